This design comes from an exercise in tuning for small area on the open sky130 flow, not from production work. RTL that was checked went through simulation tests only; none was proved equivalent to the original. The runs stand in the order in which they began. Some may have run side by side, so a run need not build on the results above it, and the first need not be the original design. Not every run is shown, and edits may drop behaviour that the tests do not exercise. No functional check of the RTL was part of runs 6 to 9, 15, 18 and 19. Power is estimated from default activity; no workload was simulated.

File: flow/design.v
module fadd(input logic clk,
            input logic [31:0] x1,
            input logic [31:0] x2,
            output logic [31:0] y
    );
    logic big;
    assign big=(x1[30:23]==x2[30:23])? ((x1[22:0]>=x2[22:0])? 1'b1 : 1'b0) : ((x1[30:23]>x2[30:23])? 1'b1 : 1'b0);
    logic calc;
    logic s1;
    logic s2;
    logic [7:0] e1;
    logic [7:0] e2;
    logic [24:0] x1_m;
    logic [24:0] x2_m;
    assign x1_m={2'b01,x1[22:0]};
    assign x2_m={2'b01,x2[22:0]};
    logic [24:0] big_x;
    logic [24:0] small_x;
    logic [24:0] m2;
    always_comb begin
        if(m2[24]==1'b1) begin
                y={s2,e2+8'd1,m2[23:1]};
        end else if(m2[23]==1'b1) begin
                y={s2,e2,m2[22:0]};
        end else if(m2[22]==1'b1) begin
                y=(e2>8'd1)? {s2,e2-8'd1,m2[21:0],1'd0} : 32'd0;
        end else if(m2[21]==1'b1) begin
                y=(e2>8'd2)? {s2,e2-8'd2,m2[20:0],2'd0} : 32'd0;
        end else if(m2[20]==1'b1) begin
                y=(e2>8'd3)? {s2,e2-8'd3,m2[19:0],3'd0} : 32'd0;
        end else if(m2[19]==1'b1) begin
                y=(e2>8'd4)? {s2,e2-8'd4,m2[18:0],4'd0} : 32'd0;
        end else if(m2[18]==1'b1) begin
                y=(e2>8'd5)? {s2,e2-8'd5,m2[17:0],5'd0} : 32'd0;
        end else if(m2[17]==1'b1) begin
                y=(e2>8'd6)? {s2,e2-8'd6,m2[16:0],6'd0} : 32'd0;
        end else if(m2[16]==1'b1) begin
                y=(e2>8'd7)? {s2,e2-8'd7,m2[15:0],7'd0} : 32'd0;
        end else if(m2[15]==1'b1) begin
                y=(e2>8'd8)? {s2,e2-8'd8,m2[14:0],8'd0} : 32'd0;
        end else if(m2[14]==1'b1) begin
                y=(e2>8'd9)? {s2,e2-8'd9,m2[13:0],9'd0} : 32'd0;
        end else if(m2[13]==1'b1) begin
                y=(e2>8'd10)? {s2,e2-8'd10,m2[12:0],10'd0} : 32'd0;
        end else if(m2[12]==1'b1) begin
                y=(e2>8'd11)? {s2,e2-8'd11,m2[11:0],11'd0} : 32'd0;
        end else if(m2[11]==1'b1) begin
                y=(e2>8'd12)? {s2,e2-8'd12,m2[10:0],12'd0} : 32'd0;
        end else if(m2[10]==1'b1) begin
                y=(e2>8'd13)? {s2,e2-8'd13,m2[9:0],13'd0} : 32'd0;
        end else if(m2[9]==1'b1) begin
                y=(e2>8'd14)? {s2,e2-8'd14,m2[8:0],14'd0} : 32'd0;
        end else if(m2[8]==1'b1) begin
                y=(e2>8'd15)? {s2,e2-8'd15,m2[7:0],15'd0} : 32'd0;
        end else if(m2[7]==1'b1) begin
                y=(e2>8'd16)? {s2,e2-8'd16,m2[6:0],16'd0} : 32'd0;
        end else if(m2[6]==1'b1) begin
                y=(e2>8'd17)? {s2,e2-8'd17,m2[5:0],17'd0} : 32'd0;
        end else if(m2[5]==1'b1) begin
                y=(e2>8'd18)? {s2,e2-8'd18,m2[4:0],18'd0} : 32'd0;
        end else if(m2[4]==1'b1) begin
                y=(e2>8'd19)? {s2,e2-8'd19,m2[3:0],19'd0} : 32'd0;
        end else if(m2[3]==1'b1) begin
                y=(e2>8'd20)? {s2,e2-8'd20,m2[2:0],20'd0} : 32'd0;
        end else if(m2[2]==1'b1) begin
                y=(e2>8'd21)? {s2,e2-8'd21,m2[1:0],21'd0} : 32'd0;
        end else if(m2[1]==1'b1) begin
                y=(e2>8'd22)? {s2,e2-8'd22,m2[0],22'd0} : 32'd0;
        end else if(m2[0]==1'b1) begin
                y=(e2>8'd23)? {s2,e2-8'd23,23'd0} : 32'd0;
        end else begin
                y=32'd0;
        end    
    end
    always@(posedge clk) begin
        s1<=(big)? x1[31] : x2[31];
        e1<=(big)? x1[30:23] : x2[30:23];
        calc<=x1[31]^x2[31];
        big_x<=(big)? ((x1[30:23]==8'd0)? 24'd0 : x1_m) : ((x2[30:23]==8'd0)? 24'd0 : x2_m);
        small_x<=(big)? ((x2[30:23]==8'd0)? 24'd0 : x2_m>>(x1[30:23]-x2[30:23])) : ((x1[30:23]==8'd0)? 24'd0 : x1_m>>(x2[30:23]-x1[30:23]));
        s2<=s1;
        e2<=e1;
        m2<=(calc)? (big_x-small_x) : (big_x+small_x);
    end
endmodule
module fsub(input logic clk,
            input logic [31:0] x1,
            input logic [31:0] x2,
            output logic [31:0] y);
    logic [31:0] x2_sub;
    assign x2_sub={~x2[31],x2[30:0]};
    fadd uut(.clk(clk),.x1(x1),.x2(x2_sub),.y(y));
endmodule
module fmul(input logic clk,
            input logic [31:0] x1,
           input logic [31:0] x2,
            output logic [31:0] y
    );
   logic s1;
   logic [7:0] e1;
   logic [22:0] m1;
   logic s2;
   logic [7:0] e2;
   logic [22:0] m2;
   assign {s1,e1,m1}=x1;
   assign {s2,e2,m2}=x2;
   logic [8:0] e1a;
   logic [8:0] e2a;
   logic zero1;
   logic zero2;
   assign e1a={1'b0,e1};
   assign e2a={1'b0,e2};
   logic s3;
   logic s3_2;
   logic [8:0] e3a;
   logic [8:0] e3a_2;
   logic [12:0] m1h;
   logic [10:0] m1l;
   logic [12:0] m2h;
   logic [10:0] m2l;
   assign m1h={1'b1,m1[22:11]};
   assign m1l=m1[10:0];
   assign m2h={1'b1,m2[22:11]};
   assign m2l=m2[10:0];
   logic [25:0] hh;
   logic [23:0] hl;
   logic [23:0] lh;
   logic [25:0] sum;
   logic [8:0] e3b;
   logic [7:0] e3;
   assign e3=(~e3a_2[8])? 8'd0 : ((sum[25])? e3b[7:0] : e3a_2[7:0]);
   logic [22:0] m3;
   assign m3=(sum[25])? sum[24:2] : sum[23:1];
   assign y=(zero2==1'b1)? 32'd0 : ((e3==8'd0)? {s3_2,8'd1,23'd0} : {s3_2,e3,m3});
   always@(posedge clk) begin
      hh<=m1h*m2h;
      hl<=m1h*m2l;
      lh<=m1l*m2h;
      e3a<=e1a+e2a+9'd129;
      s3<=s1^s2;
      zero1<=(e1==8'd0 | e2==8'd0)? 1'b1 : 1'b0;
      sum<=hh+(hl>>11)+(lh>>11)+26'd2;
      e3b<=e3a+9'b1;
      e3a_2<=e3a;
      s3_2<=s3;
      zero2<=zero1;
    end
endmodule
module ftoi(input logic clk,
            input logic [31:0] x,
            output logic [31:0] y);
    logic s1;
    logic s2;
    assign s1=x[31];
    logic [7:0] e1;
    assign e1=x[30:23];
    logic [31:0] m1;
    logic [31:0] y1;
    assign m1={9'd1,x[22:0]};
    always@(posedge clk) begin
        s2<=s1;
        if(e1>=8'd150 & e1<=8'd158) begin
            y1<=(m1<<(e1-8'd150));
        end else if(e1==8'd149) begin
            y1<=(m1[0])? ((m1>>1)+32'd1) : (m1>>1);
        end else if(e1==8'd148) begin
            y1<=(m1[1])? ((m1>>2)+32'd1) : (m1>>2);
        end else if(e1==8'd147) begin
            y1<=(m1[2])? ((m1>>3)+32'd1) : (m1>>3);
        end else if(e1==8'd146) begin
            y1<=(m1[3])? ((m1>>4)+32'd1) : (m1>>4);
        end else if(e1==8'd145) begin
            y1<=(m1[4])? ((m1>>5)+32'd1) : (m1>>5);
        end else if(e1==8'd144) begin
            y1<=(m1[5])? ((m1>>6)+32'd1) : (m1>>6);
        end else if(e1==8'd143) begin
            y1<=(m1[6])? ((m1>>7)+32'd1) : (m1>>7);
        end else if(e1==8'd142) begin
            y1<=(m1[7])? ((m1>>8)+32'd1) : (m1>>8);
        end else if(e1==8'd141) begin
            y1<=(m1[8])? ((m1>>9)+32'd1) : (m1>>9);
        end else if(e1==8'd140) begin
            y1<=(m1[9])? ((m1>>10)+32'd1) : (m1>>10);
        end else if(e1==8'd139) begin
            y1<=(m1[10])? ((m1>>11)+32'd1) : (m1>>11);
        end else if(e1==8'd138) begin
            y1<=(m1[11])? ((m1>>12)+32'd1) : (m1>>12);
        end else if(e1==8'd137) begin
            y1<=(m1[12])? ((m1>>13)+32'd1) : (m1>>13);
        end else if(e1==8'd136) begin
            y1<=(m1[13])? ((m1>>14)+32'd1) : (m1>>14);
        end else if(e1==8'd135) begin
            y1<=(m1[14])? ((m1>>15)+32'd1) : (m1>>15);
        end else if(e1==8'd134) begin
            y1<=(m1[15])? ((m1>>16)+32'd1) : (m1>>16);
        end else if(e1==8'd133) begin
            y1<=(m1[16])? ((m1>>17)+32'd1) : (m1>>17);
        end else if(e1==8'd132) begin
            y1<=(m1[17])? ((m1>>18)+32'd1) : (m1>>18);
        end else if(e1==8'd131) begin
            y1<=(m1[18])? ((m1>>19)+32'd1) : (m1>>19);
        end else if(e1==8'd130) begin
            y1<=(m1[19])? ((m1>>20)+32'd1) : (m1>>20);
        end else if(e1==8'd129) begin
            y1<=(m1[20])? ((m1>>21)+32'd1) : (m1>>21);
        end else if(e1==8'd128) begin
            y1<=(m1[21])? ((m1>>22)+32'd1) : (m1>>22);
        end else if(e1==8'd127) begin
            y1<=(m1[22])? ((m1>>23)+32'd1) : (m1>>23);
        end else if(e1==8'd126) begin
            y1<=32'd1;
        end else begin
            y1<=32'd0;
        end
        y<=(s2)? (~y1+32'd1) : y1;
    end
endmodule
module itof(input logic clk,
            input logic [31:0] x,
            output logic [31:0] y);
    logic s1;
    logic s2;
    logic [31:0] abs_x;
    logic [31:0] tmp;
    logic [7:0] e1;
    logic [7:0] e2;
    logic [22:0] m1;
    logic [22:0] m2;
    logic up;
    assign e2=(up==1'b0)? e1 : (&m1==1'b0)? e1 : e1+1;
    assign m2=(up==1'b0)? m1 : (&m1==1'b0)? m1+1 : 23'd0;
    assign tmp={s1,e2,m2};
    always_comb begin
        if(abs_x[31]==1'b1) begin
            e1=8'd0;
            m1=23'd0;
            up=1'd0;
        end else if(abs_x[30]==1'b1) begin
            e1=8'd157;
            m1=abs_x[29:7];
            up=abs_x[6];
        end else if(abs_x[29]==1'b1) begin
            e1=8'd156;
            m1=abs_x[28:6];
            up=abs_x[5];
        end else if(abs_x[28]==1'b1) begin
            e1=8'd155;
            m1=abs_x[27:5];
            up=abs_x[4];
        end else if(abs_x[27]==1'b1) begin
            e1=8'd154;
            m1=abs_x[26:4];
            up=abs_x[3];
        end else if(abs_x[26]==1'b1) begin
            e1=8'd153;
            m1=abs_x[25:3];
            up=abs_x[2];
        end else if(abs_x[25]==1'b1) begin
            e1=8'd152;
            m1=abs_x[24:2];
            up=abs_x[1];
        end else if(abs_x[24]==1'b1) begin
            e1=8'd151;
            m1=abs_x[23:1];
            up=abs_x[0];
        end else if(abs_x[23]==1'b1) begin
            e1=8'd150;
            m1=abs_x[22:0];
            up=1'b0;
        end else if(abs_x[22]==1'b1) begin
            e1=8'd149;
            m1=(abs_x[21:0]<<1);
            up=1'b0;
        end else if(abs_x[21]==1'b1) begin
            e1=8'd148;
            m1=(abs_x[20:0]<<2);
            up=1'b0;
        end else if(abs_x[20]==1'b1) begin
            e1=8'd147;
            m1=(abs_x[19:0]<<3);
            up=1'b0;
        end else if(abs_x[19]==1'b1) begin
            e1=8'd146;
            m1=(abs_x[18:0]<<4);
            up=1'b0;
        end else if(abs_x[18]==1'b1) begin
            e1=8'd145;
            m1=(abs_x[17:0]<<5);
            up=1'b0;
        end else if(abs_x[17]==1'b1) begin
            e1=8'd144;
            m1=(abs_x[16:0]<<6);
            up=1'b0;
        end else if(abs_x[16]==1'b1) begin
            e1=8'd143;
            m1=(abs_x[15:0]<<7);
            up=1'b0;
        end else if(abs_x[15]==1'b1) begin
            e1=8'd142;
            m1=(abs_x[14:0]<<8);
            up=1'b0;
        end else if(abs_x[14]==1'b1) begin
            e1=8'd141;
            m1=(abs_x[13:0]<<9);
            up=1'b0;
        end else if(abs_x[13]==1'b1) begin
            e1=8'd140;
            m1=(abs_x[12:0]<<10);
            up=1'b0;
        end else if(abs_x[12]==1'b1) begin
            e1=8'd139;
            m1=(abs_x[11:0]<<11);
            up=1'b0;
        end else if(abs_x[11]==1'b1) begin
            e1=8'd138;
            m1=(abs_x[10:0]<<12);
            up=1'b0;
        end else if(abs_x[10]==1'b1) begin
            e1=8'd137;
            m1=(abs_x[9:0]<<13);
            up=1'b0;
        end else if(abs_x[9]==1'b1) begin
            e1=8'd136;
            m1=(abs_x[8:0]<<14);
            up=1'b0;
        end else if(abs_x[8]==1'b1) begin
            e1=8'd135;
            m1=(abs_x[7:0]<<15);
            up=1'b0;
        end else if(abs_x[7]==1'b1) begin
            e1=8'd134;
            m1=(abs_x[6:0]<<16);
            up=1'b0;
        end else if(abs_x[6]==1'b1) begin
            e1=8'd133;
            m1=(abs_x[5:0]<<17);
            up=1'b0;
        end else if(abs_x[5]==1'b1) begin
            e1=8'd132;
            m1=(abs_x[4:0]<<18);
            up=1'b0;
        end else if(abs_x[4]==1'b1) begin
            e1=8'd131;
            m1=(abs_x[3:0]<<19);
            up=1'b0;
        end else if(abs_x[3]==1'b1) begin
            e1=8'd130;
            m1=(abs_x[2:0]<<20);
            up=1'b0;
        end else if(abs_x[2]==1'b1) begin
            e1=8'd129;
            m1=(abs_x[1:0]<<21);
            up=1'b0;
        end else if(abs_x[1]==1'b1) begin
            e1=8'd128;
            m1=(abs_x[0]<<22);
            up=1'b0;
        end else if(abs_x[0]==1'b1) begin
            e1=8'd127;
            m1=23'd0;
            up=1'b0;
        end else begin
            e1=8'd0;
            m1=23'd0;
            up=1'b0;
        end
    end
    always@(posedge clk) begin
        if(x[31]==1'b1) begin
            s1<=1'b1;
            abs_x<=~x+1;
        end else begin
            s1<=1'b0;
            abs_x<=x;
        end
        y<=tmp;
    end
endmodule
module floor(input logic clk,
            input logic [31:0] x,
            output logic [31:0] y);
    logic s2;
    logic s3;
    logic [7:0] e1;
    logic [7:0] e2;
    logic [22:0] m1;
    logic [23:0] m2;
    logic [24:0] m3;
    logic [23:0] over;
    logic all_zero;
    logic [31:0] tmp;
    assign e1=x[30:23];
    assign m1=x[22:0];
    assign m3=(all_zero)? m2 : m2+over;
    assign tmp=(e2<=8'd126)? ((s2==1'b0)? 32'd0 : 32'hbf800000) : ((m3[24]==1'b1)? {s2,e2+8'd1,m3[23:1]} : {s2,e2,m3[22:0]});
    always@(posedge clk) begin
        s2<=x[31];
        e2<=e1;
        if(e1==8'd127) begin
            m2<={1'b1,m1&23'b00000000000000000000000};
            over<=(x[31]<<23);
            all_zero<=~|m1[22:0];
        end else if(e1==8'd128) begin
            m2<={1'b1,m1&23'b10000000000000000000000};
            over<=(x[31]<<22);
            all_zero<=~|m1[21:0];
        end else if(e1==8'd129) begin
            m2<={1'b1,m1&23'b11000000000000000000000};
            over<=(x[31]<<21);
            all_zero<=~|m1[20:0];
        end else if(e1==8'd130) begin
            m2<={1'b1,m1&23'b11100000000000000000000};
            over<=(x[31]<<20);
            all_zero<=~|m1[19:0];
        end else if(e1==8'd131) begin
            m2<={1'b1,m1&23'b11110000000000000000000};
            over<=(x[31]<<19);
            all_zero<=~|m1[18:0];
        end else if(e1==8'd132) begin
            m2<={1'b1,m1&23'b11111000000000000000000};
            over<=(x[31]<<18);
            all_zero<=~|m1[17:0];
        end else if(e1==8'd133) begin
            m2<={1'b1,m1&23'b11111100000000000000000};
            over<=(x[31]<<17);
            all_zero<=~|m1[16:0];
        end else if(e1==8'd134) begin
            m2<={1'b1,m1&23'b11111110000000000000000};
            over<=(x[31]<<16);
            all_zero<=~|m1[15:0];
        end else if(e1==8'd135) begin
            m2<={1'b1,m1&23'b11111111000000000000000};
            over<=(x[31]<<15);
            all_zero<=~|m1[14:0];
        end else if(e1==8'd136) begin
            m2<={1'b1,m1&23'b11111111100000000000000};
            over<=(x[31]<<14);
            all_zero<=~|m1[13:0];
        end else if(e1==8'd137) begin
            m2<={1'b1,m1&23'b11111111110000000000000};
            over<=(x[31]<<13);
            all_zero<=~|m1[12:0];
        end else if(e1==8'd138) begin
            m2<={1'b1,m1&23'b11111111111000000000000};
            over<=(x[31]<<12);
            all_zero<=~|m1[11:0];
        end else if(e1==8'd139) begin
            m2<={1'b1,m1&23'b11111111111100000000000};
            over<=(x[31]<<11);
            all_zero<=~|m1[10:0];
        end else if(e1==8'd140) begin
            m2<={1'b1,m1&23'b11111111111110000000000};
            over<=(x[31]<<10);
            all_zero<=~|m1[9:0];
        end else if(e1==8'd141) begin
            m2<={1'b1,m1&23'b11111111111111000000000};
            over<=(x[31]<<9);
            all_zero<=~|m1[8:0];
        end else if(e1==8'd142) begin
            m2<={1'b1,m1&23'b11111111111111100000000};
            over<=(x[31]<<8);
            all_zero<=~|m1[7:0];
        end else if(e1==8'd143) begin
            m2<={1'b1,m1&23'b11111111111111110000000};
            over<=(x[31]<<7);
            all_zero<=~|m1[6:0];
        end else if(e1==8'd144) begin
            m2<={1'b1,m1&23'b11111111111111111000000};
            over<=(x[31]<<6);
            all_zero<=~|m1[5:0];
        end else if(e1==8'd145) begin
            m2<={1'b1,m1&23'b11111111111111111100000};
            over<=(x[31]<<5);
            all_zero<=~|m1[4:0];
        end else if(e1==8'd146) begin
            m2<={1'b1,m1&23'b11111111111111111110000};
            over<=(x[31]<<4);
            all_zero<=~|m1[3:0];
        end else if(e1==8'd147) begin
            m2<={1'b1,m1&23'b11111111111111111111000};
            over<=(x[31]<<3);
            all_zero<=~|m1[2:0];
        end else if(e1==8'd148) begin
            m2<={1'b1,m1&23'b11111111111111111111100};
            over<=(x[31]<<2);
            all_zero<=~|m1[1:0];
        end else if(e1==8'd149) begin
            m2<={1'b1,m1&23'b11111111111111111111110};
            over<=(x[31]<<1);
            all_zero<=~m1[0];
        end else if(e1>8'd149) begin
            m2<=m1;
            over<=24'd0;
            all_zero<=1'b0;
        end 
   else begin
            m2<=24'd0;
            over<=24'd0;
            all_zero<=1'b0;
        end
        y<=tmp;
    end
endmodule
module fpu(input logic clk,
           input logic [2:0] op,
           input logic [31:0] x1,
           input logic [31:0] x2,
           output logic [31:0] y);
    logic [31:0] y_add;
    logic [31:0] y_sub;
    logic [31:0] y_mul;
    logic [31:0] y_ftoi;
    logic [31:0] y_itof;
    logic [31:0] y_floor;
    logic [2:0] op1;
    logic [2:0] op2;
    fadd  u_fadd (.clk(clk),.x1(x1),.x2(x2),.y(y_add));
    fsub  u_fsub (.clk(clk),.x1(x1),.x2(x2),.y(y_sub));
    fmul  u_fmul (.clk(clk),.x1(x1),.x2(x2),.y(y_mul));
    ftoi  u_ftoi (.clk(clk),.x(x1),.y(y_ftoi));
    itof  u_itof (.clk(clk),.x(x1),.y(y_itof));
    floor u_floor(.clk(clk),.x(x1),.y(y_floor));
    always@(posedge clk) begin
        op1<=op;
        op2<=op1;
    end
    always_comb begin
        case(op2)
            3'd0: y=y_add;
            3'd1: y=y_sub;
            3'd2: y=y_mul;
            3'd3: y=y_ftoi;
            3'd4: y=y_itof;
            3'd5: y=y_floor;
            default: y=32'd0;
        endcase
    end
endmodule
File: flow/run.sh
#!/bin/bash
# synth_recipe.tcl (not shown) runs the flow's synth.tcl, then flattens the netlist and writes it again
# the make line also repeats each setting of config.mk as NAME=value (left out here)
make -C /OpenROAD-flow-scripts/flow DESIGN_CONFIG=/design/flow/config.mk WORK_HOME=/design/flow/orfs CLKGATE_MAP_FILE= SYNTH_SCRIPT=/design/flow/synth_recipe.tcl finish
File: flow/config.mk
export PLATFORM = sky130hd
export DESIGN_NAME = fpu
export DESIGN_NICKNAME = fpu
export VERILOG_FILES = /design/flow/design.v
export SDC_FILE = /design/flow/constraint.sdc
export NUM_CORES = 4
export LEC_CHECK = 0
export CAP_MARGIN = 20
export CORE_MARGIN = 2
export CORE_UTILIZATION = 40
export SLEW_MARGIN = 20
File: flow/constraint.sdc
create_clock -name core_clock -period 10.0 [get_ports {clk}]
set_input_delay 2.0000 -clock core_clock [delete_from_list [all_inputs] [get_ports {clk}]]
set_output_delay 2.0000 -clock core_clock [all_outputs]
set_load 0.01 [all_outputs]
==> impl_metrics.csv, run 1 <==
group,metric,value,unit
synthesis,synth_cell_types,114,
floorplan,die_w,399,um
synthesis,synthArstFlopShare,0,%
timing,maxSlewViolCount,0,
cts,post_cts_buffers,0,
power_and_ir_drop,p_leak,27.1,nW
grt,grt_pass1_vias,67000,
floorplan,rows,144,
detailed_routing,post_drt_wl_per_cell,34.9,um
synthesis,ys_seq_area_share,14.3,%
synthesis,ys_ff_latch,447,
cts,cts_tree,"built",
worst_setup_path,path_class,"reg2out",
detailed_routing,final_antenna_net_count,0,
grt,grt_usage,43.9,%
timing,skew,33.4,ps
layout,fill_cells,15900,
detailed_routing,drc,0,
synthesis,ys.flop_type,"dfxtp_1",
hold_path,hold_path.class,"reg2reg",
timing,slew-limit-headroom,14.0,%
timing,hold_violations,0,
worst_setup_path,worstPathRequired,8000,ps
layout,final_layout_size_suffix_gt1_share,7.68,%
grt,grt_max_degree,56,
synthesis,synth_edf_count,0,
worst_setup_path,reg2reg_depth,10,
synthesis,yosysWarnings,6,
synthesis,avgSynthCellArea,7.30,um^2
detailed_routing,dr.pass1.iters,12,
power_and_ir_drop,power_density,249,nW/um^2
worst_setup_path,critPathLaunchType,"flop",
grt,grt_pass1_wl,507000,um
floorplan,start_util,40.4,%
placement,port-buffer-count,99,
cts,cts_buffers,52,
layout,area_delta_synth_final,7.89,%
timing,setup_tns,0,ps
timing,rsz0062_at_grt,"no",
cts,cts.sinks,447,
flow_run,drv_cap,0,
placement,hpwl,268000,um
placement,gp_congestion,1.09,
synthesis,yosys-top-cells-area,"dfxtp_1 (14%), fa_1 (11%), ha_1 (8.4%), xnor2_1 (6.3%), nand2_1 (5.8%)",
outcome,outcome,"no timing/DRC/antenna violations",
cts,ctsHoldBuffers,0,
detailed_routing,drt_iter0_markers,11700,
detailed_routing,viasPerCell,6.91,
worst_setup_path,cp_data_arrival_time,7470,ps
synthesis,synthCells,8547,
cts,clk_latency,660,ps
floorplan,die-area,159000,um^2
cts,clk_pin_slew,70,ps
detailed_routing,vias,71700,
timing,fmax,106,MHz
synthesis,syn-cell-area,62400,um^2
grt,grt_overflow,0,
layout,finalInstanceArea,67300,um^2
timing,worst_slew_pin_slew,1290,ps
power_and_ir_drop,vdd_ir_drop_max,0.317,mV
timing,period_share,94.7,%
placement,placed_area,65500,um^2
hold_path,min_path_cells,0,
floorplan,io_pins,100,
worst_setup_path,cp_max_fo,20,
synthesis,yosysTopAreaCellShare,14.3,%
floorplan,fp.dieH,399,um
timing,min_period,9470,ps
cts,ctsRootBufferMaster,"clkbuf_16",
worst_setup_path,endpoint_kind,"output port",
cts,htreeDepth,2,
grt,antenna_found_initial,32,
cts,cts_resized,0,
cts,cts_buffer_depth,3,
synthesis,synth_top_area_cell,"dfxtp_1",
timing,setup_violations,0,
floorplan,coreArea,154000,um^2
detailed_routing,wirelength,362000,um
layout,nets,9099,
## cell usage after synthesis (all sizes together) (48+ instances only)
cell type	number
nor3	208
clkbuf	558
nand3	204
ha	418
and3	67
a211oi	127
o21ai	536
inv	520
nand2b	66
nand4	68
fa	334
or3	50
o211ai	87
o221ai	71
a221oi	97
dfxtp	447
a21o	59
a2111oi	48
nor2b	66
and2	50
a22oi	67
nor4	52
a31oi	144
xor2	53
nand2	969
o22ai	110
nor3b	49
o31ai	84
buf	201
xnor2	447
mux2i	141
a21oi	646
nor2	806
## registers in the layout (all words and copies together) (netlist names), 24 cells and up
name	count
u_ftoi.y	32
u_fsub.uut.big_x	24
u_ftoi.y1	32
u_fmul.hh	26
u_itof.abs_x	32
u_fmul.sum	25
u_floor.m2	24
u_fsub.uut.small_x	24
u_floor.y	32
u_itof.y	31
u_fadd.m2	24
u_fsub.uut.m2	25
## cells by family after synthesis
group,count (synthesis),synth area share [%]
AO/OA/AOI/OAI,2587,27.6
multiplexers,194,3.58
AND/OR/NAND/NOR,2763,20.3
flip-flops,447,14.3
adder cells (fa/ha/maj),752,19.1
XOR/XNOR,500,7.02
buffers and inverters,1304,8.07
## worst max-delay path, stage by stage, from the launching register on
cell and delay [ps]:
dfxtp_2 500, clkinv_1 100, buf_4 420, ha_1 650, buf_4 330, a21boi_0 710, o21ai_0 270, buf_4 260
and2_1 200, buf_4 200, a221o_1 300, a221oi_1 690, nor4_1 100, o31ai_1 640, o211ai_1 390, a211o_1 480
clkdlybuf4s50_1 520
## routing by layer
metal  share of wire [%]  global-route usage [%]  vias up
met5               0.084                   0.636        -
met2                  40                    62.2     5787
met3                  14                    15.0     1416
met4                 7.1                    24.3       26
met1                  39                    57.8    34500
li1                    -                       -    29900
## layout make-up
type	instances	area [um^2]	share of cell area (%)
clock inverter	26	277	0.411
timing repair buffer	437	3440	5.11
sequential	447	8970	13.3
inverter	545	2050	3.04
multi-input combinational	6796	48500	72.1
clock buffer	67	1460	2.17
antenna	12	30.0	0.0446
tap	2044	2560	3.80
## per-stage QoR
stage          hold WS, ps  cells  util (%)  setup slack [ps]  total power (W)
2_1_floorplan          310   8547         -              1430          0.00966
3_3_place_gp           311  10300      42.4              1110           0.0142
3_5_place_dp           313  10300      42.4              1090           0.0142
4_1_cts                328  10400      43.5              1010           0.0162
5_1_grt                329  10400      43.6               504           0.0174
6_report               326  10400      43.6               525           0.0168
## path summary, 6_finish.rpt
| kind | start | end | slack (ps) |
|---|---|---|---|
| worst max-delay path | u_fsub.uut.e2[5]$_DFF_P_ | y[20] | 530 |
| worst min-delay path | op1[1]$_DFF_P_ | op2[1]$_DFF_P_ | 330 |
| worst max register to register | u_itof.abs_x[22]$_DFF_P_ | u_itof.y[24]$_DFF_P_ | 5040 |
| worst min register to register | op1[1]$_DFF_P_ | op2[1]$_DFF_P_ | 330 |
## report_power, final
part / internal (W) / switching, W / leakage [nW]
combinational: 0.00392 / 0.00827 / 22.5
clock: 0.00109 / 0.000831 / 0.836
sequential: 0.00224 / 0.000417 / 3.73
## cell usage in the layout, fill, tap and decap left out, types with 66 or more instances in the layout
master / instances
a211oi_1: 124
a21oi_1: 644
a221oi_1: 97
a22oi_1: 67
a31oi_1: 143
and3_1: 67
buf_4: 336
clkdlybuf4s50_1: 80
dfxtp_1: 431
fa_1: 333
ha_1: 416
inv_1: 509
mux2i_1: 141
nand2_1: 968
nand2b_1: 66
nand3_1: 204
nand4_1: 68
nor2_1: 797
nor3_1: 204
o211ai_1: 87
o21ai_0: 515
o221ai_1: 71
o22ai_1: 110
o31ai_1: 82
xnor2_1: 447
==> inputs of run 2 (changes only) <==
==> flow/design.v (replaced) <==
module fmul_tree(input logic [22:0] a,
                 input logic [22:0] b,
                 output logic [25:0] X,
                 output logic [25:0] Y,
                 output logic c1,
                 output logic c2);
    logic p1;
    logic p2;
    logic p3;
    logic p4;
    logic p5;
    logic p6;
    logic p7;
    logic p8;
    logic p9;
    logic p10;
    logic p11;
    logic p12;
    logic p13;
    logic p14;
    logic p15;
    logic p16;
    logic p17;
    logic p18;
    logic p19;
    logic p20;
    logic p21;
    logic p22;
    logic p23;
    logic p24;
    logic p25;
    logic p26;
    logic p27;
    logic p28;
    logic p29;
    logic p30;
    logic p31;
    logic p32;
    logic p33;
    logic p34;
    logic p35;
    logic p36;
    logic p37;
    logic p38;
    logic p39;
    logic p40;
    logic p41;
    logic p42;
    logic p43;
    logic p44;
    logic p45;
    logic p46;
    logic p47;
    logic p48;
    logic p49;
    logic p50;
    logic p51;
    logic p52;
    logic p53;
    logic p54;
    logic p55;
    logic p56;
    logic p57;
    logic p58;
    logic p59;
    logic p60;
    logic p61;
    logic p62;
    logic p63;
    logic p64;
    logic p65;
    logic p66;
    logic p67;
    logic p68;
    logic p69;
    logic p70;
    logic p71;
    logic p72;
    logic p73;
    logic p74;
    logic p75;
    logic p76;
    logic p77;
    logic p78;
    logic p79;
    logic p80;
    logic p81;
    logic p82;
    logic p83;
    logic p84;
    logic p85;
    logic p86;
    logic p87;
    logic p88;
    logic p89;
    logic p90;
    logic p91;
    logic p92;
    logic p93;
    logic p94;
    logic p95;
    logic p96;
    logic p97;
    logic p98;
    logic p99;
    logic p100;
    logic p101;
    logic p102;
    logic p103;
    logic p104;
    logic p105;
    logic p106;
    logic p107;
    logic p108;
    logic p109;
    logic p110;
    logic p111;
    logic p112;
    logic p113;
    logic p114;
    logic p115;
    logic p116;
    logic p117;
    logic p118;
    logic p119;
    logic p120;
    logic p121;
    logic p122;
    logic p123;
    logic p124;
    logic p125;
    logic p126;
    logic p127;
    logic p128;
    logic p129;
    logic p130;
    logic p131;
    logic p132;
    logic p133;
    logic p134;
    logic p135;
    logic p136;
    logic p137;
    logic p138;
    logic p139;
    logic p140;
    logic p141;
    logic p142;
    logic p143;
    logic p144;
    logic p145;
    logic p146;
    logic p147;
    logic p148;
    logic p149;
    logic p150;
    logic p151;
    logic p152;
    logic p153;
    logic p154;
    logic p155;
    logic p156;
    logic p157;
    logic p158;
    logic p159;
    logic p160;
    logic p161;
    logic p162;
    logic p163;
    logic p164;
    logic p165;
    logic p166;
    logic p167;
    logic p168;
    logic p169;
    logic p170;
    logic p171;
    logic p172;
    logic p173;
    logic p174;
    logic p175;
    logic p176;
    logic p177;
    logic p178;
    logic p179;
    logic p180;
    logic p181;
    logic p182;
    logic p183;
    logic p184;
    logic p185;
    logic p186;
    logic p187;
    logic p188;
    logic p189;
    logic p190;
    logic p191;
    logic p192;
    logic p193;
    logic p194;
    logic p195;
    logic p196;
    logic p197;
    logic p198;
    logic p199;
    logic p200;
    logic p201;
    logic p202;
    logic p203;
    logic p204;
    logic p205;
    logic p206;
    logic p207;
    logic p208;
    logic p209;
    logic p210;
    logic p211;
    logic p212;
    logic p213;
    logic p214;
    logic p215;
    logic p216;
    logic p217;
    logic p218;
    logic p219;
    logic p220;
    logic p221;
    logic p222;
    logic p223;
    logic p224;
    logic p225;
    logic p226;
    logic p227;
    logic p228;
    logic p229;
    logic p230;
    logic p231;
    logic p232;
    logic p233;
    logic p234;
    logic p235;
    logic p236;
    logic p237;
    logic p238;
    logic p239;
    logic p240;
    logic p241;
    logic p242;
    logic p243;
    logic p244;
    logic p245;
    logic p246;
    logic p247;
    logic p248;
    logic p249;
    logic p250;
    logic p251;
    logic p252;
    logic p253;
    logic p254;
    logic p255;
    logic p256;
    logic p257;
    logic p258;
    logic p259;
    logic p260;
    logic p261;
    logic p262;
    logic p263;
    logic p264;
    logic p265;
    logic p266;
    logic p267;
    logic p268;
    logic p269;
    logic p270;
    logic p271;
    logic p272;
    logic p273;
    logic p274;
    logic p275;
    logic p276;
    logic p277;
    logic p278;
    logic p279;
    logic p280;
    logic p281;
    logic p282;
    logic p283;
    logic p284;
    logic p285;
    logic p286;
    logic p287;
    logic p288;
    logic p289;
    logic p290;
    logic p291;
    logic p292;
    logic p293;
    logic p294;
    logic p295;
    logic p296;
    logic p297;
    logic p298;
    logic p299;
    logic p300;
    logic p301;
    logic p302;
    logic p303;
    logic p304;
    logic p305;
    logic p306;
    logic p307;
    logic p308;
    logic p309;
    logic p310;
    logic p311;
    logic p312;
    logic p313;
    logic p314;
    logic p315;
    logic p316;
    logic p317;
    logic p318;
    logic p319;
    logic p320;
    logic p321;
    logic p322;
    logic p323;
    logic p324;
    logic p325;
    logic p326;
    logic p327;
    logic p328;
    logic p329;
    logic p330;
    logic p331;
    logic p332;
    logic p333;
    logic p334;
    logic p335;
    logic p336;
    logic p337;
    logic p338;
    logic p339;
    logic p340;
    logic p341;
    logic p342;
    logic p343;
    logic p344;
    logic p345;
    logic p346;
    logic p347;
    logic p348;
    logic p349;
    logic p350;
    logic p351;
    logic p352;
    logic p353;
    logic p354;
    logic p355;
    logic p356;
    logic p357;
    logic p358;
    logic p359;
    logic p360;
    logic p361;
    logic p362;
    logic p363;
    logic p364;
    logic p365;
    logic p366;
    logic p367;
    logic p368;
    logic p369;
    logic p370;
    logic p371;
    logic p372;
    logic p373;
    logic p374;
    logic p375;
    logic p376;
    logic p377;
    logic p378;
    logic p379;
    logic p380;
    logic p381;
    logic p382;
    logic p383;
    logic p384;
    logic p385;
    logic p386;
    logic p387;
    logic p388;
    logic p389;
    logic p390;
    logic p391;
    logic p392;
    logic p393;
    logic p394;
    logic p395;
    logic p396;
    logic p397;
    logic p398;
    logic p399;
    logic p400;
    logic p401;
    logic p402;
    logic p403;
    logic p404;
    logic p405;
    logic p406;
    logic p407;
    logic p408;
    logic p409;
    logic p410;
    logic p411;
    logic p412;
    logic p413;
    logic p414;
    logic p415;
    logic p416;
    logic p417;
    logic p418;
    logic p419;
    logic p420;
    logic p421;
    logic p422;
    logic p423;
    logic p424;
    logic p425;
    logic p426;
    logic p427;
    logic p428;
    logic p429;
    logic p430;
    logic p431;
    logic p432;
    logic p433;
    logic p434;
    logic p435;
    logic p436;
    logic p437;
    logic p438;
    logic p439;
    logic p440;
    logic p441;
    logic p442;
    logic p443;
    logic p444;
    logic p445;
    logic p446;
    logic p447;
    logic p448;
    logic p449;
    logic p450;
    logic p451;
    logic p452;
    logic p453;
    logic p454;
    logic s455;
    logic c456;
    logic s457;
    logic c458;
    logic s459;
    logic c460;
    logic s461;
    logic c462;
    logic s463;
    logic c464;
    logic s465;
    logic c466;
    logic s467;
    logic c468;
    logic s469;
    logic c470;
    logic s471;
    logic c472;
    logic s473;
    logic c474;
    logic s475;
    logic c476;
    logic s477;
    logic c478;
    logic s479;
    logic c480;
    logic s481;
    logic c482;
    logic s483;
    logic c484;
    logic s485;
    logic c486;
    logic s487;
    logic c488;
    logic s489;
    logic c490;
    logic s491;
    logic c492;
    logic s493;
    logic c494;
    logic s495;
    logic c496;
    logic s497;
    logic c498;
    logic s499;
    logic c500;
    logic s501;
    logic c502;
    logic s503;
    logic c504;
    logic s505;
    logic c506;
    logic s507;
    logic c508;
    logic s509;
    logic c510;
    logic s511;
    logic c512;
    logic s513;
    logic c514;
    logic s515;
    logic c516;
    logic s517;
    logic c518;
    logic s519;
    logic c520;
    logic s521;
    logic c522;
    logic s523;
    logic c524;
    logic s525;
    logic c526;
    logic s527;
    logic c528;
    logic s529;
    logic c530;
    logic s531;
    logic c532;
    logic s533;
    logic c534;
    logic s535;
    logic c536;
    logic s537;
    logic c538;
    logic s539;
    logic c540;
    logic s541;
    logic c542;
    logic s543;
    logic c544;
    logic k545;
    logic k546;
    logic k547;
    logic k548;
    logic k549;
    logic k550;
    logic k551;
    logic k552;
    logic k553;
    logic k554;
    logic s555;
    logic c556;
    logic s557;
    logic c558;
    logic s559;
    logic c560;
    logic s561;
    logic c562;
    logic s563;
    logic c564;
    logic s565;
    logic c566;
    logic s567;
    logic c568;
    logic s569;
    logic c570;
    logic s571;
    logic c572;
    logic s573;
    logic c574;
    logic s575;
    logic c576;
    logic s577;
    logic c578;
    logic s579;
    logic c580;
    logic s581;
    logic c582;
    logic s583;
    logic c584;
    logic s585;
    logic c586;
    logic s587;
    logic c588;
    logic s589;
    logic c590;
    logic s591;
    logic c592;
    logic s593;
    logic c594;
    logic s595;
    logic c596;
    logic s597;
    logic c598;
    logic s599;
    logic c600;
    logic s601;
    logic c602;
    logic s603;
    logic c604;
    logic s605;
    logic c606;
    logic s607;
    logic c608;
    logic s609;
    logic c610;
    logic s611;
    logic c612;
    logic s613;
    logic c614;
    logic s615;
    logic c616;
    logic s617;
    logic c618;
    logic s619;
    logic c620;
    logic s621;
    logic c622;
    logic s623;
    logic c624;
    logic s625;
    logic c626;
    logic s627;
    logic c628;
    logic s629;
    logic c630;
    logic s631;
    logic c632;
    logic s633;
    logic c634;
    logic s635;
    logic c636;
    logic s637;
    logic c638;
    logic s639;
    logic c640;
    logic s641;
    logic c642;
    logic s643;
    logic c644;
    logic k645;
    logic k646;
    logic k647;
    logic k648;
    logic k649;
    logic k650;
    logic k651;
    logic k652;
    logic k653;
    logic k654;
    logic s655;
    logic c656;
    logic s657;
    logic c658;
    logic s659;
    logic c660;
    logic s661;
    logic c662;
    logic s663;
    logic c664;
    logic s665;
    logic c666;
    logic s667;
    logic c668;
    logic s669;
    logic c670;
    logic s671;
    logic c672;
    logic s673;
    logic c674;
    logic s675;
    logic c676;
    logic s677;
    logic c678;
    logic s679;
    logic c680;
    logic s681;
    logic c682;
    logic s683;
    logic c684;
    logic s685;
    logic c686;
    logic s687;
    logic c688;
    logic s689;
    logic c690;
    logic s691;
    logic c692;
    logic s693;
    logic c694;
    logic s695;
    logic c696;
    logic s697;
    logic c698;
    logic s699;
    logic c700;
    logic s701;
    logic c702;
    logic s703;
    logic c704;
    logic s705;
    logic c706;
    logic s707;
    logic c708;
    logic s709;
    logic c710;
    logic s711;
    logic c712;
    logic s713;
    logic c714;
    logic s715;
    logic c716;
    logic s717;
    logic c718;
    logic s719;
    logic c720;
    logic s721;
    logic c722;
    logic s723;
    logic c724;
    logic s725;
    logic c726;
    logic s727;
    logic c728;
    logic s729;
    logic c730;
    logic s731;
    logic c732;
    logic s733;
    logic c734;
    logic s735;
    logic c736;
    logic s737;
    logic c738;
    logic s739;
    logic c740;
    logic s741;
    logic c742;
    logic s743;
    logic c744;
    logic s745;
    logic c746;
    logic s747;
    logic c748;
    logic s749;
    logic c750;
    logic s751;
    logic c752;
    logic s753;
    logic c754;
    logic s755;
    logic c756;
    logic s757;
    logic c758;
    logic s759;
    logic c760;
    logic s761;
    logic c762;
    logic s763;
    logic c764;
    logic s765;
    logic c766;
    logic s767;
    logic c768;
    logic s769;
    logic c770;
    logic s771;
    logic c772;
    logic s773;
    logic c774;
    logic s775;
    logic c776;
    logic s777;
    logic c778;
    logic s779;
    logic c780;
    logic s781;
    logic c782;
    logic s783;
    logic c784;
    logic s785;
    logic c786;
    logic s787;
    logic c788;
    logic s789;
    logic c790;
    logic s791;
    logic c792;
    logic s793;
    logic c794;
    logic s795;
    logic c796;
    logic s797;
    logic c798;
    logic s799;
    logic c800;
    logic s801;
    logic c802;
    logic s803;
    logic c804;
    logic s805;
    logic c806;
    logic s807;
    logic c808;
    logic s809;
    logic c810;
    logic s811;
    logic c812;
    logic s813;
    logic c814;
    logic s815;
    logic c816;
    logic s817;
    logic c818;
    logic s819;
    logic c820;
    logic s821;
    logic c822;
    logic s823;
    logic c824;
    logic s825;
    logic c826;
    logic s827;
    logic c828;
    logic s829;
    logic c830;
    logic s831;
    logic c832;
    logic s833;
    logic c834;
    logic s835;
    logic c836;
    logic s837;
    logic c838;
    logic s839;
    logic c840;
    logic s841;
    logic c842;
    logic s843;
    logic c844;
    logic s845;
    logic c846;
    logic s847;
    logic c848;
    logic s849;
    logic c850;
    logic s851;
    logic c852;
    logic s853;
    logic c854;
    logic s855;
    logic c856;
    logic s857;
    logic c858;
    logic s859;
    logic c860;
    logic s861;
    logic c862;
    logic s863;
    logic c864;
    logic s865;
    logic c866;
    logic s867;
    logic c868;
    logic s869;
    logic c870;
    logic s871;
    logic c872;
    logic s873;
    logic c874;
    logic s875;
    logic c876;
    logic s877;
    logic c878;
    logic s879;
    logic c880;
    logic s881;
    logic c882;
    logic s883;
    logic c884;
    logic s885;
    logic c886;
    logic s887;
    logic c888;
    logic s889;
    logic c890;
    logic s891;
    logic c892;
    logic s893;
    logic c894;
    logic s895;
    logic c896;
    logic s897;
    logic c898;
    logic s899;
    logic c900;
    logic s901;
    logic c902;
    logic s903;
    logic c904;
    logic s905;
    logic c906;
    logic s907;
    logic c908;
    logic s909;
    logic c910;
    logic s911;
    logic c912;
    logic s913;
    logic c914;
    logic s915;
    logic c916;
    logic s917;
    logic c918;
    logic s919;
    logic c920;
    logic s921;
    logic c922;
    logic s923;
    logic c924;
    logic s925;
    logic c926;
    logic s927;
    logic c928;
    logic s929;
    logic c930;
    logic s931;
    logic c932;
    logic s933;
    logic c934;
    logic s935;
    logic c936;
    logic s937;
    logic c938;
    logic s939;
    logic c940;
    logic s941;
    logic c942;
    logic s943;
    logic c944;
    logic s945;
    logic c946;
    logic s947;
    logic c948;
    logic s949;
    logic c950;
    logic s951;
    logic c952;
    logic s953;
    logic c954;
    logic s955;
    logic c956;
    logic s957;
    logic c958;
    logic s959;
    logic c960;
    logic s961;
    logic c962;
    logic s963;
    logic c964;
    logic s965;
    logic c966;
    logic s967;
    logic c968;
    logic s969;
    logic c970;
    logic s971;
    logic c972;
    logic s973;
    logic c974;
    logic s975;
    logic c976;
    logic s977;
    logic c978;
    logic s979;
    logic c980;
    logic s981;
    logic c982;
    logic s983;
    logic c984;
    logic s985;
    logic c986;
    logic s987;
    logic c988;
    logic s989;
    logic c990;
    logic s991;
    logic c992;
    logic s993;
    logic c994;
    logic s995;
    logic c996;
    logic s997;
    logic c998;
    logic s999;
    logic c1000;
    logic s1001;
    logic c1002;
    logic s1003;
    logic c1004;
    logic s1005;
    logic c1006;
    logic s1007;
    logic c1008;
    logic s1009;
    logic c1010;
    logic s1011;
    logic c1012;
    logic s1013;
    logic c1014;
    logic s1015;
    logic c1016;
    logic s1017;
    logic c1018;
    logic s1019;
    logic c1020;
    logic s1021;
    logic c1022;
    logic s1023;
    logic c1024;
    logic s1025;
    logic c1026;
    logic s1027;
    logic c1028;
    logic s1029;
    logic c1030;
    logic s1031;
    logic c1032;
    logic s1033;
    logic c1034;
    logic s1035;
    logic c1036;
    logic s1037;
    logic c1038;
    logic s1039;
    logic c1040;
    logic s1041;
    logic c1042;
    logic s1043;
    logic c1044;
    logic s1045;
    logic c1046;
    logic s1047;
    logic c1048;
    logic s1049;
    logic c1050;
    logic s1051;
    logic c1052;
    logic s1053;
    logic c1054;
    logic s1055;
    logic c1056;
    logic s1057;
    logic c1058;
    logic s1059;
    logic c1060;
    logic s1061;
    logic c1062;
    logic s1063;
    logic c1064;
    logic s1065;
    logic c1066;
    logic s1067;
    logic c1068;
    logic s1069;
    logic c1070;
    logic s1071;
    logic c1072;
    logic s1073;
    logic c1074;
    logic s1075;
    logic c1076;
    logic s1077;
    logic c1078;
    logic s1079;
    logic c1080;
    logic s1081;
    logic c1082;
    logic s1083;
    logic c1084;
    logic s1085;
    logic c1086;
    logic s1087;
    logic c1088;
    logic s1089;
    logic c1090;
    logic s1091;
    logic c1092;
    logic s1093;
    logic c1094;
    logic s1095;
    logic c1096;
    logic s1097;
    logic c1098;
    logic s1099;
    logic c1100;
    logic s1101;
    logic c1102;
    logic s1103;
    logic c1104;
    logic s1105;
    logic c1106;
    logic s1107;
    logic c1108;
    logic s1109;
    logic c1110;
    logic s1111;
    logic c1112;
    logic s1113;
    logic c1114;
    logic s1115;
    logic c1116;
    logic s1117;
    logic c1118;
    logic s1119;
    logic c1120;
    logic s1121;
    logic c1122;
    logic s1123;
    logic c1124;
    logic s1125;
    logic c1126;
    logic s1127;
    logic c1128;
    logic s1129;
    logic c1130;
    logic s1131;
    logic c1132;
    logic s1133;
    logic c1134;
    logic s1135;
    logic c1136;
    logic s1137;
    logic c1138;
    logic s1139;
    logic c1140;
    logic s1141;
    logic c1142;
    logic s1143;
    logic c1144;
    logic s1145;
    logic c1146;
    logic s1147;
    logic c1148;
    logic s1149;
    logic c1150;
    logic s1151;
    logic c1152;
    logic s1153;
    logic c1154;
    logic s1155;
    logic c1156;
    logic s1157;
    logic c1158;
    logic s1159;
    logic c1160;
    logic s1161;
    logic c1162;
    logic s1163;
    logic c1164;
    logic s1165;
    logic c1166;
    logic s1167;
    logic c1168;
    logic s1169;
    logic c1170;
    logic s1171;
    logic c1172;
    logic s1173;
    logic c1174;
    logic s1175;
    logic c1176;
    logic s1177;
    logic c1178;
    logic s1179;
    logic c1180;
    logic s1181;
    logic c1182;
    logic s1183;
    logic c1184;
    logic s1185;
    logic c1186;
    logic s1187;
    logic c1188;
    logic s1189;
    logic c1190;
    logic s1191;
    logic c1192;
    logic s1193;
    logic c1194;
    logic s1195;
    logic c1196;
    logic s1197;
    logic c1198;
    logic s1199;
    logic c1200;
    logic s1201;
    logic c1202;
    logic s1203;
    logic c1204;
    logic s1205;
    logic c1206;
    logic s1207;
    logic c1208;
    logic s1209;
    logic c1210;
    logic s1211;
    logic c1212;
    logic s1213;
    logic c1214;
    logic s1215;
    logic c1216;
    logic s1217;
    logic c1218;
    logic s1219;
    logic c1220;
    logic s1221;
    logic c1222;
    logic s1223;
    logic c1224;
    logic s1225;
    logic c1226;
    logic s1227;
    logic c1228;
    logic s1229;
    logic c1230;
    logic s1231;
    logic c1232;
    logic s1233;
    logic c1234;
    logic s1235;
    logic c1236;
    logic s1237;
    logic c1238;
    logic s1239;
    logic c1240;
    logic s1241;
    logic c1242;
    logic s1243;
    logic c1244;
    assign p1 = ~(a[11] & b[11]);
    assign p2 = ~(a[11] & b[12]);
    assign p3 = ~(a[11] & b[13]);
    assign p4 = ~(a[11] & b[14]);
    assign p5 = ~(a[11] & b[15]);
    assign p6 = ~(a[11] & b[16]);
    assign p7 = ~(a[11] & b[17]);
    assign p8 = ~(a[11] & b[18]);
    assign p9 = ~(a[11] & b[19]);
    assign p10 = ~(a[11] & b[20]);
    assign p11 = ~(a[11] & b[21]);
    assign p12 = ~(a[11] & b[22]);
    assign p13 = ~a[11];
    assign p14 = ~(a[12] & b[11]);
    assign p15 = ~(a[12] & b[12]);
    assign p16 = ~(a[12] & b[13]);
    assign p17 = ~(a[12] & b[14]);
    assign p18 = ~(a[12] & b[15]);
    assign p19 = ~(a[12] & b[16]);
    assign p20 = ~(a[12] & b[17]);
    assign p21 = ~(a[12] & b[18]);
    assign p22 = ~(a[12] & b[19]);
    assign p23 = ~(a[12] & b[20]);
    assign p24 = ~(a[12] & b[21]);
    assign p25 = ~(a[12] & b[22]);
    assign p26 = ~a[12];
    assign p27 = ~(a[13] & b[11]);
    assign p28 = ~(a[13] & b[12]);
    assign p29 = ~(a[13] & b[13]);
    assign p30 = ~(a[13] & b[14]);
    assign p31 = ~(a[13] & b[15]);
    assign p32 = ~(a[13] & b[16]);
    assign p33 = ~(a[13] & b[17]);
    assign p34 = ~(a[13] & b[18]);
    assign p35 = ~(a[13] & b[19]);
    assign p36 = ~(a[13] & b[20]);
    assign p37 = ~(a[13] & b[21]);
    assign p38 = ~(a[13] & b[22]);
    assign p39 = ~a[13];
    assign p40 = ~(a[14] & b[11]);
    assign p41 = ~(a[14] & b[12]);
    assign p42 = ~(a[14] & b[13]);
    assign p43 = ~(a[14] & b[14]);
    assign p44 = ~(a[14] & b[15]);
    assign p45 = ~(a[14] & b[16]);
    assign p46 = ~(a[14] & b[17]);
    assign p47 = ~(a[14] & b[18]);
    assign p48 = ~(a[14] & b[19]);
    assign p49 = ~(a[14] & b[20]);
    assign p50 = ~(a[14] & b[21]);
    assign p51 = ~(a[14] & b[22]);
    assign p52 = ~a[14];
    assign p53 = ~(a[15] & b[11]);
    assign p54 = ~(a[15] & b[12]);
    assign p55 = ~(a[15] & b[13]);
    assign p56 = ~(a[15] & b[14]);
    assign p57 = ~(a[15] & b[15]);
    assign p58 = ~(a[15] & b[16]);
    assign p59 = ~(a[15] & b[17]);
    assign p60 = ~(a[15] & b[18]);
    assign p61 = ~(a[15] & b[19]);
    assign p62 = ~(a[15] & b[20]);
    assign p63 = ~(a[15] & b[21]);
    assign p64 = ~(a[15] & b[22]);
    assign p65 = ~a[15];
    assign p66 = ~(a[16] & b[11]);
    assign p67 = ~(a[16] & b[12]);
    assign p68 = ~(a[16] & b[13]);
    assign p69 = ~(a[16] & b[14]);
    assign p70 = ~(a[16] & b[15]);
    assign p71 = ~(a[16] & b[16]);
    assign p72 = ~(a[16] & b[17]);
    assign p73 = ~(a[16] & b[18]);
    assign p74 = ~(a[16] & b[19]);
    assign p75 = ~(a[16] & b[20]);
    assign p76 = ~(a[16] & b[21]);
    assign p77 = ~(a[16] & b[22]);
    assign p78 = ~a[16];
    assign p79 = ~(a[17] & b[11]);
    assign p80 = ~(a[17] & b[12]);
    assign p81 = ~(a[17] & b[13]);
    assign p82 = ~(a[17] & b[14]);
    assign p83 = ~(a[17] & b[15]);
    assign p84 = ~(a[17] & b[16]);
    assign p85 = ~(a[17] & b[17]);
    assign p86 = ~(a[17] & b[18]);
    assign p87 = ~(a[17] & b[19]);
    assign p88 = ~(a[17] & b[20]);
    assign p89 = ~(a[17] & b[21]);
    assign p90 = ~(a[17] & b[22]);
    assign p91 = ~a[17];
    assign p92 = ~(a[18] & b[11]);
    assign p93 = ~(a[18] & b[12]);
    assign p94 = ~(a[18] & b[13]);
    assign p95 = ~(a[18] & b[14]);
    assign p96 = ~(a[18] & b[15]);
    assign p97 = ~(a[18] & b[16]);
    assign p98 = ~(a[18] & b[17]);
    assign p99 = ~(a[18] & b[18]);
    assign p100 = ~(a[18] & b[19]);
    assign p101 = ~(a[18] & b[20]);
    assign p102 = ~(a[18] & b[21]);
    assign p103 = ~(a[18] & b[22]);
    assign p104 = ~a[18];
    assign p105 = ~(a[19] & b[11]);
    assign p106 = ~(a[19] & b[12]);
    assign p107 = ~(a[19] & b[13]);
    assign p108 = ~(a[19] & b[14]);
    assign p109 = ~(a[19] & b[15]);
    assign p110 = ~(a[19] & b[16]);
    assign p111 = ~(a[19] & b[17]);
    assign p112 = ~(a[19] & b[18]);
    assign p113 = ~(a[19] & b[19]);
    assign p114 = ~(a[19] & b[20]);
    assign p115 = ~(a[19] & b[21]);
    assign p116 = ~(a[19] & b[22]);
    assign p117 = ~a[19];
    assign p118 = ~(a[20] & b[11]);
    assign p119 = ~(a[20] & b[12]);
    assign p120 = ~(a[20] & b[13]);
    assign p121 = ~(a[20] & b[14]);
    assign p122 = ~(a[20] & b[15]);
    assign p123 = ~(a[20] & b[16]);
    assign p124 = ~(a[20] & b[17]);
    assign p125 = ~(a[20] & b[18]);
    assign p126 = ~(a[20] & b[19]);
    assign p127 = ~(a[20] & b[20]);
    assign p128 = ~(a[20] & b[21]);
    assign p129 = ~(a[20] & b[22]);
    assign p130 = ~a[20];
    assign p131 = ~(a[21] & b[11]);
    assign p132 = ~(a[21] & b[12]);
    assign p133 = ~(a[21] & b[13]);
    assign p134 = ~(a[21] & b[14]);
    assign p135 = ~(a[21] & b[15]);
    assign p136 = ~(a[21] & b[16]);
    assign p137 = ~(a[21] & b[17]);
    assign p138 = ~(a[21] & b[18]);
    assign p139 = ~(a[21] & b[19]);
    assign p140 = ~(a[21] & b[20]);
    assign p141 = ~(a[21] & b[21]);
    assign p142 = ~(a[21] & b[22]);
    assign p143 = ~a[21];
    assign p144 = ~(a[22] & b[11]);
    assign p145 = ~(a[22] & b[12]);
    assign p146 = ~(a[22] & b[13]);
    assign p147 = ~(a[22] & b[14]);
    assign p148 = ~(a[22] & b[15]);
    assign p149 = ~(a[22] & b[16]);
    assign p150 = ~(a[22] & b[17]);
    assign p151 = ~(a[22] & b[18]);
    assign p152 = ~(a[22] & b[19]);
    assign p153 = ~(a[22] & b[20]);
    assign p154 = ~(a[22] & b[21]);
    assign p155 = ~(a[22] & b[22]);
    assign p156 = ~a[22];
    assign p157 = ~b[11];
    assign p158 = ~b[12];
    assign p159 = ~b[13];
    assign p160 = ~b[14];
    assign p161 = ~b[15];
    assign p162 = ~b[16];
    assign p163 = ~b[17];
    assign p164 = ~b[18];
    assign p165 = ~b[19];
    assign p166 = ~b[20];
    assign p167 = ~b[21];
    assign p168 = ~b[22];
    assign p169 = ~(a[11] & b[0]);
    assign p170 = ~(a[0] & b[11]);
    assign p171 = ~(a[11] & b[1]);
    assign p172 = ~(a[1] & b[11]);
    assign p173 = ~(a[11] & b[2]);
    assign p174 = ~(a[2] & b[11]);
    assign p175 = ~(a[11] & b[3]);
    assign p176 = ~(a[3] & b[11]);
    assign p177 = ~(a[11] & b[4]);
    assign p178 = ~(a[4] & b[11]);
    assign p179 = ~(a[11] & b[5]);
    assign p180 = ~(a[5] & b[11]);
    assign p181 = ~(a[11] & b[6]);
    assign p182 = ~(a[6] & b[11]);
    assign p183 = ~(a[11] & b[7]);
    assign p184 = ~(a[7] & b[11]);
    assign p185 = ~(a[11] & b[8]);
    assign p186 = ~(a[8] & b[11]);
    assign p187 = ~(a[11] & b[9]);
    assign p188 = ~(a[9] & b[11]);
    assign p189 = ~(a[11] & b[10]);
    assign p190 = ~(a[10] & b[11]);
    assign p191 = ~(a[12] & b[0]);
    assign p192 = ~(a[0] & b[12]);
    assign p193 = ~(a[12] & b[1]);
    assign p194 = ~(a[1] & b[12]);
    assign p195 = ~(a[12] & b[2]);
    assign p196 = ~(a[2] & b[12]);
    assign p197 = ~(a[12] & b[3]);
    assign p198 = ~(a[3] & b[12]);
    assign p199 = ~(a[12] & b[4]);
    assign p200 = ~(a[4] & b[12]);
    assign p201 = ~(a[12] & b[5]);
    assign p202 = ~(a[5] & b[12]);
    assign p203 = ~(a[12] & b[6]);
    assign p204 = ~(a[6] & b[12]);
    assign p205 = ~(a[12] & b[7]);
    assign p206 = ~(a[7] & b[12]);
    assign p207 = ~(a[12] & b[8]);
    assign p208 = ~(a[8] & b[12]);
    assign p209 = ~(a[12] & b[9]);
    assign p210 = ~(a[9] & b[12]);
    assign p211 = ~(a[12] & b[10]);
    assign p212 = ~(a[10] & b[12]);
    assign p213 = ~(a[13] & b[0]);
    assign p214 = ~(a[0] & b[13]);
    assign p215 = ~(a[13] & b[1]);
    assign p216 = ~(a[1] & b[13]);
    assign p217 = ~(a[13] & b[2]);
    assign p218 = ~(a[2] & b[13]);
    assign p219 = ~(a[13] & b[3]);
    assign p220 = ~(a[3] & b[13]);
    assign p221 = ~(a[13] & b[4]);
    assign p222 = ~(a[4] & b[13]);
    assign p223 = ~(a[13] & b[5]);
    assign p224 = ~(a[5] & b[13]);
    assign p225 = ~(a[13] & b[6]);
    assign p226 = ~(a[6] & b[13]);
    assign p227 = ~(a[13] & b[7]);
    assign p228 = ~(a[7] & b[13]);
    assign p229 = ~(a[13] & b[8]);
    assign p230 = ~(a[8] & b[13]);
    assign p231 = ~(a[13] & b[9]);
    assign p232 = ~(a[9] & b[13]);
    assign p233 = ~(a[13] & b[10]);
    assign p234 = ~(a[10] & b[13]);
    assign p235 = ~(a[14] & b[0]);
    assign p236 = ~(a[0] & b[14]);
    assign p237 = ~(a[14] & b[1]);
    assign p238 = ~(a[1] & b[14]);
    assign p239 = ~(a[14] & b[2]);
    assign p240 = ~(a[2] & b[14]);
    assign p241 = ~(a[14] & b[3]);
    assign p242 = ~(a[3] & b[14]);
    assign p243 = ~(a[14] & b[4]);
    assign p244 = ~(a[4] & b[14]);
    assign p245 = ~(a[14] & b[5]);
    assign p246 = ~(a[5] & b[14]);
    assign p247 = ~(a[14] & b[6]);
    assign p248 = ~(a[6] & b[14]);
    assign p249 = ~(a[14] & b[7]);
    assign p250 = ~(a[7] & b[14]);
    assign p251 = ~(a[14] & b[8]);
    assign p252 = ~(a[8] & b[14]);
    assign p253 = ~(a[14] & b[9]);
    assign p254 = ~(a[9] & b[14]);
    assign p255 = ~(a[14] & b[10]);
    assign p256 = ~(a[10] & b[14]);
    assign p257 = ~(a[15] & b[0]);
    assign p258 = ~(a[0] & b[15]);
    assign p259 = ~(a[15] & b[1]);
    assign p260 = ~(a[1] & b[15]);
    assign p261 = ~(a[15] & b[2]);
    assign p262 = ~(a[2] & b[15]);
    assign p263 = ~(a[15] & b[3]);
    assign p264 = ~(a[3] & b[15]);
    assign p265 = ~(a[15] & b[4]);
    assign p266 = ~(a[4] & b[15]);
    assign p267 = ~(a[15] & b[5]);
    assign p268 = ~(a[5] & b[15]);
    assign p269 = ~(a[15] & b[6]);
    assign p270 = ~(a[6] & b[15]);
    assign p271 = ~(a[15] & b[7]);
    assign p272 = ~(a[7] & b[15]);
    assign p273 = ~(a[15] & b[8]);
    assign p274 = ~(a[8] & b[15]);
    assign p275 = ~(a[15] & b[9]);
    assign p276 = ~(a[9] & b[15]);
    assign p277 = ~(a[15] & b[10]);
    assign p278 = ~(a[10] & b[15]);
    assign p279 = ~(a[16] & b[0]);
    assign p280 = ~(a[0] & b[16]);
    assign p281 = ~(a[16] & b[1]);
    assign p282 = ~(a[1] & b[16]);
    assign p283 = ~(a[16] & b[2]);
    assign p284 = ~(a[2] & b[16]);
    assign p285 = ~(a[16] & b[3]);
    assign p286 = ~(a[3] & b[16]);
    assign p287 = ~(a[16] & b[4]);
    assign p288 = ~(a[4] & b[16]);
    assign p289 = ~(a[16] & b[5]);
    assign p290 = ~(a[5] & b[16]);
    assign p291 = ~(a[16] & b[6]);
    assign p292 = ~(a[6] & b[16]);
    assign p293 = ~(a[16] & b[7]);
    assign p294 = ~(a[7] & b[16]);
    assign p295 = ~(a[16] & b[8]);
    assign p296 = ~(a[8] & b[16]);
    assign p297 = ~(a[16] & b[9]);
    assign p298 = ~(a[9] & b[16]);
    assign p299 = ~(a[16] & b[10]);
    assign p300 = ~(a[10] & b[16]);
    assign p301 = ~(a[17] & b[0]);
    assign p302 = ~(a[0] & b[17]);
    assign p303 = ~(a[17] & b[1]);
    assign p304 = ~(a[1] & b[17]);
    assign p305 = ~(a[17] & b[2]);
    assign p306 = ~(a[2] & b[17]);
    assign p307 = ~(a[17] & b[3]);
    assign p308 = ~(a[3] & b[17]);
    assign p309 = ~(a[17] & b[4]);
    assign p310 = ~(a[4] & b[17]);
    assign p311 = ~(a[17] & b[5]);
    assign p312 = ~(a[5] & b[17]);
    assign p313 = ~(a[17] & b[6]);
    assign p314 = ~(a[6] & b[17]);
    assign p315 = ~(a[17] & b[7]);
    assign p316 = ~(a[7] & b[17]);
    assign p317 = ~(a[17] & b[8]);
    assign p318 = ~(a[8] & b[17]);
    assign p319 = ~(a[17] & b[9]);
    assign p320 = ~(a[9] & b[17]);
    assign p321 = ~(a[17] & b[10]);
    assign p322 = ~(a[10] & b[17]);
    assign p323 = ~(a[18] & b[0]);
    assign p324 = ~(a[0] & b[18]);
    assign p325 = ~(a[18] & b[1]);
    assign p326 = ~(a[1] & b[18]);
    assign p327 = ~(a[18] & b[2]);
    assign p328 = ~(a[2] & b[18]);
    assign p329 = ~(a[18] & b[3]);
    assign p330 = ~(a[3] & b[18]);
    assign p331 = ~(a[18] & b[4]);
    assign p332 = ~(a[4] & b[18]);
    assign p333 = ~(a[18] & b[5]);
    assign p334 = ~(a[5] & b[18]);
    assign p335 = ~(a[18] & b[6]);
    assign p336 = ~(a[6] & b[18]);
    assign p337 = ~(a[18] & b[7]);
    assign p338 = ~(a[7] & b[18]);
    assign p339 = ~(a[18] & b[8]);
    assign p340 = ~(a[8] & b[18]);
    assign p341 = ~(a[18] & b[9]);
    assign p342 = ~(a[9] & b[18]);
    assign p343 = ~(a[18] & b[10]);
    assign p344 = ~(a[10] & b[18]);
    assign p345 = ~(a[19] & b[0]);
    assign p346 = ~(a[0] & b[19]);
    assign p347 = ~(a[19] & b[1]);
    assign p348 = ~(a[1] & b[19]);
    assign p349 = ~(a[19] & b[2]);
    assign p350 = ~(a[2] & b[19]);
    assign p351 = ~(a[19] & b[3]);
    assign p352 = ~(a[3] & b[19]);
    assign p353 = ~(a[19] & b[4]);
    assign p354 = ~(a[4] & b[19]);
    assign p355 = ~(a[19] & b[5]);
    assign p356 = ~(a[5] & b[19]);
    assign p357 = ~(a[19] & b[6]);
    assign p358 = ~(a[6] & b[19]);
    assign p359 = ~(a[19] & b[7]);
    assign p360 = ~(a[7] & b[19]);
    assign p361 = ~(a[19] & b[8]);
    assign p362 = ~(a[8] & b[19]);
    assign p363 = ~(a[19] & b[9]);
    assign p364 = ~(a[9] & b[19]);
    assign p365 = ~(a[19] & b[10]);
    assign p366 = ~(a[10] & b[19]);
    assign p367 = ~(a[20] & b[0]);
    assign p368 = ~(a[0] & b[20]);
    assign p369 = ~(a[20] & b[1]);
    assign p370 = ~(a[1] & b[20]);
    assign p371 = ~(a[20] & b[2]);
    assign p372 = ~(a[2] & b[20]);
    assign p373 = ~(a[20] & b[3]);
    assign p374 = ~(a[3] & b[20]);
    assign p375 = ~(a[20] & b[4]);
    assign p376 = ~(a[4] & b[20]);
    assign p377 = ~(a[20] & b[5]);
    assign p378 = ~(a[5] & b[20]);
    assign p379 = ~(a[20] & b[6]);
    assign p380 = ~(a[6] & b[20]);
    assign p381 = ~(a[20] & b[7]);
    assign p382 = ~(a[7] & b[20]);
    assign p383 = ~(a[20] & b[8]);
    assign p384 = ~(a[8] & b[20]);
    assign p385 = ~(a[20] & b[9]);
    assign p386 = ~(a[9] & b[20]);
    assign p387 = ~(a[20] & b[10]);
    assign p388 = ~(a[10] & b[20]);
    assign p389 = ~(a[21] & b[0]);
    assign p390 = ~(a[0] & b[21]);
    assign p391 = ~(a[21] & b[1]);
    assign p392 = ~(a[1] & b[21]);
    assign p393 = ~(a[21] & b[2]);
    assign p394 = ~(a[2] & b[21]);
    assign p395 = ~(a[21] & b[3]);
    assign p396 = ~(a[3] & b[21]);
    assign p397 = ~(a[21] & b[4]);
    assign p398 = ~(a[4] & b[21]);
    assign p399 = ~(a[21] & b[5]);
    assign p400 = ~(a[5] & b[21]);
    assign p401 = ~(a[21] & b[6]);
    assign p402 = ~(a[6] & b[21]);
    assign p403 = ~(a[21] & b[7]);
    assign p404 = ~(a[7] & b[21]);
    assign p405 = ~(a[21] & b[8]);
    assign p406 = ~(a[8] & b[21]);
    assign p407 = ~(a[21] & b[9]);
    assign p408 = ~(a[9] & b[21]);
    assign p409 = ~(a[21] & b[10]);
    assign p410 = ~(a[10] & b[21]);
    assign p411 = ~(a[22] & b[0]);
    assign p412 = ~(a[0] & b[22]);
    assign p413 = ~(a[22] & b[1]);
    assign p414 = ~(a[1] & b[22]);
    assign p415 = ~(a[22] & b[2]);
    assign p416 = ~(a[2] & b[22]);
    assign p417 = ~(a[22] & b[3]);
    assign p418 = ~(a[3] & b[22]);
    assign p419 = ~(a[22] & b[4]);
    assign p420 = ~(a[4] & b[22]);
    assign p421 = ~(a[22] & b[5]);
    assign p422 = ~(a[5] & b[22]);
    assign p423 = ~(a[22] & b[6]);
    assign p424 = ~(a[6] & b[22]);
    assign p425 = ~(a[22] & b[7]);
    assign p426 = ~(a[7] & b[22]);
    assign p427 = ~(a[22] & b[8]);
    assign p428 = ~(a[8] & b[22]);
    assign p429 = ~(a[22] & b[9]);
    assign p430 = ~(a[9] & b[22]);
    assign p431 = ~(a[22] & b[10]);
    assign p432 = ~(a[10] & b[22]);
    assign p433 = ~b[0];
    assign p434 = ~a[0];
    assign p435 = ~b[1];
    assign p436 = ~a[1];
    assign p437 = ~b[2];
    assign p438 = ~a[2];
    assign p439 = ~b[3];
    assign p440 = ~a[3];
    assign p441 = ~b[4];
    assign p442 = ~a[4];
    assign p443 = ~b[5];
    assign p444 = ~a[5];
    assign p445 = ~b[6];
    assign p446 = ~a[6];
    assign p447 = ~b[7];
    assign p448 = ~a[7];
    assign p449 = ~b[8];
    assign p450 = ~a[8];
    assign p451 = ~b[9];
    assign p452 = ~a[9];
    assign p453 = ~b[10];
    assign p454 = ~a[10];
    fa3 us455(.a(p173), .b(p193), .c(p213), .s(s455), .co(c456));
    fa3 us457(.a(p175), .b(p195), .c(p215), .s(s457), .co(c458));
    fa3 us459(.a(p235), .b(c456), .c(s457), .s(s459), .co(c460));
    fa3 us461(.a(p177), .b(p197), .c(p217), .s(s461), .co(c462));
    fa3 us463(.a(p237), .b(p257), .c(c458), .s(s463), .co(c464));
    fa3 us465(.a(s461), .b(c460), .c(s463), .s(s465), .co(c466));
    fa3 us467(.a(p179), .b(p199), .c(p219), .s(s467), .co(c468));
    fa3 us469(.a(p239), .b(p259), .c(p279), .s(s469), .co(c470));
    fa3 us471(.a(c462), .b(s467), .c(s469), .s(s471), .co(c472));
    fa3 us473(.a(c464), .b(s471), .c(c466), .s(s473), .co(c474));
    fa3 us475(.a(p181), .b(p201), .c(p221), .s(s475), .co(c476));
    fa3 us477(.a(p241), .b(p261), .c(p281), .s(s477), .co(c478));
    fa3 us479(.a(p301), .b(c468), .c(c470), .s(s479), .co(c480));
    fa3 us481(.a(s475), .b(s477), .c(c472), .s(s481), .co(c482));
    fa3 us483(.a(s479), .b(s481), .c(c474), .s(s483), .co(c484));
    fa3 us485(.a(p183), .b(p203), .c(p223), .s(s485), .co(c486));
    fa3 us487(.a(p243), .b(p263), .c(p283), .s(s487), .co(c488));
    fa3 us489(.a(p303), .b(p323), .c(c476), .s(s489), .co(c490));
    fa3 us491(.a(c478), .b(s485), .c(s487), .s(s491), .co(c492));
    fa3 us493(.a(c480), .b(s489), .c(s491), .s(s493), .co(c494));
    fa3 us495(.a(c482), .b(s493), .c(c484), .s(s495), .co(c496));
    fa3 us497(.a(p185), .b(p205), .c(p225), .s(s497), .co(c498));
    fa3 us499(.a(p245), .b(p265), .c(p285), .s(s499), .co(c500));
    fa3 us501(.a(p305), .b(p325), .c(p345), .s(s501), .co(c502));
    fa3 us503(.a(c486), .b(c488), .c(s497), .s(s503), .co(c504));
    fa3 us505(.a(s499), .b(s501), .c(c490), .s(s505), .co(c506));
    fa3 us507(.a(c492), .b(s503), .c(c494), .s(s507), .co(c508));
    fa3 us509(.a(s505), .b(s507), .c(c496), .s(s509), .co(c510));
    fa3 us511(.a(p187), .b(p207), .c(p227), .s(s511), .co(c512));
    fa3 us513(.a(p247), .b(p267), .c(p287), .s(s513), .co(c514));
    fa3 us515(.a(p307), .b(p327), .c(p347), .s(s515), .co(c516));
    fa3 us517(.a(p367), .b(c498), .c(c500), .s(s517), .co(c518));
    fa3 us519(.a(c502), .b(s511), .c(s513), .s(s519), .co(c520));
    fa3 us521(.a(s515), .b(c504), .c(s517), .s(s521), .co(c522));
    fa3 us523(.a(s519), .b(c506), .c(s521), .s(s523), .co(c524));
    fa3 us525(.a(c508), .b(s523), .c(c510), .s(s525), .co(c526));
    fa3 us527(.a(p189), .b(p209), .c(p229), .s(s527), .co(c528));
    fa3 us529(.a(p249), .b(p269), .c(p289), .s(s529), .co(c530));
    fa3 us531(.a(p309), .b(p329), .c(p349), .s(s531), .co(c532));
    fa3 us533(.a(p369), .b(p389), .c(c512), .s(s533), .co(c534));
    fa3 us535(.a(c514), .b(c516), .c(s527), .s(s535), .co(c536));
    fa3 us537(.a(s529), .b(s531), .c(c518), .s(s537), .co(c538));
    fa3 us539(.a(c520), .b(s533), .c(s535), .s(s539), .co(c540));
    fa3 us541(.a(c522), .b(s537), .c(s539), .s(s541), .co(c542));
    fa3 us543(.a(c524), .b(s541), .c(c526), .s(s543), .co(c544));
    assign k545 = p171 | p191;
    assign k546 = s455 | k545;
    assign k547 = s459 | k546;
    assign k548 = s465 | k547;
    assign k549 = s473 | k548;
    assign k550 = s483 | k549;
    assign k551 = s495 | k550;
    assign k552 = s509 | k551;
    assign k553 = s525 | k552;
    assign k554 = s543 | k553;
    fa3 us555(.a(p174), .b(p194), .c(p214), .s(s555), .co(c556));
    fa3 us557(.a(p176), .b(p196), .c(p216), .s(s557), .co(c558));
    fa3 us559(.a(p236), .b(c556), .c(s557), .s(s559), .co(c560));
    fa3 us561(.a(p178), .b(p198), .c(p218), .s(s561), .co(c562));
    fa3 us563(.a(p238), .b(p258), .c(c558), .s(s563), .co(c564));
    fa3 us565(.a(s561), .b(c560), .c(s563), .s(s565), .co(c566));
    fa3 us567(.a(p180), .b(p200), .c(p220), .s(s567), .co(c568));
    fa3 us569(.a(p240), .b(p260), .c(p280), .s(s569), .co(c570));
    fa3 us571(.a(c562), .b(s567), .c(s569), .s(s571), .co(c572));
    fa3 us573(.a(c564), .b(s571), .c(c566), .s(s573), .co(c574));
    fa3 us575(.a(p182), .b(p202), .c(p222), .s(s575), .co(c576));
    fa3 us577(.a(p242), .b(p262), .c(p282), .s(s577), .co(c578));
    fa3 us579(.a(p302), .b(c568), .c(c570), .s(s579), .co(c580));
    fa3 us581(.a(s575), .b(s577), .c(c572), .s(s581), .co(c582));
    fa3 us583(.a(s579), .b(s581), .c(c574), .s(s583), .co(c584));
    fa3 us585(.a(p184), .b(p204), .c(p224), .s(s585), .co(c586));
    fa3 us587(.a(p244), .b(p264), .c(p284), .s(s587), .co(c588));
    fa3 us589(.a(p304), .b(p324), .c(c576), .s(s589), .co(c590));
    fa3 us591(.a(c578), .b(s585), .c(s587), .s(s591), .co(c592));
    fa3 us593(.a(c580), .b(s589), .c(s591), .s(s593), .co(c594));
    fa3 us595(.a(c582), .b(s593), .c(c584), .s(s595), .co(c596));
    fa3 us597(.a(p186), .b(p206), .c(p226), .s(s597), .co(c598));
    fa3 us599(.a(p246), .b(p266), .c(p286), .s(s599), .co(c600));
    fa3 us601(.a(p306), .b(p326), .c(p346), .s(s601), .co(c602));
    fa3 us603(.a(c586), .b(c588), .c(s597), .s(s603), .co(c604));
    fa3 us605(.a(s599), .b(s601), .c(c590), .s(s605), .co(c606));
    fa3 us607(.a(c592), .b(s603), .c(c594), .s(s607), .co(c608));
    fa3 us609(.a(s605), .b(s607), .c(c596), .s(s609), .co(c610));
    fa3 us611(.a(p188), .b(p208), .c(p228), .s(s611), .co(c612));
    fa3 us613(.a(p248), .b(p268), .c(p288), .s(s613), .co(c614));
    fa3 us615(.a(p308), .b(p328), .c(p348), .s(s615), .co(c616));
    fa3 us617(.a(p368), .b(c598), .c(c600), .s(s617), .co(c618));
    fa3 us619(.a(c602), .b(s611), .c(s613), .s(s619), .co(c620));
    fa3 us621(.a(s615), .b(c604), .c(s617), .s(s621), .co(c622));
    fa3 us623(.a(s619), .b(c606), .c(s621), .s(s623), .co(c624));
    fa3 us625(.a(c608), .b(s623), .c(c610), .s(s625), .co(c626));
    fa3 us627(.a(p190), .b(p210), .c(p230), .s(s627), .co(c628));
    fa3 us629(.a(p250), .b(p270), .c(p290), .s(s629), .co(c630));
    fa3 us631(.a(p310), .b(p330), .c(p350), .s(s631), .co(c632));
    fa3 us633(.a(p370), .b(p390), .c(c612), .s(s633), .co(c634));
    fa3 us635(.a(c614), .b(c616), .c(s627), .s(s635), .co(c636));
    fa3 us637(.a(s629), .b(s631), .c(c618), .s(s637), .co(c638));
    fa3 us639(.a(c620), .b(s633), .c(s635), .s(s639), .co(c640));
    fa3 us641(.a(c622), .b(s637), .c(s639), .s(s641), .co(c642));
    fa3 us643(.a(c624), .b(s641), .c(c626), .s(s643), .co(c644));
    assign k645 = p172 | p192;
    assign k646 = s555 | k645;
    assign k647 = s559 | k646;
    assign k648 = s565 | k647;
    assign k649 = s573 | k648;
    assign k650 = s583 | k649;
    assign k651 = s595 | k650;
    assign k652 = s609 | k651;
    assign k653 = s625 | k652;
    assign k654 = s643 | k653;
    fa3 us655(.a(p1), .b(p211), .c(p212), .s(s655), .co(c656));
    fa3 us657(.a(p231), .b(p232), .c(p251), .s(s657), .co(c658));
    fa3 us659(.a(p252), .b(p271), .c(p272), .s(s659), .co(c660));
    fa3 us661(.a(p291), .b(p292), .c(p311), .s(s661), .co(c662));
    fa3 us663(.a(p312), .b(p331), .c(p332), .s(s663), .co(c664));
    fa3 us665(.a(p351), .b(p352), .c(p371), .s(s665), .co(c666));
    fa3 us667(.a(p372), .b(p391), .c(p392), .s(s667), .co(c668));
    fa3 us669(.a(p411), .b(p412), .c(c528), .s(s669), .co(c670));
    fa3 us671(.a(c530), .b(c532), .c(c628), .s(s671), .co(c672));
    fa3 us673(.a(c630), .b(c632), .c(s655), .s(s673), .co(c674));
    fa3 us675(.a(s657), .b(s659), .c(s661), .s(s675), .co(c676));
    fa3 us677(.a(s663), .b(s665), .c(s667), .s(s677), .co(c678));
    fa3 us679(.a(c534), .b(c536), .c(c634), .s(s679), .co(c680));
    fa3 us681(.a(c636), .b(s669), .c(s671), .s(s681), .co(c682));
    fa3 us683(.a(s673), .b(s675), .c(s677), .s(s683), .co(c684));
    fa3 us685(.a(c538), .b(c540), .c(c638), .s(s685), .co(c686));
    fa3 us687(.a(c640), .b(s679), .c(s681), .s(s687), .co(c688));
    fa3 us689(.a(s683), .b(c542), .c(c642), .s(s689), .co(c690));
    fa3 us691(.a(s685), .b(s687), .c(s689), .s(s691), .co(c692));
    fa3 us693(.a(s691), .b(c544), .c(c644), .s(s693), .co(c694));
    ha2 us695(.a(p2), .b(p14), .s(s695), .co(c696));
    fa3 us697(.a(p233), .b(p234), .c(p253), .s(s697), .co(c698));
    fa3 us699(.a(p254), .b(p273), .c(p274), .s(s699), .co(c700));
    fa3 us701(.a(p293), .b(p294), .c(p313), .s(s701), .co(c702));
    fa3 us703(.a(p314), .b(p333), .c(p334), .s(s703), .co(c704));
    fa3 us705(.a(p353), .b(p354), .c(p373), .s(s705), .co(c706));
    fa3 us707(.a(p374), .b(p393), .c(p394), .s(s707), .co(c708));
    fa3 us709(.a(p413), .b(p414), .c(p433), .s(s709), .co(c710));
    fa3 us711(.a(p434), .b(s695), .c(c656), .s(s711), .co(c712));
    fa3 us713(.a(c658), .b(c660), .c(c662), .s(s713), .co(c714));
    fa3 us715(.a(c664), .b(c666), .c(c668), .s(s715), .co(c716));
    fa3 us717(.a(s697), .b(s699), .c(s701), .s(s717), .co(c718));
    fa3 us719(.a(s703), .b(s705), .c(s707), .s(s719), .co(c720));
    fa3 us721(.a(s709), .b(c670), .c(c672), .s(s721), .co(c722));
    fa3 us723(.a(c674), .b(c676), .c(c678), .s(s723), .co(c724));
    fa3 us725(.a(s711), .b(s713), .c(s715), .s(s725), .co(c726));
    fa3 us727(.a(s717), .b(s719), .c(c680), .s(s727), .co(c728));
    fa3 us729(.a(c682), .b(c684), .c(s721), .s(s729), .co(c730));
    fa3 us731(.a(s723), .b(s725), .c(c686), .s(s731), .co(c732));
    fa3 us733(.a(c688), .b(s727), .c(s729), .s(s733), .co(c734));
    fa3 us735(.a(c690), .b(s731), .c(s733), .s(s735), .co(c736));
    fa3 us737(.a(c692), .b(s735), .c(c694), .s(s737), .co(c738));
    fa3 us739(.a(p3), .b(p15), .c(p27), .s(s739), .co(c740));
    fa3 us741(.a(p255), .b(p256), .c(p275), .s(s741), .co(c742));
    fa3 us743(.a(p276), .b(p295), .c(p296), .s(s743), .co(c744));
    fa3 us745(.a(p315), .b(p316), .c(p335), .s(s745), .co(c746));
    fa3 us747(.a(p336), .b(p355), .c(p356), .s(s747), .co(c748));
    fa3 us749(.a(p375), .b(p376), .c(p395), .s(s749), .co(c750));
    fa3 us751(.a(p396), .b(p415), .c(p416), .s(s751), .co(c752));
    fa3 us753(.a(p435), .b(p436), .c(c696), .s(s753), .co(c754));
    fa3 us755(.a(c698), .b(c700), .c(c702), .s(s755), .co(c756));
    fa3 us757(.a(c704), .b(c706), .c(c708), .s(s757), .co(c758));
    fa3 us759(.a(c710), .b(s739), .c(s741), .s(s759), .co(c760));
    fa3 us761(.a(s743), .b(s745), .c(s747), .s(s761), .co(c762));
    fa3 us763(.a(s749), .b(s751), .c(s753), .s(s763), .co(c764));
    fa3 us765(.a(c712), .b(c714), .c(c716), .s(s765), .co(c766));
    fa3 us767(.a(c718), .b(c720), .c(s755), .s(s767), .co(c768));
    fa3 us769(.a(s757), .b(s759), .c(s761), .s(s769), .co(c770));
    fa3 us771(.a(s763), .b(c722), .c(c724), .s(s771), .co(c772));
    fa3 us773(.a(c726), .b(s765), .c(s767), .s(s773), .co(c774));
    fa3 us775(.a(s769), .b(c728), .c(c730), .s(s775), .co(c776));
    fa3 us777(.a(s771), .b(s773), .c(c732), .s(s777), .co(c778));
    fa3 us779(.a(c734), .b(s775), .c(c736), .s(s779), .co(c780));
    fa3 us781(.a(s777), .b(s779), .c(c738), .s(s781), .co(c782));
    fa3 us783(.a(p4), .b(p16), .c(p28), .s(s783), .co(c784));
    fa3 us785(.a(p40), .b(p277), .c(p278), .s(s785), .co(c786));
    fa3 us787(.a(p297), .b(p298), .c(p317), .s(s787), .co(c788));
    fa3 us789(.a(p318), .b(p337), .c(p338), .s(s789), .co(c790));
    fa3 us791(.a(p357), .b(p358), .c(p377), .s(s791), .co(c792));
    fa3 us793(.a(p378), .b(p397), .c(p398), .s(s793), .co(c794));
    fa3 us795(.a(p417), .b(p418), .c(p437), .s(s795), .co(c796));
    fa3 us797(.a(p438), .b(c740), .c(c742), .s(s797), .co(c798));
    fa3 us799(.a(c744), .b(c746), .c(c748), .s(s799), .co(c800));
    fa3 us801(.a(c750), .b(c752), .c(s783), .s(s801), .co(c802));
    fa3 us803(.a(s785), .b(s787), .c(s789), .s(s803), .co(c804));
    fa3 us805(.a(s791), .b(s793), .c(s795), .s(s805), .co(c806));
    fa3 us807(.a(c754), .b(c756), .c(c758), .s(s807), .co(c808));
    fa3 us809(.a(c760), .b(c762), .c(s797), .s(s809), .co(c810));
    fa3 us811(.a(s799), .b(s801), .c(s803), .s(s811), .co(c812));
    fa3 us813(.a(s805), .b(c764), .c(c766), .s(s813), .co(c814));
    fa3 us815(.a(c768), .b(c770), .c(s807), .s(s815), .co(c816));
    fa3 us817(.a(s809), .b(s811), .c(c772), .s(s817), .co(c818));
    fa3 us819(.a(c774), .b(s813), .c(s815), .s(s819), .co(c820));
    fa3 us821(.a(c776), .b(s817), .c(s819), .s(s821), .co(c822));
    fa3 us823(.a(c778), .b(s821), .c(c780), .s(s823), .co(c824));
    fa3 us825(.a(p5), .b(p17), .c(p29), .s(s825), .co(c826));
    fa3 us827(.a(p41), .b(p53), .c(p299), .s(s827), .co(c828));
    fa3 us829(.a(p300), .b(p319), .c(p320), .s(s829), .co(c830));
    fa3 us831(.a(p339), .b(p340), .c(p359), .s(s831), .co(c832));
    fa3 us833(.a(p360), .b(p379), .c(p380), .s(s833), .co(c834));
    fa3 us835(.a(p399), .b(p400), .c(p419), .s(s835), .co(c836));
    fa3 us837(.a(p420), .b(p439), .c(p440), .s(s837), .co(c838));
    fa3 us839(.a(c784), .b(c786), .c(c788), .s(s839), .co(c840));
    fa3 us841(.a(c790), .b(c792), .c(c794), .s(s841), .co(c842));
    fa3 us843(.a(c796), .b(s825), .c(s827), .s(s843), .co(c844));
    fa3 us845(.a(s829), .b(s831), .c(s833), .s(s845), .co(c846));
    fa3 us847(.a(s835), .b(s837), .c(c798), .s(s847), .co(c848));
    fa3 us849(.a(c800), .b(c802), .c(c804), .s(s849), .co(c850));
    fa3 us851(.a(c806), .b(s839), .c(s841), .s(s851), .co(c852));
    fa3 us853(.a(s843), .b(s845), .c(c808), .s(s853), .co(c854));
    fa3 us855(.a(c810), .b(c812), .c(s847), .s(s855), .co(c856));
    fa3 us857(.a(s849), .b(s851), .c(c814), .s(s857), .co(c858));
    fa3 us859(.a(c816), .b(s853), .c(s855), .s(s859), .co(c860));
    fa3 us861(.a(c818), .b(c820), .c(s857), .s(s861), .co(c862));
    fa3 us863(.a(s859), .b(c822), .c(s861), .s(s863), .co(c864));
    fa3 us865(.a(p6), .b(p18), .c(p30), .s(s865), .co(c866));
    fa3 us867(.a(p42), .b(p54), .c(p66), .s(s867), .co(c868));
    fa3 us869(.a(p321), .b(p322), .c(p341), .s(s869), .co(c870));
    fa3 us871(.a(p342), .b(p361), .c(p362), .s(s871), .co(c872));
    fa3 us873(.a(p381), .b(p382), .c(p401), .s(s873), .co(c874));
    fa3 us875(.a(p402), .b(p421), .c(p422), .s(s875), .co(c876));
    fa3 us877(.a(p441), .b(p442), .c(c826), .s(s877), .co(c878));
    fa3 us879(.a(c828), .b(c830), .c(c832), .s(s879), .co(c880));
    fa3 us881(.a(c834), .b(c836), .c(c838), .s(s881), .co(c882));
    fa3 us883(.a(s865), .b(s867), .c(s869), .s(s883), .co(c884));
    fa3 us885(.a(s871), .b(s873), .c(s875), .s(s885), .co(c886));
    fa3 us887(.a(c840), .b(c842), .c(c844), .s(s887), .co(c888));
    fa3 us889(.a(c846), .b(s877), .c(s879), .s(s889), .co(c890));
    fa3 us891(.a(s881), .b(s883), .c(s885), .s(s891), .co(c892));
    fa3 us893(.a(c848), .b(c850), .c(c852), .s(s893), .co(c894));
    fa3 us895(.a(s887), .b(s889), .c(s891), .s(s895), .co(c896));
    fa3 us897(.a(c854), .b(c856), .c(s893), .s(s897), .co(c898));
    fa3 us899(.a(s895), .b(c858), .c(c860), .s(s899), .co(c900));
    fa3 us901(.a(s897), .b(c862), .c(s899), .s(s901), .co(c902));
    fa3 us903(.a(p7), .b(p19), .c(p31), .s(s903), .co(c904));
    fa3 us905(.a(p43), .b(p55), .c(p67), .s(s905), .co(c906));
    fa3 us907(.a(p79), .b(p343), .c(p344), .s(s907), .co(c908));
    fa3 us909(.a(p363), .b(p364), .c(p383), .s(s909), .co(c910));
    fa3 us911(.a(p384), .b(p403), .c(p404), .s(s911), .co(c912));
    fa3 us913(.a(p423), .b(p424), .c(p443), .s(s913), .co(c914));
    fa3 us915(.a(p444), .b(c866), .c(c868), .s(s915), .co(c916));
    fa3 us917(.a(c870), .b(c872), .c(c874), .s(s917), .co(c918));
    fa3 us919(.a(c876), .b(s903), .c(s905), .s(s919), .co(c920));
    fa3 us921(.a(s907), .b(s909), .c(s911), .s(s921), .co(c922));
    fa3 us923(.a(s913), .b(c878), .c(c880), .s(s923), .co(c924));
    fa3 us925(.a(c882), .b(c884), .c(c886), .s(s925), .co(c926));
    fa3 us927(.a(s915), .b(s917), .c(s919), .s(s927), .co(c928));
    fa3 us929(.a(s921), .b(c888), .c(c890), .s(s929), .co(c930));
    fa3 us931(.a(c892), .b(s923), .c(s925), .s(s931), .co(c932));
    fa3 us933(.a(s927), .b(c894), .c(c896), .s(s933), .co(c934));
    fa3 us935(.a(s929), .b(s931), .c(c898), .s(s935), .co(c936));
    fa3 us937(.a(s933), .b(c900), .c(s935), .s(s937), .co(c938));
    fa3 us939(.a(p8), .b(p20), .c(p32), .s(s939), .co(c940));
    fa3 us941(.a(p44), .b(p56), .c(p68), .s(s941), .co(c942));
    fa3 us943(.a(p80), .b(p92), .c(p365), .s(s943), .co(c944));
    fa3 us945(.a(p366), .b(p385), .c(p386), .s(s945), .co(c946));
    fa3 us947(.a(p405), .b(p406), .c(p425), .s(s947), .co(c948));
    fa3 us949(.a(p426), .b(p445), .c(p446), .s(s949), .co(c950));
    fa3 us951(.a(c904), .b(c906), .c(c908), .s(s951), .co(c952));
    fa3 us953(.a(c910), .b(c912), .c(c914), .s(s953), .co(c954));
    fa3 us955(.a(s939), .b(s941), .c(s943), .s(s955), .co(c956));
    fa3 us957(.a(s945), .b(s947), .c(s949), .s(s957), .co(c958));
    fa3 us959(.a(c916), .b(c918), .c(c920), .s(s959), .co(c960));
    fa3 us961(.a(c922), .b(s951), .c(s953), .s(s961), .co(c962));
    fa3 us963(.a(s955), .b(s957), .c(c924), .s(s963), .co(c964));
    fa3 us965(.a(c926), .b(c928), .c(s959), .s(s965), .co(c966));
    fa3 us967(.a(s961), .b(c930), .c(c932), .s(s967), .co(c968));
    fa3 us969(.a(s963), .b(s965), .c(c934), .s(s969), .co(c970));
    fa3 us971(.a(s967), .b(c936), .c(s969), .s(s971), .co(c972));
    fa3 us973(.a(p9), .b(p21), .c(p33), .s(s973), .co(c974));
    fa3 us975(.a(p45), .b(p57), .c(p69), .s(s975), .co(c976));
    fa3 us977(.a(p81), .b(p93), .c(p105), .s(s977), .co(c978));
    fa3 us979(.a(p387), .b(p388), .c(p407), .s(s979), .co(c980));
    fa3 us981(.a(p408), .b(p427), .c(p428), .s(s981), .co(c982));
    fa3 us983(.a(p447), .b(p448), .c(c940), .s(s983), .co(c984));
    fa3 us985(.a(c942), .b(c944), .c(c946), .s(s985), .co(c986));
    fa3 us987(.a(c948), .b(c950), .c(s973), .s(s987), .co(c988));
    fa3 us989(.a(s975), .b(s977), .c(s979), .s(s989), .co(c990));
    fa3 us991(.a(s981), .b(c952), .c(c954), .s(s991), .co(c992));
    fa3 us993(.a(c956), .b(c958), .c(s983), .s(s993), .co(c994));
    fa3 us995(.a(s985), .b(s987), .c(s989), .s(s995), .co(c996));
    fa3 us997(.a(c960), .b(c962), .c(s991), .s(s997), .co(c998));
    fa3 us999(.a(s993), .b(s995), .c(c964), .s(s999), .co(c1000));
    fa3 us1001(.a(c966), .b(s997), .c(c968), .s(s1001), .co(c1002));
    fa3 us1003(.a(s999), .b(c970), .c(s1001), .s(s1003), .co(c1004));
    fa3 us1005(.a(p10), .b(p22), .c(p34), .s(s1005), .co(c1006));
    fa3 us1007(.a(p46), .b(p58), .c(p70), .s(s1007), .co(c1008));
    fa3 us1009(.a(p82), .b(p94), .c(p106), .s(s1009), .co(c1010));
    fa3 us1011(.a(p118), .b(p409), .c(p410), .s(s1011), .co(c1012));
    fa3 us1013(.a(p429), .b(p430), .c(p449), .s(s1013), .co(c1014));
    fa3 us1015(.a(p450), .b(c974), .c(c976), .s(s1015), .co(c1016));
    fa3 us1017(.a(c978), .b(c980), .c(c982), .s(s1017), .co(c1018));
    fa3 us1019(.a(s1005), .b(s1007), .c(s1009), .s(s1019), .co(c1020));
    fa3 us1021(.a(s1011), .b(s1013), .c(c984), .s(s1021), .co(c1022));
    fa3 us1023(.a(c986), .b(c988), .c(c990), .s(s1023), .co(c1024));
    fa3 us1025(.a(s1015), .b(s1017), .c(s1019), .s(s1025), .co(c1026));
    fa3 us1027(.a(c992), .b(c994), .c(c996), .s(s1027), .co(c1028));
    fa3 us1029(.a(s1021), .b(s1023), .c(s1025), .s(s1029), .co(c1030));
    fa3 us1031(.a(c998), .b(s1027), .c(s1029), .s(s1031), .co(c1032));
    fa3 us1033(.a(c1000), .b(s1031), .c(c1002), .s(s1033), .co(c1034));
    fa3 us1035(.a(p11), .b(p23), .c(p35), .s(s1035), .co(c1036));
    fa3 us1037(.a(p47), .b(p59), .c(p71), .s(s1037), .co(c1038));
    fa3 us1039(.a(p83), .b(p95), .c(p107), .s(s1039), .co(c1040));
    fa3 us1041(.a(p119), .b(p131), .c(p431), .s(s1041), .co(c1042));
    fa3 us1043(.a(p432), .b(p451), .c(p452), .s(s1043), .co(c1044));
    fa3 us1045(.a(c1006), .b(c1008), .c(c1010), .s(s1045), .co(c1046));
    fa3 us1047(.a(c1012), .b(c1014), .c(s1035), .s(s1047), .co(c1048));
    fa3 us1049(.a(s1037), .b(s1039), .c(s1041), .s(s1049), .co(c1050));
    fa3 us1051(.a(s1043), .b(c1016), .c(c1018), .s(s1051), .co(c1052));
    fa3 us1053(.a(c1020), .b(s1045), .c(s1047), .s(s1053), .co(c1054));
    fa3 us1055(.a(s1049), .b(c1022), .c(c1024), .s(s1055), .co(c1056));
    fa3 us1057(.a(c1026), .b(s1051), .c(s1053), .s(s1057), .co(c1058));
    fa3 us1059(.a(c1028), .b(c1030), .c(s1055), .s(s1059), .co(c1060));
    fa3 us1061(.a(s1057), .b(c1032), .c(s1059), .s(s1061), .co(c1062));
    fa3 us1063(.a(p12), .b(p24), .c(p36), .s(s1063), .co(c1064));
    fa3 us1065(.a(p48), .b(p60), .c(p72), .s(s1065), .co(c1066));
    fa3 us1067(.a(p84), .b(p96), .c(p108), .s(s1067), .co(c1068));
    fa3 us1069(.a(p120), .b(p132), .c(p144), .s(s1069), .co(c1070));
    fa3 us1071(.a(p453), .b(p454), .c(c1036), .s(s1071), .co(c1072));
    fa3 us1073(.a(c1038), .b(c1040), .c(c1042), .s(s1073), .co(c1074));
    fa3 us1075(.a(c1044), .b(s1063), .c(s1065), .s(s1075), .co(c1076));
    fa3 us1077(.a(s1067), .b(s1069), .c(c1046), .s(s1077), .co(c1078));
    fa3 us1079(.a(c1048), .b(c1050), .c(s1071), .s(s1079), .co(c1080));
    fa3 us1081(.a(s1073), .b(s1075), .c(c1052), .s(s1081), .co(c1082));
    fa3 us1083(.a(c1054), .b(s1077), .c(s1079), .s(s1083), .co(c1084));
    fa3 us1085(.a(c1056), .b(c1058), .c(s1081), .s(s1085), .co(c1086));
    fa3 us1087(.a(s1083), .b(c1060), .c(s1085), .s(s1087), .co(c1088));
    fa3 us1089(.a(p13), .b(p25), .c(p37), .s(s1089), .co(c1090));
    fa3 us1091(.a(p49), .b(p61), .c(p73), .s(s1091), .co(c1092));
    fa3 us1093(.a(p85), .b(p97), .c(p109), .s(s1093), .co(c1094));
    fa3 us1095(.a(p121), .b(p133), .c(p145), .s(s1095), .co(c1096));
    fa3 us1097(.a(p157), .b(c1064), .c(c1066), .s(s1097), .co(c1098));
    fa3 us1099(.a(c1068), .b(c1070), .c(s1089), .s(s1099), .co(c1100));
    fa3 us1101(.a(s1091), .b(s1093), .c(s1095), .s(s1101), .co(c1102));
    fa3 us1103(.a(c1072), .b(c1074), .c(c1076), .s(s1103), .co(c1104));
    fa3 us1105(.a(s1097), .b(s1099), .c(s1101), .s(s1105), .co(c1106));
    fa3 us1107(.a(c1078), .b(c1080), .c(s1103), .s(s1107), .co(c1108));
    fa3 us1109(.a(s1105), .b(c1082), .c(c1084), .s(s1109), .co(c1110));
    fa3 us1111(.a(s1107), .b(c1086), .c(s1109), .s(s1111), .co(c1112));
    fa3 us1113(.a(p26), .b(p38), .c(p50), .s(s1113), .co(c1114));
    fa3 us1115(.a(p62), .b(p74), .c(p86), .s(s1115), .co(c1116));
    fa3 us1117(.a(p98), .b(p110), .c(p122), .s(s1117), .co(c1118));
    fa3 us1119(.a(p134), .b(p146), .c(p158), .s(s1119), .co(c1120));
    fa3 us1121(.a(c1090), .b(c1092), .c(c1094), .s(s1121), .co(c1122));
    fa3 us1123(.a(c1096), .b(s1113), .c(s1115), .s(s1123), .co(c1124));
    fa3 us1125(.a(s1117), .b(s1119), .c(c1098), .s(s1125), .co(c1126));
    fa3 us1127(.a(c1100), .b(c1102), .c(s1121), .s(s1127), .co(c1128));
    fa3 us1129(.a(s1123), .b(c1104), .c(c1106), .s(s1129), .co(c1130));
    fa3 us1131(.a(s1125), .b(s1127), .c(c1108), .s(s1131), .co(c1132));
    fa3 us1133(.a(s1129), .b(c1110), .c(s1131), .s(s1133), .co(c1134));
    fa3 us1135(.a(p39), .b(p51), .c(p63), .s(s1135), .co(c1136));
    fa3 us1137(.a(p75), .b(p87), .c(p99), .s(s1137), .co(c1138));
    fa3 us1139(.a(p111), .b(p123), .c(p135), .s(s1139), .co(c1140));
    fa3 us1141(.a(p147), .b(p159), .c(c1114), .s(s1141), .co(c1142));
    fa3 us1143(.a(c1116), .b(c1118), .c(c1120), .s(s1143), .co(c1144));
    fa3 us1145(.a(s1135), .b(s1137), .c(s1139), .s(s1145), .co(c1146));
    fa3 us1147(.a(c1122), .b(c1124), .c(s1141), .s(s1147), .co(c1148));
    fa3 us1149(.a(s1143), .b(s1145), .c(c1126), .s(s1149), .co(c1150));
    fa3 us1151(.a(c1128), .b(s1147), .c(c1130), .s(s1151), .co(c1152));
    fa3 us1153(.a(s1149), .b(c1132), .c(s1151), .s(s1153), .co(c1154));
    fa3 us1155(.a(p52), .b(p64), .c(p76), .s(s1155), .co(c1156));
    fa3 us1157(.a(p88), .b(p100), .c(p112), .s(s1157), .co(c1158));
    fa3 us1159(.a(p124), .b(p136), .c(p148), .s(s1159), .co(c1160));
    fa3 us1161(.a(p160), .b(c1136), .c(c1138), .s(s1161), .co(c1162));
    fa3 us1163(.a(c1140), .b(s1155), .c(s1157), .s(s1163), .co(c1164));
    fa3 us1165(.a(s1159), .b(c1142), .c(c1144), .s(s1165), .co(c1166));
    fa3 us1167(.a(c1146), .b(s1161), .c(s1163), .s(s1167), .co(c1168));
    fa3 us1169(.a(c1148), .b(s1165), .c(s1167), .s(s1169), .co(c1170));
    fa3 us1171(.a(c1150), .b(s1169), .c(c1152), .s(s1171), .co(c1172));
    fa3 us1173(.a(p65), .b(p77), .c(p89), .s(s1173), .co(c1174));
    fa3 us1175(.a(p101), .b(p113), .c(p125), .s(s1175), .co(c1176));
    fa3 us1177(.a(p137), .b(p149), .c(p161), .s(s1177), .co(c1178));
    fa3 us1179(.a(c1156), .b(c1158), .c(c1160), .s(s1179), .co(c1180));
    fa3 us1181(.a(s1173), .b(s1175), .c(s1177), .s(s1181), .co(c1182));
    fa3 us1183(.a(c1162), .b(c1164), .c(s1179), .s(s1183), .co(c1184));
    fa3 us1185(.a(s1181), .b(c1166), .c(c1168), .s(s1185), .co(c1186));
    fa3 us1187(.a(s1183), .b(c1170), .c(s1185), .s(s1187), .co(c1188));
    fa3 us1189(.a(p78), .b(p90), .c(p102), .s(s1189), .co(c1190));
    fa3 us1191(.a(p114), .b(p126), .c(p138), .s(s1191), .co(c1192));
    fa3 us1193(.a(p150), .b(p162), .c(c1174), .s(s1193), .co(c1194));
    fa3 us1195(.a(c1176), .b(c1178), .c(s1189), .s(s1195), .co(c1196));
    fa3 us1197(.a(s1191), .b(c1180), .c(c1182), .s(s1197), .co(c1198));
    fa3 us1199(.a(s1193), .b(s1195), .c(c1184), .s(s1199), .co(c1200));
    fa3 us1201(.a(s1197), .b(c1186), .c(s1199), .s(s1201), .co(c1202));
    fa3 us1203(.a(p91), .b(p103), .c(p115), .s(s1203), .co(c1204));
    fa3 us1205(.a(p127), .b(p139), .c(p151), .s(s1205), .co(c1206));
    fa3 us1207(.a(p163), .b(c1190), .c(c1192), .s(s1207), .co(c1208));
    fa3 us1209(.a(s1203), .b(s1205), .c(c1194), .s(s1209), .co(c1210));
    fa3 us1211(.a(c1196), .b(s1207), .c(c1198), .s(s1211), .co(c1212));
    fa3 us1213(.a(s1209), .b(c1200), .c(s1211), .s(s1213), .co(c1214));
    fa3 us1215(.a(p104), .b(p116), .c(p128), .s(s1215), .co(c1216));
    fa3 us1217(.a(p140), .b(p152), .c(p164), .s(s1217), .co(c1218));
    fa3 us1219(.a(c1204), .b(c1206), .c(s1215), .s(s1219), .co(c1220));
    fa3 us1221(.a(s1217), .b(c1208), .c(s1219), .s(s1221), .co(c1222));
    fa3 us1223(.a(c1210), .b(s1221), .c(c1212), .s(s1223), .co(c1224));
    fa3 us1225(.a(p117), .b(p129), .c(p141), .s(s1225), .co(c1226));
    fa3 us1227(.a(p153), .b(p165), .c(c1216), .s(s1227), .co(c1228));
    fa3 us1229(.a(c1218), .b(s1225), .c(c1220), .s(s1229), .co(c1230));
    fa3 us1231(.a(s1227), .b(c1222), .c(s1229), .s(s1231), .co(c1232));
    fa3 us1233(.a(p130), .b(p142), .c(p154), .s(s1233), .co(c1234));
    fa3 us1235(.a(p166), .b(c1226), .c(s1233), .s(s1235), .co(c1236));
    fa3 us1237(.a(c1228), .b(s1235), .c(c1230), .s(s1237), .co(c1238));
    fa3 us1239(.a(p143), .b(p155), .c(p167), .s(s1239), .co(c1240));
    fa3 us1241(.a(c1234), .b(s1239), .c(c1236), .s(s1241), .co(c1242));
    fa3 us1243(.a(p156), .b(p168), .c(c1240), .s(s1243), .co(c1244));
    assign X = ~{1'b1, 1'b0, c1242, c1238, c1232, c1224, c1214, c1202, c1188, c1172, c1154, c1134, c1112, c1088, c1062, c1034, c1004, c972, c938, c902, c864, c824, c782, s781, s737, s693};
    assign Y = ~{1'b1, c1244, s1243, s1241, s1237, s1231, s1223, s1213, s1201, s1187, s1171, s1153, s1133, s1111, s1087, s1061, s1033, s1003, s971, s937, s901, s863, s823, 1'b1, 1'b1, 1'b1};
    assign c1 = ~k554;
    assign c2 = ~k654;
endmodule
module fa3(input logic a, input logic b, input logic c,
           output logic s, output logic co);
    assign s = a ^ b ^ c;
    assign co = (a & b) | (a & c) | (b & c);
endmodule
module ha2(input logic a, input logic b, output logic s, output logic co);
    assign s = a ^ b;
    assign co = a & b;
endmodule
module fpu(input logic clk,
           input logic [2:0] op,
           input logic [31:0] x1,
           input logic [31:0] x2,
           output logic [31:0] y);
    logic is_add, is_mul, is_ftoi, is_itof, is_floor;
    assign is_add   = (op == 3'd0) | (op == 3'd1);
    assign is_mul   = (op == 3'd2);
    assign is_ftoi  = (op == 3'd3);
    assign is_itof  = (op == 3'd4);
    assign is_floor = (op == 3'd5);
    logic s1, s2;
    logic [7:0] e1, e2;
    logic [22:0] f1, f2;
    assign s1 = x1[31];
    assign s2 = x2[31] ^ (op == 3'd1);
    assign e1 = x1[30:23];
    assign e2 = x2[30:23];
    assign f1 = x1[22:0];
    assign f2 = x2[22:0];
    logic [8:0] d1, d2;
    logic [7:0] p2;
    logic big;
    assign d1 = {1'b0, e1} - {1'b0, e2};
    assign big = (e1 == e2) ? (f1 >= f2) : ~d1[8];
    assign p2 = is_add ? e2 : (is_ftoi ? 8'd158 : 8'd151);
    assign d2 = {1'b0, p2} - {1'b0, e1};
    logic [7:0] eb, es;
    logic [22:0] fb, fs;
    assign eb = big ? e1 : e2;
    assign es = big ? e2 : e1;
    assign fb = big ? f1 : f2;
    assign fs = big ? f2 : f1;
    logic fl_int;
    assign fl_int = d2[8] | (d2 == 9'd0);
    logic sticky;
    always_comb begin
        sticky = (e1 < 8'd127);
        for (int j = 0; j < 23; j++)
            if (f1[j] && ({1'b0, e1} + 9'(j) < 9'd150)) sticky = 1'b1;
    end
    logic inc;
    assign inc = s1 & sticky;
    logic itof_min;
    assign itof_min = (x1 == 32'h80000000);
    logic [32:0] sh_in, sh_out;
    logic [7:0] sh_amt;
    logic sh_kill;
    always_comb begin
        if (is_add) begin
            sh_in  = {2'b01, fs, 8'd0};
            sh_amt = big ? d1[7:0] : d2[7:0];
            sh_kill = (es == 8'd0);
        end else if (is_itof) begin
            sh_in  = {x1, 1'b0};
            sh_amt = 8'd0;
            sh_kill = itof_min;
        end else begin
            sh_in  = {1'b1, f1, 9'd0};
            sh_amt = (is_floor & fl_int) ? 8'd1 : d2[7:0];
            sh_kill = is_ftoi & d2[8];
        end
    end
    assign sh_out = sh_kill ? 33'd0 : (sh_in >> sh_amt);
    logic [31:0] u;
    logic [6:0] half;
    assign u = x1 ^ {32{s1}};
    always_comb begin
        half = 7'd0;
        for (int j = 0; j < 7; j++)
            half[j] = u[j + 24] & ~|(u[30:24] >> (j + 1));
    end
    logic [25:0] mx, my;
    logic mc1, mc2;
    fmul_tree u_tree(.a(f1), .b(f2), .X(mx), .Y(my), .c1(mc1), .c2(mc2));
    logic [32:1] a_d;
    logic [32:0] b_d;
    logic inv_d, cin_d, s_d;
    logic [8:0] e_d;
    always_comb begin
        a_d = 32'd0;
        b_d = {sh_out[32:8], 8'd0};
        inv_d = 1'b0;
        cin_d = 1'b0;
        s_d = s1;
        e_d = 9'd0;
        case (1'b1)
            is_add: begin
                a_d[31:8] = ((e1 != 8'd0) | (e2 != 8'd0)) ? {1'b1, fb} : 24'd0;
                inv_d = s1 ^ s2;
                cin_d = s1 ^ s2;
                s_d = big ? s1 : s2;
                e_d = {1'b0, eb};
            end
            is_mul: begin
                a_d[32:7] = mx;
                b_d = {my[25:1], mc2, {7{mc1}}};
                cin_d = mc1;
                s_d = x1[31] ^ x2[31];
                e_d = {1'b0, e1} + {1'b0, e2} + 9'd129;
            end
            is_ftoi: begin
                b_d = sh_out;
                inv_d = s1;
                cin_d = 1'b1;
            end
            is_itof: begin
                a_d[7:1] = itof_min ? 7'd0 : half;
                b_d = sh_out;
                inv_d = s1 & ~itof_min;
                cin_d = s1 & ~itof_min;
                e_d = 9'd157;
            end
            is_floor: begin
                b_d[7:0] = {8{inc}};
                cin_d = inc;
                e_d = fl_int ? {1'b0, e1} : 9'd150;
            end
            default: ;
        endcase
    end
    logic [32:1] ra;
    logic [32:0] rb;
    logic rinv, rcin, rs, rmz, rmu;
    logic [8:0] re;
    logic [2:0] rop;
    always_ff @(posedge clk) begin
        ra <= a_d;
        rb <= b_d;
        rinv <= inv_d;
        rcin <= cin_d;
        rs <= s_d;
        re <= e_d;
        rop <= op;
        rmz <= (e1 == 8'd0) | (e2 == 8'd0);
    end
    logic [32:0] sum;
    assign sum = {ra, 1'b0} + (rb ^ {33{rinv}}) + {32'd0, rcin};
    logic [31:0] rm;
    logic [9:0] re1;
    logic rs2, rmz2, rmu2;
    logic [2:0] rop2;
    always_ff @(posedge clk) begin
        rm <= sum[32:1];
        re1 <= {1'b0, re} + 10'd1;
        rs2 <= rs;
        rmz2 <= rmz;
        rmu2 <= ~re[8];
        rop2 <= rop;
    end
    logic [4:0] lz;
    always_comb begin
        lz = 5'd0;
        for (int i = 0; i < 32; i++)
            if (rm[i]) lz = 5'(31 - i);
    end
    logic [31:0] nrm;
    assign nrm = rm << lz;
    logic zero;
    assign zero = (rm == 32'd0);
    logic [10:0] t;
    assign t = {1'b0, re1} - {6'd0, lz};
    always_comb begin
        case (rop2)
            3'd3: y = rm;
            3'd2: begin
                if (rmz2) y = 32'd0;
                else if (rmu2 | (t[7:0] == 8'd0)) y = {rs2, 8'd1, 23'd0};
                else y = {rs2, t[7:0], nrm[30:8]};
            end
            3'd0, 3'd1, 3'd4, 3'd5: begin
                if (zero) y = {rs2 & (rop2 == 3'd4), 31'd0};
                else if (t[10] | (t == 11'd0)) y = 32'd0;
                else y = {rs2, t[7:0], nrm[30:8]};
            end
            default: y = 32'd0;
        endcase
    end
endmodule
--- a/flow/config.mk
+++ b/flow/config.mk
@@ -9,3 +9,4 @@
 export CORE_MARGIN = 2
 export CORE_UTILIZATION = 40
 export SLEW_MARGIN = 20
+export SYNTH_HIERARCHICAL = 1
==> run 2 against run 1 <==
Area after synthesis fell by 60%; combinational power fell by about 60%; critical endpoint is now y[12]; total power fell by 63%; clock power fell by 67%; via count fell by 67%; sequential share of layout area fell by 3.9 points; final cell count fell by 63%; global-route usage fell by 14 points; still clean on timing, DRC and antenna; largest cell class unchanged; routed wire length fell by 74%; register-to-register slack improved by 550 ps; core utilization rose by 0.75 points.
==> impl_metrics.csv, run 2 <==
group,metric,value,unit
worst_setup_path,cp_data_arrival_time,6330,ps
power_and_ir_drop,pwr-share-comb,77.1,%
cts,cts_buffer_depth,2,
worst_setup_path,cp_slowest_cell,"clkdlybuf4s50_1",
worst_setup_path,timing.reg2reg.setup_slack,5590,ps
layout,final_common_cell,"nand2_1",
timing,skew,6.22,ps
power_and_ir_drop,p_int,0.00299,W
worst_setup_path,worstPathRequired,8000,ps
grt,grt_overflow,0,
cts,cts_buffers,17,
detailed_routing,drt_iter0_markers,2645,
cts,cts_tree,"built",
hold_path,hold_path.class,"reg2reg",
layout,nets,3575,
worst_setup_path,endpoint_kind,"output port",
timing,slew-limit-headroom,32.7,%
layout,fill_cells,6230,
cts,clk_pin_slew,50,ps
detailed_routing,wirelength,95800,um
grt,grt_pass1_wl,146000,um
placement,port-buffer-count,99,
power_and_ir_drop,pwr-share-clk,10.0,%
floorplan,die-area,64500,um^2
detailed_routing,post_drt_wl_per_cell,24.8,um
timing,fmax,120,MHz
layout,area_delta_synth_final,9.47,%
timing,rsz0062_at_grt,"no",
floorplan,rows,91,
power_and_ir_drop,sequentialPowerShare,12.9,%
power_and_ir_drop,vdd_ir_drop_max,0.158,mV
grt,grt_max_degree,59,
synthesis,avgSynthCellArea,8.26,um^2
cts,cts_resized,0,
timing,min_period,8330,ps
worst_setup_path,cp_common_cell,"nor3_1",
worst_setup_path,critPathLaunchType,"flop",
timing,maxSlewViolCount,0,
floorplan,coreArea,61700,um^2
outcome,outcome,"no timing/DRC/antenna violations",
layout,mostFrequentLayoutCells,"nand2_1 (598), fa_1 (389), nor2_1 (187)",
cts,clk_latency,420,ps
worst_setup_path,critPathMaxStageDelay,580,ps
layout,largest_reg_flops,33,
timing,setup_violations,0,
layout,stdcell_count,3865,
detailed_routing,viasPerCell,6.12,
synthesis,synthCells,3024,
cts,ctsHoldBuffers,0,
grt,grt_usage,29.7,%
timing,period_share,83.3,%
layout,regMostFlops,"rb",
worst_setup_path,path_class,"reg2out",
placement,placed_cells_incl_taps,3832,
worst_setup_path,path_cells,"nor2b_1 -> nor3_1 -> o21ai_0 -> nor3_1 -> nand3_1 -> nor3b_2 -> ha_1 -> fa_1 -> nor2b_1 -> o21ai_0 -> a21oi_1 -> nor3_1 -> xnor2_1 -> nand4b_1 -> a211oi_1 -> nor3_1 -> a21oi_1 -> buf_4 -> nor2_1 -> nand2_1 -> o221ai_1 -> clkdlybuf4s50_1",
floorplan,start_util,40.5,%
power_and_ir_drop,switchingPower,0.00330,W
timing,worst_slew_pin_slew,1010,ps
power_and_ir_drop,power_density,230,nW/um^2
flow_run,drv_cap,0,
cts,post_cts_buffers,0,
timing,hold_violations,0,
placement,gp_congestion,0.987,
floorplan,io_pins,100,
grt,antenna_found_initial,1,
cts,htreeDepth,4,
layout,top_regs,"rb x33, ra x32, rm x32",
power_and_ir_drop,p_leak,11.1,nW
detailed_routing,final_antenna_net_count,0,
placement,hpwl,72800,um
layout,seqCellArea,2580,um^2
layout,multi_input_comb_area,20800,um^2
floorplan,die_w,254,um
detailed_routing,dr.pass1.iters,6,
detailed_routing,drc,0,
grt,grt_pass1_vias,24200,
cts,ctsRootBufferMaster,"clkbuf_16",
synthesis,syn-cell-area,25000,um^2
cts,cts.sinks,129,
floorplan,fp.dieH,254,um
detailed_routing,vias,23700,
layout,final_layout_size_suffix_gt1_share,5.42,%
timing,setup_tns,0,ps
synthesis,yosysWarnings,7,
worst_setup_path,cp_max_fo,16,
power_and_ir_drop,switching_share,52.5,%
-- run 2: changes by cell type in the layout (fill, tap and decap cells not counted), sizes merged, moves of 156 or more --
cell   previous run  this run
a21oi           646       142
o21ai           536       175
inv             526       184
nand2           969       598
xnor2           447        75
nand3           204        48
dfxtp           447       129
nor2            806       189
ha              418       104
buf             356        83
-- run 2: critical path, delay by kind of cell, from the launching register on --
kind,cells,cell delay [ps]
AO/OA/AOI/OAI,6,1140
adder cells (fa/ha/maj),2,650
flip-flops,1,460
buffers and inverters,2,790
XOR/XNOR,1,140
AND/OR/NAND/NOR,11,2720
-- run 2: area by class of cell --
type / count / area share [%]
multi-input combinational: 2504 / 76.1
sequential: 129 / 9.44
timing repair buffer: 180 / 5.85
tap: 837 / 3.83
inverter: 182 / 2.50
clock buffer: 18 / 1.57
clock inverter: 14 / 0.654
antenna: 1 / 0.00915
-- run 2: per-stage QoR --
step	utilization [%]	hold WS, ps	cell area (um^2)	power [W]	worst slack [ps]
2_1_floorplan	-	310	25000	0.00389	2580
3_5_place_dp	43.3	312	26700	0.00557	1450
3_3_place_gp	43.3	313	26700	0.00553	1620
5_1_grt	44.3	331	27400	0.00679	1360
6_report	44.3	326	27400	0.00629	1670
4_1_cts	44.3	325	27400	0.00621	1810
-- run 2: worst paths after layout --
check                       from              end  cells past startpoint
setup / recovery  rm[31]$_DFF_P_            y[12]                     22
hold / removal    rop[0]$_DFF_P_  rop2[0]$_DFF_P_                      0
setup reg to reg    rinv$_DFF_P_   rm[30]$_DFF_P_                     14
hold reg to reg   rop[0]$_DFF_P_  rop2[0]$_DFF_P_                      0
-- run 2: power by group through the flow --
stage | registers [W] | logic [W] | clock network, W
2_1_floorplan | 0.000726 | 0.00316 | 0
3_3_place_gp | 0.000819 | 0.00471 | 0
3_5_place_dp | 0.000821 | 0.00475 | 0
4_1_cts | 0.000810 | 0.00476 | 0.000640
5_1_grt | 0.000826 | 0.00530 | 0.000665
6_report | 0.000814 | 0.00485 | 0.000629
-- run 2: routing by layer --
metal | up-vias | global-route usage (%) | wire length, um
met4 | 0 | 12.0 | 3760
met1 | 11800 | 39.0 | 39300
met2 | 1394 | 48.6 | 44400
met5 | - | 0 | 0
met3 | 220 | 5.04 | 8360
li1 | 10300 | - | -
==> inputs of run 3 (changes only) <==
--- a/flow/design.v
+++ b/flow/design.v
@@ -2126,6 +2126,10 @@
            input logic [31:0] x1,
            input logic [31:0] x2,
            output logic [31:0] y);
+    localparam logic [1:0] C_OTHER = 2'd0;   
+    localparam logic [1:0] C_ITOF  = 2'd1;
+    localparam logic [1:0] C_MUL   = 2'd2;
+    localparam logic [1:0] C_FTOI  = 2'd3;
     logic is_add, is_mul, is_ftoi, is_itof, is_floor;
     assign is_add   = (op == 3'd0) | (op == 3'd1);
     assign is_mul   = (op == 3'd2);
@@ -2148,19 +2152,20 @@
     assign big = (e1 == e2) ? (f1 >= f2) : ~d1[8];
     assign p2 = is_add ? e2 : (is_ftoi ? 8'd158 : 8'd151);
     assign d2 = {1'b0, p2} - {1'b0, e1};
-    logic [7:0] eb, es;
+    logic [7:0] eb;
     logic [22:0] fb, fs;
+    logic es_zero;
     assign eb = big ? e1 : e2;
-    assign es = big ? e2 : e1;
     assign fb = big ? f1 : f2;
     assign fs = big ? f2 : f1;
+    assign es_zero = big ? (e2 == 8'd0) : (e1 == 8'd0);
     logic fl_int;
     assign fl_int = d2[8] | (d2 == 9'd0);
     logic sticky;
     always_comb begin
         sticky = (e1 < 8'd127);
         for (int j = 0; j < 23; j++)
-            if (f1[j] && ({1'b0, e1} + 9'(j) < 9'd150)) sticky = 1'b1;
+            if (f1[j] && (e1 < 8'(150 - j))) sticky = 1'b1;
     end
     logic inc;
     assign inc = s1 & sticky;
@@ -2173,7 +2178,7 @@
         if (is_add) begin
             sh_in  = {2'b01, fs, 8'd0};
             sh_amt = big ? d1[7:0] : d2[7:0];
-            sh_kill = (es == 8'd0);
+            sh_kill = es_zero;
         end else if (is_itof) begin
             sh_in  = {x1, 1'b0};
             sh_amt = 8'd0;
@@ -2181,35 +2186,36 @@
         end else begin
             sh_in  = {1'b1, f1, 9'd0};
             sh_amt = (is_floor & fl_int) ? 8'd1 : d2[7:0];
-            sh_kill = is_ftoi & d2[8];
+            sh_kill = (is_ftoi & d2[8]) | ~(is_ftoi | is_floor | is_mul);
         end
     end
     assign sh_out = sh_kill ? 33'd0 : (sh_in >> sh_amt);
-    logic [31:0] u;
-    logic [6:0] half;
-    assign u = x1 ^ {32{s1}};
-    always_comb begin
-        half = 7'd0;
-        for (int j = 0; j < 7; j++)
-            half[j] = u[j + 24] & ~|(u[30:24] >> (j + 1));
-    end
     logic [25:0] mx, my;
     logic mc1, mc2;
     fmul_tree u_tree(.a(f1), .b(f2), .X(mx), .Y(my), .c1(mc1), .c2(mc2));
-    logic [32:1] a_d;
+    logic [8:0] me;
+    logic [8:0] mec;
+    assign mec[0] = 1'b1;
+    for (genvar i = 0; i < 8; i++) begin : g_me
+        fa3 u_fa(.a(e1[i]), .b(e2[i]), .c(mec[i]), .s(me[i]), .co(mec[i + 1]));
+    end
+    assign me[8] = mec[8];
+    logic [32:7] a_d;
     logic [32:0] b_d;
     logic inv_d, cin_d, s_d;
     logic [8:0] e_d;
+    logic [1:0] cls_d;
     always_comb begin
-        a_d = 32'd0;
+        a_d = 26'd0;
         b_d = {sh_out[32:8], 8'd0};
         inv_d = 1'b0;
         cin_d = 1'b0;
         s_d = s1;
         e_d = 9'd0;
+        cls_d = C_OTHER;
         case (1'b1)
             is_add: begin
-                a_d[31:8] = ((e1 != 8'd0) | (e2 != 8'd0)) ? {1'b1, fb} : 24'd0;
+                a_d[31:8] = (e1 != 8'd0) | (e2 != 8'd0) ? {1'b1, fb} : 24'd0;
                 inv_d = s1 ^ s2;
                 cin_d = s1 ^ s2;
                 s_d = big ? s1 : s2;
@@ -2220,19 +2226,21 @@
                 b_d = {my[25:1], mc2, {7{mc1}}};
                 cin_d = mc1;
                 s_d = x1[31] ^ x2[31];
-                e_d = {1'b0, e1} + {1'b0, e2} + 9'd129;
+                e_d = {me[8] ^ me[7], ~me[7], me[6:0]};
+                cls_d = C_MUL;
             end
             is_ftoi: begin
                 b_d = sh_out;
                 inv_d = s1;
                 cin_d = 1'b1;
+                cls_d = C_FTOI;
             end
             is_itof: begin
-                a_d[7:1] = itof_min ? 7'd0 : half;
                 b_d = sh_out;
                 inv_d = s1 & ~itof_min;
                 cin_d = s1 & ~itof_min;
                 e_d = 9'd157;
+                cls_d = C_ITOF;
             end
             is_floor: begin
                 b_d[7:0] = {8{inc}};
@@ -2242,11 +2250,11 @@
             default: ;
         endcase
     end
-    logic [32:1] ra;
+    logic [32:7] ra;
     logic [32:0] rb;
-    logic rinv, rcin, rs, rmz, rmu;
+    logic rinv, rcin, rs, rmz;
     logic [8:0] re;
-    logic [2:0] rop;
+    logic [1:0] rcls;
     always_ff @(posedge clk) begin
         ra <= a_d;
         rb <= b_d;
@@ -2254,49 +2262,84 @@
         rcin <= cin_d;
         rs <= s_d;
         re <= e_d;
-        rop <= op;
+        rcls <= cls_d;
         rmz <= (e1 == 8'd0) | (e2 == 8'd0);
     end
+    logic [32:0] bx;
+    assign bx = rb ^ {33{rinv}};
+    logic [6:0] half;
+    always_comb begin
+        for (int j = 0; j < 7; j++)
+            half[j] = (rcls == C_ITOF) & bx[j + 25] & ~|(bx[31:25] >> (j + 1));
+    end
+    logic [32:0] ax;
+    assign ax = {ra[32:8], ra[7] | half[6], half[5:0], 1'b0};
     logic [32:0] sum;
-    assign sum = {ra, 1'b0} + (rb ^ {33{rinv}}) + {32'd0, rcin};
+    add33 u_add(.a(ax), .b(bx), .cin(rcin), .s(sum));
     logic [31:0] rm;
-    logic [9:0] re1;
+    logic [8:0] re1;
     logic rs2, rmz2, rmu2;
-    logic [2:0] rop2;
+    logic [1:0] rcls2;
     always_ff @(posedge clk) begin
         rm <= sum[32:1];
-        re1 <= {1'b0, re} + 10'd1;
+        re1 <= re + 9'd1;
         rs2 <= rs;
         rmz2 <= rmz;
         rmu2 <= ~re[8];
-        rop2 <= rop;
+        rcls2 <= rcls;
     end
+    logic [31:0] n16, n8, n4, n2, n1;
     logic [4:0] lz;
-    always_comb begin
-        lz = 5'd0;
-        for (int i = 0; i < 32; i++)
-            if (rm[i]) lz = 5'(31 - i);
-    end
-    logic [31:0] nrm;
-    assign nrm = rm << lz;
+    assign lz[4] = ~|rm[31:16];
+    assign n16 = lz[4] ? {rm[15:0], 16'd0} : rm;
+    assign lz[3] = ~|n16[31:24];
+    assign n8 = lz[3] ? {n16[23:0], 8'd0} : n16;
+    assign lz[2] = ~|n8[31:28];
+    assign n4 = lz[2] ? {n8[27:0], 4'd0} : n8;
+    assign lz[1] = ~|n4[31:30];
+    assign n2 = lz[1] ? {n4[29:0], 2'd0} : n4;
+    assign lz[0] = ~n2[31];
+    assign n1 = lz[0] ? {n2[30:0], 1'd0} : n2;
     logic zero;
-    assign zero = (rm == 32'd0);
-    logic [10:0] t;
-    assign t = {1'b0, re1} - {6'd0, lz};
-    always_comb begin
-        case (rop2)
-            3'd3: y = rm;
-            3'd2: begin
+    assign zero = ~n1[31];
+    logic [9:0] t;
+    assign t = {1'b0, re1} - {5'd0, lz};
+    always_comb begin
+        case (rcls2)
+            C_FTOI: y = rm;
+            C_MUL: begin
                 if (rmz2) y = 32'd0;
                 else if (rmu2 | (t[7:0] == 8'd0)) y = {rs2, 8'd1, 23'd0};
-                else y = {rs2, t[7:0], nrm[30:8]};
+                else y = {rs2, t[7:0], n1[30:8]};
             end
-            3'd0, 3'd1, 3'd4, 3'd5: begin
-                if (zero) y = {rs2 & (rop2 == 3'd4), 31'd0};
-                else if (t[10] | (t == 11'd0)) y = 32'd0;
-                else y = {rs2, t[7:0], nrm[30:8]};
+            default: begin
+                if (zero) y = {rs2 & (rcls2 == C_ITOF), 31'd0};
+                else if (t[9] | (t == 10'd0)) y = 32'd0;
+                else y = {rs2, t[7:0], n1[30:8]};
             end
-            default: y = 32'd0;
         endcase
     end
 endmodule
+module add33(input logic [32:0] a,
+             input logic [32:0] b,
+             input logic cin,
+             output logic [32:0] s);
+    logic [17:0] cl;
+    assign cl[0] = cin;
+    for (genvar i = 0; i < 17; i++) begin : g_lo
+        fa3 u_fa(.a(a[i]), .b(b[i]), .c(cl[i]), .s(s[i]), .co(cl[i + 1]));
+    end
+    logic [15:0] h;
+    logic [16:0] ch;
+    logic [15:0] pa;
+    assign h[0] = a[17] ^ b[17];
+    assign ch[1] = a[17] & b[17];
+    for (genvar i = 1; i < 16; i++) begin : g_hi
+        fa3 u_fa(.a(a[17 + i]), .b(b[17 + i]), .c(ch[i]), .s(h[i]), .co(ch[i + 1]));
+    end
+    assign pa[0] = 1'b1;
+    for (genvar i = 1; i < 16; i++) begin : g_pa
+        assign pa[i] = pa[i - 1] & h[i - 1];
+    end
+    assign s[32:17] = h ^ (pa & {16{cl[17]}});
+endmodule
==> run 3 against run 2 <==
Synthesized cell count shrank 17%; clock power decreased by 2%; total power is 7.9% lower; maximum frequency fell by 6.1%; setup slack worse by 550 ps; combinational power shrank 9.7%.
==> impl_metrics.csv, run 3 <==
group,metric,value,unit
placement,gp_congestion,0.983,
timing,slew-limit-headroom,27.3,%
cts,clk_pin_slew,50,ps
floorplan,coreArea,53800,um^2
grt,grt_pass1_vias,20900,
floorplan,rows,85,
worst_setup_path,critPathMaxStageDelay,710,ps
grt,met2_usage,46.9,%
cts,clk_latency,410,ps
worst_setup_path,reg2reg_depth,24,
timing,worst_slew_pin_slew,1090,ps
worst_setup_path,endpoint_kind,"output port",
detailed_routing,drc,0,
cts,cts_buffers,17,
worst_setup_path,cp_slowest_cell,"and2_1",
worst_setup_path,crit_start,"rm[26]$_DFF_P_",
synthesis,synthCells,2506,
layout,antenna_cells,0,
placement,placed_cells_incl_taps,3217,
cts,ctsHoldBuffers,0,
synthesis,syn-cell-area,21800,um^2
synthesis,avgSynthCellArea,8.69,um^2
worst_setup_path,cp_top_family,"simple AND/OR/NAND/NOR gates",
power_and_ir_drop,vdd_ir_drop_max,0.162,mV
grt,grt_pass1_wl,127000,um
worst_setup_path,r2r-start,"rinv$_DFF_P_",
floorplan,io_pins,100,
cts,cts_resized,0,
grt,antenna_found_initial,0,
floorplan,fp.dieH,237,um
timing,holdWs,327,ps
cts,post_cts_buffers,0,
layout,area_delta_synth_final,10.7,%
worst_setup_path,worst-path-stages,26,
timing,skew,9.43,ps
detailed_routing,final_antenna_net_count,0,
cts,cts_buffer_depth,2,
worst_setup_path,cp_max_fo,26,
cts,htreeDepth,4,
worst_setup_path,timing.reg2reg.setup_slack,1320,ps
worst_setup_path,critPathLaunchType,"flop",
synthesis,yosysWarnings,7,
floorplan,die-area,56400,um^2
layout,mostFrequentLayoutCells,"nand2_1 (576), fa_1 (427), inv_1 (159)",
cts,ctsRootBufferMaster,"clkbuf_16",
detailed_routing,vias,19900,
detailed_routing,viasPerCell,6.13,
worst_setup_path,cp_data_arrival_time,6880,ps
detailed_routing,post_drt_wl_per_cell,25.4,um
timing,maxSlewViolCount,0,
worst_setup_path,path_class,"reg2out",
detailed_routing,dr.pass1.iters,7,
detailed_routing,drt_iter0_markers,2235,
layout,stdcell_count,3249,
layout,largest_reg_flops,33,
timing,rsz0062_at_grt,"no",
worst_setup_path,cp_common_cell,"inv_1",
floorplan,die_w,237,um
placement,hpwl,62100,um
detailed_routing,wirelength,82600,um
timing,setup_tns,0,ps
flow_run,drv_cap,0,
timing,setup_violations,0,
power_and_ir_drop,power_density,240,nW/um^2
timing,period_share,88.8,%
grt,met1_usage,40.2,%
layout,final_layout_size_suffix_gt1_share,6.03,%
grt,grt_usage,29.4,%
timing,hold_violations,0,
grt,use_met3,5.71,%
cts,cts.sinks,120,
timing,min_period,8880,ps
layout,utilization,44.8,%
layout,top_regs,"rb x33, rm x32, ra x26",
hold_path,hold_path.class,"reg2reg",
grt,busiest_layer,"met2",
grt,grt_overflow,0,
layout,nets,3083,
floorplan,start_util,40.5,%
layout,final_common_cell,"nand2_1",
layout,regMostFlops,"rb",
power_and_ir_drop,total_power,0.00579,W
cts,cts_tree,"built",
timing,fmax,113,MHz
worst_setup_path,r2r-end,"rm[25]$_DFF_P_",
worst_setup_path,path_buf_inv,7,
worst_setup_path,worstPathRequired,8000,ps
outcome,outcome,"no timing/DRC/antenna violations",
placement,port-buffer-count,99,
grt,grt_max_degree,56,
power_and_ir_drop,p_leak,9.59,nW
worst_setup_path,crit_path_end,"y[1]",
==> run 3: how the worst min path moves through the flow <==
stage / startpoint / endpoint / slack [ps] / cells after the start
3_5_place_dp: rs$_DFF_P_ / rs2$_DFF_P_ / 320 / 0
5_1_grt: rs$_DFF_P_ / rs2$_DFF_P_ / 330 / 0
4_1_cts: rs$_DFF_P_ / rs2$_DFF_P_ / 330 / 0
6_report: rs$_DFF_P_ / rs2$_DFF_P_ / 330 / 0
3_3_place_gp: rmz$_DFF_P_ / rmz2$_DFF_P_ / 320 / 0
2_1_floorplan: rmz$_DFF_P_ / rmz2$_DFF_P_ / 310 / 0
==> run 3: cell type report <==
| class | instances | area (um^2) |
|---|---|---|
| clock buffer | 21 | 460 |
| sequential | 120 | 2400 |
| multi-input combinational | 2057 | 18000 |
| timing repair buffer | 182 | 1610 |
| inverter | 162 | 608 |
| tap | 696 | 871 |
| fill | 5248 | 29700 |
| clock inverter | 11 | 148 |
==> run 3: power breakdown <==
part / switching (W) / internal (W) / total (W)
combinational: 0.00259 / 0.00179 / 0.00438
clock: 0.000214 / 0.000405 / 0.000619
sequential: 0.000181 / 0.000612 / 0.000793
total: 0.00299 / 0.00280 / 0.00579
==> run 3: layer usage <==
metal | vias up | routed length (um)
li1 | 8444 | -
met3 | 221 | 8000
met4 | 0 | 2900
met2 | 1236 | 37800
met5 | - | 0
met1 | 10000 | 33900
==> run 3: per-stage QoR <==
step	instance area, um^2	setup WS, ps
finish	24100	1120
global route	24100	600
CTS	24100	1290
detailed placement	23500	1350
global placement	23500	1490
floorplan	21800	1750
==> inputs of run 4 (changes only) <==
--- a/flow/config.mk
+++ b/flow/config.mk
@@ -8,5 +8,6 @@
 export CAP_MARGIN = 20
 export CORE_MARGIN = 2
 export CORE_UTILIZATION = 40
+export CTS_BUF_LIST = sky130_fd_sc_hd__clkbuf_4
 export SLEW_MARGIN = 20
 export SYNTH_HIERARCHICAL = 1
==> run 4 against run 3 <==
Critical path depth stayed put; final cell count is essentially flat; die area unchanged; synthesized cell count did not move; worst hold slack gained 15 ps; maximum frequency shrank 0.94%; count of clock-buffer cells in the layout down 2; total power is 4.9% lower; first-iteration DRC count is 3.3% higher; global-route usage about the same; setup slack got worse by 84 ps; routed wire length shrank 0.20%; largest cell class unchanged.
==> impl_metrics.csv, run 4 <==
group,metric,value,unit
synthesis,synthCells,2506,
cts,cts.sinks,120,
timing,period_share,89.6,%
floorplan,die-area,56400,um^2
worst_setup_path,endpoint_kind,"output port",
worst_setup_path,reg2reg_depth,24,
floorplan,rows,85,
worst_setup_path,path_class,"reg2out",
placement,gp_congestion,0.983,
layout,top_regs,"rb x33, rm x32, ra x26",
synthesis,yosysWarnings,7,
power_and_ir_drop,vdd_ir_drop_max,0.162,mV
timing,holdWs,341,ps
timing,hold_violations,0,
detailed_routing,drt_iter0_markers,2309,
detailed_routing,drc,0,
floorplan,start_util,40.5,%
timing,setup_tns,0,ps
worst_setup_path,cp_data_arrival_time,6960,ps
layout,area_delta_synth_final,9.33,%
timing,fin_ws,1040,ps
timing,worst_slew_pin_slew,1090,ps
detailed_routing,dr.pass1.iters,8,
worst_setup_path,worstPathRequired,8000,ps
worst_setup_path,crit_start,"rm[26]$_DFF_P_",
synthesis,syn-cell-area,21800,um^2
layout,mostFrequentLayoutCells,"nand2_1 (576), fa_1 (427), inv_1 (159)",
power_and_ir_drop,power_density,231,nW/um^2
layout,fill_cells,5293,
timing,rsz0062_at_grt,"no",
placement,dpl_worst_slack,1350,ps
worst_setup_path,cp_max_fo,26,
floorplan,die_w,237,um
cts,cts_resized,0,
grt,grt_max_degree,56,
detailed_routing,final_antenna_net_count,0,
worst_setup_path,r2r-end,"rm[25]$_DFF_P_",
cts,post_cts_buffers,0,
cts,clk_latency,540,ps
flow_run,drv_cap,0,
cts,ctsHoldBuffers,0,
grt,antenna_found_initial,1,
layout,finalInstanceArea,23800,um^2
hold_path,hold_path.class,"reg2reg",
timing,maxSlewViolCount,0,
detailed_routing,viasPerCell,6.13,
synthesis,avgSynthCellArea,8.69,um^2
placement,hpwl,62100,um
layout,final_layout_size_suffix_gt1_share,6.03,%
placement,port-buffer-count,99,
outcome,outcome,"no timing/DRC/antenna violations",
cts,cts_buffer_depth,2,
grt,grt_usage,29.4,%
worst_setup_path,crit_path_end,"y[1]",
worst_setup_path,timing.reg2reg.setup_slack,1320,ps
floorplan,coreArea,53800,um^2
cts,cts_tree,"built",
detailed_routing,post_drt_wl_per_cell,25.4,um
timing,min_period,8960,ps
cts,clk_pin_slew,100,ps
floorplan,io_pins,100,
detailed_routing,vias,19900,
cts,ctsRootBufferMaster,"clkbuf_4",
layout,nets,3083,
worst_setup_path,r2r-start,"rinv$_DFF_P_",
cts,htreeDepth,4,
timing,fmax,112,MHz
timing,setup_violations,0,
layout,utilization,44.3,%
layout,regMostFlops,"rb",
timing,slew-limit-headroom,27.4,%
grt,grt_pass1_wl,127000,um
timing,skew,23.5,ps
detailed_routing,wirelength,82400,um
layout,final_common_cell,"nand2_1",
worst_setup_path,critPathLaunchType,"flop",
power_and_ir_drop,p_leak,9.45,nW
floorplan,fp.dieH,237,um
grt,grt_overflow,0,
placement,placed_area,23500,um^2
grt,grt_pass1_vias,20800,
cts,cts_buffers,17,
layout,largest_reg_flops,33,
run 4: where the power goes:
group | switching (W) | internal (W) | total (W)
combinational | 0.00258 | 0.00178 | 0.00436
sequential | 0.000181 | 0.000610 | 0.000792
clock | 0.000182 | 0.000177 | 0.000359
total | 0.00294 | 0.00257 | 0.00551
run 4: routing by layer:
metal  track usage, %  part of all wire (%)  vias to the layer above
met5                0                     0                        -
met4             10.1                   3.7                        0
met3             5.89                   9.7                      213
met2             46.7                    46                     1180
met1             40.0                    41                    10100
li1                 -                     -                     8452
run 4: metrics by stage:
| step | power, W | std cells |
|---|---|---|
| 3_5_place_dp | 0.00508 | 3217 |
| 4_1_cts | 0.00545 | 3249 |
| 2_1_floorplan | 0.00350 | 2509 |
| 3_3_place_gp | 0.00501 | 3217 |
| 5_1_grt | 0.00600 | 3250 |
| 6_report | 0.00551 | 3250 |
run 4: layout make-up:
type / count / area (um^2) / share of cell area, %
Inverter: 162 / 608 / 2.55
Tap cell: 696 / 871 / 3.66
Multi-Input combinational cell: 2057 / 18000 / 75.7
Clock buffer: 19 / 143 / 0.599
Sequential cell: 120 / 2400 / 10.1
Antenna cell: 1 / 2.50 / 0.0105
Clock inverter: 13 / 155 / 0.651
Timing Repair Buffer: 182 / 1610 / 6.78
run 4: how the worst min path moves through the flow:
stage	from	end	slack, ps	cells past startpoint
after CTS	rs$_DFF_P_	rs2$_DFF_P_	340	0
after detailed placement	rs$_DFF_P_	rs2$_DFF_P_	320	0
final	rs$_DFF_P_	rs2$_DFF_P_	340	0
after global placement	rmz$_DFF_P_	rmz2$_DFF_P_	320	0
after global routing	rs$_DFF_P_	rs2$_DFF_P_	340	0
after floorplan	rmz$_DFF_P_	rmz2$_DFF_P_	310	0
run 4: worst max-delay path: stages, from the launching register on:
cell             delay [ps]
dfxtp_1                 350
nor4_1                  520
nand4_1                 220
o31ai_1                 410
nor2_1                   90
buf_4                   220
inv_1                   210
buf_4                   230
o21ai_0                 110
a21boi_1                260
o21ai_2                 120
inv_1                   110
ha_1                    180
inv_1                    50
fa_1                    400
a21oi_1                 170
nor2_1                   60
nor2_1                  150
o21ai_0                 130
xor2_1                  210
and3_1                  210
a2bb2oi_1                80
o211ai_1                220
and2_1                  690
inv_1                   250
a32o_1                  290
clkdlybuf4s50_1         480
==> inputs of run 5 (changes only) <==
==> flow/flow/run.sh (new file) <==
#!/bin/bash
# The standard layout, with the port buffers that placement inserts
# made sky130_fd_sc_hd__buf_1 (the standard flow picks a larger buffer).
set -euo pipefail
export BUFFER_PORTS_ARGS="-buffer_cell sky130_fd_sc_hd__buf_1"
bash standard.sh > standard.log 2>&1
==> flow/standard.sh (new file) <==
#!/bin/bash
# synth_recipe.tcl (not shown) runs the flow's synth.tcl, then flattens the netlist and writes it again
# the make line also repeats each setting of config.mk as NAME=value (left out here)
make -C /OpenROAD-flow-scripts/flow DESIGN_CONFIG=/design/flow/config.mk WORK_HOME=/design/flow/orfs CLKGATE_MAP_FILE= SYNTH_SCRIPT=/design/flow/synth_recipe.tcl "${@:-finish}"
--- a/flow/config.mk
+++ b/flow/config.mk
@@ -8,6 +8,5 @@
 export CAP_MARGIN = 20
 export CORE_MARGIN = 2
 export CORE_UTILIZATION = 40
-export CTS_BUF_LIST = sky130_fd_sc_hd__clkbuf_4
 export SLEW_MARGIN = 20
 export SYNTH_HIERARCHICAL = 1
removed: flow/run.sh
==> run 5 against run 4 <==
Still clean on timing, DRC and antenna; non-clock buffer count fell by 7; register-to-register slack got worse by 150 ps; flip-flop and latch count did not move; area after synthesis did not move; largest cell class unchanged; core utilization fell by 0.77 points; design area fell by 1.7%; global-route usage fell by 0.77 points.
==> impl_metrics.csv, run 5 <==
group,metric,value,unit
placement,placed_area,22900,um^2
layout,regMostFlops,"rb",
detailed_routing,drt_iter0_markers,1881,
placement,hpwl,59500,um
timing,setup_tns,0,ps
grt,grt_pass1_vias,21000,
layout,final_common_cell,"nand2_1",
placement,port-buffer-count,99,
timing,maxSlewViolCount,0,
floorplan,rows,85,
hold_path,holdCritStartpoint,"rs$_DFF_P_",
timing,fmax,112,MHz
power_and_ir_drop,vdd_ir_drop_max,0.132,mV
layout,fill_cells,5362,
floorplan,die-area,56400,um^2
layout,antenna_cells,0,
cts,cts.sinks,120,
floorplan,io_pins,100,
detailed_routing,drc,0,
power_and_ir_drop,switchingPower,0.00292,W
worst_setup_path,path_class,"reg2out",
timing,worst_slew_pin_slew,1050,ps
layout,largest_reg_flops,33,
layout,seqCellArea,2400,um^2
layout,mostFrequentLayoutCells,"nand2_1 (576), fa_1 (427), inv_1 (159)",
power_and_ir_drop,switching_share,53.2,%
cts,cts_buffers,17,
detailed_routing,dr.pass1.iters,8,
layout,multi_input_comb_area,18000,um^2
worst_setup_path,cp_data_arrival_time,6890,ps
detailed_routing,wl_met2,37100,um
power_and_ir_drop,sequentialPowerShare,14.2,%
worst_setup_path,endpoint_kind,"output port",
grt,grt_pass1_wl,124000,um
outcome,outcome,"no timing/DRC/antenna violations",
detailed_routing,post_drt_wl_per_cell,24.7,um
floorplan,fp.dieH,237,um
detailed_routing,drt-met1-wl,33600,um
detailed_routing,met3_length,6930,um
power_and_ir_drop,p_int,0.00257,W
worst_setup_path,r2r-start,"rinv$_DFF_P_",
grt,antenna_found_initial,0,
synthesis,synthCells,2506,
hold_path,hold_path.class,"reg2reg",
detailed_routing,wirelength,80200,um
timing,rsz0062_at_grt,"no",
floorplan,coreArea,53800,um^2
worst_setup_path,path_cells,"nor4_1 -> nand4_1 -> o31ai_1 -> nor2_1 -> buf_4 -> inv_1 -> o21a_1 -> inv_2 -> ha_1 -> nor2b_1 -> o21ai_0 -> a21oi_1 -> o21ai_0 -> nand2b_1 -> or3_1 -> a2bb2oi_1 -> o211ai_1 -> and2_1 -> inv_1 -> a32o_1 -> buf_1",
worst_setup_path,critPathMaxStageDelay,770,ps
detailed_routing,final_antenna_net_count,0,
timing,hold_violations,0,
cts,post_cts_buffers,0,
layout,top_regs,"rb x33, rm x32, ra x26",
cts,clk_latency,420,ps
detailed_routing,vias,19800,
synthesis,syn-cell-area,21800,um^2
timing,slew-limit-headroom,30.0,%
synthesis,avgSynthCellArea,8.69,um^2
power_and_ir_drop,pwr-share-comb,75.6,%
worst_setup_path,worstPathRequired,8000,ps
timing,setup_violations,0,
synthesis,yosysWarnings,7,
timing,period_share,88.9,%
worst_setup_path,critPathLaunchType,"flop",
grt,grt_max_degree,56,
grt,grt_usage,28.6,%
worst_setup_path,cp_slowest_cell,"o21a_1",
cts,ctsHoldBuffers,0,
detailed_routing,routed.top_layer,"met4",
floorplan,die_w,237,um
power_and_ir_drop,p_leak,9.27,nW
cts,htreeDepth,4,
grt,grt_overflow,0,
cts,clk_pin_slew,60,ps
floorplan,start_util,40.5,%
layout,finalInstanceArea,23400,um^2
worst_setup_path,cp_max_fo,26,
flow_run,drv_cap,0,
power_and_ir_drop,pwr-share-clk,10.2,%
cts,cts_buffer_depth,2,
power_and_ir_drop,power_density,234,nW/um^2
layout,area_delta_synth_final,7.42,%
placement,gp_congestion,0.970,
detailed_routing,viasPerCell,6.11,
layout,nets,3076,
cts,cts_tree,"built",
layout,final_layout_size_suffix_gt1_share,6.09,%
worst_setup_path,crit_start,"rm[26]$_DFF_P_",
cts,ctsRootBufferMaster,"clkbuf_16",
cts,cts_resized,0,
timing,skew,9.44,ps
timing,min_period,8890,ps
run 5: per-layer routing:
metal	vias up	global-route usage (%)
met1	10000	38.7
met3	186	5.46
met2	1140	46.6
met4	0	8.82
met5	-	0
li1	8440	-
run 5: critical path: cells and delay by family (launching register included):
family	cells	cell delay, ps
buf+inv	5	1230
flops	1	340
fa+ha+maj	1	370
simple gates	7	2160
compound gates	8	2340
run 5: cell type report:
class	instances	area share [%]
Tap cell	696	3.72
Multi-Input combinational cell	2057	77.0
Sequential cell	120	10.3
Clock buffer	18	1.83
Timing Repair Buffer	175	4.06
Clock inverter	14	0.502
Inverter	162	2.60
run 5: final timing paths:
path                            slack (ps)        endpoint  cells past startpoint
worst max-delay path                  1110            y[1]                     21
worst min-delay path                   330     rs2$_DFF_P_                      0
worst max register to register        1170  rm[31]$_DFF_P_                     24
worst min register to register         330     rs2$_DFF_P_                      0
run 5: power groups by stage:
stage               sequential [W]  combinational (W)  clock (W)
finish                    0.000779            0.00414   0.000558
floorplan                 0.000698            0.00280          0
global placement          0.000785            0.00402          0
global route              0.000789            0.00457   0.000591
CTS                       0.000774            0.00410   0.000566
detailed placement        0.000784            0.00408          0
run 5: stage by stage:
stage | util, % | worst slack [ps] | power, W | instances | hold WS, ps
floorplan | - | 1750 | 0.00350 | 2509 | 310
global placement | 42.5 | 1380 | 0.00480 | 3210 | 316
detailed placement | 42.5 | 1190 | 0.00487 | 3210 | 322
CTS | 43.5 | 1180 | 0.00544 | 3242 | 334
global route | 43.5 | 534 | 0.00595 | 3242 | 342
finish | 43.5 | 1110 | 0.00548 | 3242 | 330
==> inputs of run 6 (changes only) <==
--- a/flow/design.v
+++ b/flow/design.v
@@ -2150,7 +2150,7 @@
     logic big;
     assign d1 = {1'b0, e1} - {1'b0, e2};
     assign big = (e1 == e2) ? (f1 >= f2) : ~d1[8];
-    assign p2 = is_add ? e2 : (is_ftoi ? 8'd158 : 8'd151);
+    assign p2 = is_add ? e2 : (is_ftoi ? 8'd157 : 8'd150);
     assign d2 = {1'b0, p2} - {1'b0, e1};
     logic [7:0] eb;
     logic [22:0] fb, fs;
@@ -2161,6 +2161,8 @@
     assign es_zero = big ? (e2 == 8'd0) : (e1 == 8'd0);
     logic fl_int;
     assign fl_int = d2[8] | (d2 == 9'd0);
+    logic ft_158;
+    assign ft_158 = (d2 == 9'h1ff);
     logic sticky;
     always_comb begin
         sticky = (e1 < 8'd127);
@@ -2184,9 +2186,9 @@
             sh_amt = 8'd0;
             sh_kill = itof_min;
         end else begin
-            sh_in  = {1'b1, f1, 9'd0};
-            sh_amt = (is_floor & fl_int) ? 8'd1 : d2[7:0];
-            sh_kill = (is_ftoi & d2[8]) | ~(is_ftoi | is_floor | is_mul);
+            sh_in  = {2'b01, f1, 8'd0};
+            sh_amt = ((is_floor & fl_int) | ft_158) ? 8'd0 : d2[7:0];
+            sh_kill = (is_ftoi & d2[8] & ~ft_158) | ~(is_ftoi | is_floor | is_mul);
         end
     end
     assign sh_out = sh_kill ? 33'd0 : (sh_in >> sh_amt);
@@ -2233,6 +2235,7 @@
                 b_d = sh_out;
                 inv_d = s1;
                 cin_d = 1'b1;
+                e_d = {8'd0, ft_158};
                 cls_d = C_FTOI;
             end
             is_itof: begin
@@ -2306,7 +2309,7 @@
     assign t = {1'b0, re1} - {5'd0, lz};
     always_comb begin
         case (rcls2)
-            C_FTOI: y = rm;
+            C_FTOI: y = re1[1] ? {rm[30:0], 1'b0} : rm;
             C_MUL: begin
                 if (rmz2) y = 32'd0;
                 else if (rmu2 | (t[7:0] == 8'd0)) y = {rs2, 8'd1, 23'd0};
--- a/flow/config.mk
+++ b/flow/config.mk
@@ -8,5 +8,6 @@
 export CAP_MARGIN = 20
 export CORE_MARGIN = 2
 export CORE_UTILIZATION = 40
+export CTS_BUF_LIST = sky130_fd_sc_hd__clkbuf_8
 export SLEW_MARGIN = 20
 export SYNTH_HIERARCHICAL = 1
==> run 6 against run 5 <==
Setup slack better by 77 ps; maximum frequency up 0.87%; global-route usage fell by 0.48 points; still clean; critical path depth up 2; synthesized cell count down 4.2%; sequential power about the same; final cell count is 3.0% lower; worst hold slack lost 1.2 ps; total power decreased by 1.2%; core utilization fell by 0.52 points; flip-flop and latch count stayed put.
==> impl_metrics.csv, run 6 <==
group,metric,value,unit
worst_setup_path,r2r-start,"rinv$_DFF_P_",
detailed_routing,dr.pass1.iters,6,
floorplan,die-area,55900,um^2
timing,setup_violations,0,
worst_setup_path,critPathMaxStageDelay,620,ps
placement,gp_congestion,0.977,
synthesis,yosysWarnings,7,
floorplan,io_pins,100,
worst_setup_path,reg2reg_depth,24,
floorplan,start_util,40.3,%
power_and_ir_drop,p_int,0.00252,W
timing,maxSlewViolCount,0,
hold_path,holdCritStartpoint,"rmz$_DFF_P_",
synthesis,avgSynthCellArea,9.00,um^2
cts,clk_latency,450,ps
outcome,outcome,"no timing/DRC/antenna violations",
layout,finalInstanceArea,23000,um^2
placement,port-buffer-count,99,
synthesis,syn-cell-area,21600,um^2
timing,setup_tns,0,ps
timing,period_share,88.1,%
worst_setup_path,critPathLaunchType,"flop",
placement,placed_area,22700,um^2
layout,nets,2979,
layout,final_common_cell,"nand2_1",
timing,rsz0062_at_grt,"no",
layout,antenna_cells,0,
detailed_routing,final_antenna_net_count,0,
flow_run,drv_cap,0,
worst_setup_path,cp_max_fo,33,
layout,mostFrequentLayoutCells,"nand2_1 (541), fa_1 (427), inv_1 (157)",
cts,ctsHoldBuffers,0,
worst_setup_path,worstPathRequired,8000,ps
hold_path,holdPathEnd,"rmz2$_DFF_P_",
timing,slew-limit-headroom,27.5,%
detailed_routing,drc,0,
layout,top_regs,"rb x33, rm x32, ra x26",
worst_setup_path,timing.reg2reg.setup_slack,1310,ps
worst_setup_path,cp_common_cell,"a21o_1",
layout,final_layout_size_suffix_gt1_share,6.78,%
worst_setup_path,path_cells,"nor4_1 -> and4_1 -> a21oi_1 -> and4_1 -> a21oi_2 -> buf_4 -> clkinv_1 -> o221ai_1 -> nor2_1 -> inv_1 -> ha_1 -> a21o_1 -> a21o_1 -> a21o_1 -> a21o_1 -> nor3_1 -> xnor2_1 -> nand4_1 -> a21o_1 -> a32oi_2 -> buf_4 -> o22ai_1 -> buf_1",
grt,antenna_found_initial,1,
floorplan,die_w,236,um
power_and_ir_drop,power_density,235,nW/um^2
timing,hold_violations,0,
cts,post_cts_buffers,0,
worst_setup_path,endpoint_kind,"output port",
cts,ctsRootBufferMaster,"clkbuf_8",
detailed_routing,post_drt_wl_per_cell,24.8,um
cts,cts_tree,"built",
power_and_ir_drop,vdd_ir_drop_max,0.158,mV
detailed_routing,wirelength,78200,um
timing,fmax,113,MHz
cts,htreeDepth,4,
cts,clk_pin_slew,80,ps
detailed_routing,vias,19100,
floorplan,fp.dieH,236,um
hold_path,min_path_cells,0,
power_and_ir_drop,p_leak,9.15,nW
cts,cts_buffer_depth,2,
timing,skew,15.0,ps
power_and_ir_drop,pwr-share-clk,7.7,%
worst_setup_path,crit_start,"rm[22]$_DFF_P_",
detailed_routing,drt_iter0_markers,2105,
grt,grt_pass1_wl,120000,um
placement,hpwl,57400,um
power_and_ir_drop,pwr-share-comb,77.9,%
timing,min_period,8810,ps
worst_setup_path,cp_top_family,"compound AO/OA/AOI/OAI gates",
synthesis,synthCells,2401,
hold_path,hold_path.class,"reg2reg",
layout,regMostFlops,"rb",
cts,cts_resized,0,
grt,grt_max_degree,55,
grt,grt_usage,28.1,%
worst_setup_path,cp_data_arrival_time,6810,ps
cts,cts.sinks,120,
detailed_routing,viasPerCell,6.07,
floorplan,rows,85,
grt,grt_pass1_vias,20100,
layout,largest_reg_flops,33,
grt,grt_overflow,0,
worst_setup_path,path_class,"reg2out",
worst_setup_path,cp_slowest_cell,"and4_1",
worst_setup_path,r2r-end,"rm[31]$_DFF_P_",
worst_setup_path,path_buf_inv,5,
power_and_ir_drop,sequentialPowerShare,14.4,%
cts,cts_buffers,17,
power_and_ir_drop,switchingPower,0.00289,W
layout,area_delta_synth_final,6.64,%
floorplan,coreArea,53600,um^2
timing,worst_slew_pin_slew,1090,ps
power_and_ir_drop,switching_share,53.5,%
==> run 6: cell count changes in the layout (fill, tap and decap cells not counted), moves of 12 or more <==
cell	previous run	this run
and3_1	21	8
clkbuf_8	0	17
o22ai_1	10	49
mux2i_1	91	131
a31oi_1	35	6
o21ai_0	146	105
nor2_1	120	105
nand2_1	576	541
clkbuf_16	17	0
nor3_1	31	19
==> run 6: routing by layer <==
layer | part of all wire (%) | GRT usage (%) | wire length, um | vias up
met5 | 0 | 0 | 0 | -
met1 | 41 | 37.9 | 31900 | 9569
met2 | 46 | 45.1 | 35900 | 1132
met4 | 3.9 | 10.9 | 3080 | 0
met3 | 9.3 | 4.86 | 7260 | 241
li1 | - | - | - | 8142
==> run 6: final cells by class <==
type	instances	area (um^2)
multi-input combinational	1966	17900
inverter	160	601
clock inverter	15	143
sequential	120	2400
clock buffer	17	234
fill	5296	30600
tap	696	871
timing repair buffer	171	920
==> run 6: power groups by stage <==
| stage | clock network [W] | logic (W) | registers [W] |
|---|---|---|---|
| 2_1_floorplan | 0 | 0.00293 | 0.000689 |
| 3_3_place_gp | 0 | 0.00406 | 0.000785 |
| 3_5_place_dp | 0 | 0.00416 | 0.000787 |
| 4_1_cts | 0.000427 | 0.00417 | 0.000775 |
| 5_1_grt | 0.000446 | 0.00469 | 0.000788 |
| 6_report | 0.000418 | 0.00422 | 0.000781 |
==> run 6: worst max path at each step <==
stage / end / slack (ps) / cells past startpoint
4_1_cts: y[6] / 1230 / 23
5_1_grt: y[9] / 630 / 23
3_3_place_gp: rm[31]$_DFF_P_ / 1460 / 24
2_1_floorplan: rm[25]$_DFF_P_ / 1750 / 24
6_report: y[20] / 1190 / 23
3_5_place_dp: rm[31]$_DFF_P_ / 1340 / 24
==> run 6: metrics by stage <==
| stage | instances | util (%) | power (W) | hold WS [ps] | worst slack (ps) |
|---|---|---|---|---|---|
| 5_1_grt | 3145 | 43.0 | 0.00592 | 337 | 632 |
| 2_1_floorplan | 2404 | - | 0.00362 | 310 | 1750 |
| 6_report | 3145 | 43.0 | 0.00541 | 329 | 1190 |
| 4_1_cts | 3145 | 43.0 | 0.00537 | 327 | 1230 |
| 3_3_place_gp | 3113 | 42.3 | 0.00485 | 316 | 1460 |
| 3_5_place_dp | 3113 | 42.3 | 0.00494 | 312 | 1340 |
==> inputs of run 7 (changes only) <==
==> flow/config.mk (replaced) <==
export PLATFORM = sky130hd
export DESIGN_NAME = fpu
export DESIGN_NICKNAME = fpu
export VERILOG_FILES = /design/flow/design.v
export SDC_FILE = /design/flow/constraint.sdc
export NUM_CORES = 4
export LEC_CHECK = 0
export CAP_MARGIN = 0
export CORE_MARGIN = 2
export CORE_UTILIZATION = 40
export SLEW_MARGIN = 0
export SYNTH_HIERARCHICAL = 1
==> run 7 against run 6 <==
Flip-flop and latch count stayed put; count of clock-buffer cells in the layout is 1 higher; routed wire length is 0.20% higher; clock skew is 4.6 ps lower; global-route usage hardly changed; first-iteration DRC count is 2.2% lower; area after synthesis stayed put; sequential power hardly changed; via count is 0.31% higher.
==> impl_metrics.csv, run 7 <==
group,metric,value,unit
grt,grt_overflow,0,
synthesis,syn-cell-area,21600,um^2
cts,clk_pin_slew,60,ps
layout,multi_input_comb_area,17900,um^2
layout,mostFrequentLayoutCells,"nand2_1 (541), fa_1 (427), inv_1 (156)",
floorplan,die_w,236,um
layout,antenna_cells,0,
floorplan,io_pins,100,
cts,cts_buffer_depth,2,
grt,grt_pass1_vias,20100,
detailed_routing,final_antenna_net_count,0,
synthesis,yosysWarnings,7,
outcome,outcome,"no timing/DRC/antenna violations",
timing,period_share,88.0,%
power_and_ir_drop,power_density,240,nW/um^2
worst_setup_path,cp_data_arrival_time,6800,ps
placement,placed_cells_incl_taps,3113,
synthesis,synthCells,2401,
floorplan,fp.dieH,236,um
grt,antenna_found_initial,1,
timing,rsz0062_at_grt,"no",
floorplan,die-area,55900,um^2
timing,worst_slew_pin_slew,1110,ps
layout,top_regs,"rb x33, rm x32, ra x26",
layout,final_common_cell,"nand2_1",
layout,regMostFlops,"rb",
synthesis,avgSynthCellArea,9.00,um^2
layout,stdcell_count,3145,
layout,fill_cells,5284,
timing,maxSlewViolCount,0,
timing,fmax,114,MHz
placement,placed_area,22700,um^2
power_and_ir_drop,sequentialPowerShare,14.0,%
grt,grt_pass1_wl,120000,um
power_and_ir_drop,switchingPower,0.00292,W
power_and_ir_drop,pwr-share-comb,75.5,%
power_and_ir_drop,p_leak,9.24,nW
detailed_routing,drc,0,
cts,cts_tree,"built",
cts,ctsRootBufferMaster,"clkbuf_16",
timing,setup_violations,0,
timing,skew,10.4,ps
timing,hold_violations,0,
detailed_routing,dr.pass1.iters,6,
worst_setup_path,endpoint_kind,"output port",
layout,final_layout_size_suffix_gt1_share,6.78,%
worst_setup_path,cp_max_fo,33,
cts,ctsHoldBuffers,0,
worst_setup_path,path_cells,"nor4_1 -> and4_1 -> a21oi_1 -> and4_1 -> a21oi_2 -> buf_4 -> clkinv_1 -> o221ai_1 -> nor2_1 -> inv_1 -> ha_1 -> a21o_1 -> a21o_1 -> a21o_1 -> a21o_1 -> nor3_1 -> xnor2_1 -> nand4_1 -> a21o_1 -> a32oi_2 -> buf_4 -> o22ai_1 -> buf_1",
worst_setup_path,crit_start,"rm[30]$_DFF_P_",
layout,finalInstanceArea,23200,um^2
power_and_ir_drop,vdd_ir_drop_max,0.157,mV
detailed_routing,vias,19100,
grt,grt_max_degree,55,
worst_setup_path,worstPathRequired,8000,ps
cts,cts_resized,0,
hold_path,hold_path.class,"reg2reg",
layout,seqCellArea,2400,um^2
hold_path,holdCritStartpoint,"rmz$_DFF_P_",
worst_setup_path,critPathMaxStageDelay,610,ps
detailed_routing,wirelength,78300,um
power_and_ir_drop,switching_share,52.3,%
layout,area_delta_synth_final,7.53,%
layout,nets,2979,
timing,slew-limit-headroom,26.0,%
grt,grt_usage,28.1,%
layout,largest_reg_flops,33,
timing,min_period,8800,ps
detailed_routing,post_drt_wl_per_cell,24.9,um
cts,htreeDepth,4,
placement,port-buffer-count,99,
worst_setup_path,cp_common_cell,"a21o_1",
placement,hpwl,57400,um
worst_setup_path,r2r-start,"rinv$_DFF_P_",
worst_setup_path,cp_slowest_cell,"and4_1",
timing,fin_ws,1200,ps
floorplan,rows,85,
worst_setup_path,path_class,"reg2out",
detailed_routing,viasPerCell,6.09,
worst_setup_path,critPathLaunchType,"flop",
cts,clk_latency,420,ps
floorplan,start_util,40.3,%
floorplan,coreArea,53600,um^2
detailed_routing,drt_iter0_markers,2058,
placement,dpl_worst_slack,1340,ps
power_and_ir_drop,p_int,0.00267,W
layout,utilization,43.3,%
cts,cts_buffers,17,
flow_run,drv_cap,0,
cts,cts.sinks,120,
cts,post_cts_buffers,0,
power_and_ir_drop,pwr-share-clk,10.5,%
timing,setup_tns,0,ps
placement,gp_congestion,0.977,
-- run 7: final timing paths --
check / end / slack [ps] / cells past startpoint
setup / recovery: y[20] / 1200 / 23
hold / removal: rmz2$_DFF_P_ / 320 / 0
setup reg to reg: rm[31]$_DFF_P_ / 1330 / 24
hold reg to reg: rmz2$_DFF_P_ / 320 / 0
-- run 7: metrics by stage --
| step | total power, W | hold WS (ps) |
|---|---|---|
| 6_report | 0.00558 | 324 |
| 5_1_grt | 0.00609 | 333 |
| 4_1_cts | 0.00554 | 323 |
| 3_5_place_dp | 0.00494 | 312 |
| 3_3_place_gp | 0.00485 | 316 |
| 2_1_floorplan | 0.00362 | 310 |
-- run 7: cell type report --
class | count | area share, %
clock buffers | 18 | 1.85
clock inverters | 14 | 0.598
inverters | 160 | 2.59
multi-input cells | 1966 | 76.9
flip-flops and latches | 120 | 10.4
well taps | 696 | 3.75
repair buffers | 171 | 3.96
-- run 7: power groups by stage --
stage	registers, W	clock network [W]	logic (W)
6_report	0.000781	0.000587	0.00422
4_1_cts	0.000776	0.000596	0.00417
3_5_place_dp	0.000787	0	0.00416
2_1_floorplan	0.000689	0	0.00293
3_3_place_gp	0.000785	0	0.00406
5_1_grt	0.000789	0.000617	0.00469
-- run 7: metal layers --
layer  up-vias  global-route usage, %  wire length [um]
met3       213                   5.15              7070
li1       8135                      -                 -
met2      1172                   45.2             36000
met1      9623                   38.1             32300
met5         -                      0                 0
met4         0                   10.2              2880
-- run 7: worst max-delay path: cells and delay by family (launching register included) --
kind            cells  cell delay, ps
xor+xnor            1             200
buf+inv             5            1620
simple gates        6            1660
compound gates     10            2170
flops               1             350
fa+ha+maj           1             330
==> inputs of run 8 (changes only) <==
--- a/flow/design.v
+++ b/flow/design.v
@@ -2204,14 +2204,13 @@
     assign me[8] = mec[8];
     logic [32:7] a_d;
     logic [32:0] b_d;
-    logic inv_d, cin_d, s_d;
+    logic inv_d, s_d;
     logic [8:0] e_d;
     logic [1:0] cls_d;
     always_comb begin
         a_d = 26'd0;
         b_d = {sh_out[32:8], 8'd0};
         inv_d = 1'b0;
-        cin_d = 1'b0;
         s_d = s1;
         e_d = 9'd0;
         cls_d = C_OTHER;
@@ -2219,14 +2218,12 @@
             is_add: begin
                 a_d[31:8] = (e1 != 8'd0) | (e2 != 8'd0) ? {1'b1, fb} : 24'd0;
                 inv_d = s1 ^ s2;
-                cin_d = s1 ^ s2;
                 s_d = big ? s1 : s2;
                 e_d = {1'b0, eb};
             end
             is_mul: begin
                 a_d[32:7] = mx;
                 b_d = {my[25:1], mc2, {7{mc1}}};
-                cin_d = mc1;
                 s_d = x1[31] ^ x2[31];
                 e_d = {me[8] ^ me[7], ~me[7], me[6:0]};
                 cls_d = C_MUL;
@@ -2234,20 +2231,17 @@
             is_ftoi: begin
                 b_d = sh_out;
                 inv_d = s1;
-                cin_d = 1'b1;
                 e_d = {8'd0, ft_158};
                 cls_d = C_FTOI;
             end
             is_itof: begin
                 b_d = sh_out;
                 inv_d = s1 & ~itof_min;
-                cin_d = s1 & ~itof_min;
                 e_d = 9'd157;
                 cls_d = C_ITOF;
             end
             is_floor: begin
                 b_d[7:0] = {8{inc}};
-                cin_d = inc;
                 e_d = fl_int ? {1'b0, e1} : 9'd150;
             end
             default: ;
@@ -2255,14 +2249,13 @@
     end
     logic [32:7] ra;
     logic [32:0] rb;
-    logic rinv, rcin, rs, rmz;
+    logic rinv, rs, rmz;
     logic [8:0] re;
     logic [1:0] rcls;
     always_ff @(posedge clk) begin
         ra <= a_d;
         rb <= b_d;
         rinv <= inv_d;
-        rcin <= cin_d;
         rs <= s_d;
         re <= e_d;
         rcls <= cls_d;
@@ -2277,8 +2270,10 @@
     end
     logic [32:0] ax;
     assign ax = {ra[32:8], ra[7] | half[6], half[5:0], 1'b0};
+    logic cin;
+    assign cin = (rcls == C_FTOI) | rinv | rb[0];
     logic [32:0] sum;
-    add33 u_add(.a(ax), .b(bx), .cin(rcin), .s(sum));
+    add33 u_add(.a(ax), .b(bx), .cin(cin), .s(sum));
     logic [31:0] rm;
     logic [8:0] re1;
     logic rs2, rmz2, rmu2;
--- a/flow/config.mk
+++ b/flow/config.mk
@@ -5,8 +5,9 @@
 export SDC_FILE = /design/flow/constraint.sdc
 export NUM_CORES = 4
 export LEC_CHECK = 0
-export CAP_MARGIN = 0
+export CAP_MARGIN = 20
 export CORE_MARGIN = 2
 export CORE_UTILIZATION = 40
-export SLEW_MARGIN = 0
+export CTS_BUF_LIST = sky130_fd_sc_hd__clkbuf_8
+export SLEW_MARGIN = 20
 export SYNTH_HIERARCHICAL = 1
==> run 8 against run 7 <==
Still clean on timing, DRC and antenna; first-iteration DRC count grew 1.1%; clock skew is essentially flat; global-route usage grew 0.11 points; sequential power shrank 0.6%; final cell count grew 0.32%; setup slack lost 280 ps; total power shrank 1.5%; design area shrank 0.17%; synthesized cell count grew 0.79%; area after synthesis grew 0.82%; largest power group unchanged; highest routed layer unchanged.
==> impl_metrics.csv, run 8 <==
group,metric,value,unit
detailed_routing,vias,19200,
layout,mostFrequentLayoutCells,"nand2_1 (547), fa_1 (427), inv_1 (158)",
worst_setup_path,cp_max_fo,30,
cts,post_cts_buffers,0,
worst_setup_path,worstPathRequired,8000,ps
hold_path,min_path_cells,0,
layout,regMostFlops,"rb",
floorplan,rows,85,
cts,cts_buffers,17,
worst_setup_path,critPathLaunchType,"flop",
timing,rsz0062_at_grt,"no",
synthesis,yosysWarnings,7,
outcome,outcome,"no timing/DRC/antenna violations",
timing,setup_violations,0,
power_and_ir_drop,total_power,0.00550,W
detailed_routing,final_antenna_net_count,0,
floorplan,die_w,237,um
placement,gp_congestion,0.970,
worst_setup_path,cp_top_family,"compound AO/OA/AOI/OAI gates",
cts,cts.sinks,119,
worst_setup_path,path_class,"reg2out",
grt,grt_overflow,0,
timing,worst_slew_pin_slew,1100,ps
power_and_ir_drop,p_leak,9.31,nW
timing,hold_violations,0,
power_and_ir_drop,switching_share,53.9,%
timing,holdWs,335,ps
worst_setup_path,cp_data_arrival_time,7080,ps
layout,antenna_cells,0,
layout,top_regs,"rb x33, rm x32, ra x26",
worst_setup_path,reg2reg_depth,24,
cts,clk_latency,440,ps
grt,grt_usage,28.3,%
grt,met1_usage,37.7,%
flow_run,drv_cap,0,
worst_setup_path,r2r-start,"rinv$_DFF_P_",
timing,min_period,9080,ps
detailed_routing,drc,0,
power_and_ir_drop,pwr-share-clk,7.8,%
worst_setup_path,timing.reg2reg.setup_slack,1290,ps
grt,grt_pass1_vias,20100,
placement,hpwl,59300,um
grt,grt_max_degree,58,
synthesis,synthCells,2420,
cts,htreeDepth,4,
detailed_routing,post_drt_wl_per_cell,25.1,um
hold_path,holdPathEnd,"rmz2$_DFF_P_",
cts,cts_buffer_depth,2,
power_and_ir_drop,sequentialPowerShare,14.1,%
timing,setup_tns,0,ps
grt,antenna_found_initial,0,
grt,grt_pass1_wl,122000,um
floorplan,coreArea,53800,um^2
timing,maxSlewViolCount,0,
power_and_ir_drop,switchingPower,0.00296,W
layout,area_delta_synth_final,6.48,%
detailed_routing,viasPerCell,6.09,
cts,ctsHoldBuffers,0,
timing,slew-limit-headroom,26.6,%
synthesis,syn-cell-area,21800,um^2
timing,fmax,110,MHz
hold_path,holdCritStartpoint,"rmz$_DFF_P_",
floorplan,die-area,56300,um^2
worst_setup_path,cp_slowest_cell,"nor4_1",
power_and_ir_drop,power_density,237,nW/um^2
layout,largest_reg_flops,33,
floorplan,fp.dieH,237,um
placement,port-buffer-count,99,
detailed_routing,drt_iter0_markers,2081,
layout,final_layout_size_suffix_gt1_share,6.79,%
power_and_ir_drop,vdd_ir_drop_max,0.158,mV
layout,final_common_cell,"nand2_1",
grt,busiest_layer,"met2",
floorplan,io_pins,100,
cts,ctsRootBufferMaster,"clkbuf_8",
power_and_ir_drop,pwr-share-comb,78.1,%
timing,skew,10.4,ps
synthesis,avgSynthCellArea,9.00,um^2
cts,clk_pin_slew,80,ps
grt,use_met3,5.40,%
detailed_routing,dr.pass1.iters,6,
grt,met2_usage,46.0,%
power_and_ir_drop,p_int,0.00253,W
hold_path,hold_path.class,"reg2reg",
cts,cts_tree,"built",
worst_setup_path,r2r-end,"rm[31]$_DFF_P_",
layout,nets,2990,
worst_setup_path,crit_start,"rm[29]$_DFF_P_",
worst_setup_path,path_buf_inv,6,
timing,period_share,90.8,%
worst_setup_path,critPathMaxStageDelay,480,ps
worst_setup_path,endpoint_kind,"output port",
detailed_routing,wirelength,79300,um
floorplan,start_util,40.5,%
run 8: metal layers:
metal / vias up / part of all wire, % / wire length (um)
met5: - / 0 / 0
met4: 0 / 3.5 / 2790
met3: 213 / 9.3 / 7410
met2: 1117 / 46 / 36600
met1: 9741 / 41 / 32500
li1: 8150 / - / -
run 8: power by group through the flow:
stage / sequential, W / combinational (W) / clock [W]
6_report: 0.000776 / 0.00429 / 0.000429
5_1_grt: 0.000787 / 0.00474 / 0.000460
4_1_cts: 0.000770 / 0.00422 / 0.000438
3_5_place_dp: 0.000782 / 0.00421 / 0
3_3_place_gp: 0.000782 / 0.00412 / 0
2_1_floorplan: 0.000678 / 0.00290 / 0
run 8: worst max-delay path by stage:
stage | depth (start not counted) | slack [ps] | to
after floorplan | 24 | 1730 | rm[25]$_DFF_P_
after global placement | 26 | 1330 | y[2]
after detailed placement | 27 | 1220 | y[2]
after CTS | 26 | 730 | y[2]
after global routing | 27 | 270 | y[2]
final | 27 | 920 | y[2]
run 8: final cells by class:
type,instances,area (um^2)
clock buffer,17,234
sequential,119,2380
inverter,163,612
fill,5323,30600
clock inverter,15,156
tap,696,871
multi-input combinational,1979,18000
timing repair buffer,166,881
run 8: through the flow:
step	worst slack, ps	utilization [%]	area, um^2	instances
2_1_floorplan	1730	-	21800	2423
3_3_place_gp	1330	42.3	22800	3123
3_5_place_dp	1220	42.4	22800	3123
4_1_cts	732	43.1	23200	3155
5_1_grt	274	43.1	23200	3155
6_report	925	43.1	23200	3155
run 8: what timing repair did:
item,in CTS,in global routing
endpoints found under the hold margin,0,0
resized for setup,0,1
endpoints found under the setup margin,0,1
==> inputs of run 9 (changes only) <==
--- a/flow/config.mk
+++ b/flow/config.mk
@@ -9,5 +9,7 @@
 export CORE_MARGIN = 2
 export CORE_UTILIZATION = 40
 export CTS_BUF_LIST = sky130_fd_sc_hd__clkbuf_8
+export CTS_CLUSTER_DIAMETER = 100
+export CTS_CLUSTER_SIZE = 30
 export SLEW_MARGIN = 20
 export SYNTH_HIERARCHICAL = 1
==> run 9 against run 8 <==
Critical path depth is the same; global-route usage is the same; highest routed layer unchanged; count of clock-buffer cells in the layout stayed put; largest power group unchanged; total power unchanged.
==> impl_metrics.csv, run 9 <==
group,metric,value,unit
synthesis,syn-cell-area,21800,um^2
cts,cts_tree,"built",
timing,slew-limit-headroom,26.6,%
placement,hpwl,59300,um
layout,nets,2990,
placement,port-buffer-count,99,
floorplan,start_util,40.5,%
timing,setup_tns,0,ps
timing,hold_violations,0,
timing,rsz0062_at_grt,"no",
worst_setup_path,cp_max_fo,30,
cts,clk_latency,440,ps
layout,utilization,43.1,%
timing,period_share,90.8,%
synthesis,synthCells,2420,
outcome,outcome,"no timing/DRC/antenna violations",
grt,grt_pass1_wl,122000,um
cts,clk_pin_slew,80,ps
detailed_routing,post_drt_wl_per_cell,25.1,um
cts,cts_buffer_depth,2,
floorplan,fp.dieH,237,um
timing,skew,10.4,ps
timing,maxSlewViolCount,0,
cts,cts_resized,0,
layout,top_regs,"rb x33, rm x32, ra x26",
layout,regMostFlops,"rb",
grt,grt_overflow,0,
floorplan,coreArea,53800,um^2
floorplan,die-area,56300,um^2
hold_path,hold_path.class,"reg2reg",
power_and_ir_drop,power_density,237,nW/um^2
worst_setup_path,cp_slowest_cell,"nor4_1",
grt,grt_usage,28.3,%
timing,fmax,110,MHz
floorplan,rows,85,
detailed_routing,drt_iter0_markers,2081,
timing,holdWs,335,ps
worst_setup_path,reg2reg_depth,24,
layout,fill_cells,5323,
cts,ctsHoldBuffers,0,
worst_setup_path,timing.reg2reg.setup_slack,1290,ps
detailed_routing,drc,0,
timing,setup_violations,0,
grt,antenna_found_initial,0,
worst_setup_path,r2r-end,"rm[31]$_DFF_P_",
power_and_ir_drop,vdd_ir_drop_max,0.158,mV
placement,gp_congestion,0.970,
layout,largest_reg_flops,33,
worst_setup_path,cp_data_arrival_time,7080,ps
cts,ctsRootBufferMaster,"clkbuf_8",
timing,min_period,9080,ps
layout,seqCellArea,2380,um^2
timing,worst_slew_pin_slew,1100,ps
floorplan,die_w,237,um
layout,mostFrequentLayoutCells,"nand2_1 (547), fa_1 (427), inv_1 (158)",
cts,cts_buffers,17,
worst_setup_path,critPathMaxStageDelay,480,ps
cts,htreeDepth,4,
cts,cts.sinks,119,
grt,grt_pass1_vias,20100,
layout,final_common_cell,"nand2_1",
hold_path,min_path_cells,0,
synthesis,yosysWarnings,7,
grt,grt_max_degree,58,
detailed_routing,viasPerCell,6.09,
synthesis,avgSynthCellArea,9.00,um^2
hold_path,holdCritStartpoint,"rmz$_DFF_P_",
hold_path,holdPathEnd,"rmz2$_DFF_P_",
layout,multi_input_comb_area,18000,um^2
detailed_routing,final_antenna_net_count,0,
flow_run,drv_cap,0,
detailed_routing,wirelength,79300,um
floorplan,io_pins,100,
worst_setup_path,r2r-start,"rinv$_DFF_P_",
layout,final_layout_size_suffix_gt1_share,6.79,%
layout,antenna_cells,0,
layout,area_delta_synth_final,6.48,%
cts,post_cts_buffers,0,
detailed_routing,vias,19200,
worst_setup_path,path_class,"reg2out",
worst_setup_path,worstPathRequired,8000,ps
worst_setup_path,endpoint_kind,"output port",
worst_setup_path,critPathLaunchType,"flop",
power_and_ir_drop,p_leak,9.31,nW
detailed_routing,dr.pass1.iters,6,
## run 9: layout make-up
type,instances,area share (%)
clock buffer,17,1.01
clock inverter,15,0.675
inverter,163,2.64
multi-input combinational,1979,77.8
sequential,119,10.3
tap,696,3.76
timing repair buffer,166,3.80
## run 9: power by group
group / switching [W] / internal (W)
sequential: 0.000179 / 0.000596
clock: 0.000222 / 0.000207
combinational: 0.00256 / 0.00173
## run 9: how the worst max path moves through the flow
stage,slack [ps],depth (start not counted),from,end
3_3_place_gp,1330,26,rm[29]$_DFF_P_,y[2]
2_1_floorplan,1730,24,rinv$_DFF_P_,rm[25]$_DFF_P_
5_1_grt,270,27,rm[29]$_DFF_P_,y[2]
4_1_cts,730,26,rm[29]$_DFF_P_,y[2]
3_5_place_dp,1220,27,rm[29]$_DFF_P_,y[2]
6_report,920,27,rm[29]$_DFF_P_,y[2]
## run 9: through the flow
step	area [um^2]	power [W]	cells	worst slack, ps
after floorplan	21800	0.00358	2423	1730
after global placement	22800	0.00490	3123	1330
after detailed placement	22800	0.00499	3123	1220
after CTS	23200	0.00543	3155	732
after global routing	23200	0.00599	3155	274
final	23200	0.00550	3155	925
## run 9: routing by layer
| metal | up-vias | routed length [um] | GRT usage (%) |
|---|---|---|---|
| li1 | 8150 | - | - |
| met1 | 9741 | 32500 | 37.7 |
| met2 | 1117 | 36600 | 46.0 |
| met3 | 213 | 7410 | 5.40 |
| met4 | 0 | 2790 | 9.93 |
| met5 | - | 0 | 0 |
## run 9: worst max-delay path, delay by kind of cell (launching register included)
kind            cells  cell delay, ps
compound gates      9            2110
simple gates        9            2100
buf+inv             6            1310
fa+ha+maj           2             610
flops               1             340
xor+xnor            1             120
==> inputs of run 10 (changes only) <==
--- a/flow/design.v
+++ b/flow/design.v
@@ -1,9 +1,9 @@
 module fmul_tree(input logic [22:0] a,
                  input logic [22:0] b,
-                 output logic [25:0] X,
-                 output logic [25:0] Y,
-                 output logic c1,
-                 output logic c2);
+                 output logic [25:0] Xn,
+                 output logic [25:0] Yn,
+                 output logic c1n,
+                 output logic c2n);
     logic p1;
     logic p2;
     logic p3;
@@ -2107,10 +2107,10 @@
     fa3 us1239(.a(p143), .b(p155), .c(p167), .s(s1239), .co(c1240));
     fa3 us1241(.a(c1234), .b(s1239), .c(c1236), .s(s1241), .co(c1242));
     fa3 us1243(.a(p156), .b(p168), .c(c1240), .s(s1243), .co(c1244));
-    assign X = ~{1'b1, 1'b0, c1242, c1238, c1232, c1224, c1214, c1202, c1188, c1172, c1154, c1134, c1112, c1088, c1062, c1034, c1004, c972, c938, c902, c864, c824, c782, s781, s737, s693};
-    assign Y = ~{1'b1, c1244, s1243, s1241, s1237, s1231, s1223, s1213, s1201, s1187, s1171, s1153, s1133, s1111, s1087, s1061, s1033, s1003, s971, s937, s901, s863, s823, 1'b1, 1'b1, 1'b1};
-    assign c1 = ~k554;
-    assign c2 = ~k654;
+    assign Xn = {1'b1, 1'b0, c1242, c1238, c1232, c1224, c1214, c1202, c1188, c1172, c1154, c1134, c1112, c1088, c1062, c1034, c1004, c972, c938, c902, c864, c824, c782, s781, s737, s693};
+    assign Yn = {1'b1, c1244, s1243, s1241, s1237, s1231, s1223, s1213, s1201, s1187, s1171, s1153, s1133, s1111, s1087, s1061, s1033, s1003, s971, s937, s901, s863, s823, 1'b1, 1'b1, 1'b1};
+    assign c1n = k554;
+    assign c2n = k654;
 endmodule
 module fa3(input logic a, input logic b, input logic c,
            output logic s, output logic co);
@@ -2192,9 +2192,13 @@
         end
     end
     assign sh_out = sh_kill ? 33'd0 : (sh_in >> sh_amt);
-    logic [25:0] mx, my;
-    logic mc1, mc2;
-    fmul_tree u_tree(.a(f1), .b(f2), .X(mx), .Y(my), .c1(mc1), .c2(mc2));
+    logic [25:0] mxn, myn, mx, my;
+    logic mc1n, mc2n, mc1, mc2;
+    fmul_tree u_tree(.a(f1), .b(f2), .Xn(mxn), .Yn(myn), .c1n(mc1n), .c2n(mc2n));
+    assign mx = ~mxn;
+    assign my = ~myn;
+    assign mc1 = ~mc1n;
+    assign mc2 = ~mc2n;
     logic [8:0] me;
     logic [8:0] mec;
     assign mec[0] = 1'b1;
--- a/flow/config.mk
+++ b/flow/config.mk
@@ -9,7 +9,5 @@
 export CORE_MARGIN = 2
 export CORE_UTILIZATION = 40
 export CTS_BUF_LIST = sky130_fd_sc_hd__clkbuf_8
-export CTS_CLUSTER_DIAMETER = 100
-export CTS_CLUSTER_SIZE = 30
 export SLEW_MARGIN = 20
 export SYNTH_HIERARCHICAL = 1
==> run 10 against run 9 <==
Still clean on timing, DRC and antenna; first-iteration DRC count decreased by 8.1%; critical path depth increased by 1; clock skew rose by 3.1 ps; area after synthesis increased by 0.80%; worst hold slack improved by 1.6 ps; setup slack gained 170 ps; critical path type unchanged; largest cell class unchanged.
==> impl_metrics.csv, run 10 <==
group,metric,value,unit
timing,hold_violations,0,
floorplan,rows,85,
grt,grt_max_degree,58,
worst_setup_path,cp_data_arrival_time,6900,ps
timing,period_share,89.0,%
floorplan,start_util,40.6,%
worst_setup_path,path_buf_inv,7,
power_and_ir_drop,vdd_ir_drop_max,0.236,mV
detailed_routing,vias,19100,
cts,cts_buffer_depth,2,
floorplan,coreArea,54000,um^2
detailed_routing,post_drt_wl_per_cell,25.6,um
worst_setup_path,cp_max_fo,30,
floorplan,die-area,56800,um^2
worst_setup_path,critPathMaxStageDelay,460,ps
cts,clk_latency,440,ps
timing,setup_tns,0,ps
cts,cts_resized,0,
cts,cts_buffers,17,
layout,nets,2927,
timing,skew,13.5,ps
floorplan,die_w,238,um
grt,antenna_found_initial,1,
synthesis,syn-cell-area,21900,um^2
detailed_routing,dr.pass1.iters,5,
timing,fmax,112,MHz
layout,final_common_cell,"nand2_1",
timing,setup_violations,0,
timing,rsz0062_at_grt,"no",
detailed_routing,drt_iter0_markers,1912,
cts,post_cts_buffers,0,
synthesis,avgSynthCellArea,9.15,um^2
detailed_routing,viasPerCell,6.18,
cts,cts_tree,"built",
worst_setup_path,cp_common_cell,"buf_4",
placement,gp_congestion,0.959,
placement,dpl_worst_slack,1520,ps
grt,grt_pass1_wl,121000,um
layout,largest_reg_flops,33,
grt,grt_overflow,0,
grt,grt_pass1_vias,19900,
layout,fill_cells,5319,
worst_setup_path,cp_slowest_cell,"or3_1",
cts,ctsHoldBuffers,0,
layout,utilization,42.4,%
grt,grt_usage,28.2,%
layout,area_delta_synth_final,4.43,%
worst_setup_path,path_class,"reg2out",
placement,port-buffer-count,99,
worst_setup_path,critPathLaunchType,"flop",
detailed_routing,final_antenna_net_count,0,
timing,fin_ws,1100,ps
floorplan,fp.dieH,238,um
timing,min_period,8900,ps
cts,clk_pin_slew,90,ps
timing,maxSlewViolCount,0,
layout,mostFrequentLayoutCells,"nand2_1 (513), fa_1 (427), nor2_1 (133)",
floorplan,io_pins,100,
worst_setup_path,cp_top_family,"compound AO/OA/AOI/OAI gates",
worst_setup_path,worstPathRequired,8000,ps
cts,ctsRootBufferMaster,"clkbuf_8",
cts,htreeDepth,4,
detailed_routing,drc,0,
power_and_ir_drop,power_density,238,nW/um^2
synthesis,synthCells,2398,
timing,worst_slew_pin_slew,1060,ps
outcome,outcome,"no timing/DRC/antenna violations",
power_and_ir_drop,p_leak,8.92,nW
layout,regMostFlops,"rb",
timing,slew-limit-headroom,28.5,%
worst_setup_path,endpoint_kind,"output port",
placement,hpwl,59100,um
synthesis,yosysWarnings,7,
layout,top_regs,"rb x33, rm x32, ra x26",
detailed_routing,wirelength,79200,um
cts,cts.sinks,119,
flow_run,drv_cap,0,
hold_path,hold_path.class,"reg2reg",
layout,final_layout_size_suffix_gt1_share,7.51,%
[run 10: path summary, 6_finish.rpt]
check | cells after the start | end | start | slack [ps]
worst min register to register | 0 | rs2$_DFF_P_ | rs$_DFF_P_ | 340
worst max register to register | 22 | rm[31]$_DFF_P_ | rinv$_DFF_P_ | 1500
worst max-delay path | 28 | y[9] | rm[29]$_DFF_P_ | 1100
worst min-delay path | 0 | rs2$_DFF_P_ | rs$_DFF_P_ | 340
[run 10: power breakdown]
group	leakage (nW)	internal, W	switching, W
Combinational	7.74	0.00176	0.00248
Sequential	0.985	0.000597	0.000188
Clock	0.192	0.000187	0.000234
[run 10: stage by stage]
step / cell area (um^2) / total power (W) / std cells / hold slack [ps]
floorplan: 22000 / 0.00422 / 2401 / 310
global placement: 22500 / 0.00486 / 3060 / 316
detailed placement: 22500 / 0.00492 / 3060 / 321
CTS: 22900 / 0.00536 / 3092 / 337
global route: 22900 / 0.00586 / 3092 / 343
finish: 22900 / 0.00545 / 3094 / 336
[run 10: cell type report]
cell class,instances,area (um^2),share of cell area (%)
flip-flops and latches,119,2380,10.4
diodes,2,5.00,0.0218
well taps,696,871,3.80
clock buffers,17,234,1.02
clock inverters,15,154,0.671
multi-input cells,1957,17900,78.2
repair buffers,173,927,4.04
inverters,115,432,1.88
[run 10: metal layers]
| metal | global-route usage (%) | up-vias | share of wire (%) |
|---|---|---|---|
| met2 | 45.4 | 1170 | 46 |
| met4 | 9.32 | 0 | 3.4 |
| met5 | 0 | - | 0 |
| met1 | 38.1 | 9720 | 41 |
| li1 | - | 8025 | - |
| met3 | 5.46 | 194 | 9.6 |
[run 10: worst reg2reg max path: cells and delay by family (launching register included)]
family / cells / cell delay, ps
adder cells (fa/ha/maj): 17 / 6730
flip-flops: 1 / 410
buffers and inverters: 1 / 300
XOR/XNOR: 1 / 160
AND/OR/NAND/NOR: 2 / 450
AO/OA/AOI/OAI: 1 / 330
==> inputs of run 11 (changes only) <==
--- a/flow/config.mk
+++ b/flow/config.mk
@@ -7,7 +7,8 @@
 export LEC_CHECK = 0
 export CAP_MARGIN = 20
 export CORE_MARGIN = 2
-export CORE_UTILIZATION = 40
+export CORE_UTILIZATION = 65
 export CTS_BUF_LIST = sky130_fd_sc_hd__clkbuf_8
+export PLACE_DENSITY = 0.75
 export SLEW_MARGIN = 20
 export SYNTH_HIERARCHICAL = 1
==> run 11 against run 10 <==
First-iteration DRC count is 32% higher; die area decreased by 38%; non-clock buffer count shrank 7; maximum frequency down 1.9%; critical endpoint is now y[8]; largest cell class unchanged; core utilization increased by 25 points; flip-flop and latch count did not move; routed wire length down 4.8%; global-route usage grew 15 points; clock power increased by 5.5%.
==> impl_metrics.csv, run 11 <==
group,metric,value,unit
timing,fin_ws,924,ps
floorplan,fp.dieH,188,um
cts,cts_resized,0,
hold_path,min_path_cells,0,
worst_setup_path,worstPathRequired,8000,ps
timing,worst_slew_pin_slew,1110,ps
floorplan,die_w,188,um
timing,setup_tns,0,ps
timing,skew,11.8,ps
layout,largest_reg_flops,33,
synthesis,avgSynthCellArea,9.15,um^2
layout,nets,2920,
layout,top_regs,"rb x33, rm x32, ra x26",
cts,cts_tree,"built",
placement,gp_congestion,1.04,
floorplan,die-area,35300,um^2
timing,maxSlewViolCount,0,
worst_setup_path,reg2reg_depth,22,
floorplan,start_util,65.8,%
floorplan,coreArea,33400,um^2
layout,final_layout_size_suffix_gt1_share,7.24,%
layout,finalInstanceArea,22600,um^2
synthesis,synthCells,2398,
placement,port-buffer-count,99,
worst_setup_path,timing.reg2reg.setup_slack,1170,ps
flow_run,drv_cap,0,
grt,grt_usage,43.5,%
timing,period_share,90.8,%
placement,dpl_worst_slack,1270,ps
detailed_routing,dr.pass1.iters,6,
worst_setup_path,r2r-end,"rm[31]$_DFF_P_",
worst_setup_path,path_class,"reg2out",
worst_setup_path,endpoint_kind,"output port",
worst_setup_path,critPathLaunchType,"flop",
layout,mostFrequentLayoutCells,"nand2_1 (513), fa_1 (427), nor2_1 (133)",
layout,area_delta_synth_final,2.85,%
timing,slew-limit-headroom,26.0,%
floorplan,io_pins,100,
cts,clk_pin_slew,70,ps
detailed_routing,wirelength,75400,um
hold_path,holdPathEnd,"rmz2$_DFF_P_",
cts,ctsRootBufferMaster,"clkbuf_8",
synthesis,syn-cell-area,21900,um^2
outcome,outcome,"no timing/DRC/antenna violations",
cts,cts_buffers,17,
worst_setup_path,cp_max_fo,30,
power_and_ir_drop,power_density,235,nW/um^2
detailed_routing,final_antenna_net_count,0,
grt,grt_overflow,0,
grt,grt_max_degree,59,
layout,final_common_cell,"nand2_1",
placement,placed_area,22200,um^2
worst_setup_path,r2r-start,"rinv$_DFF_P_",
detailed_routing,vias,19400,
cts,post_cts_buffers,0,
floorplan,rows,67,
power_and_ir_drop,vdd_ir_drop_max,0.155,mV
worst_setup_path,cp_data_arrival_time,7080,ps
timing,setup_violations,0,
placement,hpwl,56400,um
cts,htreeDepth,4,
cts,ctsHoldBuffers,0,
detailed_routing,post_drt_wl_per_cell,26.6,um
grt,grt_pass1_vias,20400,
timing,fmax,110,MHz
timing,rsz0062_at_grt,"no",
timing,hold_violations,0,
detailed_routing,viasPerCell,6.84,
detailed_routing,drc,0,
cts,cts_buffer_depth,2,
cts,clk_latency,450,ps
grt,antenna_found_initial,1,
timing,min_period,9080,ps
grt,grt_pass1_wl,117000,um
hold_path,hold_path.class,"reg2reg",
power_and_ir_drop,p_leak,8.89,nW
synthesis,yosysWarnings,7,
layout,regMostFlops,"rb",
detailed_routing,drt_iter0_markers,2530,
cts,cts.sinks,119,
hold_path,holdCritStartpoint,"rmz$_DFF_P_",
layout,utilization,67.7,%
[run 11: worst max-delay path by stage]
stage,startpoint,to,slack (ps)
global route,rm[20]$_DFF_P_,y[7],420
detailed placement,rinv$_DFF_P_,rm[31]$_DFF_P_,1270
global placement,rinv$_DFF_P_,rm[31]$_DFF_P_,1460
CTS,rm[29]$_DFF_P_,y[3],990
floorplan,rinv$_DFF_P_,rm[25]$_DFF_P_,1730
finish,rm[29]$_DFF_P_,y[8],920
[run 11: area by class of cell]
cell class	count	area (um^2)
antenna	1	2.50
clock buffer	19	262
clock inverter	13	145
fill	2792	10800
inverter	115	432
multi-input combinational	1957	17900
sequential	119	2380
tap	448	561
timing repair buffer	166	875
[run 11: layer usage]
| metal | GRT usage [%] | part of all wire [%] |
|---|---|---|
| met2 | 69.0 | 45 |
| met5 | 0 | 0 |
| met3 | 9.36 | 11 |
| met4 | 27.3 | 7.3 |
| met1 | 54.8 | 37 |
[run 11: worst max-delay path, stage by stage (launching register included)]
cell and delay [ps]:
dfxtp_1 340, or3_1 450, nor4_2 370, and2_1 180, buf_4 270, inv_1 260
o221a_2 290, o221a_2 460, nand2_1 180, nand2b_1 80, a21o_1 430, inv_2 450
ha_1 230, inv_1 60, fa_1 390, a21o_1 190, a21oi_1 210, nor2b_1 70
nor3_1 180, xnor2_1 160, and3_1 200, nand3_1 70, a21oi_1 210, a211oi_2 80
a21oi_2 130, buf_4 310, o32ai_1 150, buf_1 180
[run 11: where the power goes]
group / internal [W] / switching [W]
logic: 0.00172 / 0.00237
clock network: 0.000237 / 0.000206
registers: 0.000597 / 0.000173
[run 11: stage by stage]
stage / hold WS [ps] / std cells / power (W)
2_1_floorplan: 310 / 2401 / 0.00422
3_3_place_gp: 315 / 2805 / 0.00464
5_1_grt: 345 / 2837 / 0.00569
6_report: 332 / 2838 / 0.00530
4_1_cts: 335 / 2837 / 0.00518
3_5_place_dp: 319 / 2805 / 0.00471
==> inputs of run 12 (changes only) <==
==> flow/flow/run.sh (replaced) <==
#!/bin/bash
# The standard layout, with the port buffers that placement inserts
# made sky130_fd_sc_hd__buf_1 (the standard flow picks a larger buffer).
set -euo pipefail
export BUFFER_PORTS_ARGS="-buffer_cell sky130_fd_sc_hd__buf_2"
bash standard.sh > standard.log 2>&1
--- a/flow/config.mk
+++ b/flow/config.mk
@@ -7,8 +7,7 @@
 export LEC_CHECK = 0
 export CAP_MARGIN = 20
 export CORE_MARGIN = 2
-export CORE_UTILIZATION = 65
+export CORE_UTILIZATION = 40
 export CTS_BUF_LIST = sky130_fd_sc_hd__clkbuf_8
-export PLACE_DENSITY = 0.75
 export SLEW_MARGIN = 20
 export SYNTH_HIERARCHICAL = 1
==> run 12 against run 11 <==
Via count shrank 2.4%; critical path type unchanged; largest power group unchanged; critical endpoint is now y[9]; still clean; synthesized cell count is the same; area after synthesis is the same; sequential share of layout area shrank 0.12 points.
==> impl_metrics.csv, run 12 <==
group,metric,value,unit
detailed_routing,drt_iter0_markers,1894,
worst_setup_path,cp_common_cell,"buf_4",
power_and_ir_drop,vdd_ir_drop_max,0.180,mV
cts,ctsRootBufferMaster,"clkbuf_8",
detailed_routing,viasPerCell,6.19,
layout,top_regs,"rb x33, rm x32, ra x26",
synthesis,avgSynthCellArea,9.15,um^2
layout,utilization,42.2,%
detailed_routing,final_antenna_net_count,0,
floorplan,start_util,40.6,%
detailed_routing,drc,0,
cts,clk_pin_slew,80,ps
hold_path,holdCritStartpoint,"rmz$_DFF_P_",
detailed_routing,vias,18900,
cts,clk_latency,440,ps
cts,cts_resized,0,
hold_path,hold_path.class,"reg2reg",
layout,regMostFlops,"rb",
timing,worst_slew_pin_slew,1040,ps
worst_setup_path,cp_max_fo,30,
layout,multi_input_comb_area,17900,um^2
cts,cts_tree,"built",
placement,gp_congestion,0.982,
cts,post_cts_buffers,0,
layout,antenna_cells,0,
placement,hpwl,58800,um
layout,fill_cells,5300,
floorplan,rows,85,
timing,slew-limit-headroom,30.6,%
timing,setup_tns,0,ps
layout,area_delta_synth_final,3.98,%
floorplan,coreArea,54000,um^2
detailed_routing,wirelength,79000,um
timing,fmax,111,MHz
worst_setup_path,cp_data_arrival_time,6980,ps
power_and_ir_drop,sequentialPowerShare,14.3,%
layout,nets,2896,
timing,min_period,8980,ps
layout,largest_reg_flops,33,
power_and_ir_drop,power_density,240,nW/um^2
grt,grt_pass1_vias,20300,
cts,cts_buffers,17,
layout,final_layout_size_suffix_gt1_share,10.5,%
worst_setup_path,cp_slowest_cell,"or3_1",
worst_setup_path,path_class,"reg2out",
power_and_ir_drop,switchingPower,0.00287,W
worst_setup_path,r2r-end,"rm[31]$_DFF_P_",
cts,ctsHoldBuffers,0,
detailed_routing,post_drt_wl_per_cell,25.8,um
power_and_ir_drop,p_leak,9.08,nW
cts,htreeDepth,4,
grt,grt_overflow,0,
timing,setup_violations,0,
floorplan,fp.dieH,238,um
timing,skew,18.1,ps
power_and_ir_drop,pwr-share-comb,77.7,%
timing,hold_violations,0,
layout,mostFrequentLayoutCells,"nand2_1 (513), fa_1 (427), nor2_1 (133)",
outcome,outcome,"no timing/DRC/antenna violations",
grt,antenna_found_initial,1,
cts,cts.sinks,119,
placement,port-buffer-count,99,
timing,rsz0062_at_grt,"no",
worst_setup_path,critPathMaxStageDelay,470,ps
worst_setup_path,timing.reg2reg.setup_slack,1360,ps
worst_setup_path,critPathLaunchType,"flop",
layout,seqCellArea,2380,um^2
grt,grt_pass1_wl,122000,um
synthesis,yosysWarnings,7,
power_and_ir_drop,pwr-share-clk,8.0,%
grt,grt_max_degree,58,
cts,cts_buffer_depth,2,
hold_path,holdPathEnd,"rmz2$_DFF_P_",
synthesis,syn-cell-area,21900,um^2
grt,grt_usage,28.1,%
power_and_ir_drop,p_int,0.00261,W
floorplan,io_pins,100,
timing,period_share,89.8,%
synthesis,synthCells,2398,
layout,final_common_cell,"nand2_1",
worst_setup_path,worstPathRequired,8000,ps
floorplan,die_w,238,um
worst_setup_path,reg2reg_depth,24,
flow_run,drv_cap,0,
worst_setup_path,r2r-start,"rinv$_DFF_P_",
power_and_ir_drop,switching_share,52.4,%
hold_path,min_path_cells,0,
timing,maxSlewViolCount,0,
detailed_routing,dr.pass1.iters,8,
floorplan,die-area,56800,um^2
worst_setup_path,endpoint_kind,"output port",
==> run 12: cell type report <==
| class | instances | share of cell area, % |
|---|---|---|
| Clock buffer | 17 | 1.03 |
| Clock inverter | 15 | 0.740 |
| Inverter | 115 | 1.89 |
| Multi-Input combinational cell | 1957 | 78.5 |
| Sequential cell | 119 | 10.4 |
| Tap cell | 696 | 3.82 |
| Timing Repair Buffer | 142 | 3.59 |
==> run 12: power by group through the flow <==
stage | clock network [W] | registers [W] | logic, W
6_report | 0.000440 | 0.000782 | 0.00426
5_1_grt | 0.000468 | 0.000789 | 0.00466
4_1_cts | 0.000447 | 0.000776 | 0.00418
3_5_place_dp | 0 | 0.000787 | 0.00416
3_3_place_gp | 0 | 0.000786 | 0.00411
2_1_floorplan | 0 | 0.000679 | 0.00354
==> run 12: worst max path at each step <==
stage / startpoint / endpoint / cells past startpoint
floorplan: rinv$_DFF_P_ / rm[25]$_DFF_P_ / 24
finish: rm[29]$_DFF_P_ / y[9] / 28
detailed placement: rinv$_DFF_P_ / rm[31]$_DFF_P_ / 24
CTS: rm[29]$_DFF_P_ / y[9] / 28
global route: rm[29]$_DFF_P_ / y[8] / 28
global placement: rinv$_DFF_P_ / rm[31]$_DFF_P_ / 24
==> run 12: through the flow <==
| step | setup WS [ps] | cell area [um^2] | total power, W | cells | hold slack [ps] |
|---|---|---|---|---|---|
| finish | 1020 | 22800 | 0.00548 | 3061 | 328 |
| CTS | 1120 | 22800 | 0.00541 | 3061 | 324 |
| global route | 586 | 22800 | 0.00592 | 3061 | 324 |
| detailed placement | 1400 | 22400 | 0.00494 | 3029 | 312 |
| floorplan | 1730 | 22000 | 0.00422 | 2401 | 310 |
| global placement | 1600 | 22400 | 0.00490 | 3029 | 316 |
==> run 12: critical path: cells and delay by family, from the launching register on <==
family,cells,cell delay [ps]
xor gates and xnor gates,1,160
buffers and inverters,7,1640
AOI/OAI and AO/OA,9,1870
DFF,1,340
and+or+nand+nor,9,1880
adders and majority gates,2,620
==> run 12: routing by layer <==
layer / track usage, % / part of all wire [%] / vias to the layer above
li1: - / - / 7947
met1: 37.6 / 41 / 9665
met2: 45.3 / 46 / 1122
met3: 6.26 / 9.7 / 204
met4: 8.83 / 3.4 / 2
met5: 0 / 0.011 / -
==> inputs of run 13 (changes only) <==
==> flow/flow/run.sh (replaced) <==
#!/bin/bash
# The standard layout, with the port buffers that placement inserts
# made sky130_fd_sc_hd__buf_1 (the standard flow picks a larger buffer).
set -euo pipefail
export BUFFER_PORTS_ARGS="-buffer_cell sky130_fd_sc_hd__buf_1"
bash standard.sh > standard.log 2>&1
--- a/flow/config.mk
+++ b/flow/config.mk
@@ -9,5 +9,6 @@
 export CORE_MARGIN = 2
 export CORE_UTILIZATION = 40
 export CTS_BUF_LIST = sky130_fd_sc_hd__clkbuf_8
+export GPL_TIMING_DRIVEN = 0
 export SLEW_MARGIN = 20
 export SYNTH_HIERARCHICAL = 1
==> run 13 against run 12 <==
Still clean; maximum frequency is 3.2% lower; count of clock-buffer cells in the layout increased by 1; setup slack lost 300 ps; via count grew 4.1%; clock power fell by 4%; non-clock buffer count grew 166; critical path depth grew 2; final cell count is 5.4% higher; sequential share of layout area fell by 0.35 points; design area grew 3.3%; critical endpoint is now y[13]; largest power group unchanged.
==> impl_metrics.csv, run 13 <==
group,metric,value,unit
cts,ctsHoldBuffers,0,
placement,dpl_worst_slack,968,ps
layout,stdcell_count,3227,
cts,htreeDepth,4,
flow_run,drv_cap,0,
layout,antenna_cells,0,
power_and_ir_drop,power_density,268,nW/um^2
grt,grt_pass1_vias,20600,
detailed_routing,drt_iter0_markers,1900,
worst_setup_path,path_buf_inv,10,
cts,cts_buffer_depth,2,
synthesis,synthCells,2398,
worst_setup_path,critPathLaunchType,"flop",
floorplan,start_util,40.6,%
timing,fmax,108,MHz
synthesis,avgSynthCellArea,9.15,um^2
detailed_routing,dr.pass1.iters,6,
layout,nets,3062,
detailed_routing,viasPerCell,6.11,
timing,rsz0062_at_grt,"no",
cts,clk_pin_slew,80,ps
worst_setup_path,worstPathRequired,8000,ps
worst_setup_path,worst-path-stages,30,
layout,regMostFlops,"rb",
detailed_routing,wirelength,83700,um
worst_setup_path,cp_data_arrival_time,7280,ps
detailed_routing,final_antenna_net_count,0,
grt,antenna_found_initial,2,
detailed_routing,vias,19700,
worst_setup_path,cp_slowest_cell,"or4_1",
placement,hpwl,67900,um
hold_path,min_path_cells,0,
timing,fin_ws,719,ps
timing,maxSlewViolCount,0,
detailed_routing,post_drt_wl_per_cell,25.9,um
timing,hold_violations,0,
placement,placed_area,23200,um^2
timing,holdWs,328,ps
timing,slew-limit-headroom,22.7,%
grt,grt_overflow,0,
layout,finalInstanceArea,23600,um^2
layout,largest_reg_flops,33,
floorplan,die_w,238,um
detailed_routing,drc,0,
cts,post_cts_buffers,0,
timing,worst_slew_pin_slew,1160,ps
cts,clk_latency,430,ps
layout,final_common_cell,"nand2_1",
placement,port-buffer-count,98,
worst_setup_path,cp_max_fo,10,
grt,use_met3,5.81,%
worst_setup_path,timing.reg2reg.setup_slack,970,ps
layout,area_delta_synth_final,7.44,%
cts,ctsRootBufferMaster,"clkbuf_8",
cts,cts_buffers,17,
timing,period_share,92.8,%
grt,grt_pass1_wl,127000,um
timing,setup_tns,0,ps
hold_path,hold_path.class,"reg2reg",
cts,cts_resized,0,
placement,placed_cells_incl_taps,3195,
worst_setup_path,critPathMaxStageDelay,550,ps
grt,grt_max_degree,17,
synthesis,syn-cell-area,21900,um^2
timing,setup_violations,0,
grt,grt_usage,29.6,%
floorplan,die-area,56800,um^2
layout,top_regs,"rb x33, rm x32, ra x26",
worst_setup_path,path_class,"reg2out",
floorplan,io_pins,100,
synthesis,yosysWarnings,7,
layout,final_layout_size_suffix_gt1_share,10.3,%
worst_setup_path,reg2reg_depth,24,
cts,cts.sinks,119,
worst_setup_path,cp_top_family,"buffers and inverters",
power_and_ir_drop,p_leak,9.34,nW
power_and_ir_drop,vdd_ir_drop_max,0.160,mV
floorplan,rows,85,
outcome,outcome,"no timing/DRC/antenna violations",
grt,met2_usage,47.4,%
grt,met1_usage,39.6,%
cts,cts_tree,"built",
worst_setup_path,endpoint_kind,"output port",
floorplan,fp.dieH,238,um
floorplan,coreArea,54000,um^2
placement,gp_congestion,0.999,
grt,busiest_layer,"met2",
timing,skew,12.5,ps
timing,min_period,9280,ps
layout,mostFrequentLayoutCells,"nand2_1 (513), fa_1 (427), nor2_1 (134)",
[run 13: routing by layer]
metal | part of all wire, % | up-vias | routed length (um)
met5 | 0 | - | 0
met4 | 4.1 | 0 | 3460
met3 | 9.6 | 196 | 8040
met2 | 45 | 1196 | 38000
met1 | 41 | 10000 | 34200
li1 | - | 8304 | -
[run 13: final timing paths]
check | start | to
worst max-delay path | rm[21]$_DFF_P_ | y[13]
worst min-delay path | rmz$_DFF_P_ | rmz2$_DFF_P_
worst max register to register | rinv$_DFF_P_ | rm[24]$_DFF_P_
worst min register to register | rmz$_DFF_P_ | rmz2$_DFF_P_
[run 13: area by class of cell]
class                   instances  area (um^2)
fillers                      5371        30400
multi-input cells            1957        17900
flip-flops and latches        119         2380
plain buffers                 210         1250
well taps                     696          871
inverters                     115          432
repair buffers                 98          368
clock buffers                  18          248
clock inverters                14          136
[run 13: worst register-to-register path: stages, from the launching register on]
cell and delay, ps:
dfxtp_1 340, clkbuf_1 440, buf_1 580, xor2_1 190
fa_1 430, fa_1 380, fa_1 380, fa_1 380
fa_1 420, fa_1 410, fa_1 400, fa_1 400
fa_1 400, fa_1 400, fa_1 390, fa_1 390
fa_1 390, fa_1 400, fa_1 420, fa_1 390
fa_1 440, nand4_2 140, buf_6 170, nor3_1 70
xor2_1 160
[run 13: power breakdown]
group	internal, W	switching [W]	total, W
sequential	0.000597	0.000152	0.000749
clock	0.000209	0.000212	0.000421
combinational	0.00240	0.00277	0.00516
total	0.00320	0.00313	0.00633
[run 13: per-stage QoR]
step                      util [%]  total power, W
final                         43.7         0.00633
after global routing          43.7         0.00680
after detailed placement      42.9         0.00584
after global placement        42.9         0.00578
after CTS                     43.7         0.00629
after floorplan                  -         0.00422
==> inputs of run 14 (changes only) <==
==> flow/flow/run.sh (replaced) <==
#!/bin/bash
# The standard layout, with the port buffers that placement inserts
# made sky130_fd_sc_hd__buf_2 (the standard flow picks a larger buffer).
set -euo pipefail
export BUFFER_PORTS_ARGS="-buffer_cell sky130_fd_sc_hd__buf_2"
bash standard.sh > standard.log 2>&1
--- a/flow/config.mk
+++ b/flow/config.mk
@@ -9,6 +9,5 @@
 export CORE_MARGIN = 2
 export CORE_UTILIZATION = 40
 export CTS_BUF_LIST = sky130_fd_sc_hd__clkbuf_8
-export GPL_TIMING_DRIVEN = 0
 export SLEW_MARGIN = 20
 export SYNTH_HIERARCHICAL = 1
==> run 14 against run 13 <==
Setup slack gained 300 ps; non-clock buffer count down 166; count of clock-buffer cells in the layout shrank 1; flip-flop and latch count did not move; critical endpoint is now y[9]; maximum frequency rose by 3.4%; highest routed layer is now met5; critical path type unchanged; final cell count shrank 5.1%; combinational power decreased by 17%; sequential power rose by 4.4%; design area fell by 3.2%; die area stayed put; via count fell by 3.9%.
==> impl_metrics.csv, run 14 <==
group,metric,value,unit
detailed_routing,wl_met2,36400,um
power_and_ir_drop,switchingPower,0.00287,W
detailed_routing,routed.top_layer,"met5",
floorplan,coreArea,54000,um^2
synthesis,yosysWarnings,7,
layout,mostFrequentLayoutCells,"nand2_1 (513), fa_1 (427), nor2_1 (133)",
grt,grt_pass1_wl,122000,um
timing,setup_tns,0,ps
worst_setup_path,critPathMaxStageDelay,470,ps
power_and_ir_drop,vdd_ir_drop_max,0.180,mV
detailed_routing,viasPerCell,6.19,
hold_path,hold_path.class,"reg2reg",
floorplan,fp.dieH,238,um
cts,cts_buffer_depth,2,
timing,setup_violations,0,
worst_setup_path,cp_slowest_cell,"or3_1",
cts,clk_pin_slew,80,ps
worst_setup_path,endpoint_kind,"output port",
detailed_routing,wirelength,79000,um
floorplan,die-area,56800,um^2
layout,finalInstanceArea,22800,um^2
power_and_ir_drop,power_density,240,nW/um^2
timing,worst_slew_pin_slew,1040,ps
power_and_ir_drop,p_int,0.00261,W
timing,maxSlewViolCount,0,
detailed_routing,met3_length,7650,um
layout,regMostFlops,"rb",
grt,grt_overflow,0,
timing,fmax,111,MHz
worst_setup_path,cp_max_fo,30,
worst_setup_path,worstPathRequired,8000,ps
flow_run,drv_cap,0,
detailed_routing,drt_iter0_markers,1894,
layout,nets,2896,
layout,stdcell_count,3061,
placement,gp_congestion,0.982,
layout,largest_reg_flops,33,
cts,ctsHoldBuffers,0,
detailed_routing,drc,0,
synthesis,syn-cell-area,21900,um^2
power_and_ir_drop,pwr-share-clk,8.0,%
floorplan,start_util,40.6,%
cts,htreeDepth,4,
cts,cts_tree,"built",
layout,antenna_cells,0,
cts,ctsRootBufferMaster,"clkbuf_8",
floorplan,io_pins,100,
timing,hold_violations,0,
worst_setup_path,path_class,"reg2out",
detailed_routing,vias,18900,
layout,area_delta_synth_final,3.98,%
detailed_routing,final_antenna_net_count,0,
layout,fill_cells,5300,
grt,grt_max_degree,58,
grt,grt_pass1_vias,20300,
timing,slew-limit-headroom,30.6,%
placement,port-buffer-count,99,
cts,cts.sinks,119,
timing,period_share,89.8,%
synthesis,synthCells,2398,
layout,final_common_cell,"nand2_1",
cts,cts_buffers,17,
placement,placed_cells_incl_taps,3029,
cts,clk_latency,440,ps
synthesis,avgSynthCellArea,9.15,um^2
placement,placed_area,22400,um^2
outcome,outcome,"no timing/DRC/antenna violations",
worst_setup_path,critPathLaunchType,"flop",
floorplan,rows,85,
worst_setup_path,cp_common_cell,"buf_4",
timing,rsz0062_at_grt,"no",
floorplan,die_w,238,um
detailed_routing,dr.pass1.iters,8,
cts,post_cts_buffers,0,
grt,grt_usage,28.1,%
power_and_ir_drop,p_leak,9.08,nW
layout,top_regs,"rb x33, rm x32, ra x26",
timing,min_period,8980,ps
power_and_ir_drop,pwr-share-comb,77.7,%
worst_setup_path,cp_data_arrival_time,6980,ps
power_and_ir_drop,switching_share,52.4,%
timing,skew,18.1,ps
grt,antenna_found_initial,1,
placement,hpwl,58800,um
detailed_routing,drt-met1-wl,32300,um
detailed_routing,post_drt_wl_per_cell,25.8,um
layout,final_layout_size_suffix_gt1_share,10.5,%
power_and_ir_drop,sequentialPowerShare,14.3,%
cts,cts_resized,0,
run 14: final cells by class:
cell class / instances / area [um^2] / area share, %
Clock buffer: 17 / 234 / 1.03
Timing Repair Buffer: 142 / 818 / 3.59
Inverter: 115 / 432 / 1.89
Tap cell: 696 / 871 / 3.82
Sequential cell: 119 / 2380 / 10.4
Multi-Input combinational cell: 1957 / 17900 / 78.5
Clock inverter: 15 / 169 / 0.740
run 14: worst max-delay path: cells and delay by family, from the launching register on:
| family | cells | cell delay [ps] |
|---|---|---|
| AOI/OAI and AO/OA | 9 | 1870 |
| xor gates and xnor gates | 1 | 160 |
| adders and majority gates | 2 | 620 |
| buffers and inverters | 7 | 1640 |
| DFF | 1 | 340 |
| and+or+nand+nor | 9 | 1880 |
run 14: per-layer routing:
metal | up-vias | track usage, %
li1 | 7947 | -
met1 | 9665 | 37.6
met2 | 1122 | 45.3
met3 | 204 | 6.26
met4 | 2 | 8.83
met5 | - | 0
run 14: through the flow:
stage / hold WS (ps) / setup WS (ps) / total power [W] / util, %
final: 328 / 1020 / 0.00548 / 42.2
after floorplan: 310 / 1730 / 0.00422 / -
after CTS: 324 / 1120 / 0.00541 / 42.2
after global placement: 316 / 1600 / 0.00490 / 41.5
after detailed placement: 312 / 1400 / 0.00494 / 41.5
after global routing: 324 / 586 / 0.00592 / 42.2
run 14: power by group through the flow:
stage / clock [W] / combinational [W] / sequential, W
finish: 0.000440 / 0.00426 / 0.000782
global route: 0.000468 / 0.00466 / 0.000789
CTS: 0.000447 / 0.00418 / 0.000776
detailed placement: 0 / 0.00416 / 0.000787
global placement: 0 / 0.00411 / 0.000786
floorplan: 0 / 0.00354 / 0.000679
run 14: worst paths after layout:
kind	startpoint	cells after the start	slack, ps	endpoint
hold reg to reg	rmz$_DFF_P_	0	330	rmz2$_DFF_P_
setup reg to reg	rinv$_DFF_P_	24	1360	rm[31]$_DFF_P_
hold / removal	rmz$_DFF_P_	0	330	rmz2$_DFF_P_
setup / recovery	rm[29]$_DFF_P_	28	1020	y[9]
==> inputs of run 15 (changes only) <==
--- a/flow/design.v
+++ b/flow/design.v
@@ -2220,7 +2220,7 @@
         cls_d = C_OTHER;
         case (1'b1)
             is_add: begin
-                a_d[31:8] = (e1 != 8'd0) | (e2 != 8'd0) ? {1'b1, fb} : 24'd0;
+                a_d[31:8] = {(e1 != 8'd0) | (e2 != 8'd0), fb};
                 inv_d = s1 ^ s2;
                 s_d = big ? s1 : s2;
                 e_d = {1'b0, eb};
==> run 15 against run 14 <==
Largest power group unchanged; routed wire length up 0.92%; design area rose by 0.45%; global-route usage grew 0.16 points; flip-flop and latch count is the same; largest cell class unchanged; setup slack got worse by 6.2 ps; worst hold slack improved by 2.5 ps; combinational power hardly changed; sequential power grew 3.2%; non-clock buffer count is 1 higher; still clean; clock power shrank 14%; final cell count grew 0.91%.
==> impl_metrics.csv, run 15 <==
group,metric,value,unit
flow_run,drv_cap,0,
cts,post_cts_buffers,0,
worst_setup_path,cp_slowest_cell,"dfxtp_2",
timing,setup_tns,0,ps
floorplan,io_pins,100,
hold_path,holdPathEnd,"rs2$_DFF_P_",
grt,grt_pass1_vias,20100,
layout,mostFrequentLayoutCells,"nand2_1 (522), fa_1 (427), nor2_1 (121)",
hold_path,hold_path.class,"reg2reg",
worst_setup_path,cp_top_family,"adder cells",
layout,utilization,42.4,%
worst_setup_path,reg2reg_depth,24,
power_and_ir_drop,total_power,0.00541,W
worst_setup_path,critPathLaunchType,"flop",
layout,regMostFlops,"rb",
floorplan,rows,85,
grt,grt_max_degree,57,
timing,period_share,89.9,%
layout,final_common_cell,"nand2_1",
grt,grt_overflow,0,
layout,largest_reg_flops,33,
placement,placed_area,22600,um^2
floorplan,die-area,56700,um^2
timing,min_period,8990,ps
cts,cts_resized,0,
layout,final_layout_size_suffix_gt1_share,10.3,%
timing,setup_violations,0,
timing,hold_violations,0,
detailed_routing,viasPerCell,6.26,
worst_setup_path,cp_max_fo,34,
power_and_ir_drop,p_leak,8.97,nW
timing,holdWs,331,ps
cts,ctsRootBufferMaster,"clkbuf_8",
timing,fmax,111,MHz
detailed_routing,post_drt_wl_per_cell,25.8,um
floorplan,coreArea,54000,um^2
detailed_routing,drt_iter0_markers,2065,
floorplan,start_util,40.6,%
layout,antenna_cells,0,
timing,rsz0062_at_grt,"no",
hold_path,min_path_cells,0,
worst_setup_path,timing.reg2reg.setup_slack,1010,ps
worst_setup_path,path_class,"reg2reg",
detailed_routing,vias,19300,
hold_path,holdCritStartpoint,"rs$_DFF_P_",
worst_setup_path,cp_common_cell,"fa_1",
worst_setup_path,r2r-end,"rm[31]$_DFF_P_",
layout,finalInstanceArea,22900,um^2
detailed_routing,drc,0,
placement,hpwl,58800,um
cts,htreeDepth,4,
detailed_routing,dr.pass1.iters,7,
cts,cts_buffer_depth,2,
worst_setup_path,path_buf_inv,0,
cts,ctsHoldBuffers,0,
cts,cts_tree,"built",
detailed_routing,final_antenna_net_count,0,
layout,nets,2924,
worst_setup_path,path_cells,"xor2_1 -> nand3b_1 -> or3_1 -> nor2_1 -> nor4bb_1 -> fa_1 -> fa_1 -> fa_1 -> fa_1 -> fa_1 -> fa_1 -> fa_1 -> fa_1 -> fa_1 -> fa_1 -> fa_1 -> fa_1 -> fa_1 -> fa_1 -> fa_1 -> fa_1 -> nand4_2 -> nor4_1 -> xor2_1",
layout,area_delta_synth_final,4.62,%
synthesis,synthCells,2420,
placement,gp_congestion,0.949,
outcome,outcome,"no timing/DRC/antenna violations",
timing,maxSlewViolCount,0,
timing,slew-limit-headroom,29.5,%
detailed_routing,wirelength,79700,um
synthesis,avgSynthCellArea,9.06,um^2
synthesis,yosysWarnings,7,
power_and_ir_drop,power_density,236,nW/um^2
placement,port-buffer-count,99,
worst_setup_path,crit_start,"rinv$_DFF_P_",
worst_setup_path,cp_data_arrival_time,9300,ps
timing,skew,29.9,ps
cts,clk_pin_slew,70,ps
floorplan,fp.dieH,238,um
grt,antenna_found_initial,2,
synthesis,syn-cell-area,21900,um^2
cts,cts.sinks,119,
grt,grt_pass1_wl,122000,um
power_and_ir_drop,vdd_ir_drop_max,0.193,mV
timing,worst_slew_pin_slew,1060,ps
floorplan,die_w,238,um
grt,grt_usage,28.2,%
layout,top_regs,"rb x33, rm x32, ra x26",
cts,clk_latency,460,ps
worst_setup_path,r2r-start,"rinv$_DFF_P_",
cts,cts_buffers,17,
worst_setup_path,endpoint_kind,"flop",
worst_setup_path,critPathMaxStageDelay,950,ps
worst_setup_path,worstPathRequired,10310,ps
## run 15: changes by cell type in the layout (fill, tap and decap cells not counted), sizes merged, moves of 9 or more
cell	delta
mux2	+15
mux2i	-24
o21ai	+19
nor2	-9
nand2	+10
a21oi	+26
o22ai	-14
o221ai	+11
## run 15: layout make-up
cell class | count | area (um^2)
repair buffers | 143 | 833
well taps | 696 | 871
multi-input cells | 1986 | 18100
clock inverters | 15 | 106
fillers | 5311 | 31100
clock buffers | 17 | 234
inverters | 113 | 424
flip-flops and latches | 119 | 2380
## run 15: through the flow
step                      cells  setup WS [ps]
after floorplan            2423           1730
after global placement     3055           1200
after detailed placement   3056           1040
after CTS                  3088           1020
after global routing       3089            584
final                      3089           1010
## run 15: report_power, final
group | internal [W] | switching, W | total (W)
Combinational | 0.00179 | 0.00244 | 0.00423
Sequential | 0.000603 | 0.000203 | 0.000807
Clock | 0.000171 | 0.000208 | 0.000378
## run 15: metal layers
layer	wire length [um]	GRT usage, %
met3	8100	5.52
met5	13	0
met1	33100	38.8
met4	2570	8.52
met2	36000	45.1
## run 15: worst max path at each step
| stage | end | slack (ps) | cells after the start |
|---|---|---|---|
| 2_1_floorplan | rm[25]$_DFF_P_ | 1730 | 24 |
| 3_3_place_gp | rm[31]$_DFF_P_ | 1200 | 24 |
| 3_5_place_dp | rm[31]$_DFF_P_ | 1040 | 24 |
| 4_1_cts | rm[31]$_DFF_P_ | 1020 | 24 |
| 5_1_grt | rm[31]$_DFF_P_ | 580 | 24 |
| 6_report | rm[31]$_DFF_P_ | 1010 | 24 |
==> inputs of run 16 (changes only) <==
--- a/flow/design.v
+++ b/flow/design.v
@@ -2220,7 +2220,7 @@
         cls_d = C_OTHER;
         case (1'b1)
             is_add: begin
-                a_d[31:8] = {(e1 != 8'd0) | (e2 != 8'd0), fb};
+                a_d[31:8] = (e1 != 8'd0) | (e2 != 8'd0) ? {1'b1, fb} : 24'd0;
                 inv_d = s1 ^ s2;
                 s_d = big ? s1 : s2;
                 e_d = {1'b0, eb};
==> flow/flow/run.sh (replaced) <==
#!/bin/bash
# The standard layout, with the port buffers that placement inserts
# chosen here: sky130_fd_sc_hd__buf_4 on the inputs (they fan out widely),
# sky130_fd_sc_hd__buf_1 on the outputs (the standard flow picks a larger
# buffer for all ports).
set -euo pipefail
export PRE_GLOBAL_PLACE_TCL="$PWD/flow/ports.tcl"
bash standard.sh > standard.log 2>&1
==> flow/flow/ports.tcl (new file) <==
# Sourced before global placement: buffer_ports, as global_place.tcl calls
# it, buffers the inputs with buf_4 and the outputs with buf_1.
rename buffer_ports my_orig_buffer_ports
proc buffer_ports {args} {
  my_orig_buffer_ports -inputs -buffer_cell sky130_fd_sc_hd__buf_4
  my_orig_buffer_ports -outputs -buffer_cell sky130_fd_sc_hd__buf_1
}
==> run 16 against run 15 <==
Combinational power about the same; first-iteration DRC count fell by 3.0%; sequential share of layout area increased by 0.074 points; critical path depth is the same; register-to-register slack better by 180 ps; still clean on timing, DRC and antenna; via count is 2.4% lower; synthesized cell count shrank 0.91%; design area down 0.71%; largest power group unchanged; setup slack improved by 180 ps; total power up 0.10%; clock power grew 15%.
==> impl_metrics.csv, run 16 <==
group,metric,value,unit
layout,area_delta_synth_final,3.72,%
floorplan,io_pins,100,
power_and_ir_drop,power_density,238,nW/um^2
worst_setup_path,reg2reg_depth,24,
detailed_routing,drc,0,
grt,grt_pass1_vias,19800,
outcome,outcome,"no timing/DRC/antenna violations",
timing,rsz0062_at_grt,"no",
timing,fin_ws,1190,ps
cts,htreeDepth,4,
hold_path,hold_path.class,"reg2reg",
layout,finalInstanceArea,22800,um^2
worst_setup_path,crit_path_end,"rm[31]$_DFF_P_",
timing,period_share,88.1,%
layout,nets,2873,
placement,port-buffer-count,99,
worst_setup_path,cp_top_family,"adder cells",
cts,ctsRootBufferMaster,"clkbuf_8",
timing,skew,15.8,ps
cts,cts_buffers,17,
worst_setup_path,r2r-end,"rm[31]$_DFF_P_",
layout,final_layout_size_suffix_gt1_share,8.28,%
worst_setup_path,worst-path-stages,24,
worst_setup_path,cp_max_fo,19,
timing,setup_tns,0,ps
placement,dpl_worst_slack,1200,ps
placement,hpwl,55500,um
detailed_routing,vias,18900,
detailed_routing,final_antenna_net_count,0,
floorplan,coreArea,54000,um^2
detailed_routing,post_drt_wl_per_cell,25.3,um
worst_setup_path,timing.reg2reg.setup_slack,1190,ps
worst_setup_path,crit_start,"rinv$_DFF_P_",
cts,ctsHoldBuffers,0,
layout,largest_reg_flops,33,
worst_setup_path,critPathMaxStageDelay,600,ps
layout,mostFrequentLayoutCells,"nand2_1 (513), fa_1 (427), nor2_1 (133)",
grt,grt_pass1_wl,118000,um
cts,cts_resized,0,
synthesis,syn-cell-area,21900,um^2
floorplan,fp.dieH,238,um
detailed_routing,dr.pass1.iters,6,
layout,utilization,42.1,%
detailed_routing,viasPerCell,6.21,
cts,clk_latency,440,ps
worst_setup_path,path_class,"reg2reg",
worst_setup_path,r2r-start,"rinv$_DFF_P_",
grt,grt_overflow,0,
worst_setup_path,cp_data_arrival_time,9120,ps
power_and_ir_drop,vdd_ir_drop_max,0.174,mV
grt,grt_max_degree,58,
worst_setup_path,path_cells,"buf_4 -> xor2_1 -> or3_1 -> nor2_1 -> nor4bb_1 -> fa_1 -> fa_1 -> fa_1 -> fa_1 -> fa_1 -> fa_1 -> fa_1 -> fa_1 -> fa_1 -> fa_1 -> fa_1 -> fa_1 -> fa_1 -> fa_1 -> fa_1 -> fa_1 -> nand4_2 -> nor4_1 -> xor2_1",
floorplan,rows,85,
worst_setup_path,worstPathRequired,10310,ps
layout,final_common_cell,"nand2_1",
floorplan,die_w,238,um
floorplan,die-area,56800,um^2
worst_setup_path,path_buf_inv,1,
layout,top_regs,"rb x33, rm x32, ra x26",
flow_run,drv_cap,0,
detailed_routing,wirelength,76700,um
floorplan,start_util,40.6,%
timing,maxSlewViolCount,0,
timing,fmax,114,MHz
power_and_ir_drop,p_leak,8.91,nW
worst_setup_path,cp_slowest_cell,"dfxtp_2",
timing,setup_violations,0,
synthesis,yosysWarnings,7,
cts,cts_buffer_depth,2,
synthesis,avgSynthCellArea,9.15,um^2
worst_setup_path,cp_common_cell,"fa_1",
power_and_ir_drop,total_power,0.00542,W
grt,antenna_found_initial,0,
placement,placed_area,22400,um^2
timing,min_period,8810,ps
layout,antenna_cells,0,
placement,gp_congestion,0.989,
cts,cts_tree,"built",
grt,grt_usage,27.1,%
worst_setup_path,critPathLaunchType,"flop",
timing,slew-limit-headroom,27.9,%
worst_setup_path,endpoint_kind,"flop",
timing,worst_slew_pin_slew,1080,ps
timing,hold_violations,0,
cts,clk_pin_slew,90,ps
layout,regMostFlops,"rb",
detailed_routing,drt_iter0_markers,2004,
cts,cts.sinks,119,
synthesis,synthCells,2398,
cts,post_cts_buffers,0,
## run 16: worst min-delay path by stage
stage               slack, ps         from  cells past startpoint            to
floorplan                 310  rmz$_DFF_P_                      0  rmz2$_DFF_P_
global placement          320   rs$_DFF_P_                      0   rs2$_DFF_P_
detailed placement        310  rmz$_DFF_P_                      0  rmz2$_DFF_P_
CTS                       340   rs$_DFF_P_                      0   rs2$_DFF_P_
global route              330   rs$_DFF_P_                      0   rs2$_DFF_P_
finish                    330   rs$_DFF_P_                      0   rs2$_DFF_P_
## run 16: layout make-up
| class | instances | area (um^2) |
|---|---|---|
| multi-input cells | 1957 | 17900 |
| flip-flops and latches | 119 | 2380 |
| inverters | 115 | 432 |
| fillers | 5306 | 31300 |
| repair buffers | 119 | 773 |
| clock buffers | 17 | 234 |
| well taps | 696 | 871 |
| clock inverters | 15 | 155 |
## run 16: worst register-to-register path, stage by stage, from the launching register on
cell and delay, ps:
dfxtp_2 600, buf_4 390, xor2_1 300, or3_1 200, nor2_1 60, nor4bb_1 160
fa_1 450, fa_1 390, fa_1 400, fa_1 390, fa_1 390, fa_1 390
fa_1 400, fa_1 400, fa_1 390, fa_1 390, fa_1 390, fa_1 400
fa_1 390, fa_1 390, fa_1 390, fa_1 450, nand4_2 310, nor4_1 130
xor2_1 150
## run 16: through the flow
step	hold WS, ps	instances
after floorplan	310	2401
after global placement	321	3006
after detailed placement	314	3006
after CTS	336	3038
after global routing	335	3038
final	331	3038
## run 16: routing by layer
metal | vias to the layer above | global-route usage, % | part of all wire, %
li1 | 7921 | - | -
met5 | - | 0.346 | 0
met1 | 9626 | 36.2 | 41
met4 | 0 | 8.47 | 3.1
met3 | 182 | 6.48 | 10
met2 | 1135 | 43.5 | 46
## run 16: report_power, final
group	leakage (nW)	internal [W]	switching (W)
combinational	7.73	0.00176	0.00244
sequential	0.985	0.000597	0.000190
clock	0.199	0.000207	0.000227
==> inputs of run 17 (changes only) <==
--- a/flow/design.v
+++ b/flow/design.v
@@ -2191,7 +2191,7 @@
             sh_kill = (is_ftoi & d2[8] & ~ft_158) | ~(is_ftoi | is_floor | is_mul);
         end
     end
-    assign sh_out = sh_kill ? 33'd0 : (sh_in >> sh_amt);
+    assign sh_out = (sh_kill | (sh_amt[7:5] != 3'd0)) ? 33'd0 : (sh_in >> sh_amt[4:0]);
     logic [25:0] mxn, myn, mx, my;
     logic mc1n, mc2n, mc1, mc2;
     fmul_tree u_tree(.a(f1), .b(f2), .Xn(mxn), .Yn(myn), .c1n(mc1n), .c2n(mc2n));
==> flow/flow/run.sh (replaced) <==
#!/bin/bash
# The standard layout, with the port buffers that placement inserts
# made sky130_fd_sc_hd__buf_2 (the standard flow picks a larger buffer).
set -euo pipefail
export BUFFER_PORTS_ARGS="-buffer_cell sky130_fd_sc_hd__buf_2"
bash standard.sh > standard.log 2>&1
removed: flow/flow/ports.tcl
==> run 17 against run 16 <==
Final cell count decreased by 0.82%; critical endpoint is now y[21]; sequential share of layout area increased by 0.088 points; maximum frequency decreased by 5.9%; clock skew decreased by 1.6 ps; flip-flop and latch count unchanged; worst hold slack got worse by 4.1 ps; synthesized cell count decreased by 2.0%; die area decreased by 1.2%; sequential power about the same; design area decreased by 0.84%.
==> impl_metrics.csv, run 17 <==
group,metric,value,unit
layout,finalInstanceArea,22600,um^2
cts,cts_buffers,17,
synthesis,syn-cell-area,21700,um^2
timing,setup_violations,0,
worst_setup_path,worstPathRequired,8000,ps
synthesis,synthCells,2350,
layout,nets,2846,
cts,cts_buffer_depth,2,
placement,gp_congestion,0.987,
grt,grt_pass1_vias,19700,
detailed_routing,viasPerCell,6.23,
detailed_routing,drt_iter0_markers,2024,
worst_setup_path,critPathMaxStageDelay,910,ps
worst_setup_path,critPathLaunchType,"flop",
placement,port-buffer-count,99,
hold_path,hold_path.class,"reg2reg",
cts,clk_latency,440,ps
worst_setup_path,path_buf_inv,3,
worst_setup_path,cp_slowest_cell,"nor4bb_4",
timing,rsz0062_at_grt,"no",
floorplan,rows,85,
synthesis,yosysWarnings,7,
layout,largest_reg_flops,33,
floorplan,die_w,237,um
synthesis,avgSynthCellArea,9.22,um^2
layout,area_delta_synth_final,4.14,%
layout,final_common_cell,"nand2_1",
floorplan,die-area,56100,um^2
floorplan,io_pins,100,
layout,final_layout_size_suffix_gt1_share,10.4,%
layout,seqCellArea,2380,um^2
detailed_routing,drc,0,
timing,hold_violations,0,
cts,cts_tree,"built",
cts,clk_pin_slew,80,ps
layout,regMostFlops,"rb",
cts,cts.sinks,119,
flow_run,drv_cap,0,
cts,htreeDepth,4,
worst_setup_path,path_cells,"or4_4 -> nor4bb_4 -> a21oi_1 -> and4_1 -> a21oi_4 -> inv_2 -> o21a_1 -> o221ai_1 -> nor2_4 -> inv_4 -> ha_1 -> nor2b_1 -> o21ai_0 -> a21oi_1 -> o21ai_0 -> nor2b_1 -> xnor2_1 -> and3_1 -> o21bai_1 -> nand3_2 -> and2_4 -> o32ai_2 -> buf_2",
floorplan,start_util,40.4,%
cts,ctsRootBufferMaster,"clkbuf_8",
detailed_routing,final_antenna_net_count,0,
placement,placed_area,22200,um^2
layout,fill_cells,5282,
grt,grt_max_degree,57,
detailed_routing,dr.pass1.iters,7,
timing,min_period,9360,ps
worst_setup_path,endpoint_kind,"output port",
detailed_routing,wirelength,77900,um
timing,slew-limit-headroom,21.7,%
cts,post_cts_buffers,0,
layout,mostFrequentLayoutCells,"nand2_1 (504), fa_1 (427), nor2_1 (134)",
grt,grt_usage,27.8,%
detailed_routing,post_drt_wl_per_cell,25.9,um
worst_setup_path,cp_max_fo,30,
timing,fmax,107,MHz
grt,grt_pass1_wl,119000,um
timing,skew,14.3,ps
outcome,outcome,"no timing/DRC/antenna violations",
layout,stdcell_count,3013,
timing,maxSlewViolCount,0,
detailed_routing,vias,18800,
cts,cts_resized,0,
grt,grt_overflow,0,
worst_setup_path,cp_top_family,"simple AND/OR/NAND/NOR gates",
power_and_ir_drop,p_leak,8.89,nW
timing,setup_tns,0,ps
cts,ctsHoldBuffers,0,
timing,period_share,93.6,%
worst_setup_path,path_class,"reg2out",
worst_setup_path,cp_data_arrival_time,7360,ps
placement,hpwl,57100,um
floorplan,coreArea,53700,um^2
timing,worst_slew_pin_slew,1170,ps
floorplan,fp.dieH,237,um
placement,placed_cells_incl_taps,2980,
power_and_ir_drop,vdd_ir_drop_max,0.175,mV
layout,multi_input_comb_area,17700,um^2
layout,top_regs,"rb x33, rm x32, ra x26",
power_and_ir_drop,power_density,243,nW/um^2
grt,antenna_found_initial,2,
==> run 17: path summary, 6_finish.rpt <==
| check | startpoint | to | slack, ps | depth (start not counted) |
|---|---|---|---|---|
| setup / recovery | rm[28]$_DFF_P_ | y[21] | 640 | 23 |
| hold / removal | rmz$_DFF_P_ | rmz2$_DFF_P_ | 330 | 0 |
| setup reg to reg | rinv$_DFF_P_ | rm[31]$_DFF_P_ | 1400 | 22 |
| hold reg to reg | rmz$_DFF_P_ | rmz2$_DFF_P_ | 330 | 0 |
==> run 17: per-stage QoR <==
step                      setup WS, ps  total power, W  util [%]  hold slack, ps
final                              642         0.00548      42.0             327
after global routing              5.62         0.00589      42.0             344
after CTS                          744         0.00539      42.0             332
after detailed placement          1270         0.00495      41.3             324
after global placement            1450         0.00489      41.3             318
after floorplan                   1730         0.00434         -             310
==> run 17: layout make-up <==
class	count	share of cell area, %
clock buffers	17	1.04
multi-input cells	1914	78.6
well taps	696	3.86
clock inverters	15	0.632
diodes	1	0.0111
repair buffers	134	3.36
flip-flops and latches	119	10.6
inverters	117	1.96
==> run 17: metal layers <==
metal,GRT usage [%],part of all wire (%)
met3,5.50,9.6
met4,9.49,3.3
met1,37.4,41
met2,44.9,46
met5,0,0
==> run 17: report_power, final <==
part           switching [W]  internal, W
registers           0.000184     0.000606
logic                0.00247      0.00180
clock network       0.000219     0.000201
==> inputs of run 18 (changes only) <==
--- a/flow/design.v
+++ b/flow/design.v
@@ -2253,20 +2253,19 @@
     end
     logic [32:7] ra;
     logic [32:0] rb;
-    logic rinv, rs, rmz;
+    logic rs, rmz;
     logic [8:0] re;
     logic [1:0] rcls;
     always_ff @(posedge clk) begin
         ra <= a_d;
-        rb <= b_d;
-        rinv <= inv_d;
+        rb <= b_d ^ {33{inv_d}};
         rs <= s_d;
         re <= e_d;
         rcls <= cls_d;
         rmz <= (e1 == 8'd0) | (e2 == 8'd0);
     end
     logic [32:0] bx;
-    assign bx = rb ^ {33{rinv}};
+    assign bx = rb;
     logic [6:0] half;
     always_comb begin
         for (int j = 0; j < 7; j++)
@@ -2275,7 +2274,7 @@
     logic [32:0] ax;
     assign ax = {ra[32:8], ra[7] | half[6], half[5:0], 1'b0};
     logic cin;
-    assign cin = (rcls == C_FTOI) | rinv | rb[0];
+    assign cin = (rcls == C_FTOI) | rb[0];
     logic [32:0] sum;
     add33 u_add(.a(ax), .b(bx), .cin(cin), .s(sum));
     logic [31:0] rm;
==> run 18 against run 17 <==
Still clean; area after synthesis up 0.75%; setup slack improved by 430 ps; final cell count increased by 1.4%; non-clock buffer count is 9 higher; first-iteration DRC count is 14% lower; critical path type unchanged.
==> impl_metrics.csv, run 18 <==
group,metric,value,unit
outcome,outcome,"no timing/DRC/antenna violations",
floorplan,fp.dieH,238,um
worst_setup_path,critPathMaxStageDelay,440,ps
layout,mostFrequentLayoutCells,"nand2_1 (499), fa_1 (427), mux2i_1 (155)",
worst_setup_path,r2r-end,"rm[31]$_DFF_P_",
detailed_routing,vias,18800,
timing,fin_ws,1070,ps
cts,ctsRootBufferMaster,"clkbuf_8",
grt,grt_pass1_wl,121000,um
timing,fmax,112,MHz
grt,grt_max_degree,51,
synthesis,syn-cell-area,21800,um^2
floorplan,coreArea,53900,um^2
power_and_ir_drop,pwr-share-clk,8.1,%
cts,post_cts_buffers,0,
cts,clk_pin_slew,80,ps
layout,nets,2888,
layout,regMostFlops,"rb",
timing,skew,22.8,ps
worst_setup_path,critPathLaunchType,"flop",
power_and_ir_drop,switching_share,52.1,%
worst_setup_path,r2r-start,"rcls[0]$_SDFF_PP0_",
floorplan,die-area,56500,um^2
timing,rsz0062_at_grt,"no",
power_and_ir_drop,switchingPower,0.00295,W
detailed_routing,viasPerCell,6.15,
timing,hold_violations,0,
layout,fill_cells,5269,
grt,grt_overflow,0,
worst_setup_path,crit_start,"rm[24]$_DFF_P_",
worst_setup_path,worstPathRequired,8000,ps
flow_run,drv_cap,0,
power_and_ir_drop,power_density,247,nW/um^2
detailed_routing,dr.pass1.iters,6,
layout,multi_input_comb_area,17900,um^2
synthesis,synthCells,2386,
placement,dpl_worst_slack,1670,ps
detailed_routing,drc,0,
grt,grt_pass1_vias,20000,
worst_setup_path,path_class,"reg2out",
synthesis,avgSynthCellArea,9.15,um^2
cts,clk_latency,450,ps
detailed_routing,wirelength,78800,um
floorplan,io_pins,100,
timing,worst_slew_pin_slew,1060,ps
cts,cts_tree,"built",
placement,hpwl,59300,um
cts,cts.sinks,118,
timing,maxSlewViolCount,0,
cts,htreeDepth,4,
detailed_routing,post_drt_wl_per_cell,25.8,um
timing,min_period,8930,ps
layout,stdcell_count,3054,
worst_setup_path,cp_data_arrival_time,6930,ps
cts,cts_buffers,17,
cts,ctsHoldBuffers,0,
hold_path,min_path_cells,0,
layout,final_layout_size_suffix_gt1_share,10.1,%
worst_setup_path,cp_slowest_cell,"nor3_1",
floorplan,start_util,40.5,%
layout,final_common_cell,"nand2_1",
placement,placed_cells_incl_taps,3022,
floorplan,rows,85,
power_and_ir_drop,total_power,0.00565,W
worst_setup_path,cp_max_fo,39,
worst_setup_path,endpoint_kind,"output port",
timing,setup_tns,0,ps
cts,cts_resized,0,
placement,gp_congestion,1.00,
layout,seqCellArea,2360,um^2
layout,top_regs,"rb x33, rm x32, ra x26",
detailed_routing,final_antenna_net_count,0,
power_and_ir_drop,pwr-share-comb,77.4,%
grt,grt_usage,28.3,%
timing,period_share,89.3,%
hold_path,holdPathEnd,"rmz2$_DFF_P_",
power_and_ir_drop,sequentialPowerShare,14.5,%
layout,antenna_cells,0,
floorplan,die_w,238,um
hold_path,holdCritStartpoint,"rmz$_DFF_P_",
hold_path,hold_path.class,"reg2reg",
power_and_ir_drop,vdd_ir_drop_max,0.206,mV
layout,area_delta_synth_final,4.71,%
timing,setup_violations,0,
power_and_ir_drop,p_leak,9.00,nW
worst_setup_path,timing.reg2reg.setup_slack,1960,ps
synthesis,yosysWarnings,7,
detailed_routing,drt_iter0_markers,1741,
power_and_ir_drop,p_int,0.00270,W
timing,slew-limit-headroom,28.9,%
placement,port-buffer-count,99,
worst_setup_path,reg2reg_depth,21,
cts,cts_buffer_depth,2,
grt,antenna_found_initial,1,
layout,largest_reg_flops,33,
==> run 18: power by group through the flow <==
stage,clock (W),sequential [W],combinational (W)
2_1_floorplan,0,0.000723,0.00361
3_3_place_gp,0,0.000825,0.00422
3_5_place_dp,0,0.000827,0.00426
4_1_cts,0.000467,0.000815,0.00428
5_1_grt,0.000486,0.000833,0.00476
6_report,0.000459,0.000818,0.00438
==> run 18: worst max-delay path by stage <==
stage | endpoint | slack, ps
6_report | y[21] | 1070
5_1_grt | y[21] | 470
4_1_cts | y[21] | 1130
3_5_place_dp | y[21] | 1670
3_3_place_gp | y[21] | 1810
2_1_floorplan | rm[25]$_DFF_P_ | 2430
==> run 18: metal layers <==
metal / up-vias / wire, um / global-route usage (%)
met5: - / 13 / 0
li1: 7896 / - / -
met4: 2 / 3030 / 11.1
met3: 212 / 8380 / 8.20
met1: 9543 / 32400 / 37.5
met2: 1117 / 35000 / 43.8
==> run 18: area by class of cell <==
| type | instances | share of cell area [%] |
|---|---|---|
| flip-flops and latches | 118 | 10.3 |
| clock buffers | 18 | 1.08 |
| multi-input cells | 1943 | 78.4 |
| clock inverters | 14 | 0.711 |
| repair buffers | 143 | 3.61 |
| inverters | 122 | 2.01 |
| well taps | 696 | 3.81 |
==> run 18: through the flow <==
stage	hold slack, ps	area, um^2	util (%)
floorplan	310	21900	-
global placement	319	22500	41.6
detailed placement	319	22500	41.6
CTS	345	22900	42.4
global route	346	22900	42.4
finish	339	22900	42.4
==> run 18: worst max-delay path: cells and delay by family (launching register included) <==
family / cells / cell delay (ps)
adder cells (fa/ha/maj): 2 / 580
buffers and inverters: 8 / 1580
AND/OR/NAND/NOR: 8 / 1770
flip-flops: 1 / 340
XOR/XNOR: 1 / 160
AO/OA/AOI/OAI: 10 / 2020
==> inputs of run 19 (changes only) <==
--- a/flow/design.v
+++ b/flow/design.v
@@ -2181,13 +2181,13 @@
             sh_in  = {2'b01, fs, 8'd0};
             sh_amt = big ? d1[7:0] : d2[7:0];
             sh_kill = es_zero;
-        end else if (is_itof) begin
+        end else if (is_itof | (is_floor & fl_int)) begin
             sh_in  = {x1, 1'b0};
             sh_amt = 8'd0;
-            sh_kill = itof_min;
+            sh_kill = is_itof & itof_min;
         end else begin
             sh_in  = {2'b01, f1, 8'd0};
-            sh_amt = ((is_floor & fl_int) | ft_158) ? 8'd0 : d2[7:0];
+            sh_amt = ft_158 ? 8'd0 : d2[7:0];
             sh_kill = (is_ftoi & d2[8] & ~ft_158) | ~(is_ftoi | is_floor | is_mul);
         end
     end
@@ -2220,7 +2220,7 @@
         cls_d = C_OTHER;
         case (1'b1)
             is_add: begin
-                a_d[31:8] = (e1 != 8'd0) | (e2 != 8'd0) ? {1'b1, fb} : 24'd0;
+                a_d[31:8] = {(e1 != 8'd0) | (e2 != 8'd0), fb};
                 inv_d = s1 ^ s2;
                 s_d = big ? s1 : s2;
                 e_d = {1'b0, eb};
@@ -2245,27 +2245,33 @@
                 cls_d = C_ITOF;
             end
             is_floor: begin
-                b_d[7:0] = {8{inc}};
-                e_d = fl_int ? {1'b0, e1} : 9'd150;
+                if (fl_int) begin
+                    b_d = sh_out;
+                    cls_d = C_FTOI;
+                end else begin
+                    b_d[7:0] = {8{inc}};
+                    e_d = 9'd150;
+                end
             end
             default: ;
         endcase
     end
     logic [32:7] ra;
     logic [32:0] rb;
-    logic rs, rmz;
+    logic rinv, rs, rmz;
     logic [8:0] re;
     logic [1:0] rcls;
     always_ff @(posedge clk) begin
         ra <= a_d;
-        rb <= b_d ^ {33{inv_d}};
+        rb <= b_d;
+        rinv <= inv_d;
         rs <= s_d;
         re <= e_d;
         rcls <= cls_d;
         rmz <= (e1 == 8'd0) | (e2 == 8'd0);
     end
     logic [32:0] bx;
-    assign bx = rb;
+    assign bx = rb ^ {33{rinv}};
     logic [6:0] half;
     always_comb begin
         for (int j = 0; j < 7; j++)
@@ -2274,7 +2280,7 @@
     logic [32:0] ax;
     assign ax = {ra[32:8], ra[7] | half[6], half[5:0], 1'b0};
     logic cin;
-    assign cin = (rcls == C_FTOI) | rb[0];
+    assign cin = (rcls == C_FTOI) | rinv | rb[0];
     logic [32:0] sum;
     add33 u_add(.a(ax), .b(bx), .cin(cin), .s(sum));
     logic [31:0] rm;
==> run 19 against run 18 <==
First-iteration DRC count increased by 15%; design area increased by 0.41%; critical path depth decreased by 5; non-clock buffer count decreased by 3; critical endpoint is now rm[31]$_DFF_P_; register-to-register slack got worse by 860 ps; still clean.
==> impl_metrics.csv, run 19 <==
group,metric,value,unit
layout,final_layout_size_suffix_gt1_share,10.3,%
grt,grt_usage,28.6,%
timing,setup_violations,0,
grt,grt_overflow,0,
cts,htreeDepth,4,
layout,multi_input_comb_area,18000,um^2
cts,cts_buffer_depth,2,
timing,setup_tns,0,ps
layout,largest_reg_flops,33,
cts,ctsHoldBuffers,0,
layout,stdcell_count,3099,
timing,min_period,8900,ps
placement,gp_congestion,0.942,
floorplan,io_pins,100,
layout,fill_cells,5312,
synthesis,avgSynthCellArea,9.00,um^2
detailed_routing,dr.pass1.iters,6,
cts,clk_pin_slew,70,ps
power_and_ir_drop,power_density,242,nW/um^2
placement,placed_cells_incl_taps,3067,
detailed_routing,wirelength,81000,um
timing,period_share,89.0,%
timing,hold_violations,0,
power_and_ir_drop,switching_share,52.5,%
cts,ctsRootBufferMaster,"clkbuf_8",
floorplan,die-area,56800,um^2
cts,cts.sinks,119,
layout,mostFrequentLayoutCells,"nand2_1 (506), fa_1 (427), nor2_1 (141)",
floorplan,fp.dieH,238,um
power_and_ir_drop,vdd_ir_drop_max,0.177,mV
detailed_routing,post_drt_wl_per_cell,26.1,um
worst_setup_path,path_class,"reg2reg",
floorplan,rows,85,
power_and_ir_drop,sequentialPowerShare,13.8,%
floorplan,coreArea,54000,um^2
worst_setup_path,path_cells,"buf_4 -> xor2_1 -> or3_1 -> nor2_1 -> nor4bb_1 -> fa_1 -> fa_1 -> fa_1 -> fa_1 -> fa_1 -> fa_1 -> fa_1 -> fa_1 -> fa_1 -> fa_1 -> fa_1 -> fa_1 -> fa_1 -> fa_1 -> fa_1 -> fa_1 -> nand4_2 -> nor4_1 -> xor2_1",
timing,slew-limit-headroom,28.7,%
worst_setup_path,cp_common_cell,"fa_1",
cts,cts_resized,0,
timing,maxSlewViolCount,0,
hold_path,hold_path.class,"reg2reg",
synthesis,yosysWarnings,7,
flow_run,drv_cap,0,
timing,holdWs,332,ps
layout,seqCellArea,2380,um^2
layout,antenna_cells,0,
power_and_ir_drop,p_leak,8.99,nW
placement,dpl_worst_slack,1080,ps
grt,grt_pass1_vias,20100,
detailed_routing,vias,19200,
placement,hpwl,61100,um
worst_setup_path,critPathMaxStageDelay,540,ps
detailed_routing,drc,0,
layout,final_common_cell,"nand2_1",
cts,clk_latency,420,ps
grt,antenna_found_initial,2,
grt,grt_pass1_wl,123000,um
placement,port-buffer-count,99,
worst_setup_path,worstPathRequired,10290,ps
power_and_ir_drop,p_int,0.00264,W
worst_setup_path,endpoint_kind,"flop",
detailed_routing,final_antenna_net_count,0,
synthesis,synthCells,2440,
layout,top_regs,"rb x33, rm x32, ra x26",
floorplan,die_w,238,um
worst_setup_path,critPathLaunchType,"flop",
floorplan,start_util,40.6,%
worst_setup_path,cp_slowest_cell,"dfxtp_2",
grt,grt_max_degree,63,
worst_setup_path,cp_max_fo,22,
cts,post_cts_buffers,0,
layout,nets,2933,
timing,fmax,112,MHz
power_and_ir_drop,pwr-share-comb,77.5,%
detailed_routing,viasPerCell,6.20,
timing,skew,13.1,ps
power_and_ir_drop,switchingPower,0.00292,W
layout,regMostFlops,"rb",
outcome,outcome,"no timing/DRC/antenna violations",
synthesis,syn-cell-area,22000,um^2
layout,area_delta_synth_final,4.60,%
detailed_routing,drt_iter0_markers,2008,
timing,worst_slew_pin_slew,1070,ps
timing,rsz0062_at_grt,"no",
power_and_ir_drop,pwr-share-clk,8.6,%
cts,cts_buffers,17,
worst_setup_path,cp_data_arrival_time,9190,ps
cts,cts_tree,"built",
timing,fin_ws,1100,ps
[run 19: final cells by class]
cell class,count,share of cell area [%]
Tap cell,696,3.79
Sequential cell,119,10.4
Clock inverter,15,0.937
Timing Repair Buffer,140,3.50
Multi-Input combinational cell,1995,78.5
Inverter,117,1.91
Clock buffer,17,1.02
[run 19: stage by stage]
step | area [um^2] | total power (W) | util, %
3_5_place_dp | 22500 | 0.00497 | 41.7
6_report | 23000 | 0.00556 | 42.5
5_1_grt | 23000 | 0.00594 | 42.5
3_3_place_gp | 22500 | 0.00492 | 41.7
4_1_cts | 23000 | 0.00547 | 42.5
2_1_floorplan | 22000 | 0.00423 | -
[run 19: final timing paths]
path,startpoint,end,slack (ps),cells after the start
max reg2reg,rinv$_DFF_P_,rm[31]$_DFF_P_,1100,24
max,rinv$_DFF_P_,rm[31]$_DFF_P_,1100,24
min,rmz$_DFF_P_,rmz2$_DFF_P_,330,0
min reg2reg,rmz$_DFF_P_,rmz2$_DFF_P_,330,0
[run 19: worst max-delay path: cells and delay by family, from the launching register on]
kind | cells | cell delay [ps]
xor gates and xnor gates | 2 | 450
DFF | 1 | 540
and+or+nand+nor | 5 | 870
buffers and inverters | 1 | 390
adders and majority gates | 16 | 6520
[run 19: metal layers]
metal / global-route usage [%] / wire length (um)
met1: 37.4 / 32700
met2: 47.0 / 37800
met3: 4.65 / 6890
met4: 12.3 / 3590
met5: 0 / 13
[run 19: power by group through the flow]
stage               logic, W  registers [W]  clock network, W
global placement     0.00414       0.000776                 0
detailed placement   0.00419       0.000780                 0
floorplan            0.00353       0.000694                 0
global route         0.00465       0.000782          0.000512
finish               0.00431       0.000769          0.000481
CTS                  0.00421       0.000767          0.000491
==> inputs of run 20 (changes only) <==
--- a/flow/design.v
+++ b/flow/design.v
@@ -2181,13 +2181,13 @@
             sh_in  = {2'b01, fs, 8'd0};
             sh_amt = big ? d1[7:0] : d2[7:0];
             sh_kill = es_zero;
-        end else if (is_itof | (is_floor & fl_int)) begin
+        end else if (is_itof) begin
             sh_in  = {x1, 1'b0};
             sh_amt = 8'd0;
-            sh_kill = is_itof & itof_min;
+            sh_kill = itof_min;
         end else begin
             sh_in  = {2'b01, f1, 8'd0};
-            sh_amt = ft_158 ? 8'd0 : d2[7:0];
+            sh_amt = ((is_floor & fl_int) | ft_158) ? 8'd0 : d2[7:0];
             sh_kill = (is_ftoi & d2[8] & ~ft_158) | ~(is_ftoi | is_floor | is_mul);
         end
     end
@@ -2220,7 +2220,7 @@
         cls_d = C_OTHER;
         case (1'b1)
             is_add: begin
-                a_d[31:8] = {(e1 != 8'd0) | (e2 != 8'd0), fb};
+                a_d[31:8] = (e1 != 8'd0) | (e2 != 8'd0) ? {1'b1, fb} : 24'd0;
                 inv_d = s1 ^ s2;
                 s_d = big ? s1 : s2;
                 e_d = {1'b0, eb};
@@ -2245,13 +2245,8 @@
                 cls_d = C_ITOF;
             end
             is_floor: begin
-                if (fl_int) begin
-                    b_d = sh_out;
-                    cls_d = C_FTOI;
-                end else begin
-                    b_d[7:0] = {8{inc}};
-                    e_d = 9'd150;
-                end
+                b_d[7:0] = {8{inc}};
+                e_d = fl_int ? {1'b0, e1} : 9'd150;
             end
             default: ;
         endcase
--- a/flow/config.mk
+++ b/flow/config.mk
@@ -7,7 +7,8 @@
 export LEC_CHECK = 0
 export CAP_MARGIN = 20
 export CORE_MARGIN = 2
-export CORE_UTILIZATION = 40
+export CORE_UTILIZATION = 65
 export CTS_BUF_LIST = sky130_fd_sc_hd__clkbuf_8
+export PLACE_DENSITY = 0.75
 export SLEW_MARGIN = 20
 export SYNTH_HIERARCHICAL = 1
==> run 20 against run 19 <==
Flip-flop and latch count unchanged; critical path type is now reg2out; non-clock buffer count decreased by 16; die area decreased by 39%; via count decreased by 1.3%; highest routed layer is now met4; sequential power increased by 0.8%; core utilization increased by 26 points; total power decreased by 3.4%; worst hold slack got worse by 3.3 ps; still clean on timing, DRC and antenna; largest power group unchanged; synthesized cell count decreased by 3.7%.
==> impl_metrics.csv, run 20 <==
group,metric,value,unit
timing,maxSlewViolCount,0,
detailed_routing,viasPerCell,6.90,
detailed_routing,drc,0,
detailed_routing,dr.pass1.iters,8,
timing,setup_violations,0,
cts,clk_latency,430,ps
cts,cts_buffers,17,
layout,nets,2836,
grt,grt_pass1_wl,111000,um
hold_path,hold_path.class,"reg2reg",
layout,finalInstanceArea,22300,um^2
worst_setup_path,critPathLaunchType,"flop",
timing,min_period,9310,ps
power_and_ir_drop,total_power,0.00537,W
floorplan,start_util,66.3,%
timing,fmax,107,MHz
cts,ctsRootBufferMaster,"clkbuf_8",
cts,cts.sinks,119,
worst_setup_path,path_cells,"or4_4 -> nor4bb_4 -> a21oi_1 -> and4_1 -> a21oi_4 -> inv_2 -> o21a_1 -> o221ai_1 -> nor2_4 -> inv_4 -> ha_1 -> nor2b_1 -> o21ai_0 -> a21oi_1 -> o21ai_0 -> nor2b_1 -> xnor2_1 -> and3_1 -> o21bai_1 -> nand3_2 -> and2_4 -> o32ai_2 -> buf_2",
power_and_ir_drop,p_leak,8.88,nW
layout,fill_cells,2652,
layout,largest_reg_flops,33,
grt,grt_overflow,0,
synthesis,syn-cell-area,21700,um^2
detailed_routing,wirelength,71600,um
synthesis,avgSynthCellArea,9.22,um^2
cts,post_cts_buffers,0,
layout,mostFrequentLayoutCells,"nand2_1 (504), fa_1 (427), nor2_1 (134)",
floorplan,coreArea,32700,um^2
placement,hpwl,51600,um
timing,slew-limit-headroom,25.0,%
floorplan,fp.dieH,187,um
cts,clk_pin_slew,80,ps
grt,grt_pass1_vias,19600,
timing,hold_violations,0,
cts,cts_buffer_depth,2,
detailed_routing,vias,19000,
layout,area_delta_synth_final,2.74,%
floorplan,rows,66,
layout,final_layout_size_suffix_gt1_share,10.1,%
outcome,outcome,"no timing/DRC/antenna violations",
worst_setup_path,cp_max_fo,30,
power_and_ir_drop,power_density,241,nW/um^2
worst_setup_path,worstPathRequired,8000,ps
detailed_routing,drt_iter0_markers,1957,
power_and_ir_drop,vdd_ir_drop_max,0.183,mV
worst_setup_path,cp_data_arrival_time,7310,ps
layout,final_common_cell,"nand2_1",
cts,cts_resized,0,
placement,gp_congestion,0.979,
worst_setup_path,endpoint_kind,"output port",
timing,setup_tns,0,ps
cts,cts_tree,"built",
floorplan,die_w,187,um
layout,top_regs,"rb x33, rm x32, ra x26",
floorplan,io_pins,100,
timing,fin_ws,692,ps
grt,antenna_found_initial,0,
worst_setup_path,path_class,"reg2out",
timing,period_share,93.1,%
grt,grt_usage,41.3,%
worst_setup_path,critPathMaxStageDelay,860,ps
placement,placed_area,21800,um^2
layout,antenna_cells,0,
layout,regMostFlops,"rb",
detailed_routing,final_antenna_net_count,0,
synthesis,synthCells,2350,
placement,port-buffer-count,99,
detailed_routing,post_drt_wl_per_cell,26.1,um
worst_setup_path,cp_slowest_cell,"nor4bb_4",
placement,dpl_worst_slack,1290,ps
timing,worst_slew_pin_slew,1120,ps
flow_run,drv_cap,0,
timing,rsz0062_at_grt,"no",
synthesis,yosysWarnings,7,
cts,ctsHoldBuffers,0,
timing,skew,16.0,ps
grt,grt_max_degree,58,
cts,htreeDepth,4,
floorplan,die-area,34800,um^2
## run 20: worst paths after layout
check,from,endpoint,slack [ps],cells after the start
min,rmz$_DFF_P_,rmz2$_DFF_P_,330,0
max,rm[28]$_DFF_P_,y[21],690,23
min reg2reg,rmz$_DFF_P_,rmz2$_DFF_P_,330,0
max reg2reg,rinv$_DFF_P_,rm[31]$_DFF_P_,1360,22
## run 20: critical path, delay by kind of cell (launching register included)
kind                       cells  cell delay [ps]
and+or+nand+nor                9             2870
AOI/OAI and AO/OA              9             2480
buffers and inverters          3              760
DFF                            1              340
adders and majority gates      1              280
xor gates and xnor gates       1              110
## run 20: layout make-up
type	count	area [um^2]	area share [%]
well taps	442	553	2.48
multi-input cells	1914	17700	79.7
inverters	117	442	1.98
clock buffers	18	248	1.11
repair buffers	124	683	3.07
clock inverters	13	215	0.966
flip-flops and latches	119	2380	10.7
## run 20: layer usage
| layer | wire [um] | track usage, % | vias up |
|---|---|---|---|
| li1 | - | - | 7759 |
| met1 | 27100 | 54.9 | 9443 |
| met2 | 32800 | 65.7 | 1481 |
| met3 | 8530 | 9.20 | 275 |
| met4 | 3180 | 17.7 | 0 |
| met5 | 0 | 0 | - |
## run 20: metrics by stage
step | hold slack (ps) | util (%) | cells
2_1_floorplan | 310 | - | 2353
3_3_place_gp | 316 | 66.7 | 2716
3_5_place_dp | 313 | 66.7 | 2716
4_1_cts | 329 | 68.1 | 2747
5_1_grt | 332 | 68.1 | 2747
6_report | 329 | 68.1 | 2747
## run 20: power breakdown
group | switching [W] | internal (W)
Clock | 0.000200 | 0.000305
Combinational | 0.00234 | 0.00175
Sequential | 0.000168 | 0.000606
Total | 0.00271 | 0.00266

afterwards: timing with drivers on the ports:
The results above use ideal ports. As a check the final layouts listed here were re-extracted and re-timed, cells and wires unchanged. Step 1 (the two cells are an assumption about what drives the block):
set clk [get_ports {clk}]
set_driving_cell -lib_cell sky130_fd_sc_hd__clkbuf_16 $clk
set_driving_cell -lib_cell sky130_fd_sc_hd__buf_2 [delete_from_list [all_inputs] $clk]
Step 2 also shifts input and output timing later by t, the mid clock arrival at the registers, as if the neighbouring blocks saw the same clock. Three values: ideal, step 1, step 2; two values: the first two.
| run | shift t [ns] | setup WS [ns] | slew at the worst register clock pin (ns) |
|---|---|---|---|
| run 1 | 0.722 | 0.525 / 0.439 / 1.011 | 0.07 / 0.07 |
| run 2 | 0.454 | 1.669 / 1.628 / 1.449 | 0.06 / 0.06 |
| run 3 | 0.444 | 1.124 / 1.089 / 1.222 | 0.06 / 0.06 |
| run 4 | 0.567 | 1.040 / 1.006 / 1.243 | 0.12 / 0.12 |
| run 5 | 0.449 | 1.111 / 1.075 / 1.171 | 0.06 / 0.06 |
| run 6 | 0.486 | 1.188 / 1.148 / 1.310 | 0.08 / 0.08 |
| run 7 | 0.462 | 1.204 / 1.160 / 1.330 | 0.06 / 0.06 |
| run 8 | 0.483 | 0.925 / 0.877 / 1.293 | 0.08 / 0.08 |
| run 9 | 0.483 | 0.925 / 0.877 / 1.293 | 0.08 / 0.08 |
| run 10 | 0.468 | 1.098 / 1.061 / 1.504 | 0.09 / 0.09 |
| run 11 | 0.480 | 0.924 / 0.883 / 1.168 | 0.08 / 0.08 |
| run 12 | 0.463 | 1.020 / 0.987 / 1.356 | 0.08 / 0.08 |
| run 13 | 0.465 | 0.719 / 0.676 / 0.877 | 0.08 / 0.08 |
| run 14 | 0.463 | 1.020 / 0.987 / 1.356 | 0.08 / 0.08 |
| run 15 | 0.477 | 1.014 / 1.014 / 1.014 | 0.09 / 0.09 |
| run 16 | 0.474 | 1.192 / 1.192 / 1.192 | 0.09 / 0.09 |
| run 17 | 0.473 | 0.642 / 0.607 / 1.080 | 0.08 / 0.08 |
| run 18 | 0.486 | 1.071 / 1.028 / 1.514 | 0.10 / 0.10 |
| run 19 | 0.453 | 1.096 / 1.096 / 1.096 | 0.08 / 0.08 |
| run 20 | 0.464 | 0.692 / 0.650 / 1.114 | 0.08 / 0.08 |
After both steps every run listed still meets setup and hold. The setup slack of run 2, which loses most, moves by -0.041 ns with the drivers and by -0.220 ns with both steps.
